What follows belongs to an exercise in optimizing a design on an open flow for small area; a production flow would make more cautious choices. At most, simulation tests tie the RTL to the original design; equivalence was not proved. The runs stand in the order in which they began. Some may have run side by side, so a run need not build on the results above it, and the first need not be the original design. The series may have gaps, and a smaller design here may also do less where the tests do not look. For runs 1 to 4 and 23, only the layout was checked, not whether the RTL still works. The clock cells of runs 14 to 23 come from the design's own scripts or RTL, not from TritonCTS. The clock port is modelled as an ideal driver, which makes a skipped or thinned clock tree look cheaper than it is; a real chip needs a root buffer or a tree.

==> flow/design.v <==
module irq_block
#(
	parameter WIDTH=8
)
(
	input wire clk
	,input wire nRst
	,input wire [WIDTH-1:0] events
	,input wire [WIDTH-1:0] mask
	,input wire [WIDTH-1:0] clear
	,output reg [WIDTH-1:0] pending
	,output wire irq
);
	always @(posedge clk,negedge nRst)
	begin
		if(~nRst)
		begin
          pending<=0;
		end
		else
		begin
          pending<=(~clear)&(pending|(mask&events));
		end
	end
  assign irq=|pending;
endmodule
module baud_generator_int
#(
	parameter BAUD_BITS=16
)
(
	input wire clk  
	,input wire nRst  
	,output wire baudClkTx  
	,output wire baudClkRx  
	,input wire [BAUD_BITS-1:0] baudDivisor  
	,input wire baudOversampling
);
	reg [BAUD_BITS-1:0] rxCounter;
	reg baudClkRxLevel;
	reg [(1<<4)-1:0] txCounter;
	wire rx_wrap;
	assign rx_wrap=~(rxCounter<(baudDivisor/2)-1);
	always @(posedge clk, negedge nRst)
	begin
		if(~nRst)
		begin
			rxCounter<=0;
			baudClkRxLevel<=0;
		end
		else
			if(~rx_wrap)
				rxCounter<=rxCounter+1;
			else
			begin
				rxCounter<=0;
				baudClkRxLevel<=~baudClkRxLevel;
			end
	end
	assign baudClkRx=rx_wrap&(~baudClkRxLevel);
	wire [(1<<4)-1:0] txCounterNext;
	assign txCounterNext=txCounter+1;
	always @(posedge clk,negedge nRst)
	begin
		if(~nRst)
			txCounter<=0;
		else if(baudClkRx)
			txCounter<=txCounterNext;
	end
	assign baudClkTx=baudClkRx&(~txCounter[baudOversampling+2])&txCounterNext[baudOversampling+2];
endmodule
module uart_tx
#(
    parameter DATA_BITS=8
)
(
    input wire clk  
    ,input wire baudClk  
    ,input wire nRst    
    ,input wire softRst  
    ,input wire startTx  
    ,input wire [DATA_BITS-1:0] dataTx  
    ,output reg uartTxLine  
    ,output reg uartTxBusy  
    ,input wire stopBits   
    ,input wire parity     
);
    reg [1:0] uart_state_tx;
    parameter BIT_INDEX=$clog2(DATA_BITS+1);
    reg [BIT_INDEX-1:0] bit_index;
    parameter STOP_BIT_COUNTER=2;
    reg [STOP_BIT_COUNTER-1:0] stop_counter;
    localparam UART_STATE_IDLE=0;
    localparam UART_STATE_START=1;
    localparam UART_STATE_DATA=2;
    localparam UART_STATE_STOP=3;
    reg [DATA_BITS-1+1:0] dataReg;
    always @(posedge clk,negedge nRst) 
    begin
        if(~nRst)
        begin
            uart_state_tx<=UART_STATE_IDLE;
            uartTxLine<=1;
            bit_index<=0;
            uartTxBusy<=0;
            stop_counter<=0;
            dataReg<=0;
        end
        else if(softRst)
        begin
            uart_state_tx<=UART_STATE_IDLE;
            uartTxLine<=1;
            bit_index<=0;
            uartTxBusy<=0;
            stop_counter<=0;
            dataReg<=0;
        end
        else if(baudClk)
        begin
            case (uart_state_tx)
                UART_STATE_IDLE:
                begin
                    uartTxLine<=1;
                    if (startTx) 
                    begin
                        uartTxBusy<=1;
                        bit_index<=0;
                        uart_state_tx<=UART_STATE_START;
                    end
                end
                UART_STATE_START: 
                begin                    
                    dataReg[DATA_BITS-1:0]<=dataTx;
                    dataReg[DATA_BITS]<=(parity)? ~(^dataTx):(^dataTx);
                    uartTxLine<=0;
                    uart_state_tx<=UART_STATE_DATA;
                end
                UART_STATE_DATA: 
                begin
                    if (bit_index<DATA_BITS+1)
                    begin
                        bit_index<=bit_index+1;
                        uartTxLine<=dataReg[bit_index];
                    end
                    else
                    begin
                        bit_index<=0;
                        uart_state_tx<=UART_STATE_STOP;
                        stop_counter<=0;
                        uartTxLine<=1;
                    end
                end
                UART_STATE_STOP: 
                begin
                    if(stop_counter<(stopBits? 1:0))
                    begin
                        uartTxLine<=1;
                        stop_counter<=stop_counter+1;
                    end
                    else
                    begin
                        begin
                            uartTxBusy<=0;
                            stop_counter<=0;
                            uart_state_tx<=UART_STATE_IDLE;                            
                        end
                    end
                end
                default: uart_state_tx<=UART_STATE_IDLE;
            endcase
        end
    end
endmodule
module uart_rx_oversampler
(
	input wire clk  
	,input wire baudClk  
	,input wire nRst  
	,input wire softRst  
	,input wire uartOverSamplerStart  
	,input wire baudOversampling  
	,input wire uartRxLine  
	,output wire uartSampleBit  
	,output wire uartSampleReady  
);
	reg [4:0] sample_middle_bit;  
	reg [4:0] sample_count;  
	reg [2:0] uart_sample_middle;
	assign uartSampleBit=(uart_sample_middle[0]&uart_sample_middle[1])|(uart_sample_middle[1]&uart_sample_middle[2])|(uart_sample_middle[2]&uart_sample_middle[0]);
	wire uart_oversampler_active;
	assign uart_oversampler_active=uartOverSamplerStart|uartSampleReady;
	reg uart_sample_ready;
	assign uartSampleReady=uart_sample_ready;
	reg first_bit;
	always @(posedge clk,negedge nRst)
	begin
		if(~nRst)
		begin
			uart_sample_middle<=0;
			sample_count<=0;
			uart_sample_ready<=0;
			first_bit<=0;
			sample_middle_bit<=0;
		end
		else if(softRst)
		begin
			uart_sample_middle<=0;
			sample_count<=0;
			uart_sample_ready<=0;
			first_bit<=0;
			sample_middle_bit<=0;
		end
		else if(baudClk)
		begin
          sample_middle_bit<=(first_bit)? ((1<<(baudOversampling+3))-1):((1<<(baudOversampling+2))-1);
			if(uart_oversampler_active)
			begin
				if(sample_count==sample_middle_bit-1)
					uart_sample_middle[0]<=uartRxLine;
				else if(sample_count==sample_middle_bit)
					uart_sample_middle[1]<=uartRxLine;
				else if(sample_count==sample_middle_bit+1)
					uart_sample_middle[2]<=uartRxLine;
				if(sample_count==sample_middle_bit)
				begin
					uart_sample_ready<=1;
					sample_count<=0;
					first_bit<=1;
				end
				else
				begin
					uart_sample_ready<=0;				
					sample_count<=sample_count+1;
				end
			end
		end
	end
endmodule
module uart_rx
#(
	parameter DATA_BITS=8
	,parameter ERR_BITS=2
)
(
	input wire clk  
	,input wire baudClk  
	,input wire nRst   
	,input wire softRst  
	,input wire uartRxLine  
	,output reg [DATA_BITS-1:0] dataRx  
	,output wire uartRxReady  
	,output reg [ERR_BITS-1:0] uartRxErr  
	,output wire uartRxBusy  
	,input wire stopBits  
	,input wire parity	  
	,input wire baudOversampling  
);
	reg [1:0] uart_state_rx;
	parameter BIT_INDEX=$clog2(DATA_BITS+1);
	reg [BIT_INDEX-1:0] bit_index;
	reg [DATA_BITS:0] uart_data_rx_parity;
	reg [1:0] stop_counter;
	localparam UART_STATE_IDLE=0;
	localparam UART_STATE_DATA=1;
	localparam UART_STATE_STOP=2;
	localparam UART_ERR_PARITY=1;
	localparam UART_ERR_FRAME=2;
	reg uart_rx_parity;
	reg uart_rx_ready_1clk;
	reg uart_rx_ready_2clk;
	reg uart_oversampler_start;	 
	wire uart_oversampler_start_wire;
	assign uart_oversampler_start_wire=uart_oversampler_start;
	wire uart_sample_ready;  
	wire uart_rx_bit;
	uart_rx_oversampler
	uart_rx_oversampler_0
	(
		.clk                  (clk)
		,.baudClk             (baudClk)
		,.nRst                (nRst)
		,.softRst             (softRst)
		,.uartRxLine          (uartRxLine)
		,.baudOversampling    (baudOversampling)
		,.uartOverSamplerStart(uart_oversampler_start_wire)
		,.uartSampleBit       (uart_rx_bit)
		,.uartSampleReady     (uart_sample_ready)
	);
	assign uartRxBusy=(uart_state_rx!=UART_STATE_IDLE);
	assign uartRxReady=uart_rx_ready_1clk^uart_rx_ready_2clk;
	always @(posedge clk,negedge nRst)
	begin
		if(~nRst)
		begin
			uart_state_rx<=UART_STATE_IDLE;
			bit_index<=0;
			uart_data_rx_parity<=0;
			uart_oversampler_start<=0;
			dataRx<=0;
			uart_rx_ready_1clk<=0;
			uart_rx_ready_2clk<=0;
			uart_rx_parity<=0;
			stop_counter<=0;
			uartRxErr<=0;
		end
		else if(softRst)
		begin
			uart_state_rx<=UART_STATE_IDLE;
			bit_index<=0;
			uart_data_rx_parity<=0;
			uart_oversampler_start<=0;
			dataRx<=0;
			uart_rx_ready_1clk<=0;
			uart_rx_ready_2clk<=0;
			uart_rx_parity<=0;
			stop_counter<=0;
			uartRxErr<=0;
		end
		else if(baudClk)
		begin
			uart_rx_ready_2clk<=uart_rx_ready_1clk;
			case(uart_state_rx)
				UART_STATE_IDLE:
				begin
					if(uartRxLine==0)
					begin
						uart_oversampler_start<=1;
						if(uart_sample_ready && uart_rx_bit==0)
						begin
							uart_state_rx<=UART_STATE_DATA;
							uartRxErr<=0;
							uart_rx_ready_1clk<=0;
							uart_rx_ready_2clk<=0;
							bit_index<=0;
							dataRx<=0;
							uart_rx_parity<=0;
						end
					end
				end
				UART_STATE_DATA:
				begin
					begin
						if(bit_index<DATA_BITS+1)	 
						begin
							if(uart_sample_ready)
							begin
								uart_data_rx_parity[bit_index]<=uart_rx_bit;
								bit_index<=bit_index+1;
							end
						end
						else
						begin
							uart_rx_parity<=(parity==0)? (^uart_data_rx_parity):(~^uart_data_rx_parity);
							uart_state_rx<=UART_STATE_STOP;
							stop_counter<=0;
						end
					end
				end
				UART_STATE_STOP:
				begin
					if(uart_rx_parity==1)
					begin
						uartRxErr<=UART_ERR_PARITY;
						uart_state_rx<=UART_STATE_IDLE;
					end
					else
					begin
						if(uart_sample_ready)
						begin
							if(stop_counter<(stopBits+1))
								if(uart_rx_bit)
									stop_counter<=stop_counter+1;
								else
								begin
									uartRxErr<=UART_ERR_FRAME;
									uart_state_rx<=UART_STATE_IDLE;
								end
							else
							begin
								uart_rx_ready_1clk<=1;
								dataRx<=uart_data_rx_parity[DATA_BITS-1:0];
								uart_state_rx<=UART_STATE_IDLE;								
							end
						end
					end
				end
				default: uart_state_rx<=UART_STATE_IDLE;
			endcase
		end
	end
endmodule
module uart_engine
#(
	parameter BAUD_BITS=16
	,DATA_BITS=8
	,ERR_BITS=2
)
(
	input wire clk
	,input wire nRst
	,input wire [BAUD_BITS-1:0] configBaudGen
	,input wire configOs
	,input wire configStopBits
	,input wire configParity
	,input wire nRstTxSft
	,input wire txStart
	,input wire [DATA_BITS-1:0] txWriteData
	,output wire txBusy
	,output wire uartTxLine
	,input wire nRstRxSft
	,input wire uartRxLine 
	,output wire [DATA_BITS-1:0] rxReadData
	,output wire rxReady
	,output wire [ERR_BITS-1:0] rxErr
	,output wire rxBusy
	,input wire testEnable
	,input wire txEnable
	,input wire rxEnable
);
	wire baud_clk_tx,baud_clk_rx;
	baud_generator_int
	#(
		.BAUD_BITS(BAUD_BITS)
	)
	baud_generator_int_0
	(
		.clk          	  (clk)
		,.nRst            (nRst)
		,.baudClkTx       (baud_clk_tx)
		,.baudClkRx       (baud_clk_rx)
		,.baudDivisor     (configBaudGen)
		,.baudOversampling(configOs)
	);
	uart_tx
	#(
		.DATA_BITS(DATA_BITS)
	)
	uart_tx_0
	(
		.clk       (clk)
		,.nRst      (nRst)
		,.softRst   (nRstTxSft)
		,.baudClk   (baud_clk_tx)
		,.startTx   (txStart)
		,.dataTx    (txWriteData)
		,.uartTxLine(uartTxLine)
		,.uartTxBusy(txBusy)
		,.stopBits  (configStopBits)
		,.parity    (configParity)
	);
	uart_rx
	#(
		.DATA_BITS        (DATA_BITS)
		,.ERR_BITS         (ERR_BITS)
	)
	uart_rx_0
	(
		.clk              (clk)
		,.nRst            (nRst)
		,.softRst         (nRstRxSft)
		,.parity          (configParity)
		,.stopBits        (configStopBits)
		,.baudClk         (baud_clk_rx)
		,.baudOversampling(configOs)
		,.uartRxLine      (testEnable? uartTxLine:uartRxLine)
		,.dataRx          (rxReadData)
		,.uartRxReady     (rxReady)
		,.uartRxErr       (rxErr)
		,.uartRxBusy      (rxBusy)
	);
endmodule
module uart_core
#(
	parameter DATA_BITS=8
	,parameter BAUD_BITS=16
	,parameter ERR_BITS=2
	,parameter UART_ADDR_BITS=8
	,parameter UART_DATA_BITS=32
)
(
	input wire clk  
	,input wire nRst  
	,input wire [UART_ADDR_BITS-1:0] addrIn  
	,input wire [UART_DATA_BITS-1:0] dataIn  
	,output reg [UART_DATA_BITS-1:0] dataOut  
	,input wire wr  
	,input wire valid  
	,output reg ready  
	,output wire irq  
	,output wire uartTxLine  
	,input wire uartRxLine  
);
	localparam UART_REG_BASE		=8'h00;
	localparam UART_REG_WRITE 		=8'h00;
	localparam UART_REG_READ		=8'h04;
	localparam UART_REG_CONFIG		=8'h08;
	localparam UART_REG_CONTROL		=8'h0C;
	localparam UART_REG_RESET		=8'h10;
	localparam UART_REG_STATUS		=8'h14;
	localparam UART_REG_INT_STATUS	=8'h18;
	localparam UART_REG_INT_MASK  	=8'h1C;
	localparam UART_REG_INT_PEND	=8'h20;
	localparam UART_REG_INT_CLR 	=8'h24;
	localparam UART_REG_END 		=8'h28;
	parameter OVERSAMPLING_MULT=1;
	reg [DATA_BITS-1:0] reg_write;
	wire [DATA_BITS-1:0] reg_read;
	reg [7:0] reg_intr_mask;
	wire [7:0] reg_intr_pend;
	reg [7:0] reg_intr_clr;
  	reg reg_tx_busy_intr;
	reg reg_start_tx;
	reg reg_enable_tx;
	reg reg_enable_rx;
	reg reg_reset_tx;
	reg reg_reset_tx_in;
	reg reg_reset_tx_1clk;
	reg reg_reset_rx;
	reg reg_reset_rx_in;
	reg reg_reset_rx_1clk;
	wire test_available;
	assign test_available=reg_enable_tx&reg_enable_rx;
	reg config_test_mode;
	wire config_test_mode_wire;
	assign config_test_mode_wire=config_test_mode;
	reg config_parity;
	reg config_stop_bits;
	reg config_os;
	reg [BAUD_BITS-1:0] config_baud;
	wire uart_tx_busy;
	wire uart_rx_ready;
	wire [ERR_BITS-1:0] uart_rx_err;
	wire reg_uart_tx_busy;
	wire reg_uart_rx_busy;
	/*verilator lint_off UNUSED*/
	wire [31:9] unused_data=dataIn[31:9];
	/*verilator lint_on UNUSED*/
	assign reg_uart_tx_busy=uart_tx_busy|reg_start_tx;
	always @(posedge clk,negedge nRst)
	begin
		if(~nRst)
		begin
			reg_write<=0;
			reg_start_tx<=0;
			reg_enable_tx<=0;
			reg_enable_rx<=0;
			reg_reset_tx<=1;
			reg_reset_rx<=1;
			reg_reset_tx_1clk<=0;
			reg_reset_rx_1clk<=0;
			reg_reset_tx_in<=0;
			reg_reset_rx_in<=0;
			config_test_mode<=0;
			config_parity<=0;
			config_stop_bits<=0;
			config_os<=0;
			config_baud<=0;
			reg_intr_mask<=0;
			reg_intr_clr<=0;
			reg_tx_busy_intr<=0;
			dataOut<=0;
			ready<=1;
		end
		else
		begin
			reg_reset_tx_1clk<=reg_reset_tx_in;
			reg_reset_rx_1clk<=reg_reset_rx_in;
			reg_reset_tx<=(~reg_reset_tx_1clk)&reg_reset_tx_in;
			reg_reset_rx<=(~reg_reset_rx_1clk)&reg_reset_rx_in;
			if(uart_tx_busy)
				reg_start_tx<=0;
			if(reg_tx_busy_intr)
				reg_tx_busy_intr<=0;
			if(reg_intr_clr!=0)
				reg_intr_clr<=0;
			if(valid)
			begin
				case(addrIn)
					UART_REG_WRITE:
					begin
						if(reg_enable_tx)
						begin
							if(wr)
							begin
								if(~reg_uart_tx_busy)
								begin
									reg_write[DATA_BITS-1:0]<=dataIn[DATA_BITS-1:0];
									reg_start_tx<=1;
								end
								else
									reg_tx_busy_intr<=1;
							end
						end
					end
					UART_REG_READ:
					begin
						if(reg_enable_rx)
						begin
							if(~wr)
								dataOut<={24'd0,reg_read};
						end
					end
					UART_REG_CONFIG:
					begin
						if(wr)
						begin
							if(~(uart_tx_busy|reg_uart_rx_busy))
							begin
								config_baud<=dataIn[BAUD_BITS-1:0];  
								config_os<=dataIn[BAUD_BITS];  
								config_parity<=dataIn[BAUD_BITS+OVERSAMPLING_MULT];  
								config_stop_bits<=dataIn[BAUD_BITS+OVERSAMPLING_MULT+1];  
							end
						end
					end
					UART_REG_CONTROL:
					begin
						if(wr)
						begin
							if(dataIn[0])
								reg_enable_tx<=1;
							else if(~uart_tx_busy)
								reg_enable_tx<=0;
							if(dataIn[1])
								reg_enable_rx<=1;
							else if(~reg_uart_rx_busy)
								reg_enable_rx<=0;
							if(dataIn[0]&dataIn[1]&dataIn[2])
								config_test_mode<=1;
							else
								config_test_mode<=0;
						end
						else
						begin
							dataOut<={{27{1'd0}},config_test_mode,reg_reset_rx,reg_reset_tx,reg_enable_rx,reg_enable_tx};
						end
					end
					UART_REG_RESET:
					begin
						if(wr)
						begin
							reg_reset_tx_in<=~dataIn[0];
							reg_reset_rx_in<=~dataIn[1];
						end
					end
					UART_REG_STATUS:
					begin
						if(~wr)
							dataOut<={{29{1'b0}},uart_rx_ready,reg_uart_rx_busy,reg_uart_tx_busy};
					end
					UART_REG_INT_STATUS:
					begin
						if(~wr)
							dataOut<={{(32-(ERR_BITS+1)){1'b0}},reg_intr_pend};
					end
					UART_REG_INT_MASK:
					begin
						if(wr)
							reg_intr_mask<=dataIn[7:0];
						else
							dataOut<={{(32-8){1'b0}},reg_intr_mask};
					end
					UART_REG_INT_CLR:
					begin
						if(wr)
						begin
							reg_intr_clr<=dataIn[7:0];
							reg_tx_busy_intr<=0;
						end
					end
					default:
					begin
						dataOut<=0;
					end
				endcase
			end
		end
	end
	irq_block
	#(
		.WIDTH(8)
	)
	irq_block_0
	(
		.clk(clk)
		,.nRst(nRst)
      	,.events({{4{1'b0}},reg_tx_busy_intr,uart_rx_err,uart_rx_ready})
		,.mask(reg_intr_mask)
		,.clear(reg_intr_clr)
		,.pending(reg_intr_pend)
		,.irq(irq)
	);
	uart_engine
	#(
		.BAUD_BITS(BAUD_BITS)
		,.DATA_BITS(DATA_BITS)
		,.ERR_BITS (ERR_BITS)
	)
	uart_engine_0
	(
		.clk            (clk)
		,.nRst          (nRst)
		,.uartRxLine    (uartRxLine)
		,.uartTxLine    (uartTxLine)
		,.configBaudGen (config_baud)
		,.configOs      (config_os)
		,.configStopBits(config_stop_bits)
		,.configParity  (config_parity)
		,.nRstTxSft     (reg_reset_tx)
		,.txStart       (reg_start_tx)
		,.txWriteData   (reg_write)
		,.txBusy        (uart_tx_busy)
		,.nRstRxSft     (reg_reset_rx)
		,.rxReadData    (reg_read)
		,.rxReady       (uart_rx_ready)
		,.rxErr         (uart_rx_err)
		,.rxBusy        (reg_uart_rx_busy)
		,.testEnable    (config_test_mode_wire)
		,.txEnable      (reg_enable_tx)
		,.rxEnable      (reg_enable_rx)
	);
endmodule
==> flow/run.sh <==
#!/bin/bash
# synth_recipe.tcl (not shown) runs the flow's synth.tcl, then flattens the netlist and writes it again
# the make line also repeats each setting of config.mk as NAME=value (left out here)
make -C /OpenROAD-flow-scripts/flow DESIGN_CONFIG=/design/flow/config.mk WORK_HOME=/design/flow/orfs CLKGATE_MAP_FILE= SYNTH_SCRIPT=/design/flow/synth_recipe.tcl finish
==> flow/config.mk <==
export PLATFORM = sky130hd
export DESIGN_NAME = uart_core
export DESIGN_NICKNAME = uart_core
export VERILOG_FILES = /design/flow/design.v
export SDC_FILE = /design/flow/constraint.sdc
export NUM_CORES = 4
export LEC_CHECK = 0
export CAP_MARGIN = 20
export CORE_MARGIN = 2
export CORE_UTILIZATION = 40
export SLEW_MARGIN = 20
==> flow/constraint.sdc <==
create_clock -name core_clock -period 10.0 [get_ports {clk}]
set_input_delay 2.0000 -clock core_clock [delete_from_list [all_inputs] [get_ports {clk}]]
set_output_delay 2.0000 -clock core_clock [all_outputs]
set_load 0.01 [all_outputs]
==> flow_summary.json, run 1 <==
{
  "grt_pass1_vias": 6054,
  "synth_seq_area_share_pct": 44.9,
  "drtAntennaViolNets": 0,
  "startpoint_type": "register",
  "synth.most_common_cell": "dfrtp_1",
  "maxSlewViolCount": 0,
  "drt-initial-drc-count": 471,
  "fin_tns_setup_ns": 0,
  "htreeDepth": 4,
  "initial_core_util_pct": 40.9,
  "yosysTopAreaCellShare_pct": 44.0,
  "io_buffers": 41,
  "antenna_found_initial": 0,
  "numCtsBuffers": 17,
  "die_w_um": 151,
  "grt_util_all_layers_pct": 18.3,
  "place_hpwl_um": 14000,
  "fill_cells": 2043,
  "drt_wl_total_um": 19800,
  "period_needed_ns": 4.80,
  "ys_top_cells_by_count": "dfrtp_1 (152), nor2_1 (80), nand2_1 (67)",
  "place_congestion": 0.797,
  "worst_pin_slew_ns": 1.04,
  "num_vias": 6343,
  "cp_max_fo": 19,
  "finalSetupViolations": 0,
  "die_area_um2": 22800,
  "crit_type": "register to register",
  "syn-cell-area_um2": 8650,
  "synthCells": 856,
  "synth_edf_count": 0,
  "maxCapViolCount": 0,
  "setup_ws_ns": 5.20,
  "antenna_cells": 0,
  "cp_common_cell": "nand4_1",
  "synthToLayoutAreaGrowth_pct": 13.1,
  "cp_data_arrival_time_ns": 5.11,
  "hold_viol": 0,
  "cpMaxStageDelayCell": "nor4b_1",
  "drcViolationCount": 0,
  "design.core.area_um2": 21200,
  "firstDrtPassIters": 5,
  "final_util_pct": 46.3,
  "wire_per_inst_um": 16.8,
  "clockRootBuffer": "clkbuf_16",
  "clock.fmax_mhz": 208,
  "ys_seq_elements": 155,
  "post_synth.cell_area_avg_um2": 10.1,
  "status": "no timing/DRC/antenna violations",
  "drive_above_1_share_pct": 11.5,
  "ctsHoldBuffers": 0,
  "ys_top_cells_by_area": "dfrtp_1 (44%), ha_1 (5.2%), mux2_2 (4.7%)",
  "yosys_warnings": 6,
  "clk_pin_slew_ns": 0.07,
  "overflow": 0,
  "finalCritPeriodShare_pct": 48.0,
  "cts_setup_buffers": 0,
  "cts_tree": "done",
  "fin_hold_ws_ns": 0.364,
  "rsz0062_at_grt": "false",
  "synth_top_flop_cell": "dfrtp_1",
  "die_h_um": 151,
  "critPathMaxStageDelay_ns": 0.79,
  "cts_resized": 0,
  "grt_pass1_wl_um": 32400,
  "crit_chain": "or4_4 -> nor4b_1 -> nand2_1 -> ha_1 -> nand4_1 -> nor3_1 -> a32oi_2 -> a21oi_2 -> buf_4 -> nand4_1 -> mux2_2",
  "end_kind": "register",
  "final_nets": 973,
  "grt_max_degree": 101,
  "synth_async_sr_flop_share_pct": 100,
  "required_ns": 10.31,
  "regArea_um2": 3880,
  "cts_buffer_depth": 2,
  "place_ws_ns": 5.27,
  "io_pins": 80,
  "clkLatencyLatePin_ns": 0.43,
  "fin_worst_skew_ns": 0.0142,
  "synth_cell_types": 80,
  "vias_per_cell": 5.38,
  "multiInputGateArea_um2": 4380,
  "synth_top_area_cell": "dfrtp_1",
  "fp-row-count": 53,
  "slew_headroom_pct": 30.3,
  "min_path_type": "register to register",
  "cts_sinks": 155
}
stage by stage:
step	instance area, um2	std cells
2_1_floorplan	8740	879
4_1_cts	9780	1180
5_1_grt	9780	1180
3_3_place_gp	9200	1148
3_5_place_dp	9200	1148
6_report	9780	1180
path summary, 6_finish.rpt:
kind	from	end	slack (ns)	cells after the start
max in group asynchronous	nRst	reg_intr_mask[0]	7.00	2
worst max-delay path	config_baud[7]	uart_engine_0.uart_rx_0.uart_data_rx_parity[4]	5.20	11
worst min register to register	reg_reset_tx_1clk	reg_reset_tx	0.36	1
min in group asynchronous	nRst	uart_engine_0.baud_generator_int_0.rxCounter[10]	1.69	1
worst max register to register	config_baud[7]	uart_engine_0.uart_rx_0.uart_data_rx_parity[4]	5.20	11
worst min-delay path	reg_reset_tx_1clk	reg_reset_tx	0.36	1
critical path: cells and delay by family (launching register included):
| kind | cells | cell delay [ns] |
|---|---|---|
| AO/OA/AOI/OAI | 2 | 1.01 |
| adder cells (fa/ha/maj) | 1 | 0.38 |
| buffers and inverters | 1 | 0.35 |
| flip-flops | 1 | 0.41 |
| multiplexers | 1 | 0.33 |
| AND/OR/NAND/NOR | 6 | 2.18 |
sequential cells by signal, summed over array words and instances (netlist names), 9 cells and up, named ones only:
| register | cells |
|---|---|
| uart_engine_0.uart_rx_0.uart_data_rx_parity | 9 |
| uart_engine_0.uart_tx_0.dataReg | 9 |
| config_baud | 15 |
| uart_engine_0.baud_generator_int_0.rxCounter | 16 |
per-layer routing:
layer / vias to the layer above / share of wire (%) / GRT usage [%]
li1: 3097 / - / -
met1: 3107 / 49 / 26.0
met2: 123 / 46 / 29.0
met3: 16 / 3.6 / 3.46
met4: 0 / 0.97 / 4.16
met5: - / 0 / 0
placed cells by master, fill, tap and decap left out, drive strengths merged, types with 10 or more instances in the layout:
cell type        n
a211oi          10
a21oi           37
a22oi           11
a31oi           15
and2            10
clkbuf          18
clkdlybuf4s50   40
conb            25
dfrtp          152
ha              36
inv             37
mux2            36
mux2i           25
nand2           67
nand2b          14
nand3           32
nand4           12
nor2            83
nor2b           13
nor3            20
nor4            12
o21ai           26
xnor2           35
xor2            24
cells by family (layout without fill, tap and decap cells):
family / after synthesis / in the layout / synth area share [%]
AO/OA/AOI/OAI: 153 / 153 / 12.5
other: 2 / 25 / 0.0868
buffers and inverters: 85 / 111 / 5.51
XOR/XNOR: 59 / 59 / 5.97
adder cells (fa/ha/maj): 37 / 37 / 5.32
multiplexers: 63 / 63 / 8.10
flip-flops: 155 / 155 / 44.9
AND/OR/NAND/NOR: 302 / 302 / 17.6
layout make-up:
class / instances / share of cell area [%]
inverters: 30 / 1.15
clock buffers: 18 / 4.49
clock inverters: 14 / 1.53
repair buffers: 49 / 4.82
multi-input cells: 639 / 44.8
flip-flops and latches: 155 / 39.7
well taps: 275 / 3.52
Power of run 1 is not shown: the default activity estimate is doubtful for this run.
==> inputs of run 2 (changes only) <==
==> flow/design.v (replaced) <==
module uart_core
#(
	parameter DATA_BITS=8
	,parameter BAUD_BITS=16
	,parameter ERR_BITS=2
	,parameter UART_ADDR_BITS=8
	,parameter UART_DATA_BITS=32
)
(
	input wire clk  
	,input wire nRst  
	,input wire [UART_ADDR_BITS-1:0] addrIn  
	,input wire [UART_DATA_BITS-1:0] dataIn  
	,output wire [UART_DATA_BITS-1:0] dataOut  
	,input wire wr  
	,input wire valid  
	,output wire ready  
	,output wire irq  
	,output reg uartTxLine  
	,input wire uartRxLine  
);
	wire a00=(addrIn==8'h00);
	wire a04=(addrIn==8'h04);
	wire a08=(addrIn==8'h08);
	wire a0C=(addrIn==8'h0C);
	wire a10=(addrIn==8'h10);
	wire a14=(addrIn==8'h14);
	wire a18=(addrIn==8'h18);
	wire a1C=(addrIn==8'h1C);
	wire a24=(addrIn==8'h24);
	wire aOther=~(a00|a04|a08|a0C|a10|a14|a18|a1C|a24);
	wire wv=valid&wr;
	reg [7:0] txData;	 
	reg txStart;
	reg enTx;
	reg enRx;
	reg testMode;
	reg cfgParity;
	reg cfgStop;
	reg cfgOs;
	reg [15:1] cfgDiv;
	reg rstTxIn,rstTxD,rstTx;
	reg rstRxIn,rstRxD,rstRx;
	reg [7:0] intMask;
	reg [3:0] intClr;
	reg txBusyIntr;
	reg [7:0] dOut;
	reg [3:0] intPend;
	localparam TX_IDLE=4'd14;
	reg [3:0] txc;
	reg txPar;
	wire txBusy=(txc!=TX_IDLE);
	wire txBusyAll=txBusy|txStart;
	localparam RX_IDLE=4'd15;
	reg [3:0] rxc;
	reg [7:0] rxData;
	reg rxPar;
	reg rxR1,rxR2;
	reg rxOsStart;
	reg [1:0] rxErr;
	wire rxBusy=(rxc!=RX_IDLE);
	wire rxReady=rxR1^rxR2;
	assign ready=1'b1;
	assign dataOut={24'd0,dOut};
	assign irq=|intPend;
	wire txWrite=wv&a00&enTx;
	always @(posedge clk)
		if(txWrite&~txBusyAll)
			txData<=dataIn[7:0];
	always @(posedge clk,negedge nRst)
	begin
		if(~nRst)
		begin
			txStart<=0;
			enTx<=0;
			enRx<=0;
			testMode<=0;
			cfgParity<=0;
			cfgStop<=0;
			cfgOs<=0;
			cfgDiv<=0;
			rstTxIn<=0;
			rstTxD<=0;
			rstTx<=1;
			rstRxIn<=0;
			rstRxD<=0;
			rstRx<=1;
			intMask<=0;
			intClr<=0;
			txBusyIntr<=0;
			dOut<=0;
			intPend<=0;
		end
		else
		begin
			rstTxD<=rstTxIn;
			rstRxD<=rstRxIn;
			rstTx<=rstTxIn&~rstTxD;
			rstRx<=rstRxIn&~rstRxD;
			if(txWrite&~txBusyAll)
				txStart<=1;
			else if(txBusy)
				txStart<=0;
			txBusyIntr<=txWrite&txBusyAll;
			intClr<=(wv&a24)? dataIn[3:0]:4'd0;
			intPend<=(~intClr)&(intPend|(intMask[3:0]&{txBusyIntr,rxErr,rxReady}));
			if(wv&a08&~(txBusy|rxBusy))
			begin
				cfgDiv<=dataIn[15:1];
				cfgOs<=dataIn[16];
				cfgParity<=dataIn[17];
				cfgStop<=dataIn[18];
			end
			if(wv&a0C)
			begin
				if(dataIn[0])
					enTx<=1;
				else if(~txBusy)
					enTx<=0;
				if(dataIn[1])
					enRx<=1;
				else if(~rxBusy)
					enRx<=0;
				testMode<=&dataIn[2:0];
			end
			if(wv&a10)
			begin
				rstTxIn<=~dataIn[0];
				rstRxIn<=~dataIn[1];
			end
			if(wv&a1C)
				intMask<=dataIn[7:0];
			if(valid)
			begin
				if(aOther)
					dOut<=8'd0;
				else if(~wr)
				begin
					if(a04&enRx)
						dOut<=rxData&{8{rxR1}};
					else if(a0C)
						dOut<={3'd0,testMode,rstRx,rstTx,enRx,enTx};
					else if(a14)
						dOut<={5'd0,rxReady,rxBusy,txBusyAll};
					else if(a18)
						dOut<={4'd0,intPend};
					else if(a1C)
						dOut<=intMask;
				end
			end
		end
	end
	reg [15:0] bCnt;
	reg bLevel;
	reg [3:0] bTx;
	wire [14:0] half=cfgDiv[15:1];
	wire bWrap=(half!=15'd0)&({1'b0,bCnt}>={2'b0,half}-17'd1);
	wire tickRx=bWrap&~bLevel;
	wire tickTx=tickRx&(cfgOs? (bTx==4'b0111):(bTx[2:0]==3'b011));
	always @(posedge clk,negedge nRst)
	begin
		if(~nRst)
		begin
			bCnt<=0;
			bLevel<=0;
			bTx<=0;
		end
		else
		begin
			if(bWrap)
			begin
				bCnt<=0;
				bLevel<=~bLevel;
			end
			else
				bCnt<=bCnt+16'd1;
			if(tickRx)
				bTx<=bTx+4'd1;
		end
	end
	wire txBit=txData[txc[2:0]];
	always @(posedge clk)
		if(tickTx)
		begin
			if(txc==4'd15)
				txPar<=cfgParity;
			else if(~txc[3])
				txPar<=txPar^txBit;
		end
	always @(posedge clk,negedge nRst)
	begin
		if(~nRst)
		begin
			txc<=TX_IDLE;
			uartTxLine<=1;
		end
		else if(rstTx)
		begin
			txc<=TX_IDLE;
			uartTxLine<=1;
		end
		else if(tickTx)
		begin
			case(txc)
				4'd14: begin
					uartTxLine<=1;
					if(txStart)
						txc<=4'd15;
				end
				4'd15: begin
					uartTxLine<=0;
					txc<=4'd0;
				end
				4'd8: begin
					uartTxLine<=txPar;
					txc<=4'd9;
				end
				4'd9: begin
					uartTxLine<=1;
					txc<=4'd10;
				end
				4'd10: begin
					txc<=cfgStop? 4'd11:TX_IDLE;
				end
				4'd11,4'd12,4'd13: begin
					txc<=TX_IDLE;
				end
				default: begin
					uartTxLine<=txBit;
					txc<=txc+4'd1;
				end
			endcase
		end
	end
	wire rxLine=testMode? uartTxLine:uartRxLine;
	reg [4:0] osCnt;
	reg osOp;		 
	reg osM0,osM1,osM2;
	reg osReady;
	reg osFirst;
	wire osActive=rxOsStart|osReady;
	wire sBit=(osM0&osM1)|(osM1&osM2)|(osM2&osM0);
	wire [4:0] smb=osFirst? (osOp? 5'd15:5'd7):(osOp? 5'd7:5'd3);
	wire osAtM1=(osCnt==smb-5'd1);
	wire osAtMid=(osCnt==smb);
	wire osAtP1=(osCnt==smb+5'd1);
	always @(posedge clk)
		if(tickRx)
			osOp<=cfgOs;
	always @(posedge clk)
		if(tickRx&osActive&osAtMid)
			osM1<=rxLine;
	always @(posedge clk,negedge nRst)
	begin
		if(~nRst)
		begin
			osCnt<=0;
			osM0<=0;
			osM2<=0;
			osReady<=0;
			osFirst<=0;
		end
		else if(rstRx)
		begin
			osCnt<=0;
			osM0<=0;
			osM2<=0;
			osReady<=0;
			osFirst<=0;
		end
		else if(tickRx&osActive)
		begin
			if(osAtM1)
				osM0<=rxLine;
			if(osAtP1)
				osM2<=rxLine;
			if(osAtMid)
			begin
				osReady<=1;
				osCnt<=0;
				osFirst<=1;
			end
			else
			begin
				osReady<=0;
				osCnt<=osCnt+5'd1;
			end
		end
	end
	always @(posedge clk)
		if(tickRx&osReady&(rxc<4'd8))
			rxData<={sBit,rxData[7:1]};
	always @(posedge clk)
		if(tickRx)
		begin
			if(rxc==RX_IDLE)
				rxPar<=0;
			else if(rxc==4'd9)
				rxPar<=rxPar^cfgParity;
			else if(osReady&(rxc<4'd9))
				rxPar<=rxPar^sBit;
		end
	always @(posedge clk,negedge nRst)
	begin
		if(~nRst)
		begin
			rxc<=RX_IDLE;
			rxR1<=0;
			rxR2<=0;
			rxOsStart<=0;
			rxErr<=0;
		end
		else if(rstRx)
		begin
			rxc<=RX_IDLE;
			rxR1<=0;
			rxR2<=0;
			rxOsStart<=0;
			rxErr<=0;
		end
		else if(tickRx)
		begin
			rxR2<=rxR1;
			if(rxc==RX_IDLE)
			begin
				if(~rxLine)
				begin
					rxOsStart<=1;
					if(osReady&~sBit)
					begin
						rxc<=4'd0;
						rxErr<=0;
						rxR1<=0;
						rxR2<=0;
					end
				end
			end
			else if(rxc<4'd9)
			begin
				if(osReady)
					rxc<=rxc+4'd1;
			end
			else if(rxc==4'd9)
				rxc<=4'd10;
			else
			begin
				if(rxPar)
				begin
					rxErr<=2'd1;
					rxc<=RX_IDLE;
				end
				else if(osReady)
				begin
					if(rxc<(cfgStop? 4'd12:4'd11))
					begin
						if(sBit)
							rxc<=rxc+4'd1;
						else
						begin
							rxErr<=2'd2;
							rxc<=RX_IDLE;
						end
					end
					else
					begin
						rxR1<=1;
						rxc<=RX_IDLE;
					end
				end
			end
		end
	end
endmodule
==> flow_summary.json, run 2 <==
{
  "drive_above_1_share_pct": 12.4,
  "die_w_um": 133,
  "final_nets": 780,
  "die_area_um2": 17800,
  "clkLatencyLatePin_ns": 0.42,
  "yosysTopAreaCellShare_pct": 32.6,
  "fin_tns_setup_ns": 0,
  "dp_cells": 899,
  "overflow": 0,
  "status": "no timing/DRC/antenna violations",
  "cp_data_arrival_time_ns": 4.95,
  "post_synth.cell_area_avg_um2": 10.0,
  "drcViolationCount": 0,
  "maxCapViolCount": 0,
  "fin_worst_skew_ns": 0.00772,
  "required_ns": 10.07,
  "synth_async_sr_flop_share_pct": 82.9,
  "antenna_cells": 0,
  "io_pins": 80,
  "place_hpwl_um": 11200,
  "finalSetupViolations": 0,
  "place_congestion": 0.869,
  "final_area_um2": 7760,
  "crit_type": "register to register",
  "htreeDepth": 4,
  "cts_buffer_depth": 2,
  "reg_top3": "bCnt (16), cfgDiv (15)",
  "synth_edf_count": 20,
  "antenna_found_initial": 0,
  "finalCritPeriodShare_pct": 48.8,
  "clock.fmax_mhz": 205,
  "vias_per_cell": 5.47,
  "fill_cells": 1503,
  "num_vias": 5097,
  "dpl_cell_area_um2": 7170,
  "firstDrtPassIters": 5,
  "drt_wl_total_um": 15200,
  "synth_top_flop_cell": "dfrtp_1",
  "wire_per_inst_um": 16.3,
  "syn-cell-area_um2": 6680,
  "ys_top_cells_by_count": "dfrtp_1 (87), nor2_1 (56), nand2_1 (42), ha_1 (36), inv_1 (35)",
  "drt-initial-drc-count": 422,
  "synth.most_common_cell": "dfrtp_1",
  "fin_hold_ws_ns": 0.349,
  "numCtsBuffers": 17,
  "hold_viol": 0,
  "worst_pin_slew_ns": 1.02,
  "die_h_um": 133,
  "grt_max_degree": 71,
  "mostFrequentLayoutCells": "dfrtp_1 (87), nor2_1 (56), nand2_1 (42)",
  "synthToLayoutAreaGrowth_pct": 16.2,
  "end_kind": "register",
  "layout_commonest_cell": "dfrtp_1",
  "maxSlewViolCount": 0,
  "drtAntennaViolNets": 0,
  "ys_seq_elements": 117,
  "top_register": "bCnt",
  "grt_pass1_wl_um": 25700,
  "ff2ff_setup_slack_ns": 5.12,
  "clk_pin_slew_ns": 0.05,
  "largest_register_ff_count": 16,
  "grt_pass1_vias": 4985,
  "ys_top_cells_by_area": "dfrtp_1 (33%), edfxtp_1 (9.0%), ha_1 (6.7%)",
  "startpoint_type": "register",
  "slew_headroom_pct": 31.6,
  "synthCells": 665,
  "grt_util_all_layers_pct": 18.2,
  "ctsHoldBuffers": 0,
  "yosys_warnings": 1,
  "cts_setup_buffers": 0,
  "initial_core_util_pct": 40.6,
  "design.core.area_um2": 16500,
  "fp-row-count": 47,
  "cts_tree": "done",
  "cts_sinks": 117,
  "synth_top_area_cell": "dfrtp_1",
  "io_buffers": 41,
  "cts_resized": 0,
  "synth_cell_types": 72,
  "final_cells": 932,
  "cp_max_fo": 20,
  "min_path_type": "register to register",
  "synth_seq_area_share_pct": 45.5,
  "rsz0062_at_grt": "false",
  "period_needed_ns": 4.88,
  "clockRootBuffer": "clkbuf_16"
}
==> run 2: worst max-delay path: stages (launching register included) <==
cell	delay, ns
dfrtp_1	0.44
nor4_1	0.38
nor2b_4	0.27
nand3_1	0.16
nor4_1	0.27
xnor2_1	0.12
ha_1	0.32
nand4_1	0.14
or4_1	0.49
a21o_1	0.19
nand4_1	0.71
nand2_2	0.28
inv_1	0.29
and3_1	0.46
==> run 2: worst paths after layout <==
path / start / to / depth (start not counted)
max: cfgDiv[5] / rxData[5] / 13
min: rstTxD / rstTx / 1
max reg2reg: cfgDiv[5] / rxData[5] / 13
min reg2reg: rstTxD / rstTx / 1
max in group asynchronous: nRst / cfgStop / 2
min in group asynchronous: nRst / cfgDiv[7] / 1
==> run 2: metrics by stage <==
stage	util (%)	setup WS (ns)
2_1_floorplan	-	6.18
3_3_place_gp	43.5	5.23
3_5_place_dp	43.5	5.12
4_1_cts	47.0	5.08
5_1_grt	47.1	4.56
6_report	47.1	5.12
==> run 2: area by class of cell <==
type	count	area, um2	area share [%]
inverter	36	135	1.74
multi-input combinational	483	3300	42.5
tap	220	275	3.55
clock inverter	8	97.6	1.26
clock buffer	24	482	6.21
sequential	117	3040	39.2
timing repair buffer	44	430	5.54
==> run 2: cells by family after synthesis <==
family                     after synthesis  synth area share [%]
and+or+nand+nor                        224                  17.1
xor gates and xnor gates                36                  4.72
muxes                                   40                  6.87
AOI/OAI and AO/OA                      121                  12.2
buffers and inverters                   88                  6.61
other                                    2                 0.112
adders and majority gates               37                  6.89
DFF                                    117                  45.5
==> run 2: layer usage <==
| layer | vias to the layer above | wire [um] | track usage, % |
|---|---|---|---|
| li1 | 2422 | - | - |
| met2 | 144 | 7450 | 30.0 |
| met1 | 2514 | 6860 | 24.0 |
| met3 | 17 | 749 | 4.64 |
| met4 | 0 | 169 | 4.96 |
| met5 | - | 0 | 0 |
Power of run 2 is not shown: the default activity estimate is doubtful for this run.
==> inputs of run 3 (changes only) <==
--- a/flow/design.v
+++ b/flow/design.v
@@ -67,6 +67,19 @@
 	always @(posedge clk)
 		if(txWrite&~txBusyAll)
 			txData<=dataIn[7:0];
+	always @(posedge clk)
+	begin
+		rstTxD<=rstTxIn;
+		rstRxD<=rstRxIn;
+		txBusyIntr<=txWrite&txBusyAll;
+		intClr<=(wv&a24)? dataIn[3:0]:4'd0;
+		if(wv&a08&~(txBusy|rxBusy))
+		begin
+			cfgOs<=dataIn[16];
+			cfgParity<=dataIn[17];
+			cfgStop<=dataIn[18];
+		end
+	end
 	always @(posedge clk,negedge nRst)
 	begin
 		if(~nRst)
@@ -75,42 +88,26 @@
 			enTx<=0;
 			enRx<=0;
 			testMode<=0;
-			cfgParity<=0;
-			cfgStop<=0;
-			cfgOs<=0;
 			cfgDiv<=0;
 			rstTxIn<=0;
-			rstTxD<=0;
 			rstTx<=1;
 			rstRxIn<=0;
-			rstRxD<=0;
 			rstRx<=1;
 			intMask<=0;
-			intClr<=0;
-			txBusyIntr<=0;
 			dOut<=0;
 			intPend<=0;
 		end
 		else
 		begin
-			rstTxD<=rstTxIn;
-			rstRxD<=rstRxIn;
 			rstTx<=rstTxIn&~rstTxD;
 			rstRx<=rstRxIn&~rstRxD;
 			if(txWrite&~txBusyAll)
 				txStart<=1;
 			else if(txBusy)
 				txStart<=0;
-			txBusyIntr<=txWrite&txBusyAll;
-			intClr<=(wv&a24)? dataIn[3:0]:4'd0;
 			intPend<=(~intClr)&(intPend|(intMask[3:0]&{txBusyIntr,rxErr,rxReady}));
 			if(wv&a08&~(txBusy|rxBusy))
-			begin
 				cfgDiv<=dataIn[15:1];
-				cfgOs<=dataIn[16];
-				cfgParity<=dataIn[17];
-				cfgStop<=dataIn[18];
-			end
 			if(wv&a0C)
 			begin
 				if(dataIn[0])
@@ -250,17 +247,9 @@
 	always @(posedge clk)
 		if(tickRx&osActive&osAtMid)
 			osM1<=rxLine;
-	always @(posedge clk,negedge nRst)
+	always @(posedge clk)
 	begin
-		if(~nRst)
-		begin
-			osCnt<=0;
-			osM0<=0;
-			osM2<=0;
-			osReady<=0;
-			osFirst<=0;
-		end
-		else if(rstRx)
+		if(rstRx)
 		begin
 			osCnt<=0;
 			osM0<=0;
@@ -288,6 +277,33 @@
 		end
 	end
 	always @(posedge clk)
+	begin
+		if(rstRx)
+		begin
+			rxOsStart<=0;
+			rxErr<=0;
+		end
+		else if(tickRx)
+		begin
+			if(rxc==RX_IDLE)
+			begin
+				if(~rxLine)
+				begin
+					rxOsStart<=1;
+					if(osReady&~sBit)
+						rxErr<=0;
+				end
+			end
+			else if(rxc>=4'd10)
+			begin
+				if(rxPar)
+					rxErr<=2'd1;
+				else if(osReady&(rxc<(cfgStop? 4'd12:4'd11))&~sBit)
+					rxErr<=2'd2;
+			end
+		end
+	end
+	always @(posedge clk)
 		if(tickRx&osReady&(rxc<4'd8))
 			rxData<={sBit,rxData[7:1]};
 	always @(posedge clk)
@@ -307,16 +323,12 @@
 			rxc<=RX_IDLE;
 			rxR1<=0;
 			rxR2<=0;
-			rxOsStart<=0;
-			rxErr<=0;
 		end
 		else if(rstRx)
 		begin
 			rxc<=RX_IDLE;
 			rxR1<=0;
 			rxR2<=0;
-			rxOsStart<=0;
-			rxErr<=0;
 		end
 		else if(tickRx)
 		begin
@@ -325,11 +337,9 @@
 			begin
 				if(~rxLine)
 				begin
-					rxOsStart<=1;
 					if(osReady&~sBit)
 					begin
 						rxc<=4'd0;
-						rxErr<=0;
 						rxR1<=0;
 						rxR2<=0;
 					end
@@ -346,7 +356,6 @@
 			begin
 				if(rxPar)
 				begin
-					rxErr<=2'd1;
 					rxc<=RX_IDLE;
 				end
 				else if(osReady)
@@ -356,10 +365,7 @@
 						if(sBit)
 							rxc<=rxc+4'd1;
 						else
-						begin
-							rxErr<=2'd2;
 							rxc<=RX_IDLE;
-						end
 					end
 					else
 					begin
==> flow_summary.json, run 3 <==
{
  "status": "no timing/DRC/antenna violations",
  "cp_common_cell": "nand2_1",
  "synth-xor-area-share_pct": 4.56,
  "clock.fmax_mhz": 230,
  "antenna_cells": 0,
  "worst_pin_slew_ns": 1.01,
  "grt_pass1_vias": 5020,
  "synthToLayoutAreaGrowth_pct": 16.6,
  "grt_pass1_wl_um": 25500,
  "maxCapViolCount": 0,
  "fin_tns_setup_ns": 0,
  "cts_sinks": 117,
  "finalSetupViolations": 0,
  "cts_tree": "done",
  "syn-cell-area_um2": 6720,
  "synth_top_family_by_area": "simple AND/OR/NAND/NOR gates",
  "place_congestion": 0.890,
  "clockRootBuffer": "clkbuf_16",
  "fp-row-count": 47,
  "num_vias": 5077,
  "vias_per_cell": 5.46,
  "synth_top_area_cell": "dfrtp_1",
  "design.core.area_um2": 16500,
  "io_buffers": 41,
  "initial_core_util_pct": 40.7,
  "die_area_um2": 17900,
  "htreeDepth": 4,
  "yosysTopAreaCellShare_pct": 24.2,
  "synth_top_flop_cell": "dfrtp_1",
  "synth_edf_count": 23,
  "cp_max_fo": 24,
  "cts_resized": 0,
  "firstDrtPassIters": 5,
  "die_w_um": 134,
  "clkLatencyLatePin_ns": 0.42,
  "wire_per_inst_um": 16.6,
  "grt_max_degree": 76,
  "synth_fa_ha_area_share_pct": 7.04,
  "critPathMaxStageDelay_ns": 0.60,
  "mostFrequentLayoutCells": "dfrtp_1 (65), nor2_1 (54), nand2_1 (53)",
  "yosys_warnings": 1,
  "grt_util_all_layers_pct": 18.1,
  "ys_seq_elements": 117,
  "rsz0062_at_grt": "false",
  "drcViolationCount": 0,
  "cpMaxStageDelayCell": "or4_4",
  "synth_seq_area_share_pct": 44.1,
  "dp_cells": 898,
  "ctsHoldBuffers": 0,
  "drive_above_1_share_pct": 13.5,
  "largest_register_ff_count": 16,
  "final_nets": 779,
  "top_register": "bCnt",
  "drtAntennaViolNets": 0,
  "reg_top3": "bCnt (16), cfgDiv (15)",
  "synth_async_sr_flop_share_pct": 64.1,
  "overflow": 0,
  "slew_headroom_pct": 32.2,
  "crit_type": "register to register",
  "cts_buffer_depth": 2,
  "finalCritPeriodShare_pct": 43.5,
  "layout_commonest_cell": "dfrtp_1",
  "setup_ws_ns": 5.65,
  "startpoint_type": "register",
  "ys_top_cells_by_count": "dfrtp_1 (65), nor2_1 (54), nand2_1 (53), ha_1 (37), nand3_1 (29)",
  "cts_setup_buffers": 0,
  "period_needed_ns": 4.35,
  "cp_data_arrival_time_ns": 4.40,
  "min_path_type": "register to register",
  "synth_compound_area_share_pct": 13.5,
  "synthCells": 657,
  "synth.most_common_cell": "dfrtp_1",
  "drt-initial-drc-count": 358,
  "synth_mux_area_share_pct": 6.42,
  "place_hpwl_um": 11000,
  "hold_viol": 0,
  "synth_cell_types": 82,
  "clk_pin_slew_ns": 0.06,
  "end_kind": "register",
  "numCtsBuffers": 17,
  "post_synth.cell_area_avg_um2": 10.2,
  "crit_chain": "or4_4 -> nor3_4 -> nand2_1 -> nor4_1 -> xnor2_1 -> ha_1 -> nand2_1 -> nor3_1 -> o2111ai_4 -> o211ai_4 -> nand2_4 -> nor3_2",
  "maxSlewViolCount": 0,
  "fin_worst_skew_ns": 0.00658,
  "antenna_found_initial": 0,
  "io_pins": 80,
  "place_ws_ns": 5.26,
  "final_cells": 930,
  "ys_top_cells_by_area": "dfrtp_1 (24%), edfxtp_1 (10%), ha_1 (6.9%)",
  "die_h_um": 134,
  "required_ns": 10.05,
  "drt_wl_total_um": 15500,
  "synth-simple-area-share_pct": 18.1
}
run 3: stage by stage:
| step | utilization (%) | hold slack (ns) | area [um2] |
|---|---|---|---|
| after floorplan | - | 0.327 | 6810 |
| after global placement | 43.5 | 0.331 | 7180 |
| after detailed placement | 43.5 | 0.334 | 7190 |
| after CTS | 47.4 | 0.342 | 7830 |
| after global routing | 47.4 | 0.367 | 7840 |
| final | 47.4 | 0.341 | 7840 |
run 3: final cells by class:
| cell class | count | area (um2) |
|---|---|---|
| clock inverters | 10 | 103 |
| repair buffers | 41 | 408 |
| well taps | 220 | 275 |
| fillers | 1511 | 8690 |
| clock buffers | 22 | 539 |
| flip-flops and latches | 117 | 2960 |
| multi-input cells | 491 | 3440 |
| inverters | 29 | 111 |
run 3: cells by family (layout without fill, tap and decap cells):
group | Yosys count | after routing
compound gates | 123 | 123
xor+xnor | 35 | 35
fa+ha+maj | 38 | 38
buf+inv | 72 | 102
flops | 117 | 117
mux | 37 | 37
other cells | 2 | 25
simple gates | 233 | 233
run 3: per-layer routing:
layer	global-route usage, %	up-vias	part of all wire, %
met1	24.9	2466	47
li1	-	2426	-
met3	3.92	24	5.0
met5	0	-	0
met4	6.62	0	1.7
met2	28.3	161	47
run 3: final timing paths:
path                       slack, ns          to      start  depth (start not counted)
min reg2reg                     0.34       rstRx     rstRxD                          1
min in group asynchronous       1.74   cfgDiv[8]       nRst                          1
max in group asynchronous       7.65  intPend[3]       nRst                          1
max                             5.65   rxData[0]  cfgDiv[5]                         12
min                             0.34       rstRx     rstRxD                          1
max reg2reg                     5.65   rxData[0]  cfgDiv[5]                         12
run 3: critical path, delay by kind of cell (launching register included):
family          cells  cell delay, ns
simple gates        8            2.53
xor+xnor            1            0.12
flops               1            0.44
fa+ha+maj           1            0.30
compound gates      2            0.58
Power of run 3 is not shown: the default activity estimate is doubtful for this run.
==> inputs of run 4 (changes only) <==
--- a/flow/config.mk
+++ b/flow/config.mk
@@ -5,7 +5,11 @@
 export SDC_FILE = /design/flow/constraint.sdc
 export NUM_CORES = 4
 export LEC_CHECK = 0
+export ABC_AREA = 1
 export CAP_MARGIN = 20
 export CORE_MARGIN = 2
 export CORE_UTILIZATION = 40
+export CTS_BUF_LIST = sky130_fd_sc_hd__clkbuf_4
+export CTS_CLUSTER_DIAMETER = 100
+export CTS_CLUSTER_SIZE = 30
 export SLEW_MARGIN = 20
==> flow_summary.json, run 4 <==
{
  "status": "no timing/DRC/antenna violations",
  "io_pins": 80,
  "fin_worst_skew_ns": 0.0242,
  "drive_above_1_share_pct": 7.71,
  "reg_top3": "bCnt (16), cfgDiv (15)",
  "critPathMaxStageDelay_ns": 0.90,
  "cts_tree": "done",
  "period_needed_ns": 4.19,
  "io_buffers": 41,
  "post_synth.cell_area_avg_um2": 7.87,
  "cts_resized": 0,
  "final_cells": 1141,
  "overflow": 0,
  "synth_cell_types": 50,
  "antenna_cells": 0,
  "syn-cell-area_um2": 6770,
  "grt_util_all_layers_pct": 17.5,
  "die_h_um": 134,
  "ys_seq_elements": 117,
  "final_area_um2": 7600,
  "end_kind": "register",
  "slew_headroom_pct": 31.1,
  "yosys_warnings": 1,
  "r2r_end": "rxData[0]",
  "synth_top_area_cell": "dfrtp_1",
  "rr_startpoint": "cfgDiv[1]",
  "grt_pass1_vias": 5232,
  "crit_type": "register to register",
  "place_ws_ns": 5.35,
  "cts_buffer_depth": 2,
  "antenna_found_initial": 0,
  "ys_top_cells_by_area": "dfrtp_1 (24%), nand2_1 (12%), edfxtp_1 (10%)",
  "fin_tns_setup_ns": 0,
  "min_path_type": "register to register",
  "drtAntennaViolNets": 0,
  "dpl_cell_area_um2": 7300,
  "startpoint_type": "register",
  "cp_data_arrival_time_ns": 4.35,
  "ctsHoldBuffers": 0,
  "num_vias": 5445,
  "htreeDepth": 4,
  "firstDrtPassIters": 5,
  "top_register": "bCnt",
  "clockRootBuffer": "clkbuf_4",
  "cp_common_cell": "nor2_1",
  "grt_pass1_wl_um": 24900,
  "drcViolationCount": 0,
  "drt-initial-drc-count": 369,
  "synth_seq_area_share_pct": 43.7,
  "cp-endpoint": "rxData[0]",
  "finalCritPeriodShare_pct": 41.9,
  "worst_pin_slew_ns": 1.03,
  "startpoint": "cfgDiv[1]",
  "cpMaxStageDelayCell": "nor3_1",
  "yosysTopAreaCellShare_pct": 24.0,
  "hold_viol": 0,
  "crit_chain": "inv_1 -> ha_1 -> nand2_1 -> nor2_1 -> inv_1 -> nor2_1 -> nand2_1 -> o21ai_0 -> inv_1 -> a31oi_1 -> ha_1 -> nand2_1 -> nor2_1 -> nand2_1 -> nor2_1 -> nor2_1 -> nand3_2 -> nand3_2 -> nor3_1",
  "vias_per_cell": 4.77,
  "maxCapViolCount": 0,
  "synthCells": 861,
  "initial_core_util_pct": 40.8,
  "clock.fmax_mhz": 239,
  "synth_edf_count": 23,
  "rsz0062_at_grt": "false",
  "cp_max_fo": 11,
  "numCtsBuffers": 17,
  "die_area_um2": 18000,
  "mostFrequentLayoutCells": "nand2_1 (220), inv_1 (104), nor2_1 (92)",
  "largest_register_ff_count": 16,
  "dp_cells": 1109,
  "wire_per_inst_um": 12.9,
  "final_nets": 990,
  "synth_top_flop_cell": "dfrtp_1",
  "cts_setup_buffers": 0,
  "place_congestion": 0.861,
  "clkLatencyLatePin_ns": 0.54,
  "layout_commonest_cell": "nand2_1",
  "setup_ws_ns": 5.81,
  "fp-row-count": 47,
  "finalSetupViolations": 0,
  "die_w_um": 134,
  "synthToLayoutAreaGrowth_pct": 12.2,
  "grt_max_degree": 76,
  "design.core.area_um2": 16600,
  "maxSlewViolCount": 0,
  "drt_wl_total_um": 14700,
  "place_hpwl_um": 10900,
  "ff2ff_setup_slack_ns": 5.81,
  "cts_sinks": 117,
  "synth.most_common_cell": "nand2_1",
  "synth_async_sr_flop_share_pct": 64.1,
  "ys_top_cells_by_count": "nand2_1 (220), inv_1 (104), nor2_1 (92), dfrtp_1 (65), nand3_1 (61)",
  "reg2reg_depth": 19,
  "required_ns": 10.16,
  "clk_pin_slew_ns": 0.10
}
run 4: changes by cell type after synthesis, sizes merged, moves of 10 or more:
| cell | delta |
|---|---|
| nor2 | +45 |
| o21ai | +24 |
| inv | +79 |
| mux2 | -26 |
| nand2 | +170 |
| xnor2 | -10 |
| nand3 | +35 |
run 4: cell families (layout without fill, tap and decap cells):
logic type                 after synthesis  count (layout)  synth area share (%)
AOI/OAI and AO/OA                      109             109                  8.88
xor gates and xnor gates                25              25                  3.23
adders and majority gates               38              38                  6.98
buffers and inverters                  145             182                  9.68
DFF                                    117             117                  43.7
other                                    2              25                 0.111
and+or+nand+nor                        425             425                  27.4
run 4: final cells by class:
class                   count  area [um2]
well taps                 220         275
clock inverters            12         138
inverters                 109         414
multi-input cells         622        3250
repair buffers             41         412
flip-flops and latches    117        2960
fillers                  1683        8980
clock buffers              20         150
run 4: per-layer routing:
metal | part of all wire [%] | global-route usage (%) | vias up
li1 | - | - | 2830
met1 | 51 | 24.2 | 2501
met2 | 44 | 27.4 | 94
met3 | 3.6 | 3.78 | 20
met4 | 1.4 | 5.67 | 0
met5 | 0 | 0 | -
run 4: how the worst min path moves through the flow:
| stage | from | endpoint | slack, ns | cells after the start |
|---|---|---|---|---|
| finish | rstTxD | rstTx | 0.34 | 1 |
| global route | rstTxD | rstTx | 0.35 | 1 |
| CTS | rstTxD | rstTx | 0.35 | 1 |
| detailed placement | rstTxD | rstTx | 0.33 | 1 |
| global placement | rstTxD | rstTx | 0.33 | 1 |
| floorplan | rstRxD | rstRx | 0.33 | 1 |
run 4: stage by stage:
| step | hold WS, ns | utilization [%] |
|---|---|---|
| finish | 0.344 | 45.8 |
| global route | 0.354 | 45.8 |
| CTS | 0.348 | 45.8 |
| detailed placement | 0.334 | 44.0 |
| global placement | 0.329 | 44.0 |
| floorplan | 0.327 | - |
run 4: critical path: cells and delay by family (launching register included):
kind	cells	cell delay, ns
AO/OA/AOI/OAI	2	0.35
adder cells (fa/ha/maj)	2	0.37
buffers and inverters	3	0.28
flip-flops	1	0.40
AND/OR/NAND/NOR	12	2.40
Power of run 4 is not shown: the default activity estimate is doubtful for this run.
==> inputs of run 5 (changes only) <==
--- a/flow/design.v
+++ b/flow/design.v
@@ -151,7 +151,8 @@
 	reg bLevel;
 	reg [3:0] bTx;
 	wire [14:0] half=cfgDiv[15:1];
-	wire bWrap=(half!=15'd0)&({1'b0,bCnt}>={2'b0,half}-17'd1);
+	wire [16:0] bInc={1'b0,bCnt}+17'd1;
+	wire bWrap=(half!=15'd0)&(bInc>={2'b0,half});
 	wire tickRx=bWrap&~bLevel;
 	wire tickTx=tickRx&(cfgOs? (bTx==4'b0111):(bTx[2:0]==3'b011));
 	always @(posedge clk,negedge nRst)
@@ -170,7 +171,7 @@
 				bLevel<=~bLevel;
 			end
 			else
-				bCnt<=bCnt+16'd1;
+				bCnt<=bInc[15:0];
 			if(tickRx)
 				bTx<=bTx+4'd1;
 		end
==> flow/config.mk (replaced) <==
export PLATFORM = sky130hd
export DESIGN_NAME = uart_core
export DESIGN_NICKNAME = uart_core
export VERILOG_FILES = /design/flow/design.v
export SDC_FILE = /design/flow/constraint.sdc
export NUM_CORES = 4
export LEC_CHECK = 0
export CAP_MARGIN = 20
export CORE_MARGIN = 2
export CORE_UTILIZATION = 40
export SLEW_MARGIN = 20
==> flow_summary.json, run 5 <==
{
  "finalSetupViolations": 0,
  "grt_pass1_wl_um": 22800,
  "place_congestion": 0.850,
  "synth.most_common_cell": "nand2_1",
  "design.core.area_um2": 15200,
  "vias_per_cell": 5.39,
  "top_register": "bCnt",
  "fin_tns_setup_ns": 0,
  "fill_cells": 1401,
  "synth_seq_area_share_pct": 47.5,
  "synthCells": 629,
  "cp_data_arrival_time_ns": 4.71,
  "cts_buffer_depth": 2,
  "cpMaxStageDelayCell": "nor4b_1",
  "final_util_pct": 48.5,
  "crit_family": "simple AND/OR/NAND/NOR gates",
  "post_synth.cell_area_avg_um2": 9.92,
  "rsz0062_at_grt": "false",
  "crit_buf_inv": 1,
  "firstDrtPassIters": 4,
  "rr_startpoint": "bCnt[0]",
  "cts_tree": "done",
  "fp-row-count": 45,
  "synth_top_flop_cell": "dfrtp_1",
  "largest_register_ff_count": 16,
  "synth_cell_types": 73,
  "dp_cells": 843,
  "cts_setup_buffers": 0,
  "io_buffers": 41,
  "htreeDepth": 4,
  "clock.fmax_mhz": 226,
  "die_h_um": 129,
  "clk_pin_slew_ns": 0.06,
  "final_area_um2": 7370,
  "yosysTopAreaCellShare_pct": 26.1,
  "maxCapViolCount": 0,
  "hold_viol": 0,
  "drcViolationCount": 0,
  "startpoint_type": "input port",
  "overflow": 0,
  "end_kind": "register",
  "yosys_warnings": 1,
  "synth_edf_count": 23,
  "cp_max_fo": 6,
  "antenna_found_initial": 0,
  "grt_util_all_layers_pct": 17.7,
  "wire_per_inst_um": 16.0,
  "syn-cell-area_um2": 6240,
  "drive_above_1_share_pct": 11.2,
  "ys_top_cells_by_area": "dfrtp_1 (26%), edfxtp_1 (11%), ha_1 (6.6%)",
  "required_ns": 10.30,
  "cts_sinks": 117,
  "synth_top_area_cell": "dfrtp_1",
  "grt_max_degree": 76,
  "io_pins": 80,
  "drtAntennaViolNets": 0,
  "layout_commonest_cell": "nand2_1",
  "period_needed_ns": 4.42,
  "reg_top3": "bCnt (16), cfgDiv (15)",
  "drt_wl_total_um": 14000,
  "dpl_cell_area_um2": 6730,
  "ff2ff_setup_slack_ns": 6.20,
  "synthToLayoutAreaGrowth_pct": 18.1,
  "mostFrequentLayoutCells": "nand2_1 (67), dfrtp_1 (65), nor2_1 (40), clkdlybuf4s50_1 (40)",
  "die_area_um2": 16600,
  "ctsHoldBuffers": 0,
  "cts_resized": 0,
  "status": "no timing/DRC/antenna violations",
  "ys_seq_elements": 117,
  "drt-initial-drc-count": 307,
  "grt_pass1_vias": 4606,
  "startpoint": "addrIn[7]",
  "clockRootBuffer": "clkbuf_16",
  "initial_core_util_pct": 41.0,
  "final_nets": 753,
  "crit_chain": "clkdlybuf4s50_1 -> nor4b_1 -> nand3_1 -> nor2_1 -> mux2_2 -> a221o_1 -> a22o_1",
  "crit_type": "input port to register",
  "ys_top_cells_by_count": "nand2_1 (67), dfrtp_1 (65), nor2_1 (40), inv_1 (37), o21ai_0 (37)",
  "fin_worst_skew_ns": 0.00957,
  "clkLatencyLatePin_ns": 0.42,
  "slew_headroom_pct": 40.8,
  "min_path_type": "register to register",
  "final_cells": 876,
  "place_hpwl_um": 10200,
  "antenna_cells": 0,
  "critPathMaxStageDelay_ns": 0.61,
  "numCtsBuffers": 17,
  "synth_async_sr_flop_share_pct": 64.1,
  "num_vias": 4720,
  "die_w_um": 129,
  "worst_pin_slew_ns": 0.889,
  "finalCritPeriodShare_pct": 44.2,
  "holdCritStartpoint": "rstTxD",
  "maxSlewViolCount": 0
}
run 5: cell types whose count changed in the layout (fill, tap and decap cells not counted), sizes merged, moves of 7 or more:
cell	delta
nand2	-157
inv	-68
nor2	-61
nand3	-43
and2	+20
mux2	+13
o21ai	-10
and3	+9
xor2	-7
run 5: area by class of cell:
type                    instances  area, um2  share of cell area, %
clock inverters                12        153                   2.07
repair buffers                 44        443                   6.01
flip-flops and latches        117       2960                   40.2
well taps                     188        235                   3.19
inverters                      38        145                   1.97
multi-input cells             457       2970                   40.4
clock buffers                  20        457                   6.20
run 5: stage by stage:
step / hold slack (ns) / setup slack, ns
after CTS: 0.344 / 5.62
after global routing: 0.359 / 5.34
after floorplan: 0.327 / 6.08
after global placement: 0.331 / 5.21
after detailed placement: 0.331 / 5.20
final: 0.341 / 5.58
run 5: worst paths after layout:
kind | endpoint | cells after the start
hold reg to reg | rstTx | 1
max in group asynchronous | bCnt[6] | 2
setup / recovery | dOut[3] | 7
hold / removal | rstTx | 1
min in group asynchronous | dOut[7] | 1
setup reg to reg | rxData[0] | 12
run 5: worst register-to-register path, stage by stage, from the launching register on:
cell and delay (ns):
dfrtp_1 0.47, ha_1 0.28, and3_1 0.31, nand3_1 0.14, xnor2_1 0.16, ha_1 0.30, and3_1 0.19, o211ai_1 0.11
or3_1 0.44, a21o_4 0.30, inv_4 0.14, nand2_1 0.09, nor2_1 0.49
run 5: per-layer routing:
| layer | vias to the layer above | routed length [um] | global-route usage [%] |
|---|---|---|---|
| li1 | 2288 | - | - |
| met1 | 2322 | 6440 | 23.2 |
| met2 | 98 | 6670 | 28.7 |
| met3 | 12 | 676 | 4.53 |
| met4 | 0 | 189 | 6.27 |
| met5 | - | 0 | 0 |
run 5: kinds of logic (layout without fill, tap and decap cells):
family	Yosys count	after routing	share of synthesized area (%)
other cells	2	25	0.120
flops	117	117	47.5
fa+ha+maj	34	34	6.78
xor+xnor	22	22	3.09
buf+inv	78	114	6.44
simple gates	221	221	17.7
compound gates	135	135	14.5
mux	20	20	3.87
Power of run 5 is not shown: the default activity estimate is doubtful for this run.
==> inputs of run 6 (changes only) <==
--- a/flow/config.mk
+++ b/flow/config.mk
@@ -8,4 +8,5 @@
 export CAP_MARGIN = 20
 export CORE_MARGIN = 2
 export CORE_UTILIZATION = 40
+export CTS_BUF_LIST = sky130_fd_sc_hd__clkbuf_8
 export SLEW_MARGIN = 20
==> flow_summary.json, run 6 <==
{
  "synth_top_area_cell": "dfrtp_1",
  "yosys_warnings": 1,
  "cts_tree": "done",
  "finalSetupViolations": 0,
  "ys_top_cells_by_count": "nand2_1 (67), dfrtp_1 (65), nor2_1 (40), inv_1 (37), o21ai_0 (37)",
  "clk_pin_slew_ns": 0.08,
  "ctsHoldBuffers": 0,
  "grt_pass1_wl_um": 22400,
  "startpoint_type": "input port",
  "synth_seq_area_share_pct": 47.5,
  "clock.fmax_mhz": 227,
  "final_nets": 752,
  "drcViolationCount": 0,
  "synth_top_flop_cell": "dfrtp_1",
  "synth_fa_ha_area_share_pct": 6.78,
  "crit_family": "simple AND/OR/NAND/NOR gates",
  "ys_top_cells_by_area": "dfrtp_1 (26%), edfxtp_1 (11%), ha_1 (6.6%)",
  "min_path_type": "register to register",
  "largest_register_ff_count": 16,
  "vias_per_cell": 5.39,
  "crit_chain": "clkdlybuf4s50_1 -> nor4b_1 -> nand3_1 -> nor2_1 -> mux2_2 -> a221o_1 -> a22o_1",
  "firstDrtPassIters": 4,
  "crit_buf_inv": 1,
  "fin_worst_skew_ns": 0.0102,
  "clkLatencyLatePin_ns": 0.44,
  "grt_util_all_layers_pct": 17.5,
  "period_needed_ns": 4.41,
  "drtAntennaViolNets": 0,
  "cts_buffer_depth": 2,
  "hold_viol": 0,
  "mostFrequentLayoutCells": "nand2_1 (67), dfrtp_1 (65), nor2_1 (40), clkdlybuf4s50_1 (40), inv_1 (38)",
  "io_buffers": 41,
  "rsz0062_at_grt": "false",
  "die_w_um": 129,
  "synthCells": 629,
  "cts_setup_buffers": 0,
  "design.core.area_um2": 15200,
  "maxSlewViolCount": 0,
  "drt-initial-drc-count": 264,
  "required_ns": 10.33,
  "post_synth.cell_area_avg_um2": 9.92,
  "synth-simple-area-share_pct": 17.7,
  "clockRootBuffer": "clkbuf_8",
  "reg_top3": "bCnt (16), cfgDiv (15)",
  "cts_resized": 0,
  "numCtsBuffers": 17,
  "cp_max_fo": 6,
  "wire_per_inst_um": 15.6,
  "antenna_cells": 0,
  "critPathMaxStageDelay_ns": 0.61,
  "slew_headroom_pct": 34.9,
  "cp_data_arrival_time_ns": 4.73,
  "synth_top_family_by_area": "simple AND/OR/NAND/NOR gates",
  "io_pins": 80,
  "layout_commonest_cell": "nand2_1",
  "synth_edf_count": 23,
  "die_h_um": 129,
  "fp-row-count": 45,
  "ys_seq_elements": 117,
  "synth_async_sr_flop_share_pct": 64.1,
  "synth_compound_area_share_pct": 14.5,
  "place_hpwl_um": 10200,
  "grt_pass1_vias": 4549,
  "end_kind": "register",
  "initial_core_util_pct": 41.0,
  "synth.most_common_cell": "nand2_1",
  "status": "no timing/DRC/antenna violations",
  "finalCritPeriodShare_pct": 44.1,
  "synth-xor-area-share_pct": 3.09,
  "drt_wl_total_um": 13700,
  "crit_type": "input port to register",
  "antenna_found_initial": 0,
  "syn-cell-area_um2": 6240,
  "grt_max_degree": 76,
  "overflow": 0,
  "place_congestion": 0.850,
  "synthToLayoutAreaGrowth_pct": 14.7,
  "cts_sinks": 117,
  "final_util_pct": 47.1,
  "cpMaxStageDelayCell": "nor4b_1",
  "yosysTopAreaCellShare_pct": 26.1,
  "drive_above_1_share_pct": 11.1,
  "top_register": "bCnt",
  "worst_pin_slew_ns": 0.976,
  "htreeDepth": 4,
  "maxCapViolCount": 0,
  "synth_mux_area_share_pct": 3.87,
  "synth_cell_types": 73,
  "die_area_um2": 16600,
  "num_vias": 4716,
  "fin_tns_setup_ns": 0
}
## run 6: cell counts after synthesis
Identical to the previous run, type by type.
## run 6: final cells by class
class	instances	area [um2]
Clock buffer	19	262
Clock inverter	13	156
Fill cell	1450	8050
Inverter	38	145
Multi-Input combinational cell	457	2970
Sequential cell	117	2960
Tap cell	188	235
Timing Repair Buffer	43	423
## run 6: path summary, 6_finish.rpt
check,startpoint,to,slack (ns),depth (start not counted)
max,addrIn[7],dOut[3],5.59,7
min,rstTxD,rstTx,0.35,1
max reg2reg,bCnt[0],rxData[3],6.20,12
min reg2reg,rstTxD,rstTx,0.35,1
max in group asynchronous,nRst,bCnt[7],7.65,1
min in group asynchronous,nRst,dOut[6],1.68,1
## run 6: kinds of logic (layout without fill, tap and decap cells)
kind of cell               Yosys count  in the layout
adders and majority gates           34             34
buffers and inverters               78            113
AOI/OAI and AO/OA                  135            135
other                                2             25
xor gates and xnor gates            22             22
DFF                                117            117
and+or+nand+nor                    221            221
muxes                               20             20
## run 6: layer usage
layer  track usage [%]  part of all wire (%)  vias to the layer above
met2              27.8                    47                      104
met4              6.01                   1.3                        0
li1                  -                     -                     2292
met3              4.86                   4.9                       18
met5                 0                     0                        -
met1              23.0                    46                     2302
## run 6: stage by stage
stage	hold WS, ns	instances	instance area [um2]	worst slack (ns)
after global routing	0.362	875	7150	5.36
after CTS	0.347	875	7150	5.67
after detailed placement	0.331	843	6730	5.20
after global placement	0.331	843	6730	5.21
final	0.345	875	7150	5.59
after floorplan	0.327	652	6320	6.08
Power of run 6 is not shown: the default activity estimate is doubtful for this run.
==> inputs of run 7 (changes only) <==
==> flow/flow/run.sh (new file) <==
#!/bin/bash
# Own layout flow: the standard flow (standard.sh) with two changes:
#  1. after the standard synthesis, the combinational logic is re-mapped by
#     ABC for area (flow/remap.ys); every register keeps its instance, name
#     and cell type from the standard synthesis;
#  2. port buffers are sky130_fd_sc_hd__buf_2 instead of the default choice.
# Each tool's output goes to a log file in the work folder.
set -euo pipefail
W=$(pwd)
R=$W/orfs/results/$FLOW_PLATFORM/uart_core/base
LIB=$FLOW_HOME/platforms/$FLOW_PLATFORM/lib/sky130_fd_sc_hd__tt_025C_1v80.lib
YOSYS=${YOSYS_EXE:-$(command -v yosys || echo "$FLOW_HOME/../tools/install/yosys/bin/yosys")}
export BUFFER_PORTS_ARGS="-buffer_cell sky130_fd_sc_hd__buf_2"

bash standard.sh synth > "$W/flow_1_synth.log" 2>&1

cp "$R/1_2_yosys.v" "$W/1_2_yosys_standard.v"
sed -e "s#@LIB@#$LIB#g" -e "s#@IN@#$W/1_2_yosys_standard.v#" -e "s#@OUT@#$W/1_2_yosys_remap.v#" \
  "$W/flow/remap.ys" > "$W/remap.ys"
"$YOSYS" -s "$W/remap.ys" > "$W/flow_2_remap.log" 2>&1
cp "$W/1_2_yosys_remap.v" "$R/1_2_yosys.v"
touch "$R/1_2_yosys.v"

bash standard.sh > "$W/flow_3_layout.log" 2>&1
==> flow/flow/remap.ys (new file) <==
# Area re-mapping of the combinational logic of the standard synthesis netlist.
# Registers (and tie cells) stay the very instances the standard synthesis made,
# with their names and cell types; only the logic between them is re-mapped by
# ABC with an area-oriented script (no buffering or upsizing).
read_liberty -ignore_miss_func @LIB@
read_verilog -sv @IN@
hierarchy -top uart_core
setattr -mod -set keep_hierarchy 1 sky130_fd_sc_hd__df* sky130_fd_sc_hd__edf* sky130_fd_sc_hd__sdf* sky130_fd_sc_hd__dl* sky130_fd_sc_hd__conb_1
flatten
opt_clean -purge
abc -liberty @LIB@ -dont_use sky130_fd_sc_hd__probe_p_8 -dont_use sky130_fd_sc_hd__probec_p_8 -dont_use sky130_fd_sc_hd__lpflow_bleeder_1 -dont_use sky130_fd_sc_hd__lpflow_clkbufkapwr_1 -dont_use sky130_fd_sc_hd__lpflow_clkbufkapwr_16 -dont_use sky130_fd_sc_hd__lpflow_clkbufkapwr_2 -dont_use sky130_fd_sc_hd__lpflow_clkbufkapwr_4 -dont_use sky130_fd_sc_hd__lpflow_clkbufkapwr_8 -dont_use sky130_fd_sc_hd__lpflow_clkinvkapwr_1 -dont_use sky130_fd_sc_hd__lpflow_clkinvkapwr_16 -dont_use sky130_fd_sc_hd__lpflow_clkinvkapwr_2 -dont_use sky130_fd_sc_hd__lpflow_clkinvkapwr_4 -dont_use sky130_fd_sc_hd__lpflow_clkinvkapwr_8 -dont_use sky130_fd_sc_hd__lpflow_decapkapwr_12 -dont_use sky130_fd_sc_hd__lpflow_decapkapwr_3 -dont_use sky130_fd_sc_hd__lpflow_decapkapwr_4 -dont_use sky130_fd_sc_hd__lpflow_decapkapwr_6 -dont_use sky130_fd_sc_hd__lpflow_decapkapwr_8 -dont_use sky130_fd_sc_hd__lpflow_inputiso0n_1 -dont_use sky130_fd_sc_hd__lpflow_inputiso0p_1 -dont_use sky130_fd_sc_hd__lpflow_inputiso1n_1 -dont_use sky130_fd_sc_hd__lpflow_inputiso1p_1 -dont_use sky130_fd_sc_hd__lpflow_inputisolatch_1 -dont_use sky130_fd_sc_hd__lpflow_isobufsrc_1 -dont_use sky130_fd_sc_hd__lpflow_isobufsrc_16 -dont_use sky130_fd_sc_hd__lpflow_isobufsrc_2 -dont_use sky130_fd_sc_hd__lpflow_isobufsrc_4 -dont_use sky130_fd_sc_hd__lpflow_isobufsrc_8 -dont_use sky130_fd_sc_hd__lpflow_isobufsrckapwr_16 -dont_use sky130_fd_sc_hd__lpflow_lsbuf_lh_hl_isowell_tap_1 -dont_use sky130_fd_sc_hd__lpflow_lsbuf_lh_hl_isowell_tap_2 -dont_use sky130_fd_sc_hd__lpflow_lsbuf_lh_hl_isowell_tap_4 -dont_use sky130_fd_sc_hd__lpflow_lsbuf_lh_isowell_4 -dont_use sky130_fd_sc_hd__lpflow_lsbuf_lh_isowell_tap_1 -dont_use sky130_fd_sc_hd__lpflow_lsbuf_lh_isowell_tap_2 -dont_use sky130_fd_sc_hd__lpflow_lsbuf_lh_isowell_tap_4 -dont_use sky130_fd_sc_hd__fill_1 -dont_use sky130_fd_sc_hd__fill_2 -dont_use sky130_fd_sc_hd__fill_4 -dont_use sky130_fd_sc_hd__fill_8 -script +strash;dch,-f;amap;strash;dch,-f;amap;strash;dch,-f;amap;topo
opt_clean -purge
hilomap -singleton -hicell sky130_fd_sc_hd__conb_1 HI -locell sky130_fd_sc_hd__conb_1 LO
# left out here: clean up, clear keep_hierarchy
select uart_core
stat
write_verilog -noattr -nohex -nodec -selected @OUT@
==> flow/standard.sh (new file) <==
#!/bin/bash
# synth_recipe.tcl (not shown) runs the flow's synth.tcl, then flattens the netlist and writes it again
# the make line also repeats each setting of config.mk as NAME=value (left out here)
make -C /OpenROAD-flow-scripts/flow DESIGN_CONFIG=/design/flow/config.mk WORK_HOME=/design/flow/orfs CLKGATE_MAP_FILE= SYNTH_SCRIPT=/design/flow/synth_recipe.tcl "${@:-finish}"
removed: flow/run.sh
==> flow_summary.json, run 7 <==
{
  "status": "no timing/DRC/antenna violations",
  "wire_per_inst_um": 14.5,
  "startpoint_type": "register",
  "num_vias": 4384,
  "reg_top3": "bCnt (16), cfgDiv (15)",
  "synthToLayoutAreaGrowth_pct": 18.4,
  "clock.fmax_mhz": 179,
  "post_synth.cell_area_avg_um2": 9.27,
  "drive_above_1_share_pct": 12.6,
  "die_w_um": 118,
  "maxSlewViolCount": 0,
  "mostFrequentLayoutCells": "nor2_1 (112), clkinv_1 (69), dfrtp_1 (65)",
  "reg2reg_depth": 37,
  "io_buffers": 41,
  "cts_buffer_depth": 2,
  "numCtsBuffers": 17,
  "initial_core_util_pct": 41.0,
  "top_register": "bCnt",
  "fin_tns_setup_ns": 0,
  "design.core.area_um2": 12600,
  "cpMaxStageDelayCell": "a2111oi_0",
  "antenna_found_initial": 0,
  "crit_type": "register to register",
  "maxCapViolCount": 0,
  "end_kind": "register",
  "drtAntennaViolNets": 0,
  "die_h_um": 118,
  "synthCells": 558,
  "clockRootBuffer": "clkbuf_8",
  "clkLatencyLatePin_ns": 0.44,
  "cp_common_cell": "clkinv_1",
  "hold_viol": 0,
  "cts_tree": "done",
  "grt_pass1_wl_um": 20000,
  "finalSetupViolations": 0,
  "slew_headroom_pct": 28.6,
  "overflow": 0,
  "rr_startpoint": "bCnt[0]",
  "rsz0062_at_grt": "false",
  "holdPathEnd": "rstTx",
  "die_area_um2": 13800,
  "largest_register_ff_count": 16,
  "ff2ff_setup_slack_ns": 4.41,
  "drt-initial-drc-count": 365,
  "place_congestion": 0.853,
  "cp_data_arrival_time_ns": 5.91,
  "cts_sinks": 117,
  "required_ns": 10.32,
  "fin_worst_skew_ns": 0.0130,
  "holdCritStartpoint": "rstTxD",
  "io_pins": 80,
  "grt_max_degree": 76,
  "yosys_warnings": 1,
  "syn-cell-area_um2": 5170,
  "cts_setup_buffers": 0,
  "htreeDepth": 4,
  "place_hpwl_um": 8850,
  "firstDrtPassIters": 6,
  "fp-row-count": 41,
  "period_needed_ns": 5.59,
  "finalCritPeriodShare_pct": 55.9,
  "drt_wl_total_um": 12000,
  "critPathMaxStageDelay_ns": 0.57,
  "grt_util_all_layers_pct": 18.2,
  "ctsHoldBuffers": 0,
  "final_nets": 689,
  "min_path_type": "register to register",
  "layout_commonest_cell": "nor2_1",
  "grt_pass1_vias": 4115,
  "cp_max_fo": 9,
  "clk_pin_slew_ns": 0.07,
  "r2r_end": "osM2",
  "vias_per_cell": 5.29,
  "drcViolationCount": 0,
  "antenna_cells": 0,
  "worst_pin_slew_ns": 1.06,
  "cts_resized": 0,
  "hold_path_depth": 1
}
run 7: changes by cell type in the layout (fill, tap and decap cells not counted), sizes merged, moves of 14 or more:
cell	before	now
nor2	40	113
clkinv	4	69
buf	3	44
clkdlybuf4s50	40	0
inv	41	6
ha	33	0
nand2	67	42
and2	20	1
nand3	21	5
xnor2	14	0
run 7: cell type report:
class                           instances  area (um2)
Sequential cell                       117        2960
Fill cell                            1245        6500
Inverter                               69         259
Clock inverter                         12         138
Tap cell                              172         215
Multi-Input combinational cell        395        2050
Clock buffer                           20         275
Timing Repair Buffer                   44         230
run 7: how the worst max path moves through the flow:
stage	startpoint	to	slack, ns	cells past startpoint
6_report	bCnt[0]	osM2	4.41	37
3_3_place_gp	bCnt[0]	osM2	4.55	37
5_1_grt	bCnt[0]	osM2	3.70	37
2_1_floorplan	addrIn[6]	cfgDiv[10]	4.15	7
4_1_cts	bCnt[0]	osM2	4.42	37
3_5_place_dp	bCnt[0]	osM2	4.44	37
run 7: metal layers:
layer,GRT usage (%),wire [um],up-vias
li1,-,-,2152
met1,24.2,5550,2099
met2,29.2,5760,118
met3,4.26,552,15
met4,6.85,153,0
met5,0,0,-
run 7: per-stage QoR:
step / utilization (%) / cell area (um2) / worst slack (ns) / std cells / hold slack (ns)
2_1_floorplan: - / 5260 / 4.15 / 581 / 0.323
3_3_place_gp: 45.2 / 5710 / 4.55 / 797 / 0.330
3_5_place_dp: 45.2 / 5710 / 4.44 / 797 / 0.336
4_1_cts: 48.5 / 6120 / 4.42 / 829 / 0.348
5_1_grt: 48.5 / 6120 / 3.70 / 829 / 0.368
6_report: 48.5 / 6120 / 4.41 / 829 / 0.347
run 7: critical path: cells and delay by family (launching register included):
kind	cells	cell delay [ns]
buffers and inverters	13	1.43
flip-flops	1	0.40
AO/OA/AOI/OAI	7	1.65
AND/OR/NAND/NOR	17	1.97
Power of run 7 is not shown: the default activity estimate is doubtful for this run.
==> inputs of run 8 (changes only) <==
--- a/flow/flow/run.sh
+++ b/flow/flow/run.sh
@@ -3,7 +3,9 @@
 #  1. after the standard synthesis, the combinational logic is re-mapped by
 #     ABC for area (flow/remap.ys); every register keeps its instance, name
 #     and cell type from the standard synthesis;
-#  2. port buffers are sky130_fd_sc_hd__buf_2 instead of the default choice.
+#  2. port buffers are sky130_fd_sc_hd__buf_2 instead of the default choice;
+#  3. clock tree synthesis without dummy loads (CTS_ARGS);
+#  4. constant outputs share the synthesis's tie cells (SKIP_REPAIR_TIE_FANOUT).
 # Each tool's output goes to a log file in the work folder.
 set -euo pipefail
 W=$(pwd)
@@ -11,6 +13,8 @@
 LIB=$FLOW_HOME/platforms/$FLOW_PLATFORM/lib/sky130_fd_sc_hd__tt_025C_1v80.lib
 YOSYS=${YOSYS_EXE:-$(command -v yosys || echo "$FLOW_HOME/../tools/install/yosys/bin/yosys")}
 export BUFFER_PORTS_ARGS="-buffer_cell sky130_fd_sc_hd__buf_2"
+export CTS_ARGS="-sink_clustering_enable -repair_clock_nets -buf_list sky130_fd_sc_hd__clkbuf_8 -dont_use_dummy_load"
+export SKIP_REPAIR_TIE_FANOUT=1
 
 bash standard.sh synth > "$W/flow_1_synth.log" 2>&1
 
==> flow_summary.json, run 8 <==
{
  "status": "no timing/DRC/antenna violations",
  "critPathMaxStageDelay_ns": 0.60,
  "io_buffers": 41,
  "required_ns": 10.29,
  "antenna_found_initial": 0,
  "end_kind": "register",
  "slew_headroom_pct": 35.2,
  "fill_cells": 1242,
  "finalSetupViolations": 0,
  "final_nets": 666,
  "clkLatencyLatePin_ns": 0.43,
  "synthToLayoutAreaGrowth_pct": 13.3,
  "firstDrtPassIters": 5,
  "grt_max_degree": 76,
  "grt_util_all_layers_pct": 18.3,
  "cts_tree": "done",
  "yosys_warnings": 1,
  "cpMaxStageDelayCell": "a2111oi_0",
  "io_pins": 80,
  "num_vias": 4204,
  "period_needed_ns": 5.62,
  "cts_buffer_depth": 2,
  "cp_max_fo": 9,
  "fp-row-count": 41,
  "final_util_pct": 46.4,
  "clk_pin_slew_ns": 0.07,
  "wire_per_inst_um": 15.1,
  "vias_per_cell": 5.31,
  "die_w_um": 118,
  "startpoint_type": "register",
  "drt_wl_total_um": 11900,
  "maxCapViolCount": 0,
  "syn-cell-area_um2": 5170,
  "overflow": 0,
  "htreeDepth": 4,
  "maxSlewViolCount": 0,
  "post_synth.cell_area_avg_um2": 9.27,
  "hold_viol": 0,
  "rsz0062_at_grt": "false",
  "die_h_um": 118,
  "design.core.area_um2": 12600,
  "drtAntennaViolNets": 0,
  "cts_resized": 0,
  "die_area_um2": 13800,
  "worst_pin_slew_ns": 0.965,
  "fin_hold_ws_ns": 0.340,
  "top_register": "bCnt",
  "synthCells": 558,
  "initial_core_util_pct": 41.0,
  "drt-initial-drc-count": 263,
  "ctsHoldBuffers": 0,
  "clockRootBuffer": "clkbuf_8",
  "cp_data_arrival_time_ns": 5.91,
  "grt_pass1_vias": 4212,
  "fin_worst_skew_ns": 0.0188,
  "place_congestion": 0.873,
  "min_path_type": "register to register",
  "drive_above_1_share_pct": 11.8,
  "crit_family": "simple AND/OR/NAND/NOR gates",
  "place_hpwl_um": 8670,
  "drcViolationCount": 0,
  "crit_buf_inv": 13,
  "largest_register_ff_count": 16,
  "mostFrequentLayoutCells": "nor2_1 (112), clkinv_1 (69), dfrtp_1 (65)",
  "grt_pass1_wl_um": 20100,
  "dp_cells": 774,
  "fin_tns_setup_ns": 0,
  "reg_top3": "bCnt (16), cfgDiv (15)",
  "finalCritPeriodShare_pct": 56.2,
  "numCtsBuffers": 17,
  "clock.fmax_mhz": 178,
  "crit_type": "register to register",
  "antenna_cells": 0,
  "cts_setup_buffers": 0,
  "final_cells": 791,
  "cp_common_cell": "clkinv_1",
  "layout_commonest_cell": "nor2_1",
  "cts_sinks": 117
}
==> run 8: per-stage QoR <==
step	worst slack, ns	area (um2)
after floorplan	4.15	5170
after global placement	4.53	5620
after detailed placement	4.42	5620
after CTS	4.36	5860
after global routing	3.30	5860
final	4.38	5860
==> run 8: final timing paths <==
check / start / to / slack, ns / cells past startpoint
hold / removal: rstRxD / rstRx / 0.34 / 1
hold reg to reg: rstRxD / rstRx / 0.34 / 1
setup / recovery: bCnt[0] / osM2 / 4.38 / 37
max in group asynchronous: nRst / bTx[0] / 7.66 / 1
setup reg to reg: bCnt[0] / osM2 / 4.38 / 37
min in group asynchronous: nRst / bCnt[8] / 1.71 / 1
==> run 8: routing by layer <==
| metal | share of wire [%] | wire length (um) | GRT usage [%] | vias to the layer above |
|---|---|---|---|---|
| met5 | 0 | 0 | 0 | - |
| met4 | 1.5 | 180 | 6.93 | 0 |
| met3 | 5.4 | 639 | 5.23 | 11 |
| met2 | 46 | 5520 | 28.8 | 104 |
| met1 | 47 | 5570 | 24.1 | 1983 |
| li1 | - | - | - | 2106 |
==> run 8: layout make-up <==
type	instances	area [um2]	share of cell area (%)
Tap cell	172	215	3.67
Multi-Input combinational cell	372	1960	33.4
Timing Repair Buffer	44	230	3.93
Sequential cell	117	2960	50.5
Clock buffer	17	234	3.99
Inverter	69	259	4.42
Power of run 8 is not shown: the default activity estimate is doubtful for this run.
==> inputs of run 9 (changes only) <==
--- a/flow/flow/run.sh
+++ b/flow/flow/run.sh
@@ -3,7 +3,7 @@
 #  1. after the standard synthesis, the combinational logic is re-mapped by
 #     ABC for area (flow/remap.ys); every register keeps its instance, name
 #     and cell type from the standard synthesis;
-#  2. port buffers are sky130_fd_sc_hd__buf_2 instead of the default choice;
+#  2. port buffers are sky130_fd_sc_hd__buf_1 instead of the default choice;
 #  3. clock tree synthesis without dummy loads (CTS_ARGS);
 #  4. constant outputs share the synthesis's tie cells (SKIP_REPAIR_TIE_FANOUT).
 # Each tool's output goes to a log file in the work folder.
@@ -12,7 +12,7 @@
 R=$W/orfs/results/$FLOW_PLATFORM/uart_core/base
 LIB=$FLOW_HOME/platforms/$FLOW_PLATFORM/lib/sky130_fd_sc_hd__tt_025C_1v80.lib
 YOSYS=${YOSYS_EXE:-$(command -v yosys || echo "$FLOW_HOME/../tools/install/yosys/bin/yosys")}
-export BUFFER_PORTS_ARGS="-buffer_cell sky130_fd_sc_hd__buf_2"
+export BUFFER_PORTS_ARGS="-buffer_cell sky130_fd_sc_hd__buf_1"
 export CTS_ARGS="-sink_clustering_enable -repair_clock_nets -buf_list sky130_fd_sc_hd__clkbuf_8 -dont_use_dummy_load"
 export SKIP_REPAIR_TIE_FANOUT=1
 
==> flow_summary.json, run 9 <==
{
  "maxSlewViolCount": 0,
  "grt_use_met3_pct": 5.18,
  "wire_per_inst_um": 14.9,
  "io_pins": 80,
  "cts_tree": "done",
  "reg_top3": "bCnt (16), cfgDiv (15)",
  "crit_buf_inv": 13,
  "fill_cells": 1250,
  "cp_common_cell": "clkinv_1",
  "final_nets": 668,
  "setup_ws_ns": 4.32,
  "mostFrequentLayoutCells": "nor2_1 (113), clkinv_1 (69), dfrtp_1 (65)",
  "drt_wl_total_um": 11900,
  "drcViolationCount": 0,
  "top_register": "bCnt",
  "drtAntennaViolNets": 0,
  "syn-cell-area_um2": 5170,
  "cp_data_arrival_time_ns": 5.97,
  "place_congestion": 0.861,
  "num_vias": 4216,
  "place_hpwl_um": 8570,
  "startpoint_type": "register",
  "vias_per_cell": 5.32,
  "cp_max_fo": 9,
  "clock.fmax_mhz": 176,
  "finalCritPeriodShare_pct": 56.8,
  "post_synth.cell_area_avg_um2": 9.27,
  "design.core.area_um2": 12600,
  "required_ns": 10.29,
  "place_ws_ns": 4.40,
  "clkLatencyLatePin_ns": 0.43,
  "ctsHoldBuffers": 0,
  "status": "no timing/DRC/antenna violations",
  "synthToLayoutAreaGrowth_pct": 12.9,
  "largest_register_ff_count": 16,
  "grt_pass1_vias": 4084,
  "antenna_found_initial": 0,
  "use_met2_pct": 28.3,
  "cts_sinks": 117,
  "initial_core_util_pct": 41.0,
  "die_h_um": 118,
  "overflow": 0,
  "synthCells": 558,
  "finalSetupViolations": 0,
  "firstDrtPassIters": 6,
  "hold_viol": 0,
  "grt_util_all_layers_pct": 18.2,
  "rsz0062_at_grt": "false",
  "clockRootBuffer": "clkbuf_8",
  "layout_commonest_cell": "nor2_1",
  "io_buffers": 41,
  "die_area_um2": 13800,
  "period_needed_ns": 5.68,
  "crit_type": "register to register",
  "end_kind": "register",
  "grt_busiest_layer": "met2",
  "cts_setup_buffers": 0,
  "cts_buffer_depth": 2,
  "htreeDepth": 4,
  "grt_max_degree": 76,
  "fp-row-count": 41,
  "fin_tns_setup_ns": 0,
  "die_w_um": 118,
  "drt-initial-drc-count": 294,
  "min_path_type": "register to register",
  "grt_pass1_wl_um": 20100,
  "fin_worst_skew_ns": 0.0177,
  "cts_resized": 0,
  "yosys_warnings": 1,
  "crit_family": "simple AND/OR/NAND/NOR gates",
  "antenna_cells": 0,
  "met1_usage_pct": 24.7,
  "slew_headroom_pct": 31.3,
  "numCtsBuffers": 17,
  "cpMaxStageDelayCell": "a2111oi_0",
  "drive_above_1_share_pct": 5.48,
  "worst_pin_slew_ns": 1.03,
  "maxCapViolCount": 0,
  "critPathMaxStageDelay_ns": 0.60,
  "clk_pin_slew_ns": 0.06
}
-- run 9: through the flow --
| step | hold slack, ns | instances | util (%) | instance area (um2) |
|---|---|---|---|---|
| 3_5_place_dp | 0.338 | 774 | 44.2 | 5570 |
| 3_3_place_gp | 0.330 | 774 | 44.2 | 5570 |
| 4_1_cts | 0.351 | 791 | 46.0 | 5810 |
| 5_1_grt | 0.367 | 793 | 46.3 | 5840 |
| 2_1_floorplan | 0.323 | 558 | - | 5170 |
| 6_report | 0.352 | 793 | 46.3 | 5840 |
-- run 9: layout make-up --
| cell class | instances | area [um2] | share of cell area (%) |
|---|---|---|---|
| Sequential cell | 117 | 2960 | 50.7 |
| Multi-Input combinational cell | 372 | 1960 | 33.5 |
| Tap cell | 172 | 215 | 3.69 |
| Clock buffer | 17 | 234 | 4.01 |
| Timing Repair Buffer | 46 | 213 | 3.64 |
| Inverter | 69 | 259 | 4.44 |
-- run 9: worst paths after layout --
path	from	end	slack, ns	cells past startpoint
max reg2reg	bCnt[0]	osM2	4.32	37
min reg2reg	rstTxD	rstTx	0.35	1
min	rstTxD	rstTx	0.35	1
min in group asynchronous	nRst	bCnt[8]	1.48	1
max in group asynchronous	nRst	rxc[1]	7.86	2
max	bCnt[0]	osM2	4.32	37
-- run 9: worst reg2reg max path: cells and delay by family (launching register included) --
kind            cells  cell delay [ns]
simple gates       17             1.97
compound gates      7             1.72
buf+inv            13             1.47
flops               1             0.40
-- run 9: per-layer routing --
metal | share of wire, % | routed length, um | up-vias
li1 | - | - | 2113
met1 | 47 | 5530 | 1976
met2 | 47 | 5520 | 110
met3 | 5.4 | 636 | 17
met4 | 1.4 | 167 | 0
met5 | 0 | 0 | -
Power of run 9 is not shown: the default activity estimate is doubtful for this run.
==> inputs of run 10 (changes only) <==
--- a/flow/config.mk
+++ b/flow/config.mk
@@ -8,5 +8,5 @@
 export CAP_MARGIN = 20
 export CORE_MARGIN = 2
 export CORE_UTILIZATION = 40
-export CTS_BUF_LIST = sky130_fd_sc_hd__clkbuf_8
+export GPL_TIMING_DRIVEN = 0
 export SLEW_MARGIN = 20
==> flow_summary.json, run 10 <==
{
  "num_vias": 4212,
  "startpoint_type": "register",
  "place_hpwl_um": 8950,
  "dp_cells": 775,
  "maxCapViolCount": 0,
  "reg_top3": "bCnt (16), cfgDiv (15)",
  "cts_setup_buffers": 0,
  "die_area_um2": 13800,
  "startpoint": "bCnt[0]",
  "end_kind": "register",
  "numCtsBuffers": 17,
  "cp_max_fo": 9,
  "worst_pin_slew_ns": 1.05,
  "rr_startpoint": "bCnt[0]",
  "mostFrequentLayoutCells": "nor2_1 (113), clkinv_1 (69), dfrtp_1 (65)",
  "maxSlewViolCount": 0,
  "overflow": 0,
  "place_congestion": 0.849,
  "rsz0062_at_grt": "false",
  "dpl_cell_area_um2": 5600,
  "clk_pin_slew_ns": 0.06,
  "wire_per_inst_um": 15.0,
  "grt_max_degree": 32,
  "required_ns": 10.30,
  "regArea_um2": 2960,
  "drt-initial-drc-count": 257,
  "period_needed_ns": 6.29,
  "syn-cell-area_um2": 5170,
  "holdCritStartpoint": "rstRxD",
  "cpMaxStageDelayCell": "a2111oi_0",
  "drtAntennaViolNets": 0,
  "htreeDepth": 4,
  "io_pins": 80,
  "cts_sinks": 117,
  "vias_per_cell": 5.32,
  "synthToLayoutAreaGrowth_pct": 12.9,
  "final_cells": 792,
  "antenna_found_initial": 0,
  "cp_data_arrival_time_ns": 6.59,
  "io_buffers": 41,
  "final_nets": 667,
  "fin_hold_ws_ns": 0.331,
  "fill_cells": 1273,
  "drt_wl_total_um": 11900,
  "fin_worst_skew_ns": 0.0222,
  "grt_pass1_wl_um": 19600,
  "cts_resized": 0,
  "cts_buffer_depth": 2,
  "die_w_um": 118,
  "min_path_type": "register to register",
  "final_area_um2": 5840,
  "cp_common_cell": "clkinv_1",
  "critPathMaxStageDelay_ns": 0.71,
  "yosys_warnings": 1,
  "layout_commonest_cell": "nor2_1",
  "fin_tns_setup_ns": 0,
  "clockRootBuffer": "clkbuf_8",
  "synthCells": 558,
  "cts_tree": "done",
  "status": "no timing/DRC/antenna violations",
  "design.core.area_um2": 12600,
  "fp-row-count": 41,
  "top_register": "bCnt",
  "grt_util_all_layers_pct": 18.0,
  "clkLatencyLatePin_ns": 0.44,
  "hold_viol": 0,
  "firstDrtPassIters": 5,
  "slew_headroom_pct": 30.1,
  "multiInputGateArea_um2": 1960,
  "drive_above_1_share_pct": 5.48,
  "grt_pass1_vias": 4096,
  "clock.fmax_mhz": 159,
  "initial_core_util_pct": 41.0,
  "drcViolationCount": 0,
  "die_h_um": 118,
  "ctsHoldBuffers": 0,
  "finalSetupViolations": 0,
  "finalCritPeriodShare_pct": 62.9,
  "crit_type": "register to register",
  "antenna_cells": 0,
  "largest_register_ff_count": 16,
  "post_synth.cell_area_avg_um2": 9.27
}
==> run 10: per-layer routing <==
| metal | global-route usage (%) | up-vias | share of wire, % |
|---|---|---|---|
| met4 | 5.72 | 0 | 1.3 |
| met3 | 5.33 | 14 | 4.7 |
| met1 | 23.6 | 2010 | 47 |
| met5 | 0 | - | 0 |
| met2 | 28.6 | 84 | 47 |
| li1 | - | 2104 | - |
==> run 10: per-stage QoR <==
step | utilization, % | worst slack, ns
finish | 46.2 | 3.71
global route | 46.2 | 2.87
CTS | 46.2 | 3.27
detailed placement | 44.3 | 3.34
global placement | 43.9 | 2.06
floorplan | - | 4.15
==> run 10: path summary, 6_finish.rpt <==
kind	slack [ns]	cells after the start	endpoint
worst max-delay path	3.71	36	osM2
worst min-delay path	0.33	1	rstRx
worst max register to register	3.71	36	osM2
worst min register to register	0.33	1	rstRx
max in group asynchronous	7.82	2	rxc[1]
min in group asynchronous	1.53	1	bCnt[10]
==> run 10: critical path, delay by kind of cell (launching register included) <==
family	cells	cell delay [ns]
AOI/OAI and AO/OA	7	1.90
buffers and inverters	12	1.44
DFF	1	0.40
and+or+nand+nor	17	2.39
==> run 10: area by class of cell <==
cell class                      instances  area share, %
Sequential cell                       117           50.7
Clock buffer                           17           4.01
Timing Repair Buffer                   45           3.52
Inverter                               69           4.44
Multi-Input combinational cell        372           33.6
Tap cell                              172           3.69
Power of run 10 is not shown: the default activity estimate is doubtful for this run.
==> inputs of run 11 (changes only) <==
--- a/flow/config.mk
+++ b/flow/config.mk
@@ -5,8 +5,8 @@
 export SDC_FILE = /design/flow/constraint.sdc
 export NUM_CORES = 4
 export LEC_CHECK = 0
-export CAP_MARGIN = 20
+export CAP_MARGIN = 0
 export CORE_MARGIN = 2
 export CORE_UTILIZATION = 40
 export GPL_TIMING_DRIVEN = 0
-export SLEW_MARGIN = 20
+export SLEW_MARGIN = 0
==> flow_summary.json, run 11 <==
{
  "status": "no timing/DRC/antenna violations",
  "drt_wl_total_um": 11700,
  "fin_tns_setup_ns": 0,
  "grt_util_all_layers_pct": 17.8,
  "cpMaxStageDelayCell": "nor3_1",
  "initial_core_util_pct": 41.0,
  "cp-endpoint": "osM2",
  "drtAntennaViolNets": 0,
  "grt_pass1_vias": 4039,
  "final_nets": 666,
  "cp_max_fo": 9,
  "cts_buffer_depth": 2,
  "top_register": "bCnt",
  "antenna_cells": 0,
  "startpoint_type": "register",
  "slew_headroom_pct": 20.3,
  "mostFrequentLayoutCells": "nor2_1 (113), clkinv_1 (69), dfrtp_1 (65)",
  "cts_sinks": 117,
  "antenna_found_initial": 0,
  "reg_top3": "bCnt (16), cfgDiv (15)",
  "largest_register_ff_count": 16,
  "clockRootBuffer": "clkbuf_8",
  "syn-cell-area_um2": 5170,
  "rsz0062_at_grt": "false",
  "cts_resized": 0,
  "place_hpwl_um": 8870,
  "end_kind": "register",
  "ff2ff_setup_slack_ns": 3.21,
  "vias_per_cell": 5.30,
  "yosys_warnings": 1,
  "fill_cells": 1236,
  "finalCritPeriodShare_pct": 67.9,
  "overflow": 0,
  "wire_per_inst_um": 14.8,
  "worst_pin_slew_ns": 1.19,
  "drcViolationCount": 0,
  "maxSlewViolCount": 0,
  "place_congestion": 0.849,
  "reg2reg_depth": 36,
  "crit_type": "register to register",
  "crit_buf_inv": 12,
  "min_path_type": "register to register",
  "startpoint": "bCnt[0]",
  "numCtsBuffers": 17,
  "hold_viol": 0,
  "rr_startpoint": "bCnt[0]",
  "critPathMaxStageDelay_ns": 0.90,
  "fin_worst_skew_ns": 0.0238,
  "io_buffers": 41,
  "post_synth.cell_area_avg_um2": 9.27,
  "drive_above_1_share_pct": 5.17,
  "layout_commonest_cell": "nor2_1",
  "dpl_cell_area_um2": 5580,
  "die_area_um2": 13800,
  "period_needed_ns": 6.79,
  "clk_pin_slew_ns": 0.06,
  "io_pins": 80,
  "clkLatencyLatePin_ns": 0.44,
  "cts_tree": "done",
  "htreeDepth": 4,
  "final_area_um2": 5820,
  "cts_setup_buffers": 0,
  "clock.fmax_mhz": 147,
  "fp-row-count": 41,
  "finalSetupViolations": 0,
  "crit_family": "simple AND/OR/NAND/NOR gates",
  "die_h_um": 118,
  "grt_max_degree": 41,
  "drt-initial-drc-count": 312,
  "r2r_end": "osM2",
  "cp_data_arrival_time_ns": 7.09,
  "hold_path_depth": 1,
  "ctsHoldBuffers": 0,
  "grt_pass1_wl_um": 19400,
  "firstDrtPassIters": 5,
  "design.core.area_um2": 12600,
  "synthCells": 558,
  "num_vias": 4191,
  "maxCapViolCount": 0,
  "cp.depth": 36,
  "required_ns": 10.30,
  "cp_common_cell": "clkinv_1",
  "die_w_um": 118,
  "synthToLayoutAreaGrowth_pct": 12.5
}
==> run 11: stage by stage <==
stage / setup slack, ns / hold WS [ns] / util (%) / cells
floorplan: 4.15 / 0.323 / - / 558
global placement: 2.06 / 0.330 / 43.9 / 771
detailed placement: 3.38 / 0.331 / 44.2 / 774
CTS: 3.32 / 0.342 / 46.1 / 791
global route: 2.38 / 0.357 / 46.1 / 791
finish: 3.21 / 0.338 / 46.1 / 791
==> run 11: final cells by class <==
cell class	count	area [um2]	area share, %
clock buffers	17	234	4.02
inverters	69	259	4.45
multi-input cells	372	1960	33.6
flip-flops and latches	117	2960	50.9
well taps	172	215	3.70
repair buffers	44	190	3.27
==> run 11: per-layer routing <==
| metal | vias up | track usage (%) | share of wire [%] |
|---|---|---|---|
| met5 | - | 0 | 0 |
| met4 | 0 | 6.25 | 2.0 |
| met3 | 20 | 5.47 | 5.2 |
| met2 | 104 | 28.2 | 46 |
| met1 | 1966 | 23.3 | 46 |
| li1 | 2101 | - | - |
==> run 11: worst min-delay path by stage <==
stage | from | end | slack [ns]
after floorplan | rstRxD | rstRx | 0.32
final | rstRxD | rstRx | 0.34
after global placement | rstRxD | rstRx | 0.33
after detailed placement | rstRxD | rstRx | 0.33
after global routing | rstRxD | rstRx | 0.36
after CTS | rstRxD | rstRx | 0.34
Power of run 11 is not shown: the default activity estimate is doubtful for this run.
==> inputs of run 12 (changes only) <==
--- a/flow/flow/run.sh
+++ b/flow/flow/run.sh
@@ -19,9 +19,35 @@
 bash standard.sh synth > "$W/flow_1_synth.log" 2>&1
 
 cp "$R/1_2_yosys.v" "$W/1_2_yosys_standard.v"
-sed -e "s#@LIB@#$LIB#g" -e "s#@IN@#$W/1_2_yosys_standard.v#" -e "s#@OUT@#$W/1_2_yosys_remap.v#" \
-  "$W/flow/remap.ys" > "$W/remap.ys"
-"$YOSYS" -s "$W/remap.ys" > "$W/flow_2_remap.log" 2>&1
+MAP="strash;dch,-f;amap;strash;dch,-f;amap;strash;dch,-f;amap;topo"
+SCRIPTS=(
+  "$MAP"
+  "rewrite,-z;refactor,-z;rewrite,-z;$MAP"
+  "rewrite,-z;refactor,-z;resub,-z;rewrite,-z;$MAP"
+  "rewrite,-z;refactor,-z;resub,-z;rewrite,-z;resub,-z;refactor,-z;rewrite,-z;$MAP"
+  "rewrite,-z;refactor,-z;resub,-z;rewrite,-z;resub,-K,8,-N,2,-z;refactor,-z;resub,-K,10,-N,2,-z;rewrite,-z;$MAP"
+  "rewrite,-z;refactor,-z;rewrite,-z;rewrite,-z;refactor,-z;rewrite,-z;$MAP"
+  "dch,-f;if,-K,4;mfs2,-a;strash;rewrite,-z;refactor,-z;$MAP"
+)
+# each script is checked by ABC's own equivalence check (cec) against its input
+best=""; bestArea=""
+for i in "${!SCRIPTS[@]}"; do
+  sed -e "s#@LIB@#$LIB#g" -e "s#@IN@#$W/1_2_yosys_standard.v#" -e "s#@OUT@#$W/remap_$i.v#" \
+    -e "s#@SCRIPT@#+strash;write_blif,$W/remap_in_$i.blif;${SCRIPTS[$i]};cec,$W/remap_in_$i.blif#" \
+    "$W/flow/remap.ys" > "$W/remap_$i.ys"
+  if "$YOSYS" -s "$W/remap_$i.ys" > "$W/flow_2_remap_$i.log" 2>&1 && [[ -s "$W/remap_$i.v" ]] \
+    && grep -q "Networks are equivalent" "$W/flow_2_remap_$i.log" \
+    && ! grep -qi "not equivalent" "$W/flow_2_remap_$i.log"; then
+    a=$(python3 "$W/flow/area.py" "$LIB" "$W/remap_$i.v")
+    echo "remap script $i: area $a" >> "$W/flow_2_remap.log"
+    if [[ -z "$bestArea" ]] || python3 -c "import sys; sys.exit(0 if $a < $bestArea else 1)"; then
+      best=$i; bestArea=$a
+    fi
+  fi
+done
+echo "kept remap script $best: area $bestArea" >> "$W/flow_2_remap.log"
+[[ -n "$best" ]]
+cp "$W/remap_$best.v" "$W/1_2_yosys_remap.v"
 cp "$W/1_2_yosys_remap.v" "$R/1_2_yosys.v"
 touch "$R/1_2_yosys.v"
 
==> flow/flow/area.py (new file) <==
# Standard-cell area of a mapped netlist (cells counted by name from the liberty file).
import re, sys
lib = open(sys.argv[1]).read()
area = {m.group(1): float(m.group(2)) for m in re.finditer(
    r'cell\s*\(\s*"?(\w+)"?\s*\)\s*\{.*?area\s*:\s*([\d.]+)', lib, re.S)}
net = open(sys.argv[2]).read()
cells = re.findall(r'^\s*(sky130_fd_sc_hd__\w+)\s', net, re.M)
print(f"{sum(area[c] for c in cells):.4f}")
==> flow/flow/remap.ys (replaced) <==
# Area re-mapping of the combinational logic of the standard synthesis netlist.
# Registers (and tie cells) stay the very instances the standard synthesis made,
# with their names and cell types; only the logic between them is re-mapped by
# ABC with an area-oriented script (no buffering or upsizing). run.sh tries
# several scripts and keeps the smallest result.
read_liberty -ignore_miss_func @LIB@
read_verilog -sv @IN@
hierarchy -top uart_core
setattr -mod -set keep_hierarchy 1 sky130_fd_sc_hd__df* sky130_fd_sc_hd__edf* sky130_fd_sc_hd__sdf* sky130_fd_sc_hd__dl* sky130_fd_sc_hd__conb_1
flatten
opt_clean -purge
abc -liberty @LIB@ -dont_use sky130_fd_sc_hd__probe_p_8 -dont_use sky130_fd_sc_hd__probec_p_8 -dont_use sky130_fd_sc_hd__lpflow_bleeder_1 -dont_use sky130_fd_sc_hd__lpflow_clkbufkapwr_1 -dont_use sky130_fd_sc_hd__lpflow_clkbufkapwr_16 -dont_use sky130_fd_sc_hd__lpflow_clkbufkapwr_2 -dont_use sky130_fd_sc_hd__lpflow_clkbufkapwr_4 -dont_use sky130_fd_sc_hd__lpflow_clkbufkapwr_8 -dont_use sky130_fd_sc_hd__lpflow_clkinvkapwr_1 -dont_use sky130_fd_sc_hd__lpflow_clkinvkapwr_16 -dont_use sky130_fd_sc_hd__lpflow_clkinvkapwr_2 -dont_use sky130_fd_sc_hd__lpflow_clkinvkapwr_4 -dont_use sky130_fd_sc_hd__lpflow_clkinvkapwr_8 -dont_use sky130_fd_sc_hd__lpflow_decapkapwr_12 -dont_use sky130_fd_sc_hd__lpflow_decapkapwr_3 -dont_use sky130_fd_sc_hd__lpflow_decapkapwr_4 -dont_use sky130_fd_sc_hd__lpflow_decapkapwr_6 -dont_use sky130_fd_sc_hd__lpflow_decapkapwr_8 -dont_use sky130_fd_sc_hd__lpflow_inputiso0n_1 -dont_use sky130_fd_sc_hd__lpflow_inputiso0p_1 -dont_use sky130_fd_sc_hd__lpflow_inputiso1n_1 -dont_use sky130_fd_sc_hd__lpflow_inputiso1p_1 -dont_use sky130_fd_sc_hd__lpflow_inputisolatch_1 -dont_use sky130_fd_sc_hd__lpflow_isobufsrc_1 -dont_use sky130_fd_sc_hd__lpflow_isobufsrc_16 -dont_use sky130_fd_sc_hd__lpflow_isobufsrc_2 -dont_use sky130_fd_sc_hd__lpflow_isobufsrc_4 -dont_use sky130_fd_sc_hd__lpflow_isobufsrc_8 -dont_use sky130_fd_sc_hd__lpflow_isobufsrckapwr_16 -dont_use sky130_fd_sc_hd__lpflow_lsbuf_lh_hl_isowell_tap_1 -dont_use sky130_fd_sc_hd__lpflow_lsbuf_lh_hl_isowell_tap_2 -dont_use sky130_fd_sc_hd__lpflow_lsbuf_lh_hl_isowell_tap_4 -dont_use sky130_fd_sc_hd__lpflow_lsbuf_lh_isowell_4 -dont_use sky130_fd_sc_hd__lpflow_lsbuf_lh_isowell_tap_1 -dont_use sky130_fd_sc_hd__lpflow_lsbuf_lh_isowell_tap_2 -dont_use sky130_fd_sc_hd__lpflow_lsbuf_lh_isowell_tap_4 -dont_use sky130_fd_sc_hd__fill_1 -dont_use sky130_fd_sc_hd__fill_2 -dont_use sky130_fd_sc_hd__fill_4 -dont_use sky130_fd_sc_hd__fill_8 -script @SCRIPT@
opt_clean -purge
hilomap -singleton -hicell sky130_fd_sc_hd__conb_1 HI -locell sky130_fd_sc_hd__conb_1 LO
# left out here: clean up, clear keep_hierarchy
select uart_core
stat
write_verilog -noattr -nohex -nodec -selected @OUT@
==> flow_summary.json, run 12 <==
{
  "end_kind": "register",
  "grt_util_all_layers_pct": 17.8,
  "antenna_found_initial": 0,
  "cp_data_arrival_time_ns": 6.78,
  "io_pins": 80,
  "vias_per_cell": 5.26,
  "cts_buffer_depth": 2,
  "top_register": "bCnt",
  "hold_viol": 0,
  "grt_pass1_vias": 3920,
  "place_ws_ns": 3.50,
  "clock.fmax_mhz": 155,
  "rsz0062_at_grt": "false",
  "place_congestion": 0.858,
  "wire_per_inst_um": 14.0,
  "die_w_um": 117,
  "place_hpwl_um": 8240,
  "fp-row-count": 41,
  "ctsHoldBuffers": 0,
  "design.core.area_um2": 12500,
  "layout_commonest_cell": "nor2_1",
  "drive_above_1_share_pct": 5.52,
  "period_needed_ns": 6.46,
  "numCtsBuffers": 17,
  "io_buffers": 41,
  "critPathMaxStageDelay_ns": 0.98,
  "status": "no timing/DRC/antenna violations",
  "drcViolationCount": 0,
  "post_synth.cell_area_avg_um2": 9.48,
  "grt_max_degree": 39,
  "mostFrequentLayoutCells": "nor2_1 (102), clkinv_1 (70), dfrtp_1 (65)",
  "yosys_warnings": 1,
  "overflow": 0,
  "die_area_um2": 13600,
  "cts_setup_buffers": 0,
  "die_h_um": 117,
  "initial_core_util_pct": 40.6,
  "synthCells": 536,
  "final_cells": 770,
  "clk_pin_slew_ns": 0.07,
  "maxSlewViolCount": 0,
  "worst_pin_slew_ns": 1.27,
  "clockRootBuffer": "clkbuf_8",
  "syn-cell-area_um2": 5080,
  "cts_tree": "done",
  "maxCapViolCount": 0,
  "drtAntennaViolNets": 0,
  "startpoint_type": "register",
  "required_ns": 10.32,
  "drt_wl_total_um": 10800,
  "reg_top3": "bCnt (16), cfgDiv (15)",
  "cp_max_fo": 10,
  "cpMaxStageDelayCell": "nor3_1",
  "final_nets": 645,
  "largest_register_ff_count": 16,
  "firstDrtPassIters": 4,
  "cts_resized": 0,
  "finalSetupViolations": 0,
  "drt-initial-drc-count": 266,
  "fin_tns_setup_ns": 0,
  "finalCritPeriodShare_pct": 64.6,
  "htreeDepth": 4,
  "crit_type": "register to register",
  "antenna_cells": 0,
  "fin_worst_skew_ns": 0.0187,
  "synthToLayoutAreaGrowth_pct": 13.1,
  "cts_sinks": 117,
  "dp_cells": 753,
  "num_vias": 4054,
  "grt_pass1_wl_um": 18500,
  "min_path_type": "register to register",
  "slew_headroom_pct": 14.4,
  "ff2ff_setup_slack_ns": 3.54,
  "cp_common_cell": "clkinv_1",
  "setup_ws_ns": 3.54,
  "clkLatencyLatePin_ns": 0.42
}
-- run 12: path summary, 6_finish.rpt --
kind	startpoint	endpoint	cells past startpoint
setup / recovery	bCnt[0]	txc[3]	41
hold / removal	rstRxD	rstRx	1
max in group asynchronous	nRst	txc[2]	3
min in group asynchronous	nRst	dOut[3]	1
setup reg to reg	bCnt[0]	txc[3]	41
hold reg to reg	rstRxD	rstRx	1
-- run 12: final cells by class --
class                           instances  area (um2)
Clock buffer                           17         234
Inverter                               70         263
Tap cell                              172         215
Fill cell                            1264        6770
Sequential cell                       117        2960
Multi-Input combinational cell        349        1860
Timing Repair Buffer                   45         210
-- run 12: stage by stage --
stage | util (%) | cell area (um2) | hold slack (ns)
after floorplan | - | 5080 | 0.323
after global placement | 43.5 | 5450 | 0.326
after detailed placement | 44.0 | 5510 | 0.329
after CTS | 45.9 | 5750 | 0.339
after global routing | 45.9 | 5750 | 0.357
final | 45.9 | 5750 | 0.336
-- run 12: critical path, delay by kind of cell (launching register included) --
family,cells,cell delay (ns)
AO/OA/AOI/OAI,9,1.44
flip-flops,1,0.40
buffers and inverters,14,1.57
AND/OR/NAND/NOR,18,2.95
-- run 12: layer usage --
metal,global-route usage [%],routed length (um),share of wire (%)
met5,0,0,0
met4,8.31,184,1.7
met3,4.51,555,5.1
met2,28.6,5210,48
met1,22.8,4830,45
Power of run 12 is not shown: the default activity estimate is doubtful for this run.
==> inputs of run 13 (changes only) <==
--- a/flow/design.v
+++ b/flow/design.v
@@ -150,28 +150,28 @@
 	reg [15:0] bCnt;
 	reg bLevel;
 	reg [3:0] bTx;
+	reg bFirst;
 	wire [14:0] half=cfgDiv[15:1];
 	wire [16:0] bInc={1'b0,bCnt}+17'd1;
 	wire bWrap=(half!=15'd0)&(bInc>={2'b0,half});
 	wire tickRx=bWrap&~bLevel;
 	wire tickTx=tickRx&(cfgOs? (bTx==4'b0111):(bTx[2:0]==3'b011));
+	wire bClr=bWrap|bFirst;
+	always @(posedge clk)
+	begin
+		bCnt<=(bInc[15:0]&{16{~bClr}})|{15'd0,bFirst};
+		bLevel<=~bFirst&(bLevel^bWrap);
+	end
 	always @(posedge clk,negedge nRst)
 	begin
 		if(~nRst)
 		begin
-			bCnt<=0;
-			bLevel<=0;
+			bFirst<=1;
 			bTx<=0;
 		end
 		else
 		begin
-			if(bWrap)
-			begin
-				bCnt<=0;
-				bLevel<=~bLevel;
-			end
-			else
-				bCnt<=bInc[15:0];
+			bFirst<=0;
 			if(tickRx)
 				bTx<=bTx+4'd1;
 		end
==> flow_summary.json, run 13 <==
{
  "place_hpwl_um": 8740,
  "largest_register_ff_count": 16,
  "holdPathEnd": "rstRx",
  "layout_commonest_cell": "nor2_1",
  "firstDrtPassIters": 5,
  "synthToLayoutAreaGrowth_pct": 13.0,
  "startpoint": "bCnt[0]",
  "clock.fmax_mhz": 182,
  "min_path_type": "register to register",
  "cp_max_fo": 10,
  "maxSlewViolCount": 0,
  "status": "no timing/DRC/antenna violations",
  "period_needed_ns": 5.48,
  "place_congestion": 0.861,
  "worst_pin_slew_ns": 1.26,
  "crit_buf_inv": 11,
  "overflow": 0,
  "holdCritStartpoint": "rstRxD",
  "finalCritPeriodShare_pct": 54.8,
  "startpoint_type": "register",
  "die_h_um": 116,
  "end_kind": "register",
  "final_nets": 660,
  "r2r_end": "osM2",
  "ctsHoldBuffers": 0,
  "drtAntennaViolNets": 0,
  "reg_top3": "bCnt (16), cfgDiv (15)",
  "numCtsBuffers": 17,
  "finalSetupViolations": 0,
  "grt_max_degree": 34,
  "ff2ff_setup_slack_ns": 4.52,
  "grt_pass1_wl_um": 19300,
  "io_pins": 80,
  "yosys_warnings": 1,
  "final_cells": 785,
  "htreeDepth": 4,
  "drt_wl_total_um": 11700,
  "cts_tree": "done",
  "design.core.area_um2": 12500,
  "grt_pass1_vias": 3950,
  "post_synth.cell_area_avg_um2": 9.17,
  "cts_buffer_depth": 2,
  "hold_path_depth": 1,
  "cp.depth": 38,
  "antenna_cells": 0,
  "fp-row-count": 41,
  "rr_startpoint": "bCnt[0]",
  "cts_resized": 0,
  "cts_setup_buffers": 0,
  "drt-initial-drc-count": 360,
  "drcViolationCount": 0,
  "rsz0062_at_grt": "false",
  "maxCapViolCount": 0,
  "initial_core_util_pct": 40.6,
  "syn-cell-area_um2": 5050,
  "fin_tns_setup_ns": 0,
  "vias_per_cell": 5.37,
  "top_register": "bCnt",
  "cp_data_arrival_time_ns": 5.80,
  "die_w_um": 116,
  "antenna_found_initial": 0,
  "num_vias": 4212,
  "cts_sinks": 118,
  "mostFrequentLayoutCells": "nor2_1 (104), clkinv_1 (69), nand2_1 (52)",
  "die_area_um2": 13600,
  "slew_headroom_pct": 15.2,
  "fin_worst_skew_ns": 0.0235,
  "wire_per_inst_um": 14.9,
  "synthCells": 551,
  "clockRootBuffer": "clkbuf_8",
  "crit_type": "register to register",
  "critPathMaxStageDelay_ns": 0.67,
  "drive_above_1_share_pct": 5.55,
  "clk_pin_slew_ns": 0.07,
  "dp_cells": 768,
  "io_buffers": 41,
  "hold_viol": 0,
  "required_ns": 10.32,
  "grt_util_all_layers_pct": 18.8,
  "clkLatencyLatePin_ns": 0.44,
  "crit_family": "compound AO/OA/AOI/OAI gates",
  "cpMaxStageDelayCell": "a2111oi_0",
  "reg2reg_depth": 38
}
==> run 13: cell types whose count changed in the layout (fill, tap and decap cells not counted), sizes merged, moves of 3 or more <==
| cell | before | now |
|---|---|---|
| dfrtp | 65 | 48 |
| dfxtp | 19 | 36 |
| nand2 | 43 | 52 |
| o21ai | 41 | 50 |
| a221oi | 9 | 4 |
| a22oi | 3 | 8 |
| a31oi | 6 | 11 |
| a211oi | 7 | 4 |
| a32oi | 5 | 2 |
| o21bai | 3 | 0 |
| o221ai | 4 | 7 |
==> run 13: worst max path at each step <==
stage and end:
3_5_place_dp dOut[0], 5_1_grt osM2, 4_1_cts osM2, 6_report osM2, 3_3_place_gp cfgDiv[9], 2_1_floorplan cfgDiv[10]
==> run 13: metrics by stage <==
step           area, um2  util [%]  setup slack [ns]  hold slack, ns
2_1_floorplan       5050         -              4.80           0.323
3_3_place_gp        5420      43.5              2.89           0.328
3_5_place_dp        5480      44.0              4.52           0.336
4_1_cts             5710      45.8              4.52           0.343
5_1_grt             5710      45.8              3.88           0.359
6_report            5710      45.8              4.52           0.345
==> run 13: final cells by class <==
class                   count  area (um2)
clock buffers              17         234
fillers                  1243        6750
inverters                  69         259
multi-input cells         364        1900
flip-flops and latches    118        2900
well taps                 172         215
repair buffers             45         205
==> run 13: metal layers <==
metal  vias to the layer above  track usage (%)  wire [um]
li1                       2078                -          -
met1                      2009             25.5       5600
met2                       107             28.8       5410
met3                        18             5.40        539
met4                         0             6.67        169
met5                         -                0          0
==> run 13: worst reg2reg max path: cells and delay by family (launching register included) <==
family / cells / cell delay [ns]
AOI/OAI and AO/OA: 11 / 2.22
DFF: 1 / 0.33
and+or+nand+nor: 16 / 1.74
buffers and inverters: 11 / 1.08
Power of run 13 is not shown: the default activity estimate is doubtful for this run.
==> inputs of run 14 (changes only) <==
--- a/flow/design.v
+++ b/flow/design.v
@@ -150,28 +150,28 @@
 	reg [15:0] bCnt;
 	reg bLevel;
 	reg [3:0] bTx;
-	reg bFirst;
 	wire [14:0] half=cfgDiv[15:1];
 	wire [16:0] bInc={1'b0,bCnt}+17'd1;
 	wire bWrap=(half!=15'd0)&(bInc>={2'b0,half});
 	wire tickRx=bWrap&~bLevel;
 	wire tickTx=tickRx&(cfgOs? (bTx==4'b0111):(bTx[2:0]==3'b011));
-	wire bClr=bWrap|bFirst;
-	always @(posedge clk)
-	begin
-		bCnt<=(bInc[15:0]&{16{~bClr}})|{15'd0,bFirst};
-		bLevel<=~bFirst&(bLevel^bWrap);
-	end
 	always @(posedge clk,negedge nRst)
 	begin
 		if(~nRst)
 		begin
-			bFirst<=1;
+			bCnt<=0;
+			bLevel<=0;
 			bTx<=0;
 		end
 		else
 		begin
-			bFirst<=0;
+			if(bWrap)
+			begin
+				bCnt<=0;
+				bLevel<=~bLevel;
+			end
+			else
+				bCnt<=bInc[15:0];
 			if(tickRx)
 				bTx<=bTx+4'd1;
 		end
--- a/flow/flow/run.sh
+++ b/flow/flow/run.sh
@@ -1,10 +1,11 @@
 #!/bin/bash
-# Own layout flow: the standard flow (standard.sh) with two changes:
+# Own layout flow: the standard flow (standard.sh) with these changes:
 #  1. after the standard synthesis, the combinational logic is re-mapped by
 #     ABC for area (flow/remap.ys); every register keeps its instance, name
 #     and cell type from the standard synthesis;
 #  2. port buffers are sky130_fd_sc_hd__buf_1 instead of the default choice;
-#  3. clock tree synthesis without dummy loads (CTS_ARGS);
+#  3. a small clock tree of its own in place of TritonCTS (flow/cts.tcl):
+#     the clock port drives 4 clkbuf_16, each feeding a cluster of flip-flops;
 #  4. constant outputs share the synthesis's tie cells (SKIP_REPAIR_TIE_FANOUT).
 # Each tool's output goes to a log file in the work folder.
 set -euo pipefail
@@ -13,7 +14,6 @@
 LIB=$FLOW_HOME/platforms/$FLOW_PLATFORM/lib/sky130_fd_sc_hd__tt_025C_1v80.lib
 YOSYS=${YOSYS_EXE:-$(command -v yosys || echo "$FLOW_HOME/../tools/install/yosys/bin/yosys")}
 export BUFFER_PORTS_ARGS="-buffer_cell sky130_fd_sc_hd__buf_1"
-export CTS_ARGS="-sink_clustering_enable -repair_clock_nets -buf_list sky130_fd_sc_hd__clkbuf_8 -dont_use_dummy_load"
 export SKIP_REPAIR_TIE_FANOUT=1
 
 bash standard.sh synth > "$W/flow_1_synth.log" 2>&1
@@ -51,4 +51,11 @@
 cp "$W/1_2_yosys_remap.v" "$R/1_2_yosys.v"
 touch "$R/1_2_yosys.v"
 
-bash standard.sh > "$W/flow_3_layout.log" 2>&1
+bash standard.sh place > "$W/flow_3_place.log" 2>&1
+
+MCTS_RESULTS="$R" MCTS_LIB="$LIB" MCTS_NBUF=4 MCTS_BUF=sky130_fd_sc_hd__clkbuf_16 MCTS_CLK=clk \
+  openroad -no_init -exit "$W/flow/cts.tcl" > "$W/flow_4_cts.log" 2>&1
+cp "$R/4_1_cts.odb" "$R/4_cts.odb"
+touch "$R/4_cts.sdc"
+
+bash standard.sh > "$W/flow_5_layout.log" 2>&1
==> flow/flow/cts.tcl (new file) <==
# Clock tree step in place of ORFS's TritonCTS step (4_1_cts): reads the
# placed design, builds the clock tree of cts_manual.tcl, legalizes the new
# buffers and writes the results the rest of the standard flow reads.
set R $::env(MCTS_RESULTS)
read_liberty $::env(MCTS_LIB)
read_db $R/3_place.odb
read_sdc $R/3_place.sdc
source $::env(FLOW_HOME)/platforms/$::env(FLOW_PLATFORM)/setRC.tcl
source [file join [file dirname [info script]] cts_manual.tcl]
set_placement_padding -global -left 0 -right 0
detailed_placement
check_placement -verbose
set_propagated_clock [all_clocks]
estimate_parasitics -placement
report_clock_skew
report_worst_slack -min
report_worst_slack -max
set mx 0
foreach p [get_pins -hierarchical */CLK] {
  set s [get_property $p slew_max]
  if {$s > $mx} { set mx $s }
}
puts "manual cts: largest flip-flop clock-pin slew (placement estimate) $mx"
write_db $R/4_1_cts.odb
write_sdc -no_timestamp $R/4_cts.sdc
==> flow/flow/cts_manual.tcl (new file) <==
# Manual clock tree: the clock port drives MCTS_NBUF clock buffers directly,
# each placed at the centre of a balanced k-means cluster of flip-flop clock
# pins. Replaces TritonCTS, whose H-tree is far larger than this design needs.
set nbuf $::env(MCTS_NBUF)
set bufm $::env(MCTS_BUF)
set db [ord::get_db]
set block [ord::get_db_block]
set clkNet [$block findNet $::env(MCTS_CLK)]
set master [$db findMaster $bufm]

set sinks {}
foreach it [$clkNet getITerms] {
  set inst [$it getInst]
  set bb [$inst getBBox]
  set x [expr {([$bb xMin] + [$bb xMax]) / 2.0}]
  set y [expr {([$bb yMin] + [$bb yMax]) / 2.0}]
  lappend sinks [list $it $x $y]
}
set n [llength $sinks]
puts "manual cts: $n sinks, $nbuf buffers of $bufm"

# seeds spread along the sinks sorted by x+y
set sorted [lsort -real -command {apply {{a b} {expr {([lindex $a 1]+[lindex $a 2]) < ([lindex $b 1]+[lindex $b 2]) ? -1 : 1}}}} $sinks]
set cx {}; set cy {}
for {set k 0} {$k < $nbuf} {incr k} {
  set s [lindex $sorted [expr {int(($k + 0.5) * $n / $nbuf)}]]
  lappend cx [lindex $s 1]; lappend cy [lindex $s 2]
}
set cap [expr {int(ceil(double($n) / $nbuf)) + 2}]
for {set iter 0} {$iter < 50} {incr iter} {
  # balanced assignment: nearest centre with room left, closest pairs first
  set pairs {}
  set i 0
  foreach s $sinks {
    for {set k 0} {$k < $nbuf} {incr k} {
      set dx [expr {[lindex $s 1] - [lindex $cx $k]}]
      set dy [expr {[lindex $s 2] - [lindex $cy $k]}]
      lappend pairs [list [expr {abs($dx) + abs($dy)}] $i $k]
    }
    incr i
  }
  set pairs [lsort -real -index 0 $pairs]
  set assign [lrepeat $n -1]
  set cnt [lrepeat $nbuf 0]
  foreach p $pairs {
    lassign $p d i k
    if {[lindex $assign $i] >= 0} continue
    if {[lindex $cnt $k] >= $cap} continue
    lset assign $i $k
    lset cnt $k [expr {[lindex $cnt $k] + 1}]
  }
  set sx [lrepeat $nbuf 0.0]; set sy [lrepeat $nbuf 0.0]
  for {set i 0} {$i < $n} {incr i} {
    set k [lindex $assign $i]
    lset sx $k [expr {[lindex $sx $k] + [lindex $sinks $i 1]}]
    lset sy $k [expr {[lindex $sy $k] + [lindex $sinks $i 2]}]
  }
  for {set k 0} {$k < $nbuf} {incr k} {
    if {[lindex $cnt $k] > 0} {
      lset cx $k [expr {[lindex $sx $k] / [lindex $cnt $k]}]
      lset cy $k [expr {[lindex $sy $k] / [lindex $cnt $k]}]
    }
  }
}
puts "manual cts: cluster sizes $cnt"

for {set k 0} {$k < $nbuf} {incr k} {
  set inst [odb::dbInst_create $block $master "mcts_buf_$k"]
  set net [odb::dbNet_create $block "mcts_net_$k"]
  $net setSigType CLOCK
  [$inst findITerm A] connect $clkNet
  [$inst findITerm X] connect $net
  set w [$master getWidth]; set h [$master getHeight]
  $inst setLocation [expr {int([lindex $cx $k] - $w / 2)}] [expr {int([lindex $cy $k] - $h / 2)}]
  $inst setPlacementStatus PLACED
}
for {set i 0} {$i < $n} {incr i} {
  set it [lindex $sinks $i 0]
  set k [lindex $assign $i]
  $it disconnect
  $it connect [$block findNet "mcts_net_$k"]
}
==> flow_summary.json, run 14 <==
{
  "wire_per_inst_um": 14.2,
  "die_area_um2": 13600,
  "period_needed_ns": 6.49,
  "grt_pass1_vias": 3815,
  "grt_util_all_layers_pct": 16.3,
  "drt_wl_total_um": 10700,
  "grt_pass1_wl_um": 18200,
  "place_hpwl_um": 8240,
  "fin_worst_skew_ns": 0.0273,
  "die_h_um": 117,
  "cpMaxStageDelayCell": "nor3_1",
  "rsz0062_at_grt": "false",
  "finalSetupViolations": 0,
  "cp_data_arrival_time_ns": 6.58,
  "drive_above_1_share_pct": 3.42,
  "worst_pin_slew_ns": 1.30,
  "reg_top3": "bCnt (16), cfgDiv (15)",
  "min_path_type": "register to register",
  "num_vias": 3968,
  "clkLatencyLatePin_ns": 0.18,
  "drcViolationCount": 0,
  "post_synth.cell_area_avg_um2": 9.48,
  "drtAntennaViolNets": 0,
  "finalCritPeriodShare_pct": 64.9,
  "antenna_cells": 0,
  "slew_headroom_pct": 13.0,
  "firstDrtPassIters": 4,
  "required_ns": 10.09,
  "design.core.area_um2": 12500,
  "io_buffers": 41,
  "status": "no timing/DRC/antenna violations",
  "syn-cell-area_um2": 5080,
  "end_kind": "register",
  "die_w_um": 117,
  "drt-initial-drc-count": 269,
  "fin_tns_setup_ns": 0,
  "fp-row-count": 41,
  "crit_type": "register to register",
  "place_congestion": 0.858,
  "grt_max_degree": 39,
  "maxSlewViolCount": 0,
  "cp_common_cell": "clkinv_1",
  "cp_max_fo": 10,
  "startpoint_type": "register",
  "antenna_found_initial": 0,
  "synthCells": 536,
  "fill_cells": 1279,
  "overflow": 0,
  "hold_viol": 0,
  "synthToLayoutAreaGrowth_pct": 10.5,
  "final_nets": 632,
  "critPathMaxStageDelay_ns": 1.00,
  "initial_core_util_pct": 40.6,
  "io_pins": 80,
  "dpl_cell_area_um2": 5510,
  "final_area_um2": 5610,
  "largest_register_ff_count": 16,
  "layout_commonest_cell": "nor2_1",
  "vias_per_cell": 5.24,
  "maxCapViolCount": 0,
  "clk_pin_slew_ns": 0.12,
  "yosys_warnings": 1,
  "top_register": "bCnt",
  "clock.fmax_mhz": 154,
  "mostFrequentLayoutCells": "nor2_1 (102), clkinv_1 (70), dfrtp_1 (65)"
}
run 14: changes by cell type in the layout (fill, tap and decap cells not counted), moves of 5 or more:
cell      previous run  this run
clkbuf_8            17         0
dfrtp_1             48        65
dfxtp_1             36        19
nand2_1             52        43
o21ai_0             49        41
a221oi_1             4         9
a22oi_1              8         3
a31oi_1             11         6
run 14: cell type report:
| class | count | area, um2 | share of cell area [%] |
|---|---|---|---|
| tap | 172 | 215 | 3.83 |
| inverter | 70 | 263 | 4.68 |
| sequential | 117 | 2960 | 52.8 |
| buffer | 4 | 100 | 1.78 |
| multi-input combinational | 349 | 1860 | 33.2 |
| timing repair buffer | 45 | 210 | 3.75 |
run 14: per-stage QoR:
| step | setup WS (ns) | hold slack (ns) | std cells | util [%] |
|---|---|---|---|---|
| after detailed placement | 3.50 | 0.329 | 753 | 44.0 |
| after global routing | 2.53 | 0.364 | 757 | 44.8 |
| after global placement | 2.34 | 0.326 | 749 | 43.5 |
| final | 3.51 | 0.344 | 757 | 44.8 |
| after floorplan | 4.17 | 0.323 | 536 | - |
run 14: worst paths after layout:
check | from | end | slack, ns | depth (start not counted)
setup / recovery | bCnt[0] | txc[3] | 3.51 | 41
setup reg to reg | bCnt[0] | txc[3] | 3.51 | 41
max in group asynchronous | nRst | rxc[1] | 7.66 | 3
hold reg to reg | rstRxD | rstRx | 0.34 | 1
hold / removal | rstRxD | rstRx | 0.34 | 1
min in group asynchronous | nRst | dOut[3] | 1.59 | 1
run 14: critical path: cells and delay by family, from the launching register on:
kind | cells | cell delay [ns]
compound gates | 9 | 1.45
buf+inv | 14 | 1.58
flops | 1 | 0.41
simple gates | 18 | 2.98
run 14: per-layer routing:
metal  track usage, %  wire length [um]  vias up
met5                0                 0        -
met2             28.5              5170       78
met4             2.51               155        0
met3             1.09               355       10
met1             23.0              5040     1874
li1                 -                 -     2006
Power of run 14 is not shown: the default activity estimate is doubtful for this run.
==> inputs of run 15 (changes only) <==
--- a/flow/design.v
+++ b/flow/design.v
@@ -150,28 +150,28 @@
 	reg [15:0] bCnt;
 	reg bLevel;
 	reg [3:0] bTx;
+	reg bFirst;
 	wire [14:0] half=cfgDiv[15:1];
 	wire [16:0] bInc={1'b0,bCnt}+17'd1;
 	wire bWrap=(half!=15'd0)&(bInc>={2'b0,half});
 	wire tickRx=bWrap&~bLevel;
 	wire tickTx=tickRx&(cfgOs? (bTx==4'b0111):(bTx[2:0]==3'b011));
+	wire bClr=bWrap|bFirst;
+	always @(posedge clk)
+	begin
+		bCnt<=(bInc[15:0]&{16{~bClr}})|{15'd0,bFirst};
+		bLevel<=~bFirst&(bLevel^bWrap);
+	end
 	always @(posedge clk,negedge nRst)
 	begin
 		if(~nRst)
 		begin
-			bCnt<=0;
-			bLevel<=0;
+			bFirst<=1;
 			bTx<=0;
 		end
 		else
 		begin
-			if(bWrap)
-			begin
-				bCnt<=0;
-				bLevel<=~bLevel;
-			end
-			else
-				bCnt<=bInc[15:0];
+			bFirst<=0;
 			if(tickRx)
 				bTx<=bTx+4'd1;
 		end
--- a/flow/config.mk
+++ b/flow/config.mk
@@ -7,6 +7,6 @@
 export LEC_CHECK = 0
 export CAP_MARGIN = 0
 export CORE_MARGIN = 2
-export CORE_UTILIZATION = 40
+export CORE_UTILIZATION = 50
 export GPL_TIMING_DRIVEN = 0
 export SLEW_MARGIN = 0
==> flow_summary.json, run 15 <==
{
  "grt_util_all_layers_pct": 20.9,
  "fin_hold_ws_ns": 0.345,
  "maxSlewViolCount": 0,
  "drtAntennaViolNets": 0,
  "fin_tns_setup_ns": 0,
  "worst_pin_slew_ns": 0.994,
  "required_ns": 10.07,
  "die_area_um2": 10900,
  "drt_wl_total_um": 11300,
  "critPathMaxStageDelay_ns": 0.69,
  "finalSetupViolations": 0,
  "fin_worst_skew_ns": 0.0323,
  "use_met2_pct": 36.8,
  "die_h_um": 105,
  "overflow": 0,
  "grt_pass1_wl_um": 19000,
  "cp_common_cell": "nand2_1",
  "mostFrequentLayoutCells": "nor2_1 (104), clkinv_1 (69), nand2_1 (52)",
  "fp-row-count": 36,
  "place_congestion": 0.894,
  "finalCritPeriodShare_pct": 54.9,
  "largest_register_ff_count": 16,
  "drive_above_1_share_pct": 3.51,
  "num_vias": 4086,
  "cp_max_fo": 10,
  "io_pins": 80,
  "grt_max_degree": 36,
  "io_buffers": 41,
  "met1_usage_pct": 29.1,
  "firstDrtPassIters": 5,
  "die_w_um": 105,
  "yosys_warnings": 1,
  "initial_core_util_pct": 51.7,
  "syn-cell-area_um2": 5050,
  "cp_data_arrival_time_ns": 5.57,
  "design.core.area_um2": 9770,
  "grt_use_met3_pct": 1.43,
  "slew_headroom_pct": 33.3,
  "drt-initial-drc-count": 271,
  "hold_viol": 0,
  "clk_pin_slew_ns": 0.12,
  "startpoint_type": "register",
  "rsz0062_at_grt": "false",
  "crit_type": "register to register",
  "synthCells": 551,
  "drcViolationCount": 0,
  "reg_top3": "bCnt (16), cfgDiv (15)",
  "fill_cells": 932,
  "min_path_type": "register to register",
  "final_nets": 646,
  "end_kind": "register",
  "layout_commonest_cell": "nor2_1",
  "antenna_found_initial": 0,
  "cpMaxStageDelayCell": "a2111oi_0",
  "clkLatencyLatePin_ns": 0.18,
  "place_hpwl_um": 8650,
  "grt_pass1_vias": 3821,
  "antenna_cells": 0,
  "final_cells": 732,
  "status": "no timing/DRC/antenna violations",
  "vias_per_cell": 5.58,
  "period_needed_ns": 5.49,
  "wire_per_inst_um": 15.5,
  "final_util_pct": 56.5,
  "clock.fmax_mhz": 182,
  "synthToLayoutAreaGrowth_pct": 9.31,
  "grt_busiest_layer": "met2",
  "dp_cells": 728,
  "post_synth.cell_area_avg_um2": 9.17,
  "maxCapViolCount": 0,
  "top_register": "bCnt"
}
run 15: layout make-up:
cell class                      count  area (um2)  area share (%)
Buffer                              4         100            1.81
Timing Repair Buffer               44         194            3.51
Tap cell                          133         166            3.01
Multi-Input combinational cell    364        1900            34.5
Inverter                           69         259            4.69
Sequential cell                   118        2900            52.5
run 15: critical path: cells and delay by family (launching register included):
kind | cells | cell delay (ns)
buffers and inverters | 9 | 0.98
AOI/OAI and AO/OA | 11 | 2.20
DFF | 1 | 0.39
and+or+nand+nor | 16 | 1.84
run 15: per-stage QoR:
stage	instance area (um2)	setup slack, ns
after floorplan	5050	4.80
after global placement	5380	3.26
after detailed placement	5420	4.43
after global routing	5530	3.74
final	5530	4.51
run 15: layer usage:
metal,wire length (um),part of all wire (%)
met1,4950,44
met2,5680,50
met3,506,4.5
met4,206,1.8
met5,0,0
run 15: worst paths after layout:
kind | from | endpoint | slack [ns] | cells past startpoint
worst max-delay path | bCnt[0] | osM2 | 4.51 | 36
worst min-delay path | rstRxD | rstRx | 0.35 | 1
worst max register to register | bCnt[0] | osM2 | 4.51 | 36
worst min register to register | rstRxD | rstRx | 0.35 | 1
max in group asynchronous | nRst | rxc[3] | 7.49 | 2
min in group asynchronous | nRst | rstRxIn | 1.81 | 1
Power of run 15 is not shown: the default activity estimate is doubtful for this run.
==> inputs of run 16 (changes only) <==
--- a/flow/config.mk
+++ b/flow/config.mk
@@ -7,6 +7,6 @@
 export LEC_CHECK = 0
 export CAP_MARGIN = 0
 export CORE_MARGIN = 2
-export CORE_UTILIZATION = 50
+export CORE_UTILIZATION = 60
 export GPL_TIMING_DRIVEN = 0
 export SLEW_MARGIN = 0
==> flow_summary.json, run 16 <==
{
  "status": "no timing/DRC/antenna violations",
  "maxCapViolCount": 0,
  "worst_pin_slew_ns": 1.31,
  "yosys_warnings": 1,
  "clkLatencyLatePin_ns": 0.17,
  "post_synth.cell_area_avg_um2": 9.17,
  "design.core.area_um2": 8180,
  "fin_tns_setup_ns": 0,
  "antenna_cells": 0,
  "cpMaxStageDelayCell": "o21ai_0",
  "io_buffers": 41,
  "die_h_um": 95.8,
  "wire_per_inst_um": 16.0,
  "layout_commonest_cell": "nor2_1",
  "end_kind": "register",
  "fin_worst_skew_ns": 0.0141,
  "place_congestion": 0.968,
  "finalCritPeriodShare_pct": 53.0,
  "maxSlewViolCount": 0,
  "initial_core_util_pct": 61.8,
  "crit_type": "input port to register",
  "grt_max_degree": 35,
  "slew_headroom_pct": 11.9,
  "synthToLayoutAreaGrowth_pct": 8.51,
  "drtAntennaViolNets": 0,
  "syn-cell-area_um2": 5050,
  "vias_per_cell": 5.83,
  "grt_pass1_vias": 3835,
  "crit_chain": "buf_1 -> or4_1 -> nor2_1 -> nand2_1 -> nand2_1 -> nor2_1 -> nand3_1 -> and3_1 -> a21oi_1 -> o21ai_0 -> or2_0 -> o21ai_0",
  "hold_viol": 0,
  "rsz0062_at_grt": "false",
  "top_register": "bCnt",
  "crit_buf_inv": 1,
  "io_pins": 80,
  "required_ns": 10.02,
  "die_w_um": 95.8,
  "die_area_um2": 9170,
  "synthCells": 551,
  "fp-row-count": 33,
  "grt_util_all_layers_pct": 25.3,
  "num_vias": 4104,
  "firstDrtPassIters": 5,
  "drcViolationCount": 0,
  "finalSetupViolations": 0,
  "startpoint_type": "input port",
  "drt_wl_total_um": 11200,
  "final_nets": 646,
  "min_path_type": "register to register",
  "mostFrequentLayoutCells": "nor2_1 (104), clkinv_1 (69), nand2_1 (52)",
  "reg_top3": "bCnt (16), cfgDiv (15)",
  "largest_register_ff_count": 16,
  "cp_max_fo": 9,
  "grt_pass1_wl_um": 18400,
  "clock.fmax_mhz": 189,
  "cp_data_arrival_time_ns": 5.32,
  "clk_pin_slew_ns": 0.11,
  "crit_family": "simple AND/OR/NAND/NOR gates",
  "place_hpwl_um": 8730,
  "critPathMaxStageDelay_ns": 0.72,
  "period_needed_ns": 5.30,
  "antenna_found_initial": 0,
  "overflow": 0,
  "drt-initial-drc-count": 219,
  "drive_above_1_share_pct": 3.34
}
==> run 16: final timing paths <==
path | depth (start not counted) | slack, ns | to | startpoint
max in group asynchronous | 2 | 7.49 | txc[3] | nRst
hold reg to reg | 1 | 0.35 | rstRx | rstRxD
min in group asynchronous | 1 | 1.85 | txStart | nRst
setup / recovery | 12 | 4.70 | dOut[7] | addrIn[6]
hold / removal | 1 | 0.35 | rstRx | rstRxD
setup reg to reg | 38 | 4.80 | osM2 | bCnt[0]
==> run 16: cell type report <==
class,count,area [um2]
sequential,118,2900
fill,667,2690
multi-input combinational,364,1900
inverter,69,259
timing repair buffer,44,194
tap,105,131
buffer,4,100
==> run 16: per-stage QoR <==
| step | hold slack (ns) | setup slack, ns | util (%) | cell area (um2) | instances |
|---|---|---|---|---|---|
| floorplan | 0.323 | 4.80 | - | 5050 | 551 |
| global placement | 0.328 | 3.35 | 65.3 | 5340 | 697 |
| detailed placement | 0.336 | 4.61 | 65.9 | 5390 | 700 |
| global route | 0.367 | 3.76 | 67.1 | 5490 | 704 |
| finish | 0.352 | 4.70 | 67.1 | 5490 | 704 |
==> run 16: layer usage <==
layer | vias to the layer above | global-route usage (%) | routed length (um)
li1 | 2051 | - | -
met1 | 1942 | 36.3 | 5120
met2 | 100 | 43.8 | 5400
met3 | 11 | 1.96 | 567
met4 | 0 | 3.10 | 141
met5 | - | 0 | 0
Power of run 16 is not shown: the default activity estimate is doubtful for this run.
==> inputs of run 17 (changes only) <==
--- a/flow/design.v
+++ b/flow/design.v
@@ -38,7 +38,8 @@
 	reg cfgParity;
 	reg cfgStop;
 	reg cfgOs;
-	reg [15:1] cfgDiv;
+	reg [15:1] cfgDiv;	 
+	reg cfgSet;
 	reg rstTxIn,rstTxD,rstTx;
 	reg rstRxIn,rstRxD,rstRx;
 	reg [7:0] intMask;
@@ -75,6 +76,7 @@
 		intClr<=(wv&a24)? dataIn[3:0]:4'd0;
 		if(wv&a08&~(txBusy|rxBusy))
 		begin
+			cfgDiv<=dataIn[15:1];
 			cfgOs<=dataIn[16];
 			cfgParity<=dataIn[17];
 			cfgStop<=dataIn[18];
@@ -88,7 +90,7 @@
 			enTx<=0;
 			enRx<=0;
 			testMode<=0;
-			cfgDiv<=0;
+			cfgSet<=0;
 			rstTxIn<=0;
 			rstTx<=1;
 			rstRxIn<=0;
@@ -107,7 +109,7 @@
 				txStart<=0;
 			intPend<=(~intClr)&(intPend|(intMask[3:0]&{txBusyIntr,rxErr,rxReady}));
 			if(wv&a08&~(txBusy|rxBusy))
-				cfgDiv<=dataIn[15:1];
+				cfgSet<=1;
 			if(wv&a0C)
 			begin
 				if(dataIn[0])
@@ -153,7 +155,7 @@
 	reg bFirst;
 	wire [14:0] half=cfgDiv[15:1];
 	wire [16:0] bInc={1'b0,bCnt}+17'd1;
-	wire bWrap=(half!=15'd0)&(bInc>={2'b0,half});
+	wire bWrap=cfgSet&(half!=15'd0)&(bInc>={2'b0,half});
 	wire tickRx=bWrap&~bLevel;
 	wire tickTx=tickRx&(cfgOs? (bTx==4'b0111):(bTx[2:0]==3'b011));
 	wire bClr=bWrap|bFirst;
==> flow_summary.json, run 17 <==
{
  "finalCritPeriodShare_pct": 53.3,
  "crit_buf_inv": 10,
  "startpoint_type": "register",
  "grt_max_degree": 33,
  "grt_busiest_layer": "met2",
  "slew_headroom_pct": 32.3,
  "drt-initial-drc-count": 204,
  "reg2reg_depth": 38,
  "crit_family": "simple AND/OR/NAND/NOR gates",
  "design.core.area_um2": 8220,
  "grt_use_met3_pct": 1.64,
  "fill_cells": 697,
  "syn-cell-area_um2": 5070,
  "use_met2_pct": 42.2,
  "grt_util_all_layers_pct": 24.2,
  "place_congestion": 0.948,
  "final_nets": 629,
  "mostFrequentLayoutCells": "nor2_1 (105), clkinv_1 (76), o21ai_0 (43)",
  "initial_core_util_pct": 61.7,
  "firstDrtPassIters": 5,
  "die_w_um": 95.9,
  "worst_pin_slew_ns": 1.01,
  "reg_top3": "bCnt (16), cfgDiv (15)",
  "antenna_cells": 0,
  "cp.depth": 38,
  "yosys_warnings": 1,
  "drcViolationCount": 0,
  "drt_wl_total_um": 10800,
  "crit_type": "register to register",
  "rr_startpoint": "bCnt[0]",
  "rsz0062_at_grt": "false",
  "synthCells": 534,
  "top_register": "bCnt",
  "vias_per_cell": 5.82,
  "hold_viol": 0,
  "met1_usage_pct": 33.5,
  "r2r_end": "txc[3]",
  "io_pins": 80,
  "cp-endpoint": "txc[3]",
  "grt_pass1_vias": 3791,
  "cp_data_arrival_time_ns": 5.43,
  "grt_pass1_wl_um": 17700,
  "drtAntennaViolNets": 0,
  "fin_tns_setup_ns": 0,
  "post_synth.cell_area_avg_um2": 9.50,
  "maxSlewViolCount": 0,
  "drive_above_1_share_pct": 3.44,
  "status": "no timing/DRC/antenna violations",
  "wire_per_inst_um": 15.7,
  "clkLatencyLatePin_ns": 0.18,
  "io_buffers": 41,
  "largest_register_ff_count": 16,
  "critPathMaxStageDelay_ns": 0.34,
  "startpoint": "bCnt[0]",
  "cp_common_cell": "nand2_1",
  "fp-row-count": 33,
  "ff2ff_setup_slack_ns": 4.67,
  "place_hpwl_um": 8160,
  "place_ws_ns": 4.72,
  "cp_max_fo": 6,
  "antenna_found_initial": 0,
  "clock.fmax_mhz": 188,
  "required_ns": 10.10,
  "die_h_um": 95.9,
  "overflow": 0,
  "setup_ws_ns": 4.67,
  "synthToLayoutAreaGrowth_pct": 8.51,
  "layout_commonest_cell": "nor2_1",
  "cpMaxStageDelayCell": "dfxtp_1",
  "end_kind": "register",
  "period_needed_ns": 5.33,
  "finalSetupViolations": 0,
  "fin_worst_skew_ns": 0.0190,
  "maxCapViolCount": 0,
  "die_area_um2": 9200,
  "num_vias": 4001,
  "clk_pin_slew_ns": 0.11,
  "min_path_type": "register to register"
}
## run 17: worst min-delay path by stage
stage	slack (ns)	cells past startpoint	from	end
floorplan	0.33	1	rstRxD	rstRx
global placement	0.33	1	rstTxD	rstTx
detailed placement	0.34	1	rstTxD	rstTx
global route	0.37	1	rstTxD	rstTx
finish	0.36	1	rstTxD	rstTx
## run 17: layer usage
| layer | vias up | part of all wire [%] |
|---|---|---|
| li1 | 1998 | - |
| met1 | 1863 | 46 |
| met2 | 122 | 46 |
| met3 | 18 | 5.5 |
| met4 | 0 | 2.3 |
| met5 | - | 0 |
## run 17: worst reg2reg max path, delay by kind of cell (launching register included)
| family | cells | cell delay, ns |
|---|---|---|
| AND/OR/NAND/NOR | 20 | 2.67 |
| AO/OA/AOI/OAI | 8 | 1.42 |
| buffers and inverters | 10 | 0.86 |
| flip-flops | 1 | 0.34 |
## run 17: layout make-up
cell class | instances | area (um2) | share of cell area (%)
sequential | 119 | 3000 | 54.5
multi-input combinational | 339 | 1790 | 32.5
inverter | 76 | 285 | 5.18
timing repair buffer | 44 | 194 | 3.52
tap | 105 | 131 | 2.39
buffer | 4 | 100 | 1.82
## run 17: through the flow
stage          instance area (um2)  std cells  hold WS [ns]  utilization, %
6_report                      5500        687         0.357            67.0
3_5_place_dp                  5400        683         0.340            65.8
2_1_floorplan                 5070        534         0.327               -
3_3_place_gp                  5360        680         0.332            65.2
5_1_grt                       5500        687         0.375            67.0
Power of run 17 is not shown: the default activity estimate is doubtful for this run.
==> inputs of run 18 (changes only) <==
--- a/flow/design.v
+++ b/flow/design.v
@@ -38,8 +38,7 @@
 	reg cfgParity;
 	reg cfgStop;
 	reg cfgOs;
-	reg [15:1] cfgDiv;	 
-	reg cfgSet;
+	reg [15:1] cfgDiv;
 	reg rstTxIn,rstTxD,rstTx;
 	reg rstRxIn,rstRxD,rstRx;
 	reg [7:0] intMask;
@@ -76,7 +75,6 @@
 		intClr<=(wv&a24)? dataIn[3:0]:4'd0;
 		if(wv&a08&~(txBusy|rxBusy))
 		begin
-			cfgDiv<=dataIn[15:1];
 			cfgOs<=dataIn[16];
 			cfgParity<=dataIn[17];
 			cfgStop<=dataIn[18];
@@ -90,7 +88,7 @@
 			enTx<=0;
 			enRx<=0;
 			testMode<=0;
-			cfgSet<=0;
+			cfgDiv<=0;
 			rstTxIn<=0;
 			rstTx<=1;
 			rstRxIn<=0;
@@ -109,7 +107,7 @@
 				txStart<=0;
 			intPend<=(~intClr)&(intPend|(intMask[3:0]&{txBusyIntr,rxErr,rxReady}));
 			if(wv&a08&~(txBusy|rxBusy))
-				cfgSet<=1;
+				cfgDiv<=dataIn[15:1];
 			if(wv&a0C)
 			begin
 				if(dataIn[0])
@@ -155,7 +153,7 @@
 	reg bFirst;
 	wire [14:0] half=cfgDiv[15:1];
 	wire [16:0] bInc={1'b0,bCnt}+17'd1;
-	wire bWrap=cfgSet&(half!=15'd0)&(bInc>={2'b0,half});
+	wire bWrap=(half!=15'd0)&(bInc>={2'b0,half});
 	wire tickRx=bWrap&~bLevel;
 	wire tickTx=tickRx&(cfgOs? (bTx==4'b0111):(bTx[2:0]==3'b011));
 	wire bClr=bWrap|bFirst;
--- a/flow/config.mk
+++ b/flow/config.mk
@@ -7,6 +7,6 @@
 export LEC_CHECK = 0
 export CAP_MARGIN = 0
 export CORE_MARGIN = 2
-export CORE_UTILIZATION = 60
+export CORE_UTILIZATION = 80
 export GPL_TIMING_DRIVEN = 0
 export SLEW_MARGIN = 0
==> flow_summary.json, run 18 <==
{
  "status": "no timing/DRC/antenna violations",
  "firstDrtPassIters": 5,
  "startpoint_type": "register",
  "drtAntennaViolNets": 0,
  "io_pins": 80,
  "grt_pass1_wl_um": 21100,
  "final_area_um2": 5450,
  "top_register": "bCnt",
  "finalSetupViolations": 0,
  "drt_wl_total_um": 12800,
  "fill_cells": 271,
  "vias_per_cell": 6.86,
  "syn-cell-area_um2": 5050,
  "clkLatencyLatePin_ns": 0.17,
  "clk_pin_slew_ns": 0.10,
  "setup_ws_ns": 4.04,
  "die_area_um2": 6970,
  "startpoint": "bCnt[0]",
  "design.core.area_um2": 6030,
  "largest_register_ff_count": 16,
  "fp-row-count": 28,
  "rsz0062_at_grt": "false",
  "dpl_cell_area_um2": 5350,
  "hold_viol": 0,
  "place_ws_ns": 4.45,
  "period_needed_ns": 5.96,
  "reg_top3": "bCnt (16), cfgDiv (15)",
  "cp_data_arrival_time_ns": 6.05,
  "critPathMaxStageDelay_ns": 0.38,
  "overflow": 0,
  "fin_hold_ws_ns": 0.354,
  "yosys_warnings": 1,
  "drive_above_1_share_pct": 3.34,
  "grt_max_degree": 41,
  "layout_commonest_cell": "nor2_1",
  "num_vias": 4623,
  "min_path_type": "register to register",
  "synthCells": 551,
  "grt_util_all_layers_pct": 36.7,
  "reg2reg_depth": 40,
  "drt-initial-drc-count": 477,
  "r2r_end": "txc[3]",
  "drcViolationCount": 0,
  "mostFrequentLayoutCells": "nor2_1 (104), clkinv_1 (69), nand2_1 (52)",
  "finalCritPeriodShare_pct": 59.6,
  "antenna_found_initial": 0,
  "crit_type": "register to register",
  "fin_tns_setup_ns": 0,
  "ff2ff_setup_slack_ns": 4.04,
  "rr_startpoint": "bCnt[0]",
  "slew_headroom_pct": 14.9,
  "die_w_um": 83.5,
  "antenna_cells": 0,
  "grt_pass1_vias": 4452,
  "cp-endpoint": "txc[3]",
  "end_kind": "register",
  "place_congestion": 0.974,
  "place_hpwl_um": 9060,
  "io_buffers": 41,
  "initial_core_util_pct": 83.9,
  "final_nets": 646,
  "required_ns": 10.09,
  "die_h_um": 83.5,
  "cpMaxStageDelayCell": "o21ai_0",
  "synthToLayoutAreaGrowth_pct": 7.77,
  "maxSlewViolCount": 0,
  "cp_max_fo": 6,
  "clock.fmax_mhz": 168,
  "post_synth.cell_area_avg_um2": 9.17,
  "fin_worst_skew_ns": 0.0167,
  "wire_per_inst_um": 19.0,
  "worst_pin_slew_ns": 1.27,
  "maxCapViolCount": 0
}
[run 18: changes by cell type in the layout (fill, tap and decap cells not counted), sizes merged, moves of 5 or more]
cell    before  now
a22o         0    7
nand2       40   52
a22oi        2    8
o22ai       21   13
clkinv      76   69
edfxtp      38   23
a21oi       19   29
dfrtp       34   48
o21ai       43   50
a31oi        6   11
[run 18: final cells by class]
class	count	area, um2	share of cell area, %
repair buffers	44	194	3.56
plain buffers	4	100	1.84
inverters	69	259	4.75
flip-flops and latches	118	2900	53.3
well taps	75	93.8	1.72
multi-input cells	364	1900	34.9
[run 18: layer usage]
layer | track usage [%] | vias up | wire [um]
met5 | 0 | - | 0
met4 | 13.0 | 0 | 615
met3 | 4.75 | 88 | 1440
met2 | 63.9 | 399 | 6150
met1 | 47.8 | 2089 | 4600
li1 | - | 2047 | -
[run 18: critical path: cells and delay by family (launching register included)]
family | cells | cell delay, ns
and+or+nand+nor | 18 | 2.49
AOI/OAI and AO/OA | 10 | 1.90
buffers and inverters | 12 | 1.10
DFF | 1 | 0.36
[run 18: worst min-delay path by stage]
stage	startpoint	endpoint	slack [ns]	cells after the start
floorplan	rstRxD	rstRx	0.32	1
global placement	rstRxD	rstRx	0.33	1
detailed placement	rstTxD	rstTx	0.35	1
global route	rstTxD	rstTx	0.37	1
finish	rstTxD	rstTx	0.35	1
[run 18: stage by stage]
stage	util [%]	cells
global placement	88.0	667
floorplan	-	551
detailed placement	88.7	670
global route	90.4	674
finish	90.4	674
Power of run 18 is not shown: the default activity estimate is doubtful for this run.
==> inputs of run 19 (changes only) <==
--- a/flow/config.mk
+++ b/flow/config.mk
@@ -7,6 +7,6 @@
 export LEC_CHECK = 0
 export CAP_MARGIN = 0
 export CORE_MARGIN = 2
-export CORE_UTILIZATION = 80
+export CORE_UTILIZATION = 70
 export GPL_TIMING_DRIVEN = 0
 export SLEW_MARGIN = 0
==> flow_summary.json, run 19 <==
{
  "antenna_cells": 0,
  "fill_cells": 467,
  "reg_top3": "bCnt (16), cfgDiv (15)",
  "required_ns": 10.06,
  "num_vias": 4261,
  "drt_wl_total_um": 11100,
  "grt_pass1_wl_um": 18200,
  "drtAntennaViolNets": 0,
  "finalCritPeriodShare_pct": 56.7,
  "clkLatencyLatePin_ns": 0.17,
  "fin_worst_skew_ns": 0.0192,
  "syn-cell-area_um2": 5050,
  "r2r_end": "osM2",
  "grt_util_all_layers_pct": 29.0,
  "die_area_um2": 7920,
  "crit_family": "compound AO/OA/AOI/OAI gates",
  "min_path_type": "register to register",
  "mostFrequentLayoutCells": "nor2_1 (104), clkinv_1 (69), nand2_1 (52)",
  "maxCapViolCount": 0,
  "io_buffers": 41,
  "fp-row-count": 30,
  "synthToLayoutAreaGrowth_pct": 8.29,
  "wire_per_inst_um": 16.0,
  "grt_max_degree": 35,
  "cp_max_fo": 10,
  "design.core.area_um2": 6910,
  "grt_pass1_vias": 3887,
  "place_hpwl_um": 8410,
  "critPathMaxStageDelay_ns": 0.74,
  "status": "no timing/DRC/antenna violations",
  "hold_viol": 0,
  "period_needed_ns": 5.67,
  "holdPathEnd": "rstTx",
  "cpMaxStageDelayCell": "a2111oi_0",
  "rr_startpoint": "bCnt[0]",
  "top_register": "bCnt",
  "layout_commonest_cell": "nor2_1",
  "io_pins": 80,
  "die_w_um": 89.0,
  "reg2reg_depth": 38,
  "crit_type": "register to register",
  "synthCells": 551,
  "finalSetupViolations": 0,
  "holdCritStartpoint": "rstTxD",
  "drcViolationCount": 0,
  "antenna_found_initial": 0,
  "crit_buf_inv": 11,
  "final_nets": 646,
  "cp_data_arrival_time_ns": 5.74,
  "post_synth.cell_area_avg_um2": 9.17,
  "vias_per_cell": 6.13,
  "fin_hold_ws_ns": 0.343,
  "startpoint": "bCnt[0]",
  "end_kind": "register",
  "clock.fmax_mhz": 176,
  "overflow": 0,
  "worst_pin_slew_ns": 1.22,
  "yosys_warnings": 1,
  "place_congestion": 0.922,
  "rsz0062_at_grt": "false",
  "hold_path_depth": 1,
  "initial_core_util_pct": 73.2,
  "startpoint_type": "register",
  "firstDrtPassIters": 5,
  "slew_headroom_pct": 18.3,
  "ff2ff_setup_slack_ns": 4.33,
  "fin_tns_setup_ns": 0,
  "largest_register_ff_count": 16,
  "die_h_um": 89.0,
  "maxSlewViolCount": 0,
  "drive_above_1_share_pct": 3.34,
  "clk_pin_slew_ns": 0.11,
  "drt-initial-drc-count": 291
}
run 19: cell counts in the layout (fill, tap and decap cells not counted):
Identical to the previous run, type by type.
run 19: worst max-delay path by stage:
stage / end / slack (ns) / cells after the start
2_1_floorplan: cfgDiv[10] / 4.80 / 6
3_3_place_gp: cfgDiv[13] / 3.40 / 7
3_5_place_dp: osM2 / 4.50 / 38
5_1_grt: osM2 / 3.60 / 38
6_report: osM2 / 4.33 / 38
run 19: per-layer routing:
layer / part of all wire (%) / vias up / GRT usage, %
met5: 0 / - / 0
met4: 3.6 / 0 / 9.63
met3: 7.2 / 26 / 2.59
met2: 47 / 197 / 48.2
met1: 42 / 1982 / 41.1
li1: - / 2056 / -
run 19: cell type report:
class,count,area [um2],share of cell area [%]
inverters,69,259,4.73
plain buffers,4,100,1.83
flip-flops and latches,118,2900,53.0
repair buffers,44,194,3.54
well taps,96,120,2.19
multi-input cells,364,1900,34.7
run 19: per-stage QoR:
stage | util [%] | cells | setup WS (ns) | instance area (um2)
6_report | 79.3 | 695 | 4.33 | 5470
3_3_place_gp | 77.2 | 688 | 3.40 | 5330
5_1_grt | 79.3 | 695 | 3.60 | 5470
3_5_place_dp | 77.8 | 691 | 4.50 | 5370
2_1_floorplan | - | 551 | 4.80 | 5050
run 19: worst register-to-register path, delay by kind of cell, from the launching register on:
family	cells	cell delay (ns)
compound gates	11	2.38
simple gates	16	1.74
buf+inv	11	1.07
flops	1	0.35
Power of run 19 is not shown: the default activity estimate is doubtful for this run.
==> inputs of run 20 (changes only) <==
--- a/flow/flow/run.sh
+++ b/flow/flow/run.sh
@@ -28,14 +28,26 @@
   "rewrite,-z;refactor,-z;resub,-z;rewrite,-z;resub,-K,8,-N,2,-z;refactor,-z;resub,-K,10,-N,2,-z;rewrite,-z;$MAP"
   "rewrite,-z;refactor,-z;rewrite,-z;rewrite,-z;refactor,-z;rewrite,-z;$MAP"
   "dch,-f;if,-K,4;mfs2,-a;strash;rewrite,-z;refactor,-z;$MAP"
+  "rewrite,-z;refactor,-z;resub,-z;rewrite,-z;&get,-n;&deepsyn,-J,300,-S,0;&put;$MAP"
+  "rewrite,-z;refactor,-z;resub,-z;rewrite,-z;&get,-n;&deepsyn,-J,300,-S,1;&put;$MAP"
+  "rewrite,-z;refactor,-z;resub,-z;rewrite,-z;&get,-n;&deepsyn,-J,300,-S,2;&put;$MAP"
+  "rewrite,-z;refactor,-z;resub,-z;rewrite,-z;&get,-n;&deepsyn,-J,300,-S,3;&put;$MAP"
+  "&get,-n;&deepsyn,-J,300,-S,0;&put;$MAP"
+  "&get,-n;&deepsyn,-J,300,-S,1;&put;$MAP"
 )
 # each script is checked by ABC's own equivalence check (cec) against its input
 best=""; bestArea=""
+# the scripts run in parallel, NUM_CORES at a time
 for i in "${!SCRIPTS[@]}"; do
+  script="+strash;write_blif,$W/remap_in_$i.blif;${SCRIPTS[$i]};cec,$W/remap_in_$i.blif"
   sed -e "s#@LIB@#$LIB#g" -e "s#@IN@#$W/1_2_yosys_standard.v#" -e "s#@OUT@#$W/remap_$i.v#" \
-    -e "s#@SCRIPT@#+strash;write_blif,$W/remap_in_$i.blif;${SCRIPTS[$i]};cec,$W/remap_in_$i.blif#" \
-    "$W/flow/remap.ys" > "$W/remap_$i.ys"
-  if "$YOSYS" -s "$W/remap_$i.ys" > "$W/flow_2_remap_$i.log" 2>&1 && [[ -s "$W/remap_$i.v" ]] \
+    -e "s#@SCRIPT@#${script//&/\\&}#" "$W/flow/remap.ys" > "$W/remap_$i.ys"
+  while (( $(jobs -rp | wc -l) >= ${NUM_CORES:-4} )); do sleep 1; done
+  ( "$YOSYS" -s "$W/remap_$i.ys" > "$W/flow_2_remap_$i.log" 2>&1; echo $? > "$W/remap_$i.rc" ) &
+done
+wait
+for i in "${!SCRIPTS[@]}"; do
+  if [[ "$(cat "$W/remap_$i.rc")" == 0 ]] && [[ -s "$W/remap_$i.v" ]] \
     && grep -q "Networks are equivalent" "$W/flow_2_remap_$i.log" \
     && ! grep -qi "not equivalent" "$W/flow_2_remap_$i.log"; then
     a=$(python3 "$W/flow/area.py" "$LIB" "$W/remap_$i.v")
--- a/flow/config.mk
+++ b/flow/config.mk
@@ -7,6 +7,6 @@
 export LEC_CHECK = 0
 export CAP_MARGIN = 0
 export CORE_MARGIN = 2
-export CORE_UTILIZATION = 70
+export CORE_UTILIZATION = 60
 export GPL_TIMING_DRIVEN = 0
 export SLEW_MARGIN = 0
==> flow_summary.json, run 20 <==
{
  "crit_type": "register to register",
  "period_needed_ns": 5.13,
  "rsz0062_at_grt": "false",
  "yosys_warnings": 1,
  "vias_per_cell": 5.84,
  "hold_path_depth": 1,
  "min_path_type": "register to register",
  "post_synth.cell_area_avg_um2": 9.55,
  "cp_max_fo": 8,
  "final_util_pct": 66.4,
  "clock.fmax_mhz": 195,
  "mostFrequentLayoutCells": "nor2_1 (98), clkinv_1 (69), dfrtp_1 (48)",
  "worst_pin_slew_ns": 1.31,
  "grt_pass1_wl_um": 17400,
  "clk_pin_slew_ns": 0.12,
  "grt_pass1_vias": 3647,
  "status": "no timing/DRC/antenna violations",
  "synthCells": 518,
  "die_area_um2": 8980,
  "reg2reg_depth": 40,
  "finalCritPeriodShare_pct": 51.3,
  "design.core.area_um2": 8090,
  "drcViolationCount": 0,
  "die_h_um": 94.8,
  "drtAntennaViolNets": 0,
  "drt_wl_total_um": 10700,
  "critPathMaxStageDelay_ns": 0.33,
  "fp-row-count": 33,
  "layout_commonest_cell": "nor2_1",
  "slew_headroom_pct": 12.3,
  "antenna_cells": 0,
  "top_register": "bCnt",
  "drive_above_1_share_pct": 3.53,
  "ff2ff_setup_slack_ns": 4.87,
  "place_congestion": 0.873,
  "synthToLayoutAreaGrowth_pct": 8.65,
  "antenna_found_initial": 0,
  "startpoint_type": "register",
  "required_ns": 10.10,
  "die_w_um": 94.8,
  "grt_util_all_layers_pct": 24.2,
  "holdCritStartpoint": "rstTxD",
  "fin_worst_skew_ns": 0.0156,
  "end_kind": "register",
  "holdPathEnd": "rstTx",
  "maxCapViolCount": 0,
  "place_hpwl_um": 8090,
  "fin_tns_setup_ns": 0,
  "drt-initial-drc-count": 192,
  "maxSlewViolCount": 0,
  "num_vias": 3917,
  "wire_per_inst_um": 15.9,
  "finalSetupViolations": 0,
  "cp_data_arrival_time_ns": 5.23,
  "syn-cell-area_um2": 4940,
  "largest_register_ff_count": 16,
  "io_pins": 80,
  "io_buffers": 41,
  "overflow": 0,
  "rr_startpoint": "bCnt[0]",
  "reg_top3": "bCnt (16), cfgDiv (15)",
  "grt_max_degree": 42,
  "final_nets": 613,
  "r2r_end": "txc[1]",
  "hold_viol": 0,
  "clkLatencyLatePin_ns": 0.18,
  "firstDrtPassIters": 4,
  "initial_core_util_pct": 61.1,
  "cpMaxStageDelayCell": "dfxtp_1"
}
==> run 20: layer usage <==
layer	up-vias	wire length, um	track usage [%]
li1	1950	-	-
met3	10	606	2.00
met4	0	127	2.90
met2	88	5080	41.1
met1	1869	4850	35.2
met5	-	0	0
==> run 20: final cells by class <==
type	count	area, um2
plain buffers	4	100
fillers	685	2720
inverters	69	259
multi-input cells	331	1790
flip-flops and latches	118	2900
well taps	105	131
repair buffers	44	190
==> run 20: through the flow <==
step	hold WS, ns	std cells	setup slack [ns]	instance area, um2
after global routing	0.361	671	3.94	5370
after floorplan	0.323	518	3.96	4940
after global placement	0.329	664	2.32	5230
after detailed placement	0.339	667	4.88	5270
final	0.351	671	4.87	5370
==> run 20: how the worst max path moves through the flow <==
stage | from | to | slack (ns) | cells after the start
floorplan | addrIn[6] | cfgDiv[10] | 3.96 | 7
global placement | addrIn[6] | cfgDiv[8] | 2.32 | 8
detailed placement | bCnt[0] | txc[1] | 4.88 | 40
global route | bCnt[0] | txc[1] | 3.94 | 40
finish | bCnt[0] | txc[1] | 4.87 | 40
==> run 20: worst max-delay path, delay by kind of cell (launching register included) <==
kind	cells	cell delay, ns
simple gates	21	2.58
buf+inv	13	0.97
compound gates	6	1.22
flops	1	0.33
Power of run 20 is not shown: the default activity estimate is doubtful for this run.
==> inputs of run 21 (changes only) <==
--- a/flow/flow/run.sh
+++ b/flow/flow/run.sh
@@ -34,6 +34,10 @@
   "rewrite,-z;refactor,-z;resub,-z;rewrite,-z;&get,-n;&deepsyn,-J,300,-S,3;&put;$MAP"
   "&get,-n;&deepsyn,-J,300,-S,0;&put;$MAP"
   "&get,-n;&deepsyn,-J,300,-S,1;&put;$MAP"
+  "rewrite,-z;refactor,-z;resub,-z;rewrite,-z;&get,-n;&deepsyn,-J,300,-S,4;&put;$MAP"
+  "rewrite,-z;refactor,-z;resub,-z;rewrite,-z;&get,-n;&deepsyn,-J,300,-S,5;&put;$MAP"
+  "rewrite,-z;refactor,-z;resub,-z;rewrite,-z;&get,-n;&deepsyn,-J,600,-S,1;&put;$MAP"
+  "rewrite,-z;refactor,-z;resub,-z;rewrite,-z;&get,-n;&deepsyn,-J,600,-S,2;&put;$MAP"
 )
 # each script is checked by ABC's own equivalence check (cec) against its input
 best=""; bestArea=""
==> flow_summary.json, run 21 <==
{
  "post_synth.cell_area_avg_um2": 9.55,
  "required_ns": 10.10,
  "overflow": 0,
  "antenna_found_initial": 0,
  "dpl_cell_area_um2": 5270,
  "design.core.area_um2": 8090,
  "wire_per_inst_um": 15.9,
  "status": "no timing/DRC/antenna violations",
  "top_register": "bCnt",
  "initial_core_util_pct": 61.1,
  "crit_family": "simple AND/OR/NAND/NOR gates",
  "maxCapViolCount": 0,
  "cpMaxStageDelayCell": "dfxtp_1",
  "num_vias": 3917,
  "critPathMaxStageDelay_ns": 0.33,
  "drive_above_1_share_pct": 3.53,
  "synthToLayoutAreaGrowth_pct": 8.65,
  "period_needed_ns": 5.13,
  "finalSetupViolations": 0,
  "hold_viol": 0,
  "final_nets": 613,
  "drt_wl_total_um": 10700,
  "finalCritPeriodShare_pct": 51.3,
  "synthCells": 518,
  "rr_startpoint": "bCnt[0]",
  "clkLatencyLatePin_ns": 0.18,
  "die_w_um": 94.8,
  "final_util_pct": 66.4,
  "slew_headroom_pct": 12.3,
  "crit_type": "register to register",
  "syn-cell-area_um2": 4940,
  "antenna_cells": 0,
  "fin_worst_skew_ns": 0.0156,
  "end_kind": "register",
  "grt_util_all_layers_pct": 24.2,
  "io_pins": 80,
  "cp_data_arrival_time_ns": 5.23,
  "place_hpwl_um": 8090,
  "drtAntennaViolNets": 0,
  "crit_buf_inv": 13,
  "grt_pass1_wl_um": 17400,
  "final_area_um2": 5370,
  "die_area_um2": 8980,
  "grt_pass1_vias": 3647,
  "holdCritStartpoint": "rstTxD",
  "yosys_warnings": 1,
  "worst_pin_slew_ns": 1.31,
  "rsz0062_at_grt": "false",
  "grt_max_degree": 42,
  "firstDrtPassIters": 4,
  "min_path_type": "register to register",
  "layout_commonest_cell": "nor2_1",
  "clk_pin_slew_ns": 0.12,
  "maxSlewViolCount": 0,
  "mostFrequentLayoutCells": "nor2_1 (98), clkinv_1 (69), dfrtp_1 (48)",
  "cp_max_fo": 8,
  "place_congestion": 0.873,
  "clock.fmax_mhz": 195,
  "startpoint_type": "register",
  "fp-row-count": 33,
  "fin_tns_setup_ns": 0,
  "drcViolationCount": 0,
  "vias_per_cell": 5.84,
  "startpoint": "bCnt[0]",
  "largest_register_ff_count": 16,
  "fin_hold_ws_ns": 0.351,
  "die_h_um": 94.8,
  "reg_top3": "bCnt (16), cfgDiv (15)",
  "drt-initial-drc-count": 192,
  "io_buffers": 41
}
-- run 21: cell counts in the layout (fill, tap and decap cells not counted) --
Identical to the previous run, type by type.
-- run 21: layer usage --
| metal | GRT usage, % | vias up | wire (um) |
|---|---|---|---|
| li1 | - | 1950 | - |
| met1 | 35.2 | 1869 | 4850 |
| met3 | 2.00 | 10 | 606 |
| met4 | 2.90 | 0 | 127 |
| met5 | 0 | - | 0 |
| met2 | 41.1 | 88 | 5080 |
-- run 21: through the flow --
stage / std cells / worst slack, ns
after floorplan: 518 / 3.96
after global placement: 664 / 2.32
after detailed placement: 667 / 4.88
after global routing: 671 / 3.94
final: 671 / 4.87
-- run 21: worst paths after layout --
| path | depth (start not counted) | slack (ns) | to |
|---|---|---|---|
| worst min-delay path | 1 | 0.35 | rstTx |
| max in group asynchronous | 2 | 7.61 | txc[2] |
| worst max register to register | 40 | 4.87 | txc[1] |
| min in group asynchronous | 1 | 1.76 | testMode |
| worst max-delay path | 40 | 4.87 | txc[1] |
| worst min register to register | 1 | 0.35 | rstTx |
-- run 21: layout make-up --
class	instances	area, um2
flip-flops and latches	118	2900
fillers	685	2720
multi-input cells	331	1790
inverters	69	259
repair buffers	44	190
well taps	105	131
plain buffers	4	100
-- run 21: worst reg2reg max path: cells and delay by family, from the launching register on --
family,cells,cell delay (ns)
buffers and inverters,13,0.97
DFF,1,0.33
AOI/OAI and AO/OA,6,1.22
and+or+nand+nor,21,2.58
Power of run 21 is not shown: the default activity estimate is doubtful for this run.
==> inputs of run 22 (changes only) <==
--- a/flow/design.v
+++ b/flow/design.v
@@ -38,7 +38,8 @@
 	reg cfgParity;
 	reg cfgStop;
 	reg cfgOs;
-	reg [15:1] cfgDiv;
+	reg [15:1] cfgDiv;	 
+	reg cfgSet;
 	reg rstTxIn,rstTxD,rstTx;
 	reg rstRxIn,rstRxD,rstRx;
 	reg [7:0] intMask;
@@ -75,6 +76,7 @@
 		intClr<=(wv&a24)? dataIn[3:0]:4'd0;
 		if(wv&a08&~(txBusy|rxBusy))
 		begin
+			cfgDiv<=dataIn[15:1];
 			cfgOs<=dataIn[16];
 			cfgParity<=dataIn[17];
 			cfgStop<=dataIn[18];
@@ -88,7 +90,7 @@
 			enTx<=0;
 			enRx<=0;
 			testMode<=0;
-			cfgDiv<=0;
+			cfgSet<=0;
 			rstTxIn<=0;
 			rstTx<=1;
 			rstRxIn<=0;
@@ -107,7 +109,7 @@
 				txStart<=0;
 			intPend<=(~intClr)&(intPend|(intMask[3:0]&{txBusyIntr,rxErr,rxReady}));
 			if(wv&a08&~(txBusy|rxBusy))
-				cfgDiv<=dataIn[15:1];
+				cfgSet<=1;
 			if(wv&a0C)
 			begin
 				if(dataIn[0])
@@ -153,7 +155,7 @@
 	reg bFirst;
 	wire [14:0] half=cfgDiv[15:1];
 	wire [16:0] bInc={1'b0,bCnt}+17'd1;
-	wire bWrap=(half!=15'd0)&(bInc>={2'b0,half});
+	wire bWrap=cfgSet&(half!=15'd0)&(bInc>={2'b0,half});
 	wire tickRx=bWrap&~bLevel;
 	wire tickTx=tickRx&(cfgOs? (bTx==4'b0111):(bTx[2:0]==3'b011));
 	wire bClr=bWrap|bFirst;
--- a/flow/flow/run.sh
+++ b/flow/flow/run.sh
@@ -34,10 +34,6 @@
   "rewrite,-z;refactor,-z;resub,-z;rewrite,-z;&get,-n;&deepsyn,-J,300,-S,3;&put;$MAP"
   "&get,-n;&deepsyn,-J,300,-S,0;&put;$MAP"
   "&get,-n;&deepsyn,-J,300,-S,1;&put;$MAP"
-  "rewrite,-z;refactor,-z;resub,-z;rewrite,-z;&get,-n;&deepsyn,-J,300,-S,4;&put;$MAP"
-  "rewrite,-z;refactor,-z;resub,-z;rewrite,-z;&get,-n;&deepsyn,-J,300,-S,5;&put;$MAP"
-  "rewrite,-z;refactor,-z;resub,-z;rewrite,-z;&get,-n;&deepsyn,-J,600,-S,1;&put;$MAP"
-  "rewrite,-z;refactor,-z;resub,-z;rewrite,-z;&get,-n;&deepsyn,-J,600,-S,2;&put;$MAP"
 )
 # each script is checked by ABC's own equivalence check (cec) against its input
 best=""; bestArea=""
==> flow_summary.json, run 22 <==
{
  "status": "no timing/DRC/antenna violations",
  "final_nets": 606,
  "holdPathEnd": "rstTx",
  "grt_util_all_layers_pct": 24.3,
  "worst_pin_slew_ns": 1.05,
  "cpMaxStageDelayCell": "nor2_1",
  "final_util_pct": 68.2,
  "min_path_type": "register to register",
  "finalCritPeriodShare_pct": 56.4,
  "grt_pass1_vias": 3703,
  "overflow": 0,
  "antenna_found_initial": 0,
  "drtAntennaViolNets": 0,
  "initial_core_util_pct": 62.8,
  "io_buffers": 41,
  "critPathMaxStageDelay_ns": 0.53,
  "dp_cells": 657,
  "clk_pin_slew_ns": 0.11,
  "io_pins": 80,
  "firstDrtPassIters": 4,
  "antenna_cells": 0,
  "synthToLayoutAreaGrowth_pct": 8.65,
  "finalSetupViolations": 0,
  "regArea_um2": 3000,
  "design.core.area_um2": 7810,
  "die_area_um2": 8910,
  "cp_data_arrival_time_ns": 5.53,
  "drcViolationCount": 0,
  "hold_path_depth": 1,
  "r2r_end": "txPar",
  "reg2reg_depth": 36,
  "drt-initial-drc-count": 253,
  "mostFrequentLayoutCells": "nor2_1 (93), clkinv_1 (72), o21ai_0 (44), nand2_1 (44), buf_1 (40)",
  "grt_max_degree": 33,
  "drt_wl_total_um": 10500,
  "maxCapViolCount": 0,
  "crit_type": "register to register",
  "place_congestion": 0.906,
  "cp_max_fo": 8,
  "num_vias": 3857,
  "die_w_um": 94.4,
  "fp-row-count": 32,
  "rr_startpoint": "bCnt[0]",
  "dpl_cell_area_um2": 5230,
  "startpoint_type": "register",
  "clock.fmax_mhz": 177,
  "largest_register_ff_count": 16,
  "vias_per_cell": 5.84,
  "holdCritStartpoint": "rstTxD",
  "rsz0062_at_grt": "false",
  "grt_pass1_wl_um": 17400,
  "reg_top3": "bCnt (16), cfgDiv (15)",
  "synthCells": 511,
  "die_h_um": 94.4,
  "slew_headroom_pct": 29.8,
  "place_hpwl_um": 7930,
  "layout_commonest_cell": "nor2_1",
  "ff2ff_setup_slack_ns": 4.36,
  "final_area_um2": 5330,
  "yosys_warnings": 1,
  "top_register": "bCnt",
  "hold_viol": 0,
  "period_needed_ns": 5.64,
  "post_synth.cell_area_avg_um2": 9.59,
  "fin_worst_skew_ns": 0.0112,
  "syn-cell-area_um2": 4900,
  "end_kind": "register",
  "maxSlewViolCount": 0,
  "required_ns": 9.89,
  "final_cells": 661,
  "clkLatencyLatePin_ns": 0.17,
  "wire_per_inst_um": 15.8,
  "cp_common_cell": "nand2_1",
  "drive_above_1_share_pct": 3.58,
  "multiInputGateArea_um2": 1640,
  "fin_tns_setup_ns": 0,
  "fill_cells": 656
}
==> run 22: changes by cell type in the layout (fill, tap and decap cells not counted), moves of 4 or more <==
cell      before  now
a211oi_1      11    6
a32oi_1        4    0
dfrtp_1       48   34
edfxtp_1      23   38
nand2_1       37   44
nor2_1        98   93
nor3_1        17   26
o21ai_0       27   44
o22a_1        17    5
or2_0         10    5
or3_1          1    5
==> run 22: per-layer routing <==
layer	part of all wire (%)	global-route usage [%]	up-vias
li1	-	-	1888
met1	44	33.6	1841
met2	50	43.1	109
met3	4.0	1.44	19
met4	2.6	5.07	0
met5	0	0	-
==> run 22: worst max path at each step <==
stage	startpoint	end	slack (ns)	cells past startpoint
floorplan	addrIn[6]	cfgDiv[10]	4.72	5
global placement	addrIn[6]	cfgDiv[15]	3.43	6
detailed placement	bCnt[0]	txPar	4.52	36
global route	bCnt[0]	txPar	3.66	36
finish	bCnt[0]	txPar	4.36	36
==> run 22: metrics by stage <==
step	hold slack (ns)	worst slack (ns)
floorplan	0.327	4.72
global placement	0.332	3.43
detailed placement	0.336	4.52
global route	0.376	3.66
finish	0.350	4.36
==> run 22: cell type report <==
type	instances	area share, %
Sequential cell	119	56.4
Multi-Input combinational cell	320	30.7
Inverter	72	5.07
Timing Repair Buffer	44	3.57
Tap cell	102	2.40
Buffer	4	1.88
==> run 22: worst max-delay path, delay by kind of cell, from the launching register on <==
family	cells	cell delay, ns
compound gates	4	0.68
buf+inv	10	1.12
flops	1	0.37
simple gates	22	3.22
Power of run 22 is not shown: the default activity estimate is doubtful for this run.
==> inputs of run 23 (changes only) <==
--- a/flow/design.v
+++ b/flow/design.v
@@ -164,20 +164,16 @@
 		bCnt<=(bInc[15:0]&{16{~bClr}})|{15'd0,bFirst};
 		bLevel<=~bFirst&(bLevel^bWrap);
 	end
+	always @(posedge clk)
+		if(bFirst)
+			bTx<=4'd0;
+		else if(tickRx)
+			bTx<=bTx+4'd1;
 	always @(posedge clk,negedge nRst)
-	begin
 		if(~nRst)
-		begin
 			bFirst<=1;
-			bTx<=0;
-		end
 		else
-		begin
 			bFirst<=0;
-			if(tickRx)
-				bTx<=bTx+4'd1;
-		end
-	end
 	wire txBit=txData[txc[2:0]];
 	always @(posedge clk)
 		if(tickTx)
==> flow_summary.json, run 23 <==
{
  "final_util_pct": 68.2,
  "io_buffers": 41,
  "clkLatencyLatePin_ns": 0.18,
  "holdPathEnd": "rstRx",
  "r2r_end": "txPar",
  "startpoint_type": "register",
  "reg2reg_depth": 33,
  "drt_wl_total_um": 10200,
  "end_kind": "register",
  "grt_max_degree": 33,
  "cpMaxStageDelayCell": "nor2_1",
  "period_needed_ns": 6.46,
  "finalSetupViolations": 0,
  "fill_cells": 614,
  "rr_startpoint": "bCnt[0]",
  "required_ns": 9.90,
  "drt-initial-drc-count": 230,
  "final_nets": 596,
  "min_path_type": "register to register",
  "antenna_cells": 0,
  "crit_type": "register to register",
  "holdCritStartpoint": "rstRxD",
  "critPathMaxStageDelay_ns": 0.48,
  "place_ws_ns": 3.58,
  "drive_above_1_share_pct": 3.64,
  "worst_pin_slew_ns": 0.978,
  "hold_viol": 0,
  "firstDrtPassIters": 7,
  "die_h_um": 94.3,
  "place_hpwl_um": 7850,
  "yosys_warnings": 1,
  "fp-row-count": 32,
  "num_vias": 3799,
  "rsz0062_at_grt": "false",
  "grt_pass1_vias": 3682,
  "status": "no timing/DRC/antenna violations",
  "place_congestion": 0.902,
  "dpl_cell_area_um2": 5220,
  "post_synth.cell_area_avg_um2": 9.77,
  "drcViolationCount": 0,
  "ff2ff_setup_slack_ns": 3.54,
  "hold_path_depth": 1,
  "cp_common_cell": "nor2_1",
  "wire_per_inst_um": 15.6,
  "slew_headroom_pct": 34.3,
  "grt_util_all_layers_pct": 23.7,
  "design.core.area_um2": 7810,
  "maxCapViolCount": 0,
  "top_register": "bCnt",
  "syn-cell-area_um2": 4900,
  "mostFrequentLayoutCells": "nor2_1 (90), clkinv_1 (64), nand2_1 (41)",
  "largest_register_ff_count": 16,
  "layout_commonest_cell": "nor2_1",
  "antenna_found_initial": 0,
  "drtAntennaViolNets": 0,
  "finalCritPeriodShare_pct": 64.6,
  "fin_tns_setup_ns": 0,
  "cp_max_fo": 8,
  "synthToLayoutAreaGrowth_pct": 8.74,
  "grt_pass1_wl_um": 17000,
  "cp_data_arrival_time_ns": 6.36,
  "die_w_um": 94.3,
  "maxSlewViolCount": 0,
  "setup_ws_ns": 3.54,
  "fin_worst_skew_ns": 0.0197,
  "vias_per_cell": 5.84,
  "clk_pin_slew_ns": 0.12,
  "initial_core_util_pct": 62.7,
  "final_area_um2": 5320,
  "overflow": 0,
  "synthCells": 501,
  "clock.fmax_mhz": 155,
  "reg_top3": "bCnt (16), cfgDiv (15)",
  "io_pins": 80,
  "die_area_um2": 8900
}
## run 23: final cells by class
class,count,area [um2],share of cell area [%]
timing repair buffer,44,194,3.64
tap,102,128,2.40
sequential,119,2980,56.0
inverter,64,240,4.51
multi-input combinational,318,1680,31.6
buffer,4,100,1.88
## run 23: worst max-delay path by stage
stage              start      end  slack, ns  cells after the start
2_1_floorplan    bCnt[0]    txPar       4.92                     33
3_3_place_gp   addrIn[6]  cfgStop       3.71                      5
3_5_place_dp     bCnt[0]    txPar       3.58                     33
5_1_grt          bCnt[0]    txPar       2.80                     33
6_report         bCnt[0]    txPar       3.54                     33
## run 23: per-stage QoR
stage / cells / hold WS (ns)
floorplan: 501 / 0.327
global placement: 644 / 0.332
detailed placement: 647 / 0.337
global route: 651 / 0.366
finish: 651 / 0.348
## run 23: worst max-delay path, delay by kind of cell, from the launching register on
| kind | cells | cell delay [ns] |
|---|---|---|
| buffers and inverters | 6 | 0.94 |
| and+or+nand+nor | 17 | 2.78 |
| DFF | 1 | 0.37 |
| AOI/OAI and AO/OA | 10 | 2.09 |
## run 23: per-layer routing
| layer | wire, um | vias to the layer above | share of wire, % | track usage, % |
|---|---|---|---|---|
| met5 | 0 | - | 0 | 0 |
| met4 | 142 | 0 | 1.4 | 2.90 |
| met3 | 411 | 12 | 4.0 | 1.60 |
| met2 | 5020 | 94 | 49 | 42.2 |
| met1 | 4570 | 1822 | 45 | 33.5 |
| li1 | - | 1871 | - | - |
Power of run 23 is not shown: the default activity estimate is doubtful for this run.

==> port drivers added, routing unchanged <==
In the flow no input, the clock included, has a driving cell. The finished layouts below were timed again as built, in two steps. Step 1, drivers: a clkbuf_16 drives clk and a buf_2 each remaining input, both assumed. Step 2 adds t to the input delays and takes it off the output delays; t is the mean of the earliest and latest rising clock arrival at the registers after step 1. Input paths then give back, and output paths get back, about the clock's delay inside the block. Three values: ideal, step 1, step 2; two values: the first two.
run	t, ns	setup WS [ns]	worst data-port slew with drivers (ns)
run 1	0.468	5.198 / 5.198 / 5.198	0.04
run 2	0.459	5.118 / 5.118 / 5.118	0.04
run 3	0.456	5.646 / 5.646 / 5.337	0.04
run 4	0.567	5.808 / 5.808 / 5.384	0.04
run 5	0.451	5.582 / 5.599 / 5.149	0.04
run 6	0.470	5.592 / 5.604 / 5.134	0.04
run 7	0.467	4.412 / 4.412 / 4.412	0.04
run 8	0.459	4.381 / 4.381 / 4.381	0.06
run 9	0.457	4.316 / 4.316 / 4.316	0.05
run 10	0.468	3.708 / 3.708 / 3.708	0.06
run 11	0.462	3.210 / 3.210 / 3.210	0.05
run 12	0.448	3.543 / 3.543 / 3.543	0.03
run 13	0.460	4.518 / 4.518 / 4.514	0.03
run 14	0.253	3.508 / 3.508 / 3.508	0.03
run 15	0.248	4.505 / 4.505 / 4.505	0.03
run 16	0.247	4.703 / 4.766 / 4.519	0.03
run 17	0.249	4.674 / 4.674 / 4.674	0.04
run 18	0.248	4.038 / 4.038 / 4.038	0.04
run 19	0.246	4.326 / 4.326 / 4.326	0.04
run 20	0.250	4.865 / 4.865 / 4.865	0.04
run 21	0.250	4.865 / 4.865 / 4.865	0.04
run 22	0.246	4.364 / 4.364 / 4.364	0.04
run 23	0.241	3.538 / 3.538 / 3.538	0.03
After both steps every run listed still meets setup and hold. For run 6, which loses most, drivers alone change the setup slack by +0.012 ns; drivers and shift together by -0.458 ns.
